Background: an optimization exercise with open tools, aiming at small area. Do not read the settings as production practice.
RTL that was checked went through simulation tests only; none was proved equivalent to the original.
Order is by start time. A run may have started before the one above it ended, and the first run may already hold edits.
The series may have gaps, and a smaller design here may also do less where the tests do not look.
The RTL of run 3 was laid out without a check of its function.

## design/flow/design.v

```verilog
module Counter(clk, rst, Counter_in ,Counter_out);
	input clk, rst, Counter_in;
	output[3:0] Counter_out;
	reg[3:0] Counter_out;
	always @(posedge clk)
		begin
			if(rst == 0)
				begin
					Counter_out <= 0;
				end
			else 
				begin
					if(Counter_in == 1)
						begin
							if(Counter_out >= 9)
								begin
									Counter_out <= 0;
								end
							else
								begin
									Counter_out <= Counter_out+1;
								end
						end
					else
						begin
							Counter_out <= Counter_out;
						end
				end
		end
endmodule
module Random_Number_Generator(clk, rst, Button_in, Random_Number);
	input clk, rst;
	input Button_in;
	output[3:0] Random_Number;
	reg[3:0] Random_Number;
	wire Button_invert;
	wire[3:0] count;
	assign Button_invert = ~Button_in;
	Counter Counter_module1(clk, rst, Button_invert, count);
	always @(posedge clk)
		begin
			if(rst == 0)
				Random_Number <= 0;
			else
				begin
					if(Button_invert == 0)
						Random_Number <= count;
					else
						Random_Number <= 0;
				end
		end
endmodule
module Button_Shaper(Button_in,clk,rst,Pulse_out);
	input Button_in;
	input clk, rst;
	output Pulse_out;
	reg Pulse_out;
	parameter INITIAL = 0, PULSE = 1, WAIT = 2;
	reg[1:0] Present_State, Next_State;
	always @(Button_in, Present_State)
	 begin
	  case(Present_State)
	    INITIAL: 
	      begin
	        Pulse_out <= 0;
	        if(Button_in == 1)
	          Next_State <= INITIAL;
	        else
	          Next_State <= PULSE;              
	      end
	    PULSE:
	      begin
	        Pulse_out <= 1;
	        Next_State <= WAIT;
	      end
	    WAIT:
	      begin
	        Pulse_out <= 0;
	        if(Button_in == 1)
	          Next_State <= INITIAL;
	        else
	          Next_State <= WAIT;
	      end
	    default:
	      begin
	        Pulse_out <= 0;
	        Next_State <= INITIAL;
	      end
	 endcase
	end
	always @(posedge clk)
	 begin	 
	  if(rst == 0)
	     Present_State <= INITIAL;
	  else
	     Present_State <= Next_State;
	 end
endmodule
module LoadRegister_4bit(load,reset, clk, Register_in,Register_out);
	input[3:0] Register_in;
	input load;
	output[3:0] Register_out;
	input clk,reset;
	reg[3:0] Register_out;
	always @(posedge clk)
	  begin
	    if(reset == 0)
	      begin
	       Register_out <= 4'b0000;
	      end
	    else if(load == 1)
	      begin
	       Register_out <= Register_in;
	      end
	    else
	      begin
	      end
	  end
endmodule
module Adder(a,b,sum_ones,sum_tens);
input [3:0] a,b;
output reg [3:0] sum_ones,sum_tens;
always@(a,b)
 begin
sum_ones= ((a+b) % 10);
sum_tens = ((a+b) / 10);
 end
endmodule
module OneMilliSec (clk, rst, enable, OneMilliSec);
input clk, rst, enable;
output reg OneMilliSec;
reg [15:0] LFSR;
wire Feedback = LFSR[15];
	always @ (posedge clk)
	begin
		if(rst == 0)
		begin
			LFSR <= 16'b1111111111111111; 
			OneMilliSec<=0;
		end
		else
		begin
			if (enable == 1)
			begin
	     			 LFSR[0] <= Feedback;
 				 LFSR[1] <= LFSR[0];
   				 LFSR[2] <= LFSR[1] ^ Feedback;
   				 LFSR[3] <= LFSR[2] ^ Feedback;
   				 LFSR[4] <= LFSR[3];
   				 LFSR[5] <= LFSR[4] ^ Feedback;
   				 LFSR[6] <= LFSR[5];
   				 LFSR[7] <= LFSR[6];
    				 LFSR[8] <= LFSR[7];
    				 LFSR[9] <= LFSR[8];
    				 LFSR[10] <= LFSR[9];
    				 LFSR[11] <= LFSR[10];
    				 LFSR[12] <= LFSR[11];
    				 LFSR[13] <= LFSR[12];
    				 LFSR[14] <= LFSR[13];
   				 LFSR[15] <= LFSR[14];
					if (LFSR == 16'b1111111100111011)
					begin
						OneMilliSec<=1;
					        LFSR <= 16'b1111111111111111; 
					end
					else
					begin
						OneMilliSec<=0;
					end
			end
		end
	end
endmodule
module Count1000(clk,rst,count,out);
input clk,rst,count;
output reg out;
reg [9:0] counter;
	always@(posedge clk)
	begin
		if(rst==0)
			begin
				out<=0;
				counter<=0;
			end
		else
			begin
				if(count==1)
				begin
					if(counter>=999)
						begin
							out<=1;
							counter<=0;
						end
					else
						begin
							counter<=counter+1;
							out<=0;
						end
				end
				else
					begin
						out<=0;
					end
			end
	end
endmodule
module OneSecond(clk, rst, enable, OneSecond);
input clk, rst, enable;
output OneSecond;
wire OneMilliSec;	
	OneMilliSec om1 (clk, rst, enable, OneMilliSec);
	Count1000   c1  (clk, rst, OneMilliSec, OneSecond);
endmodule
module Count1000_WatchDog(clk,rst,count, WatchDogEnable, out);
input clk,rst,count,WatchDogEnable;
output reg out;
reg [9:0] counter;
	always@(posedge clk)
	begin
		if(rst==0)
			begin
				out<=0;
				counter<=0;
			end
		else
			begin
				if(WatchDogEnable==1)
				begin
					if(count==1)
					begin
							if(counter>=999)
							begin
								out<=1;
								counter<=0;
							end
							else
							begin
								counter<=counter+1;
								out<=0;
							end
					end
					else
					begin
						out<=0;
					end
				end
				else
				begin
					counter<=0;
					out<=0;
				end
			end
	end
endmodule
module OneSecond_WatchDog(clk, rst, enable, WatchDogEnable, OneSecond);
input clk, rst, enable, WatchDogEnable;
output OneSecond;
wire OneMilliSec;	
	OneMilliSec om1 (clk, rst, enable, OneMilliSec);
	Count1000_WatchDog   c1  (clk, rst, OneMilliSec, WatchDogEnable, OneSecond);
endmodule
module Digit(clk, rst, Binary_in, Binary_load, Borrow_disable, dec, Binary_out, Borrow_req, TimeOut);
	input clk, rst;
	input Binary_load, Borrow_disable, dec;
	input[3:0] Binary_in;
	output[3:0] Binary_out;
	output Borrow_req, TimeOut;
	reg[3:0] Binary_out;
	reg Borrow_req, TimeOut;
	always @(posedge clk)
		begin
		     if( rst == 0)
		    	 begin
			       Binary_out <= 0;
			       Borrow_req <= 0;
			       TimeOut <= 0;
			       Binary_out <= 0;
		    	 end
		     else
		    	 begin
			       if( Binary_load == 1 )
				  begin
					Borrow_req <= 0;
					TimeOut <= 0;
					if( Binary_in > 9 )
					    Binary_out <= 9;
					else
					     Binary_out <= Binary_in;
				  end
			       else
				  begin
				       if( dec == 1 )
					  begin
					       if( Binary_out == 0 )
						  begin
						       if( Borrow_disable == 0 )
							  begin
								Binary_out <= 9;
								TimeOut <= 0;
								Borrow_req <= 1;
							  end
						       else 
							  begin
								Borrow_req <= 0;
								Binary_out <= 0;
								TimeOut <= 1;
							  end
						  end
					       else
						  begin
						       if( Binary_out == 1 )
							   begin
								if( Borrow_disable == 1 )
								   begin 
									TimeOut <= 1;
									Borrow_req <= 0;
									Binary_out <= 0;
								   end
								else
								   begin 
									Binary_out <= Binary_out - 1;
									TimeOut <= 0;
									Borrow_req <= 0;
								   end
							   end
						       else
							   begin
								Binary_out <= Binary_out - 1;
								TimeOut <= 0;
								Borrow_req <= 0;
							   end
						  end  
					  end  
				       else
					  begin
						TimeOut <= TimeOut;
						Binary_out <= Binary_out;
						Borrow_req <= 0;	
						if( Borrow_disable == 1 && Binary_out == 0 )
						    begin
							Binary_out <= 0;
							TimeOut <= 1;
							Borrow_req <= 0;
						    end		
					  end  
				  end  
		    	 end  
		end  
endmodule
module digitTimer (clk, rst, Binary_Tens_in, Binary_Units_in, Timer_Load, dec, Binary_Tens_out, Binary_Units_out, TimeOut_Final);
	input clk, rst;
	input Timer_Load, dec;
	input [3:0] Binary_Tens_in, Binary_Units_in;
	output [3:0] Binary_Tens_out, Binary_Units_out;
	output TimeOut_Final;
	wire Borrow_req_Units, TimeOut_Tens, Borrow_req_Tens;
	Digit Digit_Units(clk, rst, Binary_Units_in, Timer_Load, TimeOut_Tens, dec, Binary_Units_out, Borrow_req_Units, TimeOut_Final);
	Digit Digit_Tens(clk, rst, Binary_Tens_in, Timer_Load, 1'b1, Borrow_req_Units, Binary_Tens_out, Borrow_req_Tens, TimeOut_Tens);
endmodule
module user_id_rom (
	address,
	clock,
	q);
	input	[4:0]  address;
	input	  clock;
	output	[3:0]  q;
	reg [4:0] address_reg;
	reg [3:0] q;
	reg [3:0] rom_data;
	always @(*)
	  begin
	    case(address_reg)
	      5'd0: rom_data = 4'd8;
	      5'd1: rom_data = 4'd0;
	      5'd2: rom_data = 4'd4;
	      5'd3: rom_data = 4'd6;
	      5'd4: rom_data = 4'd9;
	      5'd5: rom_data = 4'd1;
	      5'd6: rom_data = 4'd1;
	      5'd7: rom_data = 4'd1;
	      5'd8: rom_data = 4'd7;
	      5'd9: rom_data = 4'd2;
	      5'd10: rom_data = 4'd3;
	      5'd11: rom_data = 4'd1;
	      5'd12: rom_data = 4'd5;
	      5'd13: rom_data = 4'd4;
	      5'd14: rom_data = 4'd2;
	      5'd15: rom_data = 4'd1;
	      5'd16: rom_data = 4'd6;
	      5'd17: rom_data = 4'd9;
	      5'd18: rom_data = 4'd4;
	      5'd19: rom_data = 4'd3;
	      default: rom_data = 4'd0;
	    endcase
	  end
	always @(posedge clock)
	  begin
	    address_reg <= address;
	    q <= rom_data;
	  end
endmodule
module password_ROM (
	address,
	clock,
	q);
	input	[4:0]  address;
	input	  clock;
	output	[3:0]  q;
	reg [4:0] address_reg;
	reg [3:0] q;
	reg [3:0] rom_data;
	always @(*)
	  begin
	    case(address_reg)
	      5'd0: rom_data = 4'd1;
	      5'd1: rom_data = 4'd0;
	      5'd2: rom_data = 4'd0;
	      5'd3: rom_data = 4'd1;
	      5'd4: rom_data = 4'd2;
	      5'd5: rom_data = 4'd0;
	      5'd6: rom_data = 4'd0;
	      5'd7: rom_data = 4'd2;
	      5'd8: rom_data = 4'd3;
	      5'd9: rom_data = 4'd0;
	      5'd10: rom_data = 4'd0;
	      5'd11: rom_data = 4'd3;
	      5'd12: rom_data = 4'd4;
	      5'd13: rom_data = 4'd0;
	      5'd14: rom_data = 4'd0;
	      5'd15: rom_data = 4'd4;
	      5'd16: rom_data = 4'd5;
	      5'd17: rom_data = 4'd0;
	      5'd18: rom_data = 4'd0;
	      5'd19: rom_data = 4'd5;
	      default: rom_data = 4'd0;
	    endcase
	  end
	always @(posedge clock)
	  begin
	    address_reg <= address;
	    q <= rom_data;
	  end
endmodule
module user_id_rom_controller(user_id_inp, clk, reset, Load_pwd, GreenLed, RedLed, user_id_display, Logout_signal, address_out);
	input [3:0] user_id_inp;
	input clk, reset, Load_pwd, Logout_signal;   
	output GreenLed, RedLed;
	output [3:0] user_id_display;
	output [4:0] address_out;
	reg Load_random_num_out, Load_player2_out_value, GreenLed, RedLed;
	reg [3:0] user_id_display;
	reg [5:0] STATE;
	reg [4:0] address_out;
	reg counter_flag;
	reg[4:0] ROM_address;
	reg[15:0] stored_pwd_ROM, entered_pwd;
	wire[3:0] ROM_data;
	parameter PWD_1_DIGIT = 0, PWD_2_DIGIT = 1, PWD_3_DIGIT = 2, PWD_4_DIGIT = 3, DIGIT_1_FETCH = 4, WAIT_CYCLE1_DIG_1 = 5,  WAIT_CYCLE2_DIG_1 = 6,
	CATCH_1_DIGIT = 7, DIGIT_2_FETCH = 8, WAIT_CYCLE1_DIG_2 = 9,  WAIT_CYCLE2_DIG_2 = 10, CATCH_2_DIGIT = 11, DIGIT_3_FETCH = 12, WAIT_CYCLE1_DIG_3 = 13, 
	WAIT_CYCLE2_DIG_3 = 14, CATCH_3_DIGIT = 15, DIGIT_4_FETCH = 16, WAIT_CYCLE1_DIG_4 = 17,  WAIT_CYCLE2_DIG_4 = 18, CATCH_4_DIGIT = 19, AUTHORIZE = 20, CHECK_FOR_LOGOUT=21;
	user_id_rom mem(ROM_address ,clk , ROM_data);
	always @(posedge clk)
	  begin
	    if(reset == 0)
	       begin
		 RedLed<=1'b1; GreenLed<=1'b0;
		 user_id_display <=4'b1010;   
		 stored_pwd_ROM <= 0;
		 entered_pwd <= 0;
		 ROM_address <= 0;
		 counter_flag <= 0;
		 STATE <= PWD_1_DIGIT;
		 address_out <= 0;
	       end
	    else
	       begin
		 case(STATE)
		   PWD_1_DIGIT:
			begin
			  if(Load_pwd == 1)
			     begin
				user_id_display <= user_id_inp;
				entered_pwd[15:12] <= user_id_inp;
				STATE <= PWD_2_DIGIT;
			     end
			  else
			     begin
				STATE <= PWD_1_DIGIT;
			     end
			end 
		   PWD_2_DIGIT:
			begin
			  if(Load_pwd == 1)
			     begin
				user_id_display <= user_id_inp;
				entered_pwd[11:8] <= user_id_inp;
				STATE <= PWD_3_DIGIT;
			     end
			  else
			     begin
				STATE <= PWD_2_DIGIT;
			     end
			end 
		   PWD_3_DIGIT:
			begin
			  if(Load_pwd == 1)
			     begin
				user_id_display <= user_id_inp;
				entered_pwd[7:4] <= user_id_inp;
				STATE <= PWD_4_DIGIT;
			     end
			  else
			     begin
				STATE <= PWD_3_DIGIT;
			     end
			end 
		   PWD_4_DIGIT:
			begin
			  if(Load_pwd == 1)
			     begin
				user_id_display <= user_id_inp;
				entered_pwd[3:0] <= user_id_inp;
				STATE <= DIGIT_1_FETCH;
			     end
			  else
			     begin
				STATE <= PWD_4_DIGIT;
			     end
			end 
		   DIGIT_1_FETCH:
			begin
			  ROM_address <= 0;
			  STATE <= WAIT_CYCLE1_DIG_1;
			end 
		   WAIT_CYCLE1_DIG_1:
			begin
			  STATE <= WAIT_CYCLE2_DIG_1;
			end 
		   WAIT_CYCLE2_DIG_1:
			begin
			  STATE <= CATCH_1_DIGIT;
			end 
		   CATCH_1_DIGIT:
			begin
			  stored_pwd_ROM[15:12] = ROM_data;
			  STATE <= DIGIT_2_FETCH;
			end 
		   DIGIT_2_FETCH:
			begin
			  ROM_address <= ROM_address + 1;
			  STATE <= WAIT_CYCLE1_DIG_2;
			end 
		   WAIT_CYCLE1_DIG_2:
			begin
			  STATE <= WAIT_CYCLE2_DIG_2;
			end 
		   WAIT_CYCLE2_DIG_2:
			begin
			  STATE <= CATCH_2_DIGIT;
			end 
		   CATCH_2_DIGIT:
			begin
			  stored_pwd_ROM[11:8] = ROM_data;
			  STATE <= DIGIT_3_FETCH;
			end 
		   DIGIT_3_FETCH:
			begin
			  ROM_address <= ROM_address + 1;
			  STATE <= WAIT_CYCLE1_DIG_3;
			end 
		   WAIT_CYCLE1_DIG_3:
			begin
			  STATE <= WAIT_CYCLE2_DIG_3;
			end 
		   WAIT_CYCLE2_DIG_3:
			begin
			  STATE <= CATCH_3_DIGIT;
			end 
		   CATCH_3_DIGIT:
			begin
			  stored_pwd_ROM[7:4] = ROM_data;
			  STATE <= DIGIT_4_FETCH;
			end 
		   DIGIT_4_FETCH:
			begin
			  ROM_address <= ROM_address + 1;
			  STATE <= WAIT_CYCLE1_DIG_4;
			end 
		   WAIT_CYCLE1_DIG_4:
			begin
			  STATE <= WAIT_CYCLE2_DIG_4;
			end 
		   WAIT_CYCLE2_DIG_4:
			begin
			  STATE <= CATCH_4_DIGIT;
			end 
		   CATCH_4_DIGIT:
			begin
			  stored_pwd_ROM[3:0] = ROM_data;
			  STATE <= AUTHORIZE;
			end 
		   AUTHORIZE:
			begin
			  if( entered_pwd == stored_pwd_ROM)
			     begin
		 		RedLed <= 1'b0;
		 		GreenLed <= 1'b1;
				STATE <= CHECK_FOR_LOGOUT;
                                counter_flag <= 0;
				address_out <= ROM_address - 3;
			     end
			  else
			     begin
                                if (counter_flag <= 4)
					begin
					ROM_address <= ROM_address + 1;
					STATE <= WAIT_CYCLE1_DIG_1;
                                	counter_flag <= counter_flag + 1;
					stored_pwd_ROM <= 0;
					end
				else
					begin
					RedLed <= 1'b1;
					GreenLed <= 1'b0;
					STATE <= AUTHORIZE;
					end
			     end
			end 
                   CHECK_FOR_LOGOUT:    
			begin
			  if( Logout_signal == 1)
			     begin
				STATE <= PWD_1_DIGIT;
		 	  	ROM_address <= 0;
		 	  	RedLed <= 1'b1;
		 	  	GreenLed <= 1'b0;
		 	  	user_id_display <= 4'b1010;
		 	  	stored_pwd_ROM <= 0;
				counter_flag <= 0;
		 	  	entered_pwd<= 0;
				address_out <= 0;
			     end
			  else
			     begin
				STATE <= CHECK_FOR_LOGOUT;
			     end
			end
                    default:
			begin
		 	  STATE <= PWD_1_DIGIT;
		 	   ROM_address<= 0;
		 	   RedLed<= 1'b1;
		 	   GreenLed<= 1'b0;
		 	   user_id_display <= 4'b1010;
		 	   stored_pwd_ROM<= 0;
		 	   entered_pwd<= 0;
			   counter_flag <= 0;
			   address_out <= 0;
			end
               endcase
        end
    end
endmodule
module password_controller(Password_inp, clk, reset, Load_pwd, GreenLed, RedLed, pswrd_display, Logout_signal, address_inp, user_id_success);
	input [3:0] Password_inp;
	input clk, reset, Load_pwd, Logout_signal, user_id_success;
	input [4:0] address_inp;
	output GreenLed, RedLed;
	output [3:0] pswrd_display;
	reg Load_random_num_out, Load_player2_out_value, GreenLed, RedLed;
	reg [3:0] pswrd_display;
	reg [5:0] STATE;
	reg[4:0] ROM_address;
	reg[15:0] stored_pwd_ROM, entered_pwd;
	wire[3:0] ROM_data;
	parameter PASS_AUTHENTICATION_USER_ID = 0, PWD_1_DIGIT = 1, PWD_2_DIGIT = 2, PWD_3_DIGIT = 3, PWD_4_DIGIT = 4, DIGIT_1_FETCH = 5, WAIT_CYCLE1_DIG_1 = 6,  WAIT_CYCLE2_DIG_1 = 7,
	CATCH_1_DIGIT = 8, DIGIT_2_FETCH = 9, WAIT_CYCLE1_DIG_2 = 10,  WAIT_CYCLE2_DIG_2 = 11, CATCH_2_DIGIT = 12, DIGIT_3_FETCH = 13, WAIT_CYCLE1_DIG_3 = 14, 
	WAIT_CYCLE2_DIG_3 = 15, CATCH_3_DIGIT = 16, DIGIT_4_FETCH = 17, WAIT_CYCLE1_DIG_4 = 18,  WAIT_CYCLE2_DIG_4 = 19, CATCH_4_DIGIT = 20, AUTHORIZE = 21, CHECK_FOR_LOGOUT=22;
	password_ROM mem1(ROM_address, clk , ROM_data);
	always @(posedge clk)
	  begin
	    if(reset == 0)
	       begin
		 RedLed<=1'b1; GreenLed<=1'b0;
		 pswrd_display <=4'b0000;
		 stored_pwd_ROM <= 0;
		 entered_pwd <= 0;
		 ROM_address <= 0;
		 STATE <= PASS_AUTHENTICATION_USER_ID;
	       end
	    else
	       begin
		 case(STATE)
                   PASS_AUTHENTICATION_USER_ID: 
			begin
			   if (user_id_success == 1)
				begin
				  STATE <= PWD_1_DIGIT;
				end
			   else 
  				begin
				  STATE <= PASS_AUTHENTICATION_USER_ID;
				end
			end
		   PWD_1_DIGIT:
			begin
			  if(Load_pwd == 1)
			     begin
				entered_pwd[15:12] <= Password_inp;
				STATE <= PWD_2_DIGIT;
			     end
			  else
			     begin
				STATE <= PWD_1_DIGIT;
			     end
			end 
		   PWD_2_DIGIT:
			begin
			  if(Load_pwd == 1)
			     begin
				entered_pwd[11:8] <= Password_inp;
				STATE <= PWD_3_DIGIT;
			     end
			  else
			     begin
				STATE <= PWD_2_DIGIT;
			     end
			end 
		   PWD_3_DIGIT:
			begin
			  if(Load_pwd == 1)
			     begin
				entered_pwd[7:4] <= Password_inp;
				STATE <= PWD_4_DIGIT;
			     end
			  else
			     begin
				STATE <= PWD_3_DIGIT;
			     end
			end 
		   PWD_4_DIGIT:
			begin
			  if(Load_pwd == 1)
			     begin
				pswrd_display <= Password_inp;
				entered_pwd[3:0] <= Password_inp;
				STATE <= DIGIT_1_FETCH;
			     end
			  else
			     begin
				STATE <= PWD_4_DIGIT;
			     end
			end 
		   DIGIT_1_FETCH:
			begin
			  ROM_address <= address_inp;
			  STATE <= WAIT_CYCLE1_DIG_1;
			end 
		   WAIT_CYCLE1_DIG_1:
			begin
			  STATE <= WAIT_CYCLE2_DIG_1;
			end 
		   WAIT_CYCLE2_DIG_1:
			begin
			  STATE <= CATCH_1_DIGIT;
			end 
		   CATCH_1_DIGIT:
			begin
			  stored_pwd_ROM[15:12] = ROM_data;
			  STATE <= DIGIT_2_FETCH;
			end 
		   DIGIT_2_FETCH:
			begin
			  ROM_address <= ROM_address + 1;
			  STATE <= WAIT_CYCLE1_DIG_2;
			end 
		   WAIT_CYCLE1_DIG_2:
			begin
			  STATE <= WAIT_CYCLE2_DIG_2;
			end 
		   WAIT_CYCLE2_DIG_2:
			begin
			  STATE <= CATCH_2_DIGIT;
			end 
		   CATCH_2_DIGIT:
			begin
			  stored_pwd_ROM[11:8] = ROM_data;
			  STATE <= DIGIT_3_FETCH;
			end 
		   DIGIT_3_FETCH:
			begin
			  ROM_address <= ROM_address + 1;
			  STATE <= WAIT_CYCLE1_DIG_3;
			end 
		   WAIT_CYCLE1_DIG_3:
			begin
			  STATE <= WAIT_CYCLE2_DIG_3;
			end 
		   WAIT_CYCLE2_DIG_3:
			begin
			  STATE <= CATCH_3_DIGIT;
			end 
		   CATCH_3_DIGIT:
			begin
			  stored_pwd_ROM[7:4] = ROM_data;
			  STATE <= DIGIT_4_FETCH;
			end 
		   DIGIT_4_FETCH:
			begin
			  ROM_address <= ROM_address + 1;
			  STATE <= WAIT_CYCLE1_DIG_4;
			end 
		   WAIT_CYCLE1_DIG_4:
			begin
			  STATE <= WAIT_CYCLE2_DIG_4;
			end 
		   WAIT_CYCLE2_DIG_4:
			begin
			  STATE <= CATCH_4_DIGIT;
			end 
		   CATCH_4_DIGIT:
			begin
			  stored_pwd_ROM[3:0] = ROM_data;
			  STATE <= AUTHORIZE;
			end 
		   AUTHORIZE:
			begin
			  if( entered_pwd == stored_pwd_ROM)
			     begin
		 		RedLed <= 1'b0;
		 		GreenLed <= 1'b1;
                                STATE <= CHECK_FOR_LOGOUT;
			     end
			  else
			     begin
				STATE <= AUTHORIZE;
			     end
			end 
                   CHECK_FOR_LOGOUT:
			begin
			  if( Logout_signal == 1)
			     begin
				STATE <= PASS_AUTHENTICATION_USER_ID;
		 	  	ROM_address <= 0;
		 	  	RedLed <= 1'b1;
		 	  	GreenLed <= 1'b0;
		 	  	pswrd_display <= 4'b0000;
		 	  	stored_pwd_ROM <= 0;
		 	  	entered_pwd<= 0;
			     end
			  else
			     begin
				STATE <= CHECK_FOR_LOGOUT;
			     end
			end
                    default:
			begin
		 	   STATE <= PASS_AUTHENTICATION_USER_ID;
		 	   ROM_address<= 0;
		 	   RedLed<= 1'b1;
		 	   GreenLed<= 1'b0;
		 	   pswrd_display <= 4'b0000;
		 	   stored_pwd_ROM<= 0;
		 	   entered_pwd<= 0;
			end
               endcase
        end
    end
endmodule
module Access_Control_Top(clk, reset, Pwd_In, pwd_BS, user_id_inp, user_id_BS, SevSeg_userID , SevSeg_PWD, Red_LED, Green_LED, RLED_pwd, GLED_pwd, Logout_signal, address_out_user_id);
	input [3:0] Pwd_In, user_id_inp;
	input pwd_BS, user_id_BS, clk, reset, Logout_signal;
	output Red_LED, Green_LED, RLED_pwd, GLED_pwd;
	output [3:0] SevSeg_userID , SevSeg_PWD;
	output [4:0] address_out_user_id;
user_id_rom_controller user_id(user_id_inp, clk, reset, user_id_BS, Green_LED, Red_LED, SevSeg_userID, Logout_signal, address_out_user_id);
password_controller pwd(Pwd_In, clk, reset, pwd_BS, GLED_pwd, RLED_pwd, SevSeg_PWD, Logout_signal, address_out_user_id, Green_LED);
endmodule
module score_level2(clock, reset,clear, player_toggle,RNG_op, rng_load, Player_Ld, SC_Tens, SC_Units,ledr_out ,
 ledg_out);
	input clock, reset;
	input rng_load, Player_Ld;
	input clear;
	input[3:0] player_toggle;
	output reg [3:0] SC_Tens, SC_Units;
	input  [3:0] RNG_op;
	output ledr_out , ledg_out;
    reg ledr_out , ledg_out;
	parameter LOAD_WAIT = 0, SCORE_CAL = 1, WAIT_RNGLOAD =2;
	reg [1:0] state;
	always@(posedge clock) 
	  begin
		if(reset == 0 | clear==1)
			 begin
				if(reset == 0)
					state <= LOAD_WAIT;
   				SC_Tens <= 0;
   				SC_Units <= 0;
				ledr_out <=0 ; 
                                ledg_out <=0;
 			end
		else 
 		   	begin
				case(state) 
					LOAD_WAIT: 
						begin
						  if(Player_Ld == 1) begin
							state <= SCORE_CAL; end
						  else begin
							state <= LOAD_WAIT; end
						end
					SCORE_CAL: 
						begin
						     if( player_toggle == RNG_op ) 
							begin
							  ledr_out = 1'b0;		
							  ledg_out = 1'b1;
							     if( SC_Units == 9)
								begin
								    SC_Units <= 0;
								    SC_Tens <= SC_Tens + 1;
								end
					     		     else
								begin
								    SC_Units <= SC_Units + 1;
								    SC_Tens <= SC_Tens;
								end 
							     state <= WAIT_RNGLOAD;
						        end
						  else 
                        begin
						        ledr_out = 1'b1;
                          ledg_out = 1'b0;
 							     SC_Units <= SC_Units;
							     SC_Tens <= SC_Tens;
							     state <= LOAD_WAIT; 
                        end
                  end							  
					WAIT_RNGLOAD: 
						begin
						  SC_Units <= SC_Units;
					 	  SC_Tens <= SC_Tens;
						  if(rng_load == 0)
							state <= LOAD_WAIT;
						  else
							state <= WAIT_RNGLOAD;
						end
					default:
						begin
   						     SC_Tens <= 0;
   						     SC_Units <= 0;
								  ledr_out <=0 ; 
                          ledg_out <=0;
						     state <= LOAD_WAIT;
						end
				endcase				   					   									
 		   end	
	  end
endmodule 
module score_level3(clock, reset,clear, sum_ones,sum_tens,plyr_toggle_Tens, plyr_toggle_Units, rng_load, rng2_load, Player_Ld, SC_Tens, SC_Units,verifier_flag);
	input clock, reset;
	input rng_load, Player_Ld, rng2_load;
	input clear;
	input[3:0] plyr_toggle_Tens, plyr_toggle_Units;
	output reg [3:0] SC_Tens, SC_Units;
	input  [3:0] sum_ones,sum_tens;
	output reg verifier_flag;
	parameter LOAD_WAIT = 0, SCORE_CAL = 1, WAIT_RNGLOAD =2, WAIT_RNG2LOAD =3;
	reg [1:0] state;
	always@(posedge clock) 
	  begin
		if(reset == 0 | clear==1)
			 begin
				if(reset == 0)
					state <= LOAD_WAIT;
   				SC_Tens <= 0;
   				SC_Units <= 0;
				verifier_flag <=0;
 			end
		else 
 		   	begin
				case(state)
					LOAD_WAIT: 
						begin
						  if(Player_Ld == 1)
							state <= SCORE_CAL;
						  else
							state <= LOAD_WAIT;
						end
					SCORE_CAL: 
						begin
						     if( ( sum_ones == plyr_toggle_Units ) && ( sum_tens == plyr_toggle_Tens ))
							begin
							 verifier_flag <=1;
							     if( SC_Units == 9)
								begin
								    SC_Units <= 0;
								    SC_Tens <= SC_Tens + 1;
								end
					     		     else
								begin
								    SC_Units <= SC_Units + 1;
								    SC_Tens <= SC_Tens;
								end
							     state <= WAIT_RNGLOAD;
							end
						     else
							begin
							     verifier_flag <=0;
							     SC_Units <= SC_Units;
							     SC_Tens <= SC_Tens;
							     state <= LOAD_WAIT;
							end
						end
					WAIT_RNGLOAD: 
						begin
						  verifier_flag <=0;
						  SC_Units <= SC_Units;
					 	  SC_Tens <= SC_Tens;
						  if(rng_load == 0)
							state <= WAIT_RNG2LOAD;
						  else
							state <= WAIT_RNGLOAD;
						end
					WAIT_RNG2LOAD: 
						begin
						  verifier_flag <=0;
						  SC_Units <= SC_Units;
					 	  SC_Tens <= SC_Tens;
						  if(rng2_load == 0)
							state <= LOAD_WAIT;
						  else
							state <= WAIT_RNG2LOAD;
						end
					default:
						begin
   						     SC_Tens <= 0;
   						     SC_Units <= 0;
						     verifier_flag <=0;
						     state <= LOAD_WAIT;
						end
				endcase				   					   									
 		   	end
	  end
endmodule 
module Verifier_level3( verifier , ledr_out , ledg_out ); 
  input verifier;
  output ledr_out , ledg_out;
  reg ledr_out , ledg_out;
  always @ (verifier)
    begin
  if(verifier==1)
        begin
          ledr_out = 1'b0;		 
          ledg_out = 1'b1;		 
        end
      else
	begin
          ledr_out = 1'b1;
          ledg_out = 1'b0;
        end
    end
endmodule
module SSD_Router(Level,password_auth, user_id, Password,index, RNG1, RNG2, PlayerTIn, PlayerUIn, FRndOrig, 
FRndEncryp, SRndEncryp, 
SRndOrig,SC_Tens_l2,SC_Units_l2,SC_Tens_l3,SC_Units_l3, NumOut1, NumOut2, NumOut3, NumOut4, NumOut5, NumOut6, 
Encrypt_on1, Encrypt_on2, Encrypt_on3, Encrypt_on4,Encrypt_on5, Encrypt_on6);
	input [2:0] Level;
	input password_auth;
	input [3:0] user_id, Password, RNG1, RNG2, PlayerTIn, PlayerUIn, FRndOrig, FRndEncryp, SRndEncryp, SRndOrig, SC_Tens_l2,SC_Units_l2,SC_Tens_l3,SC_Units_l3,index;
	output [3:0]  NumOut1, NumOut2, NumOut3, NumOut4,NumOut5, NumOut6 ;
	output  Encrypt_on1, Encrypt_on2, Encrypt_on3, Encrypt_on4,Encrypt_on5, Encrypt_on6 ;
	reg [3:0] NumOut1, NumOut2, NumOut3, NumOut4,NumOut5, NumOut6 ;
	reg Encrypt_on1, Encrypt_on2, Encrypt_on3, Encrypt_on4,Encrypt_on5, Encrypt_on6;
	always@(Level, password_auth,user_id, Password,index, RNG1, RNG2, PlayerTIn, PlayerUIn, FRndOrig, FRndEncryp, SRndEncryp, 
	SRndOrig, SC_Tens_l2,SC_Units_l2,SC_Tens_l3,SC_Units_l3)
		begin
		if(password_auth==0)
		begin
		NumOut1=Password; Encrypt_on1 = 0;
		NumOut2=user_id; Encrypt_on2 = 0;
		NumOut3=4'b1111; Encrypt_on3 = 1;
		NumOut4=4'b1111; Encrypt_on4 = 1;
		NumOut5=4'b1111; Encrypt_on5 = 1;
		NumOut6=4'b1111; Encrypt_on6 = 1;
		end
		else
		begin
			case(Level)
				1: begin
					NumOut1=Password; Encrypt_on1 = 0;
					NumOut2=FRndOrig; Encrypt_on2 = 0;
					NumOut3=FRndEncryp; Encrypt_on3 = 1;
					NumOut4=4'b1111; Encrypt_on4 = 1;
					NumOut5=4'b1111; Encrypt_on5 = 1;
					NumOut6=4'b1111; Encrypt_on6 = 1;
				   end
				2: begin
					NumOut1=Password; Encrypt_on1 = 0;
					NumOut2=SRndOrig; Encrypt_on2 = 0;
					NumOut3=SRndEncryp; Encrypt_on3 = 1;
					NumOut4=4'b1111; Encrypt_on4 = 1;	
                 	NumOut5=SC_Tens_l2; Encrypt_on5 = 0;
					NumOut6=SC_Units_l2; Encrypt_on6 = 0;				
				   end
				3: begin
					NumOut1=RNG1; Encrypt_on1 = 1;
					NumOut2=RNG2; Encrypt_on2 = 1;
					NumOut3=PlayerTIn; Encrypt_on3 = 1;
					NumOut4=PlayerUIn; Encrypt_on4 = 1;		
					NumOut5=SC_Tens_l3; Encrypt_on5 = 0;
					NumOut6=SC_Units_l3; Encrypt_on6 = 0;
					end
				4:begin
					NumOut1=4'b1111; Encrypt_on1 = 1;
					NumOut2=index; Encrypt_on2 = 0;
					NumOut3=SC_Tens_l2; Encrypt_on3 = 0;
					NumOut4=SC_Units_l2; Encrypt_on4 = 0;		
					NumOut5=SC_Tens_l3; Encrypt_on5 = 0;
					NumOut6=SC_Units_l3; Encrypt_on6 = 0;				
				   end
				default: begin
					NumOut1=Password; Encrypt_on1 = 0;
					NumOut2=4'b1111; Encrypt_on2 = 1;
					NumOut3=4'b1111; Encrypt_on3 = 1;
					NumOut4=4'b1111; Encrypt_on4 = 1;	
					NumOut5=4'b1111; Encrypt_on5 = 1;
					NumOut6=4'b1111; Encrypt_on6 = 1;					
				   	 end
			endcase
		end
	end
endmodule
module Seven_segment_symbol(Input_to_segment, output_from_segment, Encrypt_on);
   input [3:0]Input_to_segment;
   input Encrypt_on;
   output [6:0]output_from_segment;
   reg [6:0]output_from_segment;
   always @(Input_to_segment, Encrypt_on)
     begin
       if(Encrypt_on == 1)
	 begin 
          case(Input_to_segment)
                   4'b0000: begin output_from_segment = 7'b0101010; end  
                   4'b0001: begin output_from_segment = 7'b0001001; end
                   4'b0010: begin output_from_segment = 7'b0110110; end
                   4'b0011: begin output_from_segment = 7'b0110111; end
                   4'b0100: begin output_from_segment = 7'b1100100; end
                   4'b0101: begin output_from_segment = 7'b1000101; end
                   4'b0110: begin output_from_segment = 7'b0010101; end
                   4'b0111: begin output_from_segment = 7'b0111010; end
                   4'b1000: begin output_from_segment = 7'b1000000; end
                   4'b1001: begin output_from_segment = 7'b0000010; end
                   4'b1010: begin output_from_segment = 7'b1111111; end
                   4'b1011: begin output_from_segment = 7'b1111111; end
                   4'b1100: begin output_from_segment = 7'b1111111; end
                   4'b1101: begin output_from_segment = 7'b1111111; end
                   4'b1110: begin output_from_segment = 7'b1111111; end
                   4'b1111: begin output_from_segment = 7'b1111111; end
                   default: begin output_from_segment = 7'b1111111; end 
          endcase
	 end
       else
	 begin 
	  case(Input_to_segment)
	      4'b0000: begin output_from_segment = 7'b1000000; end
	      4'b0001: begin output_from_segment = 7'b1001111; end
	      4'b0010: begin output_from_segment = 7'b0100100; end
	      4'b0011: begin output_from_segment = 7'b0110000; end
	      4'b0100: begin output_from_segment = 7'b0011001; end
	      4'b0101: begin output_from_segment = 7'b0010010; end
	      4'b0110: begin output_from_segment = 7'b0000010; end
	      4'b0111: begin output_from_segment = 7'b1111000; end
	      4'b1000: begin output_from_segment = 7'b0000000; end
	      4'b1001: begin output_from_segment = 7'b0010000; end
	      4'b1010: begin output_from_segment = 7'b0001000; end
	      4'b1011: begin output_from_segment = 7'b0000011; end
	      4'b1100: begin output_from_segment = 7'b1000110; end
	      4'b1101: begin output_from_segment = 7'b0100001; end
	      4'b1110: begin output_from_segment = 7'b0000110; end
	      4'b1111: begin output_from_segment = 7'b0001110; end
	      default: begin output_from_segment = 7'b1111111; end
	  endcase
	 end
      end
endmodule
module GameControl(clk, rst, User_Key, RNG_Load, Player_Load, Game_Control, Authorization_Success, Level_Select,WatchDog_TimeOut, WatchDog_Enable, Timer_TimeOut, 
Clear_Score_Level2, Clear_Score_Level3, RNG_Load_Final,RNG2_Load_Final, Player_Load_Final, Timer_Load, Timer_Enable, Timer_Tens_Digit, Timer_Units_Digit, Digit_FirstRound, LogOut, Game_Level, ScoreTens_Level2, ScoreUnits_Level2, ScoreTens_Level3, ScoreUnits_Level3, Winner_Index, Winner_Level2_Tens, Winner_Level2_Units, Winner_Level3_Tens, Winner_Level3_Units, Level3_Count );
	input clk, rst;
	input RNG_Load, Player_Load, Game_Control, Authorization_Success, WatchDog_TimeOut, Timer_TimeOut;
	input [1:0] Level_Select;
	input [3:0] ScoreTens_Level2, ScoreUnits_Level2, ScoreTens_Level3, ScoreUnits_Level3;
	input [4:0] User_Key;
	output Level3_Count, WatchDog_Enable, Clear_Score_Level2, Clear_Score_Level3, RNG_Load_Final, RNG2_Load_Final, Player_Load_Final, Timer_Load, Timer_Enable, LogOut;
	output [3:0] Timer_Tens_Digit, Timer_Units_Digit, Digit_FirstRound, Winner_Index, Winner_Level2_Tens, Winner_Level2_Units, Winner_Level3_Tens, Winner_Level3_Units;
	output [2:0] Game_Level;
	reg WatchDog_Enable, Clear_Score_Level2, Clear_Score_Level3, RNG_Load_Final, RNG2_Load_Final, Player_Load_Final, Game_Control_Final, Timer_Load, Timer_Enable, LogOut;
	reg [3:0] Timer_Tens_Digit, Timer_Units_Digit, Digit_FirstRound, Winner_Index, Winner_Level2_Tens, Winner_Level2_Units, Winner_Level3_Tens, Winner_Level3_Units;
	reg Level3_Count;
	reg [2:0] Game_Level;
	reg [18:0] RAM [4:0];
	reg [7:0] Total_Score[4:0];
	wire[3:0] ActualID;
	assign ActualID=User_Key/4;
	wire ID_Valid = (ActualID < 5);
	wire [18:0] RAM_Cur = ID_Valid ? RAM[ActualID[2:0]] : 19'd0;
	parameter WAIT_FOR_ACCESS_GRANT = 0, CHOOSE_LEVEL = 1, LEVEL1 = 2, LEVEL2_TIMER_CONFIG = 3, 
	LEVEL2_LOAD_TIMER = 4, LEVEL2_GAME_START = 5, LEVEL2_GAME_GOING_ON = 6, LEVEL2_OVER = 7, 
	LEVEL3_TIMER_CONFIG = 8, LEVEL3_LOAD_TIMER = 9, LEVEL3_GAME_START = 10, LEVEL3_GAME_GOING_ON = 11, 
	LEVEL3_COUNT = 12, LEVEL3_WAIT = 13, GAME_OVER = 14, CHECK_LEVEL_TRANSITION = 15, PAUSE = 16, RESUME = 17, 
	LOGOUT = 18, WAIT_FOR_PASSWORD_ENTER = 19, HIGH_SCORE = 20, GAME_INTERRUPT = 21;
	reg[4:0] state;
	always @(posedge clk)
	  begin
	    if(rst == 0)
	      begin
		RNG_Load_Final <= 1;
		RNG2_Load_Final <= 1;
		Player_Load_Final <= 0;
		Timer_Load <= 0;
		Timer_Enable <= 0;
		LogOut <= 0;
		WatchDog_Enable <= 0;
		Digit_FirstRound <= 0;
		Game_Level <= 0;
		Clear_Score_Level2 <= 0;
	        Clear_Score_Level3 <= 0;
		state <= WAIT_FOR_ACCESS_GRANT;
		Timer_Tens_Digit <= 0;
		Timer_Units_Digit <= 0;
		Winner_Index <= 0;
		Winner_Level2_Units <= 0;
		Winner_Level2_Tens <= 0;
		Winner_Level3_Units <= 0;
		Winner_Level3_Tens <= 0;
		Level3_Count <= 0;
		RAM[4]<= 0;
		RAM[3]<= 0;
		RAM[2]<= 0;
		RAM[1]<= 0;
		RAM[0]<= 0;
		Total_Score[4] <= 0;
		Total_Score[3] <= 0;
		Total_Score[2] <= 0;
		Total_Score[1] <= 0;
		Total_Score[0] <= 0;
	      end
	    else
	      begin
		case(state)
		  WAIT_FOR_ACCESS_GRANT:
		     begin
			if(Authorization_Success == 1)
			  begin
			    state <= CHOOSE_LEVEL;
			  end
			else
			  begin
			    state <= WAIT_FOR_ACCESS_GRANT;
			  end
		     end
		  CHOOSE_LEVEL:
		     begin
		       Game_Level <= 0;
				 Clear_Score_Level3 <= 1;
		       if(Game_Control == 1)
		 	 begin
			   if(Level_Select == 0)
			     begin
			       state <= HIGH_SCORE;
			     end
			   else if(Level_Select == 1)
			     begin
			       state <= LEVEL1;
			     end
			   else if(Level_Select == 2)
			     begin
			       if(RAM_Cur[18]== 1)
			         begin
			    	  state <= LEVEL2_TIMER_CONFIG;
			         end
			       else
			         begin
			    	  state <= LEVEL1;
			         end
			     end
			   else if(Level_Select == 3)
			     begin
			       if(RAM_Cur[17]== 1)
			         begin
			    	  state <= LEVEL3_TIMER_CONFIG;
			         end
			       else if(RAM_Cur[18]== 1)
			         begin
			    	  state <= LEVEL2_TIMER_CONFIG;
			         end
			       else
			         begin
			    	  state <= LEVEL1;
			         end
			     end
			   else
			     begin
			       state <= LEVEL1;
			     end
		 	 end
		       else
		 	 begin
			   state <= CHOOSE_LEVEL;
		 	 end
		     end
		  LEVEL1:
		     begin
			Game_Level <= 1;
		        RNG_Load_Final <= 1;
		        RNG2_Load_Final <= 1;
			Player_Load_Final <= 0;
			WatchDog_Enable <= 1;
			if(Game_Control == 1)
			  begin
			    WatchDog_Enable <= 0;
			    state <= GAME_INTERRUPT;
			  end
			else
			  begin
			    if(Player_Load == 1)
			      begin
				if(Digit_FirstRound >= 9)
				  begin
				    if(ID_Valid) RAM[ActualID[2:0]][18] <= 1;
				    Digit_FirstRound <= 0;
				  end
				else
				  begin
				    Digit_FirstRound <= Digit_FirstRound + 1;
				  end
			      end
			    else
			      begin
				Digit_FirstRound <= Digit_FirstRound;
			      end
			    state <= LEVEL1;
			  end
		     end
		  LEVEL2_TIMER_CONFIG:
		     begin
			Game_Level <= 2;
			Timer_Enable <= 0;
			Timer_Tens_Digit <= 9;
			Timer_Units_Digit <= 0;
			state <= LEVEL2_LOAD_TIMER;
		     end
		  LEVEL2_LOAD_TIMER:
		     begin
			  Clear_Score_Level2 <=1;
			Game_Level <= 2;
			Timer_Enable <= 0;
			Timer_Load <= 1;
			state <= LEVEL2_GAME_START;
		     end
		  LEVEL2_GAME_START:
		     begin
			Clear_Score_Level2 <=0;
			Game_Level <= 2;
			Timer_Load <= 0;
			Timer_Enable <= 0;
			if(Game_Control == 1)
			  begin
			    state <= LEVEL2_GAME_GOING_ON;
			  end
			else
			  begin
			    state <= LEVEL2_GAME_START;
			  end
		     end
		  LEVEL2_GAME_GOING_ON:
		     begin
			Game_Level <= 2;
			Timer_Enable <= 1;
			WatchDog_Enable <= 1;
			if(Game_Control == 1)
			  begin
			    WatchDog_Enable <= 0;
			    state <= GAME_INTERRUPT;
			  end
			else
			  begin
			    if(Timer_TimeOut == 1)
			      begin
				Timer_Enable <= 0;
				RNG_Load_Final <= 1;
				RNG2_Load_Final <= 1;
				Player_Load_Final <= 0;
				state <= LEVEL2_OVER;
			      end
			    else
			      begin
				RNG_Load_Final <= RNG_Load;
				RNG2_Load_Final <= 1;
				Player_Load_Final <= Player_Load;
				state <= LEVEL2_GAME_GOING_ON;
			      end   
			  end
		     end
		  LEVEL2_OVER:
		     begin
			Game_Level <= 2;
			Timer_Load <= 0;
			Timer_Enable <= 0;
			RNG_Load_Final <= 1;
			RNG2_Load_Final <= 1;
			Player_Load_Final <= 0;
			if(ID_Valid) RAM[ActualID[2:0]][17] <= 1;
			if(ID_Valid) RAM[ActualID[2:0]][12:9] <= ScoreUnits_Level2;
			if(ID_Valid) RAM[ActualID[2:0]][16:13] <= ScoreTens_Level2;
			if(Game_Control == 1)
			  begin
			    state <= LEVEL3_TIMER_CONFIG;
			  end
			else
			  begin
			    state <= LEVEL2_OVER;
			  end
		     end
		  LEVEL3_TIMER_CONFIG:
		     begin
			Game_Level <= 3;
			Clear_Score_Level2 <= 1;
			Timer_Enable <= 0;
			Timer_Tens_Digit <= 6;
			Timer_Units_Digit <= 0;
			state <= LEVEL3_LOAD_TIMER;
		     end
		  LEVEL3_LOAD_TIMER:
		     begin
			  Clear_Score_Level3 <=1;
			Game_Level <= 3;
			Timer_Enable <= 0;
			Timer_Load <= 1;
			state <= LEVEL3_GAME_START;
		     end
		  LEVEL3_GAME_START:
		     begin
			  Clear_Score_Level3 <=0;
			Game_Level <= 3;
			Timer_Load <= 0;
			Timer_Enable <= 0;
			if(Game_Control == 1)
			  begin
			    state <= LEVEL3_GAME_GOING_ON;
			  end
			else
			  begin
			    state <= LEVEL3_GAME_START;
			  end
		     end
		  LEVEL3_GAME_GOING_ON:
		     begin
			Game_Level <= 3;
			Timer_Enable <= 1;
			if(Game_Control == 1)
			  begin
			    WatchDog_Enable <= 0;
			    state <= GAME_INTERRUPT;
			  end
			else
			  begin
			    if(Timer_TimeOut == 1)
			      begin
				Timer_Enable <= 0;
				RNG_Load_Final <= 1;
				RNG2_Load_Final <= 1;
				Player_Load_Final <= 0;
				state <= GAME_OVER;
			      end
			    else
			      begin
				if(RNG_Load == 0)
				  begin
				  		case(Level3_Count)
				      0: begin RNG_Load_Final <= RNG_Load; RNG2_Load_Final <= 1;  end
				      1: begin RNG_Load_Final <= 1; RNG2_Load_Final <= RNG_Load;  end
				      default: begin RNG_Load_Final <= 1; RNG2_Load_Final <= 1;  end
				    endcase
				    state <= LEVEL3_COUNT;
				  end
				else
				  begin
				    RNG_Load_Final <= 1; 
				    RNG2_Load_Final <= 1;
				    state <= LEVEL3_GAME_GOING_ON;
				  end
				Player_Load_Final <= Player_Load;
			      end   
			  end
		     end
		  LEVEL3_COUNT:
		     begin
			Game_Level <= 3;
			Level3_Count <= ~ Level3_Count;
			state <= LEVEL3_WAIT;
		     end
		  LEVEL3_WAIT:
		     begin
			Game_Level <= 3;
			if(RNG_Load == 1)
			  begin
			    state <= LEVEL3_GAME_GOING_ON;
			  end
			else
			  begin
			    state <= LEVEL3_WAIT;
			  end
		     end
		  GAME_OVER:
		     begin
			Game_Level <= 3;
			Timer_Load <= 0;
			Timer_Enable <= 0;
			RNG_Load_Final <= 1;
			Player_Load_Final <= 0;
			if(ID_Valid) RAM[ActualID[2:0]][8] <= 1;
			if(ID_Valid) RAM[ActualID[2:0]][3:0] <= ScoreUnits_Level3;
			if(ID_Valid) RAM[ActualID[2:0]][7:4] <= ScoreTens_Level3;
			if(Game_Control == 1)
			  begin			    
			    state <= CHOOSE_LEVEL;
			  end
			else
			  begin
			    state <= GAME_OVER;
			  end
		     end
		  LOGOUT:
		     begin
			Timer_Enable <= 0;
			RNG_Load_Final <= 1;
			Player_Load_Final <= 0;
			Timer_Tens_Digit <= 6;
			Timer_Units_Digit <= 0;
			Timer_Load <= 1;
			LogOut <= 1;
		   Clear_Score_Level2 <= 1;
	      Clear_Score_Level3 <= 1;
			state <= WAIT_FOR_PASSWORD_ENTER;
		     end
		  WAIT_FOR_PASSWORD_ENTER:
		     begin
			Timer_Load <= 0;
			Timer_Enable <= 0;
			RNG_Load_Final <= 1;
			Player_Load_Final <= 0;
			LogOut <= 0;
			Clear_Score_Level2 <= 0;
			Clear_Score_Level3 <= 0;
			state <= WAIT_FOR_ACCESS_GRANT;
		     end
		  CHECK_LEVEL_TRANSITION:
		     begin
		       Timer_Enable <= 0;
		       RNG_Load_Final <= 1;
		       Player_Load_Final <= 0;
		       WatchDog_Enable <= 0;
		       case(Game_Level)	 
			1: 
			  begin
			    if(RAM_Cur[18]== 1)
			      begin
				state <= LEVEL2_TIMER_CONFIG;
			      end
			    else
			      begin
				state <= LEVEL1;
			      end
			  end
			2: 
			  begin
			    if(RAM_Cur[17]== 1)
			      begin
				state <= LEVEL3_TIMER_CONFIG;
			      end
			    else
			      begin
				state <= LEVEL2_GAME_GOING_ON;
			      end
			  end
			3: 
			  begin
			    if(RAM_Cur[8]== 1)
			      begin
				state <= LEVEL1;
			      end
			    else
			      begin
				state <= LEVEL3_GAME_GOING_ON;
			      end
			  end
			default: 
			  begin
			    if(RAM_Cur[18]== 0)
			      begin
				state <= LEVEL1;
			      end
			    else if(RAM_Cur[17]== 0) 
			      begin
				state <= LEVEL2_TIMER_CONFIG;
			      end
			    else if(RAM_Cur[8]== 0) 
			      begin
				state <= LEVEL3_TIMER_CONFIG;
			      end
			    else 
			      begin
				state <= LEVEL1;
			      end
			  end
		       endcase
		     end
		  PAUSE:
		     begin
		       Timer_Enable <= 0;
		       WatchDog_Enable <= 1;
		       RNG2_Load_Final <= 1;
		       RNG_Load_Final <= 1;
		       Player_Load_Final <= 0;
		       if(WatchDog_TimeOut == 1)
			       begin
			    WatchDog_Enable <= 0;
			    state <= RESUME;
			       end
		       else
			  begin
		       if(Game_Control == 1)
			      begin
			        WatchDog_Enable <= 0;
			        state <= LOGOUT;
			      end
		       	    else
			      begin
			        state <= PAUSE;
			      end
			  end
		     end
		  RESUME:
		     begin
		       Timer_Enable <= 0;
		       RNG_Load_Final <= 1;
		       RNG2_Load_Final <= 1;
		       Player_Load_Final <= 0;
		       WatchDog_Enable <= 0;
		       if(Game_Control == 1)
			 begin
		       	   case(Game_Level)
			     1: begin state <= LEVEL1; end
			     2: begin state <= LEVEL2_GAME_GOING_ON; end
			     3: begin state <= LEVEL3_GAME_GOING_ON; end
			     default: begin state <= LEVEL1; end
		       	   endcase
			 end
		       else
			 begin
		       	   state <= RESUME;
			 end
		     end
		  HIGH_SCORE:
		     begin
			Game_Level <= 4;
			Total_Score[4][7:0] <=(RAM[4][7:4]*10 + RAM[4][3:0]) + (RAM[4][16:13]*10 + RAM[4][12:9]);
			Total_Score[3][7:0] <=(RAM[3][7:4]*10 + RAM[3][3:0]) + (RAM[3][16:13]*10 + RAM[3][12:9]);
			Total_Score[2][7:0] <=(RAM[2][7:4]*10 + RAM[2][3:0]) + (RAM[2][16:13]*10 + RAM[2][12:9]);
			Total_Score[1][7:0] <=(RAM[1][7:4]*10 + RAM[1][3:0]) + (RAM[1][16:13]*10 + RAM[1][12:9]);
			Total_Score[0][7:0] <=(RAM[0][7:4]*10 + RAM[0][3:0]) + (RAM[0][16:13]*10 + RAM[0][12:9]);
			if(Total_Score[4][7:0] > Total_Score[3][7:0] && Total_Score[4][7:0] > Total_Score[2][7:0] && Total_Score[4][7:0] > Total_Score[1][7:0] && Total_Score[4][7:0] > Total_Score[0][7:0])
			  begin
			     Winner_Index <= 4;
			     Winner_Level2_Units <= RAM[4][12:9];
			     Winner_Level2_Tens <= RAM[4][16:13];
			     Winner_Level3_Units <= RAM[4][3:0];
			     Winner_Level3_Tens <= RAM[4][7:4];
			  end
			else if(Total_Score[3][7:0] > Total_Score[4] [7:0]&& Total_Score[3][7:0] > Total_Score[2][7:0] && Total_Score[3][7:0] > Total_Score[1][7:0] && Total_Score[3][7:0] > Total_Score[0][7:0])
			  begin
			     Winner_Index <= 3;
			     Winner_Level2_Units <= RAM[3][12:9];
			     Winner_Level2_Tens <= RAM[3][16:13];
			     Winner_Level3_Units <= RAM[3][3:0];
			     Winner_Level3_Tens <= RAM[3][7:4];
			  end
			  else if(Total_Score[2][7:0] > Total_Score[4][7:0] && Total_Score[2][7:0] > Total_Score[3][7:0] && Total_Score[2][7:0] > Total_Score[1][7:0] && Total_Score[2][7:0] > Total_Score[0][7:0])
			  begin
			     Winner_Index <= 2;
			     Winner_Level2_Units <= RAM[2][12:9];
			     Winner_Level2_Tens <= RAM[2][16:13];
			     Winner_Level3_Units <= RAM[2][3:0];
			     Winner_Level3_Tens <= RAM[2][7:4];
			  end
           else if(Total_Score[1][7:0] > Total_Score[4][7:0] && Total_Score[1][7:0] > Total_Score[3][7:0] && Total_Score[1][7:0] > Total_Score[2][7:0] && Total_Score[1][7:0] > Total_Score[0][7:0])
			  begin
			     Winner_Index <= 1;
			     Winner_Level2_Units <= RAM[1][12:9];
			     Winner_Level2_Tens <= RAM[1][16:13];
			     Winner_Level3_Units <= RAM[1][3:0];
			     Winner_Level3_Tens <= RAM[1][7:4];
			  end
          else if(Total_Score[0][7:0] > Total_Score[4][7:0] && Total_Score[0][7:0] > Total_Score[3][7:0] && Total_Score[0][7:0] > Total_Score[2][7:0] && Total_Score[0][7:0] > Total_Score[1][7:0])
			  begin
			     Winner_Index <= 0;
			     Winner_Level2_Units <= RAM[0][12:9];
			     Winner_Level2_Tens <= RAM[0][16:13];
			     Winner_Level3_Units <= RAM[0][3:0];
			     Winner_Level3_Tens <= RAM[0][7:4];
			  end
                       else 
			  begin
			     Winner_Index <= 0;
			     Winner_Level2_Units <= 0;
			     Winner_Level2_Tens <= 0;
			     Winner_Level3_Units <= 0;
			     Winner_Level3_Tens <= 0;
			  end
			if(Game_Control == 1)
			  begin
			     state <= CHOOSE_LEVEL;
			  end
			else
			  begin
			     state <= HIGH_SCORE;
			  end
		     end
		  GAME_INTERRUPT:
		     begin
		       Timer_Enable <= 0;
		       RNG_Load_Final <= 1;
		       RNG2_Load_Final <= 1;
		       Player_Load_Final <= 0;
		       WatchDog_Enable <= 1;
		       if(WatchDog_TimeOut == 1)
			 begin
			   WatchDog_Enable <= 0;
		           state <= CHECK_LEVEL_TRANSITION;
			 end
		       else
			 begin
		           if(Game_Control == 1)
			      begin
				WatchDog_Enable <= 0;
				state <= PAUSE;
			      end
		           else
			      begin
				    state <= GAME_INTERRUPT;
			      end
			 end
		     end
		endcase
	      end
	  end
endmodule
module IlluminatiTop(clk, rst, UserIDIn, PwdIn, Game_Load, PlayerTensIn, PlayerUnitsIn, Player_Load_in, RNG_Load_in, Level_Select,
 HEX0, HEX1, HEX2, HEX3, HEX4, HEX5, HEX6, HEX7, RUsrLED, GUsrLED, RPwdLED, GPwdLED, SuccLev2LEDR, 
 SuccLev2LEDG, SuccLev3LEDR, SuccLev3LEDG, Level3_Count);
	input clk, rst;
	input[3:0] UserIDIn, PwdIn, PlayerTensIn, PlayerUnitsIn;
	input[1:0] Level_Select;
	input Game_Load, Player_Load_in, RNG_Load_in;
	output[6:0] HEX0, HEX1, HEX2, HEX3, HEX4, HEX5, HEX6, HEX7;
	output RUsrLED, GUsrLED, RPwdLED, GPwdLED, SuccLev2LEDR, SuccLev2LEDG, SuccLev3LEDR, 
	SuccLev3LEDG, Level3_Count;
	wire  Player_Load, Game_Control, Clear_Score_Level2, Clear_Score_Level3, RNG_Load_Final, RNG2_Load_Final, 
		Player_Load_Final, Game_Control_Final, Timer_Load, Timer_Enable, LogOut, verifier_flag, Encrypt_on1, Encrypt_on2, Encrypt_on3, Encrypt_on4,
		Encrypt_on5, Encrypt_on6, WatchDog_TimeOut, WatchDog_Enable, Timer_TimeOut, OneSecond  ;
	wire [3:0] RNG1, RNG2, Timer_Tens_Digit, Timer_Units_Digit, Digit_FirstRound, Winner_Index, Winner_Level2_Tens, Winner_Level2_Units, Winner_Level3_Tens, 
		Winner_Level3_Units, userID , PWD, Timer_Tens_out, Timer_Units_out, sum_ones,sum_tens, PlayerTensDisp, PlayerUnitsDisp, NumOut1, NumOut2, 
		NumOut3, NumOut4, NumOut5, NumOut6, Counter_Out,ScoreTens_Level2, ScoreUnits_Level2, ScoreTens_Level3, ScoreUnits_Level3;
	wire [2:0] Game_Level; 
	wire[4:0] User_Key;
Access_Control_Top Access_Control_Module(clk, rst, PwdIn, Game_Control, UserIDIn, Game_Control, userID , PWD, RUsrLED, GUsrLED, RPwdLED, GPwdLED, LogOut, User_Key);
GameControl Game_Control_Module(clk, rst, User_Key, RNG_Load_in, Player_Load, Game_Control, GPwdLED, Level_Select, WatchDog_TimeOut, 
WatchDog_Enable, Timer_TimeOut, Clear_Score_Level2, Clear_Score_Level3, RNG_Load_Final,RNG2_Load_Final, Player_Load_Final, Timer_Load, Timer_Enable, 
Timer_Tens_Digit, Timer_Units_Digit, Digit_FirstRound, LogOut, Game_Level, ScoreTens_Level2, ScoreUnits_Level2, ScoreTens_Level3, ScoreUnits_Level3, 
Winner_Index, Winner_Level2_Tens, Winner_Level2_Units, Winner_Level3_Tens, Winner_Level3_Units, Level3_Count );
OneSecond_WatchDog WatchDog_Timer(clk, rst, WatchDog_Enable, WatchDog_Enable, WatchDog_TimeOut);
SSD_Router SSD_Routing_Module(.Level(Game_Level), .password_auth(GPwdLED), .user_id(userID), .Password(PWD), .index(Winner_Index),
.RNG1(RNG1), .RNG2(RNG2), .PlayerTIn(PlayerTensDisp), .PlayerUIn(PlayerUnitsDisp), .FRndOrig(Digit_FirstRound), .FRndEncryp(Digit_FirstRound),
.SRndEncryp(RNG1), .SRndOrig(PlayerUnitsDisp), .SC_Tens_l2(ScoreTens_Level2), .SC_Units_l2(ScoreUnits_Level2), .SC_Tens_l3(ScoreTens_Level3),
.SC_Units_l3(ScoreUnits_Level3), .NumOut1(NumOut1), .NumOut2(NumOut2), .NumOut3(NumOut3), .NumOut4(NumOut4), .NumOut5(NumOut5), .NumOut6(NumOut6),
.Encrypt_on1(Encrypt_on1), .Encrypt_on2(Encrypt_on2), .Encrypt_on3(Encrypt_on3), .Encrypt_on4(Encrypt_on4), .Encrypt_on5(Encrypt_on5), .Encrypt_on6(Encrypt_on6));
OneSecond OneSecond_module(clk, rst, Timer_Enable, OneSecond);
digitTimer Timer_module(clk, rst, Timer_Tens_Digit, Timer_Units_Digit, Timer_Load, OneSecond, Timer_Tens_out, Timer_Units_out, Timer_TimeOut);
score_level3 score_level3_module(clk, rst, Clear_Score_Level3, sum_ones, sum_tens, PlayerTensIn, PlayerUnitsIn, RNG_Load_Final,RNG2_Load_Final, 
Player_Load_Final, ScoreTens_Level3, ScoreUnits_Level3, verifier_flag);
Verifier_level3 Verifier_level3_module( verifier_flag , SuccLev3LEDR, SuccLev3LEDG );
score_level2 score_level2_Module(clk, rst, Clear_Score_Level2, PlayerUnitsIn, RNG1, RNG_Load_Final,
 Player_Load, ScoreTens_Level2, ScoreUnits_Level2, SuccLev2LEDR, SuccLev2LEDG);
Adder adder_module(RNG1, RNG2, sum_ones, sum_tens);
LoadRegister_4bit Player_Tens_Load(Player_Load_Final, rst, clk, PlayerTensIn, PlayerTensDisp);
LoadRegister_4bit Player_Units_Load(Player_Load_Final, rst, clk, PlayerUnitsIn, PlayerUnitsDisp);
Button_Shaper Game_Button(Game_Load, clk, rst, Game_Control);
Button_Shaper Player_Button(Player_Load_in, clk, rst, Player_Load);
Random_Number_Generator RNG1_Module(clk, rst, RNG_Load_Final, RNG1);
Random_Number_Generator RNG2_Module(clk, rst, RNG2_Load_Final, RNG2);
Seven_segment_symbol SSD1(Timer_Tens_out, HEX7, 1'b0);
Seven_segment_symbol SSD2(Timer_Units_out, HEX6, 1'b0);
Seven_segment_symbol SSD3(NumOut1, HEX5, Encrypt_on1);
Seven_segment_symbol SSD4(NumOut2, HEX4, Encrypt_on2);
Seven_segment_symbol SSD5(NumOut3, HEX3, Encrypt_on3);
Seven_segment_symbol SSD6(NumOut4, HEX2, Encrypt_on4);
Seven_segment_symbol SSD7(NumOut5, HEX1, Encrypt_on5);
Seven_segment_symbol SSD8(NumOut6, HEX0, Encrypt_on6);
endmodule
```

## design/flow/run.sh

```bash
#!/bin/bash
# synth_recipe.tcl (not shown) runs the flow's synth.tcl, then flattens the netlist and writes it again
# the make line also repeats each setting of config.mk as NAME=value (left out here)
make -C /OpenROAD-flow-scripts/flow DESIGN_CONFIG=/design/flow/config.mk WORK_HOME=/design/flow/orfs CLKGATE_MAP_FILE= SYNTH_SCRIPT=/design/flow/synth_recipe.tcl finish
```

## design/flow/config.mk

```make
export PLATFORM = sky130hd
export DESIGN_NAME = IlluminatiTop
export DESIGN_NICKNAME = IlluminatiTop
export VERILOG_FILES = /design/flow/design.v
export SDC_FILE = /design/flow/constraint.sdc
export NUM_CORES = 4
export LEC_CHECK = 0
export CAP_MARGIN = 20
export CORE_MARGIN = 2
export CORE_UTILIZATION = 40
export SLEW_MARGIN = 20
```

## design/flow/constraint.sdc

```tcl
create_clock -name core_clock -period 8.0 [get_ports {clk}]
set_input_delay 1.6000 -clock core_clock [delete_from_list [all_inputs] [get_ports {clk}]]
set_output_delay 1.6000 -clock core_clock [all_outputs]
set_load 0.01 [all_outputs]
```

==> summary.txt, run 1 <==
* Crit. Startpoint: Game_Control_Module.Game_Level[0]
* Final Hold Viols at 0
* Largest regs: Game_Control_Module.RAM (98), Game_Control_Module.Total_Score (40)
* Register with the most flip-flops: Game_Control_Module.RAM
* Mapped Area at approximately 26,000 µm²
* Die height at 259 µm
* Final std cells w/o fill at 3,924
* Antenna diodes at 0
* Initial antenna violation count at 2
* DP Area at ~28,000 µm²
* Synth top cells by count: dfxtp_1 (326), nor2_1 (317), nand2_1 (300)
* Largest stage delay, worst path at slightly below 900 ps
* Fmax achieved at approximately 150 MHz
* Post-synth net total at approximately 3,300
* Synth Warn # at 20
* # rows at 93
* Most common cell in the netlist: dfxtp_1
* CTS clk-pin slew, worst paths at approximately 60 ps
* Chip width at ~260 µm
* Avg Cell Area, Syn at between 8 and 9 µm²
* Ys async rst share at 0
* Antenna Nets Post-Route at 0
* Root Driver: clkbuf_16
* Slew margin rel. at 0.276
* H-tree levels at 2
* Share of cells above drive strength 1 at 0.0424
* Hold-fix buffers, CTS at 0
* Grt total ovfl at 0
* Type of origin of the critical path: flop
* Fill count at 6,208
* Yosys reg bits at 410
* Vias in the first global route at 21,400
* Dominant synthesized flop cell: dfxtp_1
* Clock Skews at roughly 26 ps
* Netlist cell types at 89
* WP data required at 6400 ps
* Core Box Area at around 64,000 µm²
* Critical path endpoint category: primary output
* RR Startpoint: RNG1_Module.Random_Number[0]
* Initial Util at 0.405
* Flip-flop count of the largest register after layout at 98
* Largest cells by area after synthesis: dfxtp_1 (25%), ha_1 (12%), edfxtp_1 (9.7%)
* Worst Hold Class: flop to flop
* Post-synthesis sequential area ratio at 0.347
* Clock Tree Buf Depth at 3
* Cells after DPL at 3,838
* CP arrival at 4920 ps
* Slowest CP cell: dfxtp_1
* Total CTS buffers at 47
* P&R area growth vs syn at 11.9%
* CTS tree: done
* Kind of critical path: flop to primary output
* Max_cap viols at 0
* CTS Sinks at 410
* Global-route wire length before repair at roughly 110,000 µm
* Fin crit period at ~6500 ps
* EDFF count, synth at 84
* GP Congestion at 0.896
* Fin util at 0.453
* Post-Synthesis Cells at between 3,000 and 4,000
* FF/Latch Area at 9050 µm²
* Fin crit share at 0.814
* Routed Wire Length at 71,100 µm
* Post-CTS sizing at 0
* Run status: timing/DRC/antenna clean
* Worst-path fanout max at 23
* IO Port Bufs at 87
* Hold_sp: Game_Control_Module.RAM[5][18]
* Via density at ~5.6
* WL per Instance at 18.1 µm
* Setup TNS at 0 ps
* DRC viols at 0
* Synth area leader: dfxtp_1
* DRT iter0 DRCs at 1,654
* # IOs at 88
* RSZ-0062 raised after global routing: false
* Area share of the largest cell type after synthesis at 0.250
* GRT Total Usage at 0.206
* Worst-Margin Slew at 1070 ps
* Setup bufs post-CTS at 0
* Vias post-DR at around 22,000
* Post-route design area at approximately 30,000 µm²
* Die area at around 67,000 µm²
* Largest net degree at the start of global routing at 90
* DRT Pass-1 Iters at 6
* Nets at 3,361
* Multi-input logic area at 15,900 µm²
* Setup Viol. Count Final at 0
* Final Max Tran Viols at 0
* Worst-path cell chain: nor3b_2 -> buf_4 -> nor2_1 -> nor2_1 -> buf_4 -> o22ai_1 -> inv_1 -> ha_1 -> nand2_1 -> o211ai_1 -> a32oi_1 -> clkdlybuf4s50_1
* DP HPWL at 52,800 µm
* Clk Latency, worst-skew pair at around 600 ps
## layer usage
layer,vias to the layer above,track usage,wire length [µm]
li1,10800,-,-
met2,589,0.363,34800
met3,132,0.0256,2970
met1,10600,0.260,31400
met4,4,0.0677,1910
met5,-,0,26
## placed cells by master (no fill, tap or decap), types with 14 or more instances in the layout
| cell type | n |
|---|---|
| a211oi_1 | 30 |
| a21o_1 | 48 |
| a21oi_1 | 249 |
| a22oi_1 | 48 |
| a31oi_1 | 31 |
| and2_1 | 71 |
| and3_1 | 14 |
| buf_4 | 24 |
| clkbuf_16 | 47 |
| clkdlybuf4s50_1 | 86 |
| dfxtp_1 | 326 |
| edfxtp_1 | 84 |
| fa_1 | 46 |
| ha_1 | 259 |
| inv_1 | 141 |
| mux2i_1 | 59 |
| nand2_1 | 300 |
| nand2b_1 | 37 |
| nand3_1 | 62 |
| nand4_1 | 50 |
| nor2_1 | 316 |
| nor2b_1 | 43 |
| nor3_1 | 63 |
| nor4_1 | 25 |
| o211ai_1 | 22 |
| o21a_1 | 18 |
| o21ai_0 | 135 |
| o221ai_1 | 14 |
| o22ai_1 | 32 |
| or3_1 | 15 |
| xnor2_1 | 57 |
| xor2_1 | 71 |
## worst paths after layout
path / endpoint / slack [ps] / cells after the start
max: HEX5[3] / 1480 / 12
min: Game_Control_Module.RAM[5][18] / 350 / 0
max reg2reg: score_level3_module.SC_Tens[2] / 3220 / 13
min reg2reg: Game_Control_Module.RAM[5][18] / 350 / 0
## metrics by stage
| stage | hold slack (ps) | setup WS, ps |
|---|---|---|
| 2_1_floorplan | 329 | 3500 |
| 3_3_place_gp | 336 | 2280 |
| 3_5_place_dp | 337 | 2160 |
| 4_1_cts | 351 | 1480 |
| 5_1_grt | 362 | 1050 |
| 6_report | 349 | 1480 |
## worst max-delay path, delay by kind of cell, from the launching register on
kind,cells,cell delay (ps)
compound gates,3,940
fa+ha+maj,1,370
buf+inv,4,1270
flops,1,870
simple gates,4,850
## cell families after synthesis
| kind of cell | after synthesis | share of synthesized area |
|---|---|---|
| DFF | 410 | 0.347 |
| AOI/OAI and AO/OA | 768 | 0.189 |
| and+or+nand+nor | 1043 | 0.188 |
| xor gates and xnor gates | 128 | 0.0430 |
| adders and majority gates | 306 | 0.160 |
| muxes | 72 | 0.0313 |
| buffers and inverters | 292 | 0.0422 |
## area by class of cell
cell class / count / share of cell area
well taps: 855 / 0.0367
multi-input cells: 2317 / 0.546
inverters: 145 / 0.0188
clock buffers: 65 / 0.0447
repair buffers: 112 / 0.0360
clock inverters: 20 / 0.00763
flip-flops and latches: 410 / 0.310
Power of run 1 is not shown: the default activity estimate is doubtful for this run.
==> inputs of run 2 (changes only) <==
==> design/flow/design.v (replaced) <==
module SSD_Router(Level,password_auth, user_id, Password,index, RNG1, RNG2, PlayerTIn, PlayerUIn, FRndOrig, 
FRndEncryp, SRndEncryp, 
SRndOrig,SC_Tens_l2,SC_Units_l2,SC_Tens_l3,SC_Units_l3, NumOut1, NumOut2, NumOut3, NumOut4, NumOut5, NumOut6, 
Encrypt_on1, Encrypt_on2, Encrypt_on3, Encrypt_on4,Encrypt_on5, Encrypt_on6);
	input [2:0] Level;
	input password_auth;
	input [3:0] user_id, Password, RNG1, RNG2, PlayerTIn, PlayerUIn, FRndOrig, FRndEncryp, SRndEncryp, SRndOrig, SC_Tens_l2,SC_Units_l2,SC_Tens_l3,SC_Units_l3,index;
	output [3:0]  NumOut1, NumOut2, NumOut3, NumOut4,NumOut5, NumOut6 ;
	output  Encrypt_on1, Encrypt_on2, Encrypt_on3, Encrypt_on4,Encrypt_on5, Encrypt_on6 ;
	reg [3:0] NumOut1, NumOut2, NumOut3, NumOut4,NumOut5, NumOut6 ;
	reg Encrypt_on1, Encrypt_on2, Encrypt_on3, Encrypt_on4,Encrypt_on5, Encrypt_on6;
	always@(Level, password_auth,user_id, Password,index, RNG1, RNG2, PlayerTIn, PlayerUIn, FRndOrig, FRndEncryp, SRndEncryp, 
	SRndOrig, SC_Tens_l2,SC_Units_l2,SC_Tens_l3,SC_Units_l3)
		begin
		if(password_auth==0)
		begin
		NumOut1=Password; Encrypt_on1 = 0;
		NumOut2=user_id; Encrypt_on2 = 0;
		NumOut3=4'b1111; Encrypt_on3 = 1;
		NumOut4=4'b1111; Encrypt_on4 = 1;
		NumOut5=4'b1111; Encrypt_on5 = 1;
		NumOut6=4'b1111; Encrypt_on6 = 1;
		end
		else
		begin
			case(Level)
				1: begin
					NumOut1=Password; Encrypt_on1 = 0;
					NumOut2=FRndOrig; Encrypt_on2 = 0;
					NumOut3=FRndEncryp; Encrypt_on3 = 1;
					NumOut4=4'b1111; Encrypt_on4 = 1;
					NumOut5=4'b1111; Encrypt_on5 = 1;
					NumOut6=4'b1111; Encrypt_on6 = 1;
				   end
				2: begin
					NumOut1=Password; Encrypt_on1 = 0;
					NumOut2=SRndOrig; Encrypt_on2 = 0;
					NumOut3=SRndEncryp; Encrypt_on3 = 1;
					NumOut4=4'b1111; Encrypt_on4 = 1;	
                 	NumOut5=SC_Tens_l2; Encrypt_on5 = 0;
					NumOut6=SC_Units_l2; Encrypt_on6 = 0;				
				   end
				3: begin
					NumOut1=RNG1; Encrypt_on1 = 1;
					NumOut2=RNG2; Encrypt_on2 = 1;
					NumOut3=PlayerTIn; Encrypt_on3 = 1;
					NumOut4=PlayerUIn; Encrypt_on4 = 1;		
					NumOut5=SC_Tens_l3; Encrypt_on5 = 0;
					NumOut6=SC_Units_l3; Encrypt_on6 = 0;
					end
				4:begin
					NumOut1=4'b1111; Encrypt_on1 = 1;
					NumOut2=index; Encrypt_on2 = 0;
					NumOut3=SC_Tens_l2; Encrypt_on3 = 0;
					NumOut4=SC_Units_l2; Encrypt_on4 = 0;		
					NumOut5=SC_Tens_l3; Encrypt_on5 = 0;
					NumOut6=SC_Units_l3; Encrypt_on6 = 0;				
				   end
				default: begin
					NumOut1=Password; Encrypt_on1 = 0;
					NumOut2=4'b1111; Encrypt_on2 = 1;
					NumOut3=4'b1111; Encrypt_on3 = 1;
					NumOut4=4'b1111; Encrypt_on4 = 1;	
					NumOut5=4'b1111; Encrypt_on5 = 1;
					NumOut6=4'b1111; Encrypt_on6 = 1;					
				   	 end
			endcase
		end
	end
endmodule
module Seven_segment_symbol(Input_to_segment, output_from_segment, Encrypt_on);
   input [3:0]Input_to_segment;
   input Encrypt_on;
   output [6:0]output_from_segment;
   reg [6:0]output_from_segment;
   always @(Input_to_segment, Encrypt_on)
     begin
       if(Encrypt_on == 1)
	 begin 
          case(Input_to_segment)
                   4'b0000: begin output_from_segment = 7'b0101010; end  
                   4'b0001: begin output_from_segment = 7'b0001001; end
                   4'b0010: begin output_from_segment = 7'b0110110; end
                   4'b0011: begin output_from_segment = 7'b0110111; end
                   4'b0100: begin output_from_segment = 7'b1100100; end
                   4'b0101: begin output_from_segment = 7'b1000101; end
                   4'b0110: begin output_from_segment = 7'b0010101; end
                   4'b0111: begin output_from_segment = 7'b0111010; end
                   4'b1000: begin output_from_segment = 7'b1000000; end
                   4'b1001: begin output_from_segment = 7'b0000010; end
                   4'b1010: begin output_from_segment = 7'b1111111; end
                   4'b1011: begin output_from_segment = 7'b1111111; end
                   4'b1100: begin output_from_segment = 7'b1111111; end
                   4'b1101: begin output_from_segment = 7'b1111111; end
                   4'b1110: begin output_from_segment = 7'b1111111; end
                   4'b1111: begin output_from_segment = 7'b1111111; end
                   default: begin output_from_segment = 7'b1111111; end 
          endcase
	 end
       else
	 begin 
	  case(Input_to_segment)
	      4'b0000: begin output_from_segment = 7'b1000000; end
	      4'b0001: begin output_from_segment = 7'b1001111; end
	      4'b0010: begin output_from_segment = 7'b0100100; end
	      4'b0011: begin output_from_segment = 7'b0110000; end
	      4'b0100: begin output_from_segment = 7'b0011001; end
	      4'b0101: begin output_from_segment = 7'b0010010; end
	      4'b0110: begin output_from_segment = 7'b0000010; end
	      4'b0111: begin output_from_segment = 7'b1111000; end
	      4'b1000: begin output_from_segment = 7'b0000000; end
	      4'b1001: begin output_from_segment = 7'b0010000; end
	      4'b1010: begin output_from_segment = 7'b0001000; end
	      4'b1011: begin output_from_segment = 7'b0000011; end
	      4'b1100: begin output_from_segment = 7'b1000110; end
	      4'b1101: begin output_from_segment = 7'b0100001; end
	      4'b1110: begin output_from_segment = 7'b0000110; end
	      4'b1111: begin output_from_segment = 7'b0001110; end
	      default: begin output_from_segment = 7'b1111111; end
	  endcase
	 end
      end
endmodule
module IlluminatiTop(clk, rst, UserIDIn, PwdIn, Game_Load, PlayerTensIn, PlayerUnitsIn, Player_Load_in, RNG_Load_in, Level_Select,
 HEX0, HEX1, HEX2, HEX3, HEX4, HEX5, HEX6, HEX7, RUsrLED, GUsrLED, RPwdLED, GPwdLED, SuccLev2LEDR,
 SuccLev2LEDG, SuccLev3LEDR, SuccLev3LEDG, Level3_Count);
	input clk, rst;
	input[3:0] UserIDIn, PwdIn, PlayerTensIn, PlayerUnitsIn;
	input[1:0] Level_Select;
	input Game_Load, Player_Load_in, RNG_Load_in;
	output[6:0] HEX0, HEX1, HEX2, HEX3, HEX4, HEX5, HEX6, HEX7;
	output RUsrLED, GUsrLED, RPwdLED, GPwdLED, SuccLev2LEDR, SuccLev2LEDG, SuccLev3LEDR,
	SuccLev3LEDG, Level3_Count;
	reg gb_p, gb_w, pb_p, pb_w;
	wire Game_Control = gb_p;
	wire Player_Load = pb_p;
	always @(posedge clk) begin
	  if (rst == 0) begin
	    gb_p <= 0; gb_w <= 0; pb_p <= 0; pb_w <= 0;
	  end else begin
	    gb_p <= ~gb_p & ~gb_w & ~Game_Load;
	    gb_w <= gb_p | (gb_w & ~Game_Load);
	    pb_p <= ~pb_p & ~pb_w & ~Player_Load_in;
	    pb_w <= pb_p | (pb_w & ~Player_Load_in);
	  end
	end
	reg GUsr, GPwd;
	reg [2:0] ac_ph;       
	reg [6:0] ac_cnt;
	reg [2:0] uk;          
	reg [3:0] user_disp, pwd_disp;
	wire LogOut;
	reg [2:0] uk_first;
	always @(*) begin
	  case (UserIDIn)
	    4'd8: uk_first = 3'd0;
	    4'd9: uk_first = 3'd1;
	    4'd7: uk_first = 3'd2;
	    4'd5: uk_first = 3'd3;
	    4'd6: uk_first = 3'd4;
	    4'd0: uk_first = 3'd5;
	    default: uk_first = 3'd7;
	  endcase
	end
	reg [3:0] id_digit;
	always @(*) begin
	  case ({uk, ac_ph[1:0]})
	    {3'd0, 2'd1}: id_digit = 4'd0;
	    {3'd0, 2'd2}: id_digit = 4'd4;
	    {3'd0, 2'd3}: id_digit = 4'd6;
	    {3'd1, 2'd1}: id_digit = 4'd1;
	    {3'd1, 2'd2}: id_digit = 4'd1;
	    {3'd1, 2'd3}: id_digit = 4'd1;
	    {3'd2, 2'd1}: id_digit = 4'd2;
	    {3'd2, 2'd2}: id_digit = 4'd3;
	    {3'd2, 2'd3}: id_digit = 4'd1;
	    {3'd3, 2'd1}: id_digit = 4'd4;
	    {3'd3, 2'd2}: id_digit = 4'd2;
	    {3'd3, 2'd3}: id_digit = 4'd1;
	    {3'd4, 2'd1}: id_digit = 4'd9;
	    {3'd4, 2'd2}: id_digit = 4'd4;
	    {3'd4, 2'd3}: id_digit = 4'd3;
	    default: id_digit = 4'd0;
	  endcase
	end
	wire [3:0] pwd_end = (uk == 3'd5) ? 4'd0 : {1'b0, uk} + 4'd1;
	wire [3:0] pwd_digit = (ac_ph[1:0] == 2'd0 || ac_ph[1:0] == 2'd3) ? pwd_end : 4'd0;
	wire [2:0] ac_target = GUsr ? 3'd1 : uk + 3'd1;
	wire ac_done = (ac_cnt[3:0] == 4'd0) && (ac_cnt[6:4] == ac_target) && (uk != 3'd7);
	always @(posedge clk) begin
	  if (rst == 0) begin
	    GUsr <= 0; GPwd <= 0; ac_ph <= 0;
	    user_disp <= 4'b1010; pwd_disp <= 4'b0000;
	  end else if (GPwd) begin
	    if (LogOut) begin
	      GUsr <= 0; GPwd <= 0; ac_ph <= 0;
	      user_disp <= 4'b1010; pwd_disp <= 4'b0000;
	    end
	  end else if (ac_ph[2] == 0) begin
	    ac_cnt <= 0;
	    if (Game_Control) begin
	      ac_ph <= ac_ph + 1;
	      if (!GUsr) begin
	        user_disp <= UserIDIn;
	        if (ac_ph[1:0] == 2'd0) uk <= uk_first;
	        else if (UserIDIn != id_digit) uk <= 3'd7;
	      end else begin
	        if (ac_ph[1:0] == 2'd3) pwd_disp <= PwdIn;
	        if (PwdIn != pwd_digit) uk <= 3'd7;
	      end
	    end
	  end else if (ac_ph[0] == 0) begin
	    ac_cnt <= ac_cnt + 1;
	    if (ac_done) begin
	      if (!GUsr) begin GUsr <= 1; ac_ph <= 3'd5; end
	      else GPwd <= 1;
	    end
	  end else begin
	    ac_ph <= 0;
	  end
	end
	assign GUsrLED = GUsr;
	assign RUsrLED = ~GUsr;
	assign GPwdLED = GPwd;
	assign RPwdLED = ~GPwd;
	parameter WAIT_FOR_ACCESS_GRANT = 0, CHOOSE_LEVEL = 1, LEVEL1 = 2, LEVEL2_TIMER_CONFIG = 3,
	LEVEL2_LOAD_TIMER = 4, LEVEL2_GAME_START = 5, LEVEL2_GAME_GOING_ON = 6, LEVEL2_OVER = 7,
	LEVEL3_TIMER_CONFIG = 8, LEVEL3_LOAD_TIMER = 9, LEVEL3_GAME_START = 10, LEVEL3_GAME_GOING_ON = 11,
	LEVEL3_COUNT = 12, LEVEL3_WAIT = 13, GAME_OVER = 14, CHECK_LEVEL_TRANSITION = 15, PAUSE = 16, RESUME = 17,
	LOGOUT = 18, WAIT_FOR_PASSWORD_ENTER = 19, HIGH_SCORE = 20, GAME_INTERRUPT = 21;
	reg [4:0] state;
	reg RNG_Load_Final, RNG2_Load_Final, Player_Load_Final, Timer_Load, Timer_Enable, WatchDog_Enable;
	reg Clear_Score_Level2, Clear_Score_Level3, L3Count;
	reg [3:0] Digit_FirstRound;
	reg [2:0] Game_Level;
	reg [2:0] Winner_Index;
	reg [4:0] unl2, unl3, done3;            
	reg [7:0] sc2 [0:4];                    
	reg [7:0] sc3 [0:4];                    
	wire WatchDog_TimeOut, Timer_TimeOut;
	wire [3:0] ScoreTens_Level2, ScoreUnits_Level2, ScoreTens_Level3, ScoreUnits_Level3;
	assign LogOut = (state == WAIT_FOR_PASSWORD_ENTER);
	assign Level3_Count = L3Count;
	wire ID_Valid = (uk < 3'd5);
	wire cur_unl2 = ID_Valid & unl2[uk];
	wire cur_unl3 = ID_Valid & unl3[uk];
	wire cur_done3 = ID_Valid & done3[uk];
	wire st_l3 = (state == GAME_OVER);
	wire [3:0] st_tens = st_l3 ? ScoreTens_Level3 : ScoreTens_Level2;
	wire [3:0] st_units = st_l3 ? ScoreUnits_Level3 : ScoreUnits_Level2;
	wire [7:0] st_val = {st_tens, 3'b000} + {3'b000, st_tens, 1'b0} + {4'b0000, st_units};
	wire [7:0] tot0 = sc2[0] + sc3[0];
	wire [7:0] tot1 = sc2[1] + sc3[1];
	wire [7:0] tot2 = sc2[2] + sc3[2];
	wire [7:0] tot3 = sc2[3] + sc3[3];
	wire [7:0] tot4 = sc2[4] + sc3[4];
	wire a_gt = tot0 > tot1, a_lt = tot0 < tot1;
	wire [7:0] ma = a_lt ? tot1 : tot0;
	wire [2:0] ia = a_lt ? 3'd1 : 3'd0;
	wire ta = ~a_gt & ~a_lt;
	wire b_gt = tot2 > tot3, b_lt = tot2 < tot3;
	wire [7:0] mb = b_lt ? tot3 : tot2;
	wire [2:0] ib = b_lt ? 3'd3 : 3'd2;
	wire tb_ = ~b_gt & ~b_lt;
	wire c_gt = ma > mb, c_lt = ma < mb;
	wire [7:0] mc = c_lt ? mb : ma;
	wire [2:0] ic = c_lt ? ib : ia;
	wire tc = c_lt ? tb_ : c_gt ? ta : 1'b1;
	wire d_gt = mc > tot4, d_lt = mc < tot4;
	wire [2:0] id_ = d_lt ? 3'd4 : ic;
	wire td = d_lt ? 1'b0 : d_gt ? tc : 1'b1;
	wire [2:0] winner = td ? 3'd0 : id_;
	integer i;
	always @(posedge clk) begin
	  if (rst == 0) begin
	    RNG_Load_Final <= 1;
	    RNG2_Load_Final <= 1;
	    Player_Load_Final <= 0;
	    Timer_Load <= 0;
	    Timer_Enable <= 0;
	    WatchDog_Enable <= 0;
	    Digit_FirstRound <= 0;
	    Game_Level <= 0;
	    Clear_Score_Level2 <= 0;
	    Clear_Score_Level3 <= 0;
	    state <= WAIT_FOR_ACCESS_GRANT;
	    Winner_Index <= 0;
	    L3Count <= 0;
	    unl2 <= 0; unl3 <= 0; done3 <= 0;
	    for (i = 0; i < 5; i = i + 1) begin sc2[i] <= 0; sc3[i] <= 0; end
	  end else begin
	    case (state)
	      WAIT_FOR_ACCESS_GRANT: begin
	        if (GPwd) state <= CHOOSE_LEVEL;
	      end
	      CHOOSE_LEVEL: begin
	        Game_Level <= 0;
	        Clear_Score_Level3 <= 1;
	        if (Game_Control) begin
	          if (Level_Select == 0) state <= HIGH_SCORE;
	          else if (Level_Select == 1) state <= LEVEL1;
	          else if (Level_Select == 2) state <= cur_unl2 ? LEVEL2_TIMER_CONFIG : LEVEL1;
	          else state <= cur_unl3 ? LEVEL3_TIMER_CONFIG : cur_unl2 ? LEVEL2_TIMER_CONFIG : LEVEL1;
	        end
	      end
	      LEVEL1: begin
	        Game_Level <= 1;
	        RNG_Load_Final <= 1;
	        RNG2_Load_Final <= 1;
	        Player_Load_Final <= 0;
	        WatchDog_Enable <= 1;
	        if (Game_Control) begin
	          WatchDog_Enable <= 0;
	          state <= GAME_INTERRUPT;
	        end else if (Player_Load) begin
	          if (Digit_FirstRound >= 9) begin
	            if (ID_Valid) unl2[uk] <= 1;
	            Digit_FirstRound <= 0;
	          end else
	            Digit_FirstRound <= Digit_FirstRound + 1;
	        end
	      end
	      LEVEL2_TIMER_CONFIG: begin
	        Game_Level <= 2;
	        Timer_Enable <= 0;
	        state <= LEVEL2_LOAD_TIMER;
	      end
	      LEVEL2_LOAD_TIMER: begin
	        Clear_Score_Level2 <= 1;
	        Game_Level <= 2;
	        Timer_Enable <= 0;
	        Timer_Load <= 1;
	        state <= LEVEL2_GAME_START;
	      end
	      LEVEL2_GAME_START: begin
	        Clear_Score_Level2 <= 0;
	        Game_Level <= 2;
	        Timer_Load <= 0;
	        Timer_Enable <= 0;
	        if (Game_Control) state <= LEVEL2_GAME_GOING_ON;
	      end
	      LEVEL2_GAME_GOING_ON: begin
	        Game_Level <= 2;
	        Timer_Enable <= 1;
	        WatchDog_Enable <= 1;
	        if (Game_Control) begin
	          WatchDog_Enable <= 0;
	          state <= GAME_INTERRUPT;
	        end else if (Timer_TimeOut) begin
	          Timer_Enable <= 0;
	          RNG_Load_Final <= 1;
	          RNG2_Load_Final <= 1;
	          Player_Load_Final <= 0;
	          state <= LEVEL2_OVER;
	        end else begin
	          RNG_Load_Final <= RNG_Load_in;
	          RNG2_Load_Final <= 1;
	          Player_Load_Final <= Player_Load;
	        end
	      end
	      LEVEL2_OVER: begin
	        Game_Level <= 2;
	        Timer_Load <= 0;
	        Timer_Enable <= 0;
	        RNG_Load_Final <= 1;
	        RNG2_Load_Final <= 1;
	        Player_Load_Final <= 0;
	        if (ID_Valid) begin
	          unl3[uk] <= 1;
	          sc2[uk] <= st_val;
	        end
	        if (Game_Control) state <= LEVEL3_TIMER_CONFIG;
	      end
	      LEVEL3_TIMER_CONFIG: begin
	        Game_Level <= 3;
	        Clear_Score_Level2 <= 1;
	        Timer_Enable <= 0;
	        state <= LEVEL3_LOAD_TIMER;
	      end
	      LEVEL3_LOAD_TIMER: begin
	        Clear_Score_Level3 <= 1;
	        Game_Level <= 3;
	        Timer_Enable <= 0;
	        Timer_Load <= 1;
	        state <= LEVEL3_GAME_START;
	      end
	      LEVEL3_GAME_START: begin
	        Clear_Score_Level3 <= 0;
	        Game_Level <= 3;
	        Timer_Load <= 0;
	        Timer_Enable <= 0;
	        if (Game_Control) state <= LEVEL3_GAME_GOING_ON;
	      end
	      LEVEL3_GAME_GOING_ON: begin
	        Game_Level <= 3;
	        Timer_Enable <= 1;
	        if (Game_Control) begin
	          WatchDog_Enable <= 0;
	          state <= GAME_INTERRUPT;
	        end else if (Timer_TimeOut) begin
	          Timer_Enable <= 0;
	          RNG_Load_Final <= 1;
	          RNG2_Load_Final <= 1;
	          Player_Load_Final <= 0;
	          state <= GAME_OVER;
	        end else begin
	          if (RNG_Load_in == 0) begin
	            RNG_Load_Final <= L3Count;
	            RNG2_Load_Final <= ~L3Count;
	            state <= LEVEL3_COUNT;
	          end else begin
	            RNG_Load_Final <= 1;
	            RNG2_Load_Final <= 1;
	          end
	          Player_Load_Final <= Player_Load;
	        end
	      end
	      LEVEL3_COUNT: begin
	        Game_Level <= 3;
	        L3Count <= ~L3Count;
	        state <= LEVEL3_WAIT;
	      end
	      LEVEL3_WAIT: begin
	        Game_Level <= 3;
	        if (RNG_Load_in) state <= LEVEL3_GAME_GOING_ON;
	      end
	      GAME_OVER: begin
	        Game_Level <= 3;
	        Timer_Load <= 0;
	        Timer_Enable <= 0;
	        RNG_Load_Final <= 1;
	        Player_Load_Final <= 0;
	        if (ID_Valid) begin
	          done3[uk] <= 1;
	          sc3[uk] <= st_val;
	        end
	        if (Game_Control) state <= CHOOSE_LEVEL;
	      end
	      LOGOUT: begin
	        Timer_Enable <= 0;
	        RNG_Load_Final <= 1;
	        Player_Load_Final <= 0;
	        Timer_Load <= 1;
	        Clear_Score_Level2 <= 1;
	        Clear_Score_Level3 <= 1;
	        state <= WAIT_FOR_PASSWORD_ENTER;
	      end
	      WAIT_FOR_PASSWORD_ENTER: begin
	        Timer_Load <= 0;
	        Timer_Enable <= 0;
	        RNG_Load_Final <= 1;
	        Player_Load_Final <= 0;
	        Clear_Score_Level2 <= 0;
	        Clear_Score_Level3 <= 0;
	        state <= WAIT_FOR_ACCESS_GRANT;
	      end
	      CHECK_LEVEL_TRANSITION: begin
	        Timer_Enable <= 0;
	        RNG_Load_Final <= 1;
	        Player_Load_Final <= 0;
	        WatchDog_Enable <= 0;
	        case (Game_Level)
	          1: state <= cur_unl2 ? LEVEL2_TIMER_CONFIG : LEVEL1;
	          2: state <= cur_unl3 ? LEVEL3_TIMER_CONFIG : LEVEL2_GAME_GOING_ON;
	          3: state <= cur_done3 ? LEVEL1 : LEVEL3_GAME_GOING_ON;
	          default: begin
	            if (!cur_unl2) state <= LEVEL1;
	            else if (!cur_unl3) state <= LEVEL2_TIMER_CONFIG;
	            else if (!cur_done3) state <= LEVEL3_TIMER_CONFIG;
	            else state <= LEVEL1;
	          end
	        endcase
	      end
	      PAUSE: begin
	        Timer_Enable <= 0;
	        WatchDog_Enable <= 1;
	        RNG2_Load_Final <= 1;
	        RNG_Load_Final <= 1;
	        Player_Load_Final <= 0;
	        if (WatchDog_TimeOut) begin
	          WatchDog_Enable <= 0;
	          state <= RESUME;
	        end else if (Game_Control) begin
	          WatchDog_Enable <= 0;
	          state <= LOGOUT;
	        end
	      end
	      RESUME: begin
	        Timer_Enable <= 0;
	        RNG_Load_Final <= 1;
	        RNG2_Load_Final <= 1;
	        Player_Load_Final <= 0;
	        WatchDog_Enable <= 0;
	        if (Game_Control) begin
	          case (Game_Level)
	            2: state <= LEVEL2_GAME_GOING_ON;
	            3: state <= LEVEL3_GAME_GOING_ON;
	            default: state <= LEVEL1;
	          endcase
	        end
	      end
	      HIGH_SCORE: begin
	        Game_Level <= 4;
	        if (Game_Level == 4) Winner_Index <= winner;
	        if (Game_Control) state <= CHOOSE_LEVEL;
	      end
	      GAME_INTERRUPT: begin
	        Timer_Enable <= 0;
	        RNG_Load_Final <= 1;
	        RNG2_Load_Final <= 1;
	        Player_Load_Final <= 0;
	        WatchDog_Enable <= 1;
	        if (WatchDog_TimeOut) begin
	          WatchDog_Enable <= 0;
	          state <= CHECK_LEVEL_TRANSITION;
	        end else if (Game_Control) begin
	          WatchDog_Enable <= 0;
	          state <= PAUSE;
	        end
	      end
	      default: ;
	    endcase
	  end
	end
	reg [1:0] wd_ph;
	reg wd_ms, wd_out;
	reg [9:0] wd_cnt;
	assign WatchDog_TimeOut = wd_out;
	always @(posedge clk) begin
	  if (rst == 0) begin
	    wd_ph <= 0; wd_ms <= 0; wd_cnt <= 0; wd_out <= 0;
	  end else begin
	    if (WatchDog_Enable) begin
	      wd_ph <= wd_ph + 1;
	      wd_ms <= (wd_ph == 2'd3);
	      if (wd_ms) begin
	        if (&{wd_cnt[9:5], wd_cnt[2:0]}) begin wd_out <= 1; wd_cnt <= 0; end
	        else begin wd_cnt <= wd_cnt + 1; wd_out <= 0; end
	      end else
	        wd_out <= 0;
	    end else begin
	      wd_cnt <= 0;
	      wd_out <= 0;
	    end
	  end
	end
	reg [1:0] tm_ph;
	reg tm_ms, tm_sec;
	reg [9:0] tm_cnt;
	always @(posedge clk) begin
	  if (rst == 0) begin
	    tm_ph <= 0; tm_ms <= 0; tm_cnt <= 0; tm_sec <= 0;
	  end else begin
	    if (Timer_Enable) begin
	      tm_ph <= tm_ph + 1;
	      tm_ms <= (tm_ph == 2'd3);
	    end
	    if (tm_ms) begin
	      if (&{tm_cnt[9:5], tm_cnt[2:0]}) begin tm_sec <= 1; tm_cnt <= 0; end
	      else begin tm_cnt <= tm_cnt + 1; tm_sec <= 0; end
	    end else
	      tm_sec <= 0;
	  end
	end
	reg [3:0] du, dt;
	reg du_br, du_to, dt_to;
	assign Timer_TimeOut = du_to;
	always @(posedge clk) begin
	  if (rst == 0) begin
	    du <= 0; du_br <= 0; du_to <= 0; dt <= 0; dt_to <= 0;
	  end else if (Timer_Load) begin
	    du <= 0; du_br <= 0; du_to <= 0;
	    dt <= (state == LEVEL2_GAME_START) ? 4'd9 : 4'd6;
	    dt_to <= 0;
	  end else begin
	    if (tm_sec) begin
	      if (du == 0) begin
	        if (!dt_to) begin du <= 9; du_to <= 0; du_br <= 1; end
	        else begin du_br <= 0; du_to <= 1; end
	      end else begin
	        du <= du - 1;
	        du_to <= (du == 1) & dt_to;
	        du_br <= 0;
	      end
	    end else begin
	      du_br <= 0;
	      if (dt_to && du == 0) du_to <= 1;
	    end
	    if (du_br) begin
	      if (dt[3:1] == 0) begin dt <= 0; dt_to <= 1; end
	      else begin dt <= dt - 1; dt_to <= 0; end
	    end else if (dt == 0)
	      dt_to <= 1;
	  end
	end
	reg [3:0] rc1, rc2;
	reg rl1, rl2;
	wire [3:0] RNG1 = rl1 ? rc1 : 4'd0;
	wire [3:0] RNG2 = rl2 ? rc2 : 4'd0;
	always @(posedge clk) begin
	  rl1 <= RNG_Load_Final;
	  rl2 <= RNG2_Load_Final;
	  if (rst == 0) begin
	    rc1 <= 0; rc2 <= 0;
	  end else begin
	    if (!RNG_Load_Final) rc1 <= (rc1[3] & rc1[0]) ? 4'd0 : rc1 + 1;
	    if (!RNG2_Load_Final) rc2 <= (rc2[3] & rc2[0]) ? 4'd0 : rc2 + 1;
	  end
	end
	reg [3:0] PlayerTensDisp, PlayerUnitsDisp;
	always @(posedge clk) begin
	  if (rst == 0) begin
	    PlayerTensDisp <= 0; PlayerUnitsDisp <= 0;
	  end else if (Player_Load_Final) begin
	    PlayerTensDisp <= PlayerTensIn; PlayerUnitsDisp <= PlayerUnitsIn;
	  end
	end
	reg s2_cal, s2_wait;
	reg [3:0] sc2_t, sc2_u;
	reg l2r, l2g;
	assign ScoreTens_Level2 = sc2_t;
	assign ScoreUnits_Level2 = sc2_u;
	assign SuccLev2LEDR = l2r;
	assign SuccLev2LEDG = l2g;
	wire m2 = (PlayerUnitsIn == RNG1);
	always @(posedge clk) begin
	  if (rst == 0 || Clear_Score_Level2) begin
	    if (rst == 0) begin s2_cal <= 0; s2_wait <= 0; end
	    sc2_t <= 0; sc2_u <= 0; l2r <= 0; l2g <= 0;
	  end else begin
	    s2_cal <= ~s2_cal & ~s2_wait & Player_Load;
	    s2_wait <= (s2_cal & m2) | (s2_wait & RNG_Load_Final);
	    if (s2_cal) begin
	      l2r <= ~m2;
	      l2g <= m2;
	      if (m2) begin
	        if (sc2_u == 9) begin sc2_u <= 0; sc2_t <= sc2_t + 1; end
	        else sc2_u <= sc2_u + 1;
	      end
	    end
	  end
	end
	reg [1:0] s3;
	reg [3:0] sc3_t, sc3_u;
	reg vflag;
	assign ScoreTens_Level3 = sc3_t;
	assign ScoreUnits_Level3 = sc3_u;
	assign SuccLev3LEDR = ~vflag;
	assign SuccLev3LEDG = vflag;
	wire [4:0] rsum = RNG1 + RNG2;
	wire rge10 = (rsum >= 5'd10);
	wire [4:0] rones = rge10 ? rsum - 5'd10 : rsum;
	wire m3 = (PlayerUnitsIn == rones[3:0]) && (PlayerTensIn == {3'b000, rge10});
	always @(posedge clk) begin
	  if (rst == 0 || Clear_Score_Level3) begin
	    if (rst == 0) s3 <= 0;
	    sc3_t <= 0; sc3_u <= 0; vflag <= 0;
	  end else begin
	    case (s3)
	      2'd0: if (Player_Load_Final) s3 <= 2'd1;
	      2'd1: begin
	        vflag <= m3;
	        if (m3) begin
	          if (sc3_u == 9) begin sc3_u <= 0; sc3_t <= sc3_t + 1; end
	          else sc3_u <= sc3_u + 1;
	          s3 <= 2'd2;
	        end else
	          s3 <= 2'd0;
	      end
	      2'd2: begin vflag <= 0; if (!RNG_Load_Final) s3 <= 2'd3; end
	      2'd3: begin vflag <= 0; if (!RNG2_Load_Final) s3 <= 2'd0; end
	    endcase
	  end
	end
	wire [3:0] NumOut1, NumOut2, NumOut3, NumOut4, NumOut5, NumOut6;
	wire Encrypt_on1, Encrypt_on2, Encrypt_on3, Encrypt_on4, Encrypt_on5, Encrypt_on6;
	SSD_Router SSD_Routing_Module(.Level(Game_Level), .password_auth(GPwd), .user_id(user_disp), .Password(pwd_disp), .index({1'b0, Winner_Index}),
	.RNG1(RNG1), .RNG2(RNG2), .PlayerTIn(PlayerTensDisp), .PlayerUIn(PlayerUnitsDisp), .FRndOrig(Digit_FirstRound), .FRndEncryp(Digit_FirstRound),
	.SRndEncryp(RNG1), .SRndOrig(PlayerUnitsDisp), .SC_Tens_l2(sc2_t), .SC_Units_l2(sc2_u), .SC_Tens_l3(sc3_t),
	.SC_Units_l3(sc3_u), .NumOut1(NumOut1), .NumOut2(NumOut2), .NumOut3(NumOut3), .NumOut4(NumOut4), .NumOut5(NumOut5), .NumOut6(NumOut6),
	.Encrypt_on1(Encrypt_on1), .Encrypt_on2(Encrypt_on2), .Encrypt_on3(Encrypt_on3), .Encrypt_on4(Encrypt_on4), .Encrypt_on5(Encrypt_on5), .Encrypt_on6(Encrypt_on6));
	Seven_segment_symbol SSD1(dt, HEX7, 1'b0);
	Seven_segment_symbol SSD2(du, HEX6, 1'b0);
	Seven_segment_symbol SSD3(NumOut1, HEX5, Encrypt_on1);
	Seven_segment_symbol SSD4(NumOut2, HEX4, Encrypt_on2);
	Seven_segment_symbol SSD5(NumOut3, HEX3, Encrypt_on3);
	Seven_segment_symbol SSD6(NumOut4, HEX2, Encrypt_on4);
	Seven_segment_symbol SSD7(NumOut5, HEX1, Encrypt_on5);
	Seven_segment_symbol SSD8(NumOut6, HEX0, Encrypt_on6);
endmodule
==> run 2 against run 1 <==
Compared with the run above: clock-buffer cell count decreased by 25; synthesized cell count fell by 31%; area after synthesis decreased by 34%; cell count fell by 32%; critical path depth increased by 1; maximum frequency fell by 1.4%; sequential share of layout area fell by 1.6 points; setup slack got worse by 89 ps; still clean; non-clock buffer count fell by 7.
==> summary.txt, run 2 <==
* Run status: timing/DRC/antenna clean
* Commonest non-fill, non-tap cell in the layout: nor2_1
* Antenna diodes at 0
* RSZ-0062 raised after global routing: false
* H-tree levels at 1
* Setup TNS at 0 ps
* Clk Latency, worst-skew pair at roughly 560 ps
* Core Box Area at between 40,000 and 50,000 µm²
* Synth Warn # at 3
* DRT iter0 DRCs at between 1,000 and 1,500
* Clock Tree Buf Depth at 3
* CP arrival at around 5000 ps
* Antenna Nets Post-Route at 0
* Most common cell in the netlist: nor2_1
* Post-synth net total at between 2,000 and 2,500
* Mapped Area at around 17,000 µm²
* P&R area growth vs syn at 13.7%
* Yosys reg bits at 240
* Setup bufs post-CTS at 0
* Chip width at approximately 210 µm
* Final Max Tran Viols at 0
* CTS clk-pin slew, worst paths at roughly 60 ps
* Grt total ovfl at 0
* DRC viols at 0
* Root Driver: clkbuf_16
* # IOs at 88
* CTS tree: done
* Die height at approximately 210 µm
* DP HPWL at 34,800 µm
* GRT Total Usage at 0.212
* Final worst setup slack at approximately 1400 ps
* Routed Wire Length at a little under 50,000 µm
* Max_cap viols at 0
* Nets at about 2,300
* Final std cells w/o fill at around 2,700
* Synth top cells by count: nor2_1 (315), nand2_1 (196), ha_1 (155)
* Ys async rst share at 0
* Via density at around 5.7
* GP Congestion at between 0.9 and 1
* Setup Viol. Count Final at 0
* Worst-Margin Slew at 1090 ps
* Share of cells above drive strength 1 at 0.0568
* Vias in the first global route at roughly 15,000
* Die area at between 40,000 and 50,000 µm²
* Netlist cell types at between 90 and 100
* Worst Hold Class: flop to flop
* Vias post-DR at 15,300
* Clock Skews at about 20 ps
* WL per Instance at 17.9 µm
* Fin crit share at 0.826
* Worst-path fanout max at 18
* Fmax achieved at around 150 MHz
* IO Port Bufs at between 80 and 90
* Post-synthesis sequential area ratio at 0.334
* CTS Sinks at 240
* Cells after DPL at between 2,000 and 3,000
* Fin crit period at 6600 ps
* Initial antenna violation count at 0
* # rows at 75
* EDFF count, synth at 94
* Total CTS buffers at 28
* Fill count at between 4,000 and 5,000
* Type of origin of the critical path: flop
* Global-route wire length before repair at 76,500 µm
* Post-CTS sizing at 0
* Setup WS pre-CTS at 1560 ps
* Dominant synthesized flop cell: dfxtp_1
* Largest cells by area after synthesis: dfxtp_1 (17%), edfxtp_1 (16%), ha_1 (11%)
* Largest regs: sc2 (40), sc3 (40)
* Hold-fix buffers, CTS at 0
* Kind of critical path: flop to primary output
* Area share of the largest cell type after synthesis at 0.170
* WP data required at approximately 6400 ps
* Synth area leader: dfxtp_1
* DRT Pass-1 Iters at 8
* Commonest non-fill, non-tap cells in the layout: nor2_1 (315), nand2_1 (196), ha_1 (155), a21oi_1 (151), dfxtp_1 (146)
* Largest net degree at the start of global routing at 53
* Final Hold Viols at 0
* Post-Synthesis Cells at ~2,100
* Initial Util at 0.407
* Slew margin rel. at 0.270
* Avg Cell Area, Syn at ~8.3 µm²
* Critical path endpoint category: primary output
## run 2: changes by cell type after synthesis, moves of 50 or more
cell,change
clkbuf_1,-50
and2_1,-57
dfxtp_1,-180
ha_1,-104
a21oi_1,-98
nand2_1,-104
## run 2: layout make-up
| cell class | count | area (µm²) | area share |
|---|---|---|---|
| timing repair buffer | 105 | 998 | 0.0511 |
| clock inverter | 12 | 161 | 0.00825 |
| clock buffer | 40 | 838 | 0.0429 |
| tap | 539 | 674 | 0.0345 |
| multi-input combinational | 1644 | 10700 | 0.549 |
| inverter | 105 | 394 | 0.0202 |
| sequential | 240 | 5750 | 0.294 |
## run 2: layer usage
metal	up-vias	global-route usage	share of wire
li1	7529	-	-
met1	7262	0.288	0.45
met2	466	0.347	0.46
met3	87	0.0317	0.063
met4	0	0.0634	0.029
met5	-	0	0
## run 2: path summary, 6_finish.rpt
kind | startpoint | endpoint | slack, ps | cells after the start
worst min-delay path | gb_w | gb_p | 420 | 1
worst max register to register | sc3[3][0] | Winner_Index[0] | 1520 | 30
worst max-delay path | Game_Level[0] | HEX5[0] | 1400 | 13
worst min register to register | gb_w | gb_p | 420 | 1
## run 2: per-stage QoR
stage	util	hold WS [ps]	area [µm²]
global placement	0.439	404	18500
finish	0.463	418	19600
detailed placement	0.439	410	18500
floorplan	-	329	17200
CTS	0.463	420	19500
global route	0.463	433	19600
## run 2: cell families after synthesis
family	synth area share
fa+ha+maj	0.122
xor+xnor	0.0458
buf+inv	0.0440
mux	0.0420
flops	0.334
compound gates	0.198
simple gates	0.214
## run 2: critical path, cell delays in order (launching register included)
cell	delay, ps
dfxtp_1	580
buf_4	320
and3b_1	460
buf_4	300
o21a_1	560
nor2_1	80
a31oi_1	600
inv_1	260
ha_1	280
nor2_1	110
a21oi_1	50
o311ai_0	100
o21ai_0	180
clkdlybuf4s50_1	570
Power of run 2 is not shown: the default activity estimate is doubtful for this run.
==> inputs of run 3 (changes only) <==
--- a/design/flow/design.v
+++ b/design/flow/design.v
@@ -1,3 +1,51 @@
+module rc_add #(parameter W = 8) (a, b, ci, s, co);
+	input [W-1:0] a, b;
+	input ci;
+	output [W-1:0] s;
+	output co;
+	wire [W:0] c;
+	assign c[0] = ci;
+	genvar i;
+	generate for (i = 0; i < W; i = i + 1) begin : bit_
+	  assign s[i] = a[i] ^ b[i] ^ c[i];
+	  assign c[i+1] = (a[i] & b[i]) | (c[i] & (a[i] ^ b[i]));
+	end endgenerate
+	assign co = c[W];
+endmodule
+module rc_inc #(parameter W = 4) (a, ci, s);
+	input [W-1:0] a;
+	input ci;
+	output [W-1:0] s;
+	wire [W:0] c;
+	assign c[0] = ci;
+	genvar i;
+	generate for (i = 0; i < W; i = i + 1) begin : bit_
+	  assign s[i] = a[i] ^ c[i];
+	  assign c[i+1] = a[i] & c[i];
+	end endgenerate
+endmodule
+module rc_dec #(parameter W = 4) (a, s);
+	input [W-1:0] a;
+	output [W-1:0] s;
+	wire [W:0] b;
+	assign b[0] = 1'b1;
+	genvar i;
+	generate for (i = 0; i < W; i = i + 1) begin : bit_
+	  assign s[i] = a[i] ^ b[i];
+	  assign b[i+1] = ~a[i] & b[i];
+	end endgenerate
+endmodule
+module rc_lt #(parameter W = 8) (a, b, lt);
+	input [W-1:0] a, b;
+	output lt;
+	wire [W:0] l;
+	assign l[0] = 1'b0;
+	genvar i;
+	generate for (i = 0; i < W; i = i + 1) begin : bit_
+	  assign l[i+1] = (~a[i] & b[i]) | (~(a[i] ^ b[i]) & l[i]);
+	end endgenerate
+	assign lt = l[W];
+endmodule
 module SSD_Router(Level,password_auth, user_id, Password,index, RNG1, RNG2, PlayerTIn, PlayerUIn, FRndOrig, 
 FRndEncryp, SRndEncryp, 
 SRndOrig,SC_Tens_l2,SC_Units_l2,SC_Tens_l3,SC_Units_l3, NumOut1, NumOut2, NumOut3, NumOut4, NumOut5, NumOut6, 
@@ -69,57 +117,11 @@
 	end
 endmodule
 module Seven_segment_symbol(Input_to_segment, output_from_segment, Encrypt_on);
-   input [3:0]Input_to_segment;
+   input [3:0] Input_to_segment;
    input Encrypt_on;
-   output [6:0]output_from_segment;
-   reg [6:0]output_from_segment;
-   always @(Input_to_segment, Encrypt_on)
-     begin
-       if(Encrypt_on == 1)
-	 begin 
-          case(Input_to_segment)
-                   4'b0000: begin output_from_segment = 7'b0101010; end  
-                   4'b0001: begin output_from_segment = 7'b0001001; end
-                   4'b0010: begin output_from_segment = 7'b0110110; end
-                   4'b0011: begin output_from_segment = 7'b0110111; end
-                   4'b0100: begin output_from_segment = 7'b1100100; end
-                   4'b0101: begin output_from_segment = 7'b1000101; end
-                   4'b0110: begin output_from_segment = 7'b0010101; end
-                   4'b0111: begin output_from_segment = 7'b0111010; end
-                   4'b1000: begin output_from_segment = 7'b1000000; end
-                   4'b1001: begin output_from_segment = 7'b0000010; end
-                   4'b1010: begin output_from_segment = 7'b1111111; end
-                   4'b1011: begin output_from_segment = 7'b1111111; end
-                   4'b1100: begin output_from_segment = 7'b1111111; end
-                   4'b1101: begin output_from_segment = 7'b1111111; end
-                   4'b1110: begin output_from_segment = 7'b1111111; end
-                   4'b1111: begin output_from_segment = 7'b1111111; end
-                   default: begin output_from_segment = 7'b1111111; end 
-          endcase
-	 end
-       else
-	 begin 
-	  case(Input_to_segment)
-	      4'b0000: begin output_from_segment = 7'b1000000; end
-	      4'b0001: begin output_from_segment = 7'b1001111; end
-	      4'b0010: begin output_from_segment = 7'b0100100; end
-	      4'b0011: begin output_from_segment = 7'b0110000; end
-	      4'b0100: begin output_from_segment = 7'b0011001; end
-	      4'b0101: begin output_from_segment = 7'b0010010; end
-	      4'b0110: begin output_from_segment = 7'b0000010; end
-	      4'b0111: begin output_from_segment = 7'b1111000; end
-	      4'b1000: begin output_from_segment = 7'b0000000; end
-	      4'b1001: begin output_from_segment = 7'b0010000; end
-	      4'b1010: begin output_from_segment = 7'b0001000; end
-	      4'b1011: begin output_from_segment = 7'b0000011; end
-	      4'b1100: begin output_from_segment = 7'b1000110; end
-	      4'b1101: begin output_from_segment = 7'b0100001; end
-	      4'b1110: begin output_from_segment = 7'b0000110; end
-	      4'b1111: begin output_from_segment = 7'b0001110; end
-	      default: begin output_from_segment = 7'b1111111; end
-	  endcase
-	 end
-      end
+   output [6:0] output_from_segment;
+   localparam [223:0] SEG_TABLE = 224'b11111111111111111111111111111111111111111100000101000000011101000101011000101110010001101110110110000100101010100001110000011001000011000110000001100010000010000000000011110000000010001001000110010110000010010010011111000000;
+   assign output_from_segment = SEG_TABLE[{Encrypt_on, Input_to_segment}*7 +: 7];
 endmodule
 module IlluminatiTop(clk, rst, UserIDIn, PwdIn, Game_Load, PlayerTensIn, PlayerUnitsIn, Player_Load_in, RNG_Load_in, Level_Select,
  HEX0, HEX1, HEX2, HEX3, HEX4, HEX5, HEX6, HEX7, RUsrLED, GUsrLED, RPwdLED, GPwdLED, SuccLev2LEDR,
@@ -146,7 +148,6 @@
 	end
 	reg GUsr, GPwd;
 	reg [2:0] ac_ph;       
-	reg [6:0] ac_cnt;
 	reg [2:0] uk;          
 	reg [3:0] user_disp, pwd_disp;
 	wire LogOut;
@@ -183,10 +184,25 @@
 	    default: id_digit = 4'd0;
 	  endcase
 	end
-	wire [3:0] pwd_end = (uk == 3'd5) ? 4'd0 : {1'b0, uk} + 4'd1;
+	reg [3:0] pwd_end;
+	reg [2:0] uk_inc;
+	always @(*) begin
+	  case (uk)
+	    3'd0: begin pwd_end = 4'd1; uk_inc = 3'd1; end
+	    3'd1: begin pwd_end = 4'd2; uk_inc = 3'd2; end
+	    3'd2: begin pwd_end = 4'd3; uk_inc = 3'd3; end
+	    3'd3: begin pwd_end = 4'd4; uk_inc = 3'd4; end
+	    3'd4: begin pwd_end = 4'd5; uk_inc = 3'd5; end
+	    3'd5: begin pwd_end = 4'd0; uk_inc = 3'd6; end
+	    3'd6: begin pwd_end = 4'd7; uk_inc = 3'd7; end
+	    default: begin pwd_end = 4'd8; uk_inc = 3'd0; end
+	  endcase
+	end
 	wire [3:0] pwd_digit = (ac_ph[1:0] == 2'd0 || ac_ph[1:0] == 2'd3) ? pwd_end : 4'd0;
-	wire [2:0] ac_target = GUsr ? 3'd1 : uk + 3'd1;
-	wire ac_done = (ac_cnt[3:0] == 4'd0) && (ac_cnt[6:4] == ac_target) && (uk != 3'd7);
+	wire [2:0] ac_target = GUsr ? 3'd1 : uk_inc;
+	wire [9:0] wd_cnt;
+	wire ac_wait = ~GPwd & (ac_ph == 3'd4);
+	wire ac_done = (wd_cnt[3:0] == 4'd0) && (wd_cnt[6:4] == ac_target) && (uk != 3'd7);
 	always @(posedge clk) begin
 	  if (rst == 0) begin
 	    GUsr <= 0; GPwd <= 0; ac_ph <= 0;
@@ -197,9 +213,8 @@
 	      user_disp <= 4'b1010; pwd_disp <= 4'b0000;
 	    end
 	  end else if (ac_ph[2] == 0) begin
-	    ac_cnt <= 0;
 	    if (Game_Control) begin
-	      ac_ph <= ac_ph + 1;
+	      ac_ph <= {ac_ph[1] & ac_ph[0], ac_ph[1] ^ ac_ph[0], ~ac_ph[0]};
 	      if (!GUsr) begin
 	        user_disp <= UserIDIn;
 	        if (ac_ph[1:0] == 2'd0) uk <= uk_first;
@@ -210,7 +225,6 @@
 	      end
 	    end
 	  end else if (ac_ph[0] == 0) begin
-	    ac_cnt <= ac_cnt + 1;
 	    if (ac_done) begin
 	      if (!GUsr) begin GUsr <= 1; ac_ph <= 3'd5; end
 	      else GPwd <= 1;
@@ -241,36 +255,59 @@
 	wire [3:0] ScoreTens_Level2, ScoreUnits_Level2, ScoreTens_Level3, ScoreUnits_Level3;
 	assign LogOut = (state == WAIT_FOR_PASSWORD_ENTER);
 	assign Level3_Count = L3Count;
-	wire ID_Valid = (uk < 3'd5);
+	wire ID_Valid = ~uk[2] | (~uk[1] & ~uk[0]);
 	wire cur_unl2 = ID_Valid & unl2[uk];
 	wire cur_unl3 = ID_Valid & unl3[uk];
 	wire cur_done3 = ID_Valid & done3[uk];
 	wire st_l3 = (state == GAME_OVER);
 	wire [3:0] st_tens = st_l3 ? ScoreTens_Level3 : ScoreTens_Level2;
 	wire [3:0] st_units = st_l3 ? ScoreUnits_Level3 : ScoreUnits_Level2;
-	wire [7:0] st_val = {st_tens, 3'b000} + {3'b000, st_tens, 1'b0} + {4'b0000, st_units};
-	wire [7:0] tot0 = sc2[0] + sc3[0];
-	wire [7:0] tot1 = sc2[1] + sc3[1];
-	wire [7:0] tot2 = sc2[2] + sc3[2];
-	wire [7:0] tot3 = sc2[3] + sc3[3];
-	wire [7:0] tot4 = sc2[4] + sc3[4];
-	wire a_gt = tot0 > tot1, a_lt = tot0 < tot1;
+	wire [4:0] st_lo;
+	wire st_lo_c;
+	wire [7:0] st_val;
+	wire st_c;
+	rc_add #(4) st_add1({st_tens[2:0], 1'b0}, st_units, 1'b0, st_lo[3:0], st_lo_c);
+	assign st_lo[4] = st_tens[3] ^ st_lo_c;
+	rc_add #(5) st_add2({1'b0, st_tens}, {2'b00, st_tens[3] & st_lo_c, st_lo[4:3]}, 1'b0, st_val[7:3], st_c);
+	assign st_val[2:0] = st_lo[2:0];
+	wire [7:0] tot0;
+	wire tot0_c;
+	rc_add #(8) tot_add0(sc2[0], sc3[0], 1'b0, tot0, tot0_c);
+	wire [7:0] tot1;
+	wire tot1_c;
+	rc_add #(8) tot_add1(sc2[1], sc3[1], 1'b0, tot1, tot1_c);
+	wire [7:0] tot2;
+	wire tot2_c;
+	rc_add #(8) tot_add2(sc2[2], sc3[2], 1'b0, tot2, tot2_c);
+	wire [7:0] tot3;
+	wire tot3_c;
+	rc_add #(8) tot_add3(sc2[3], sc3[3], 1'b0, tot3, tot3_c);
+	wire [7:0] tot4;
+	wire tot4_c;
+	rc_add #(8) tot_add4(sc2[4], sc3[4], 1'b0, tot4, tot4_c);
+	wire a_lt, a_eq = tot0 == tot1;
+	rc_lt #(8) lt_a(tot0, tot1, a_lt);
 	wire [7:0] ma = a_lt ? tot1 : tot0;
-	wire [2:0] ia = a_lt ? 3'd1 : 3'd0;
-	wire ta = ~a_gt & ~a_lt;
-	wire b_gt = tot2 > tot3, b_lt = tot2 < tot3;
+	wire [2:0] ia = {2'b00, a_lt};
+	wire ta = a_eq;
+	wire b_lt, b_eq = tot2 == tot3;
+	rc_lt #(8) lt_b(tot2, tot3, b_lt);
 	wire [7:0] mb = b_lt ? tot3 : tot2;
-	wire [2:0] ib = b_lt ? 3'd3 : 3'd2;
-	wire tb_ = ~b_gt & ~b_lt;
-	wire c_gt = ma > mb, c_lt = ma < mb;
+	wire [2:0] ib = {2'b01, b_lt};
+	wire tb_ = b_eq;
+	wire c_lt, c_eq = ma == mb;
+	rc_lt #(8) lt_c(ma, mb, c_lt);
 	wire [7:0] mc = c_lt ? mb : ma;
 	wire [2:0] ic = c_lt ? ib : ia;
-	wire tc = c_lt ? tb_ : c_gt ? ta : 1'b1;
-	wire d_gt = mc > tot4, d_lt = mc < tot4;
+	wire tc = c_eq | (c_lt ? tb_ : ta);
+	wire d_lt, d_eq = mc == tot4;
+	rc_lt #(8) lt_d(mc, tot4, d_lt);
 	wire [2:0] id_ = d_lt ? 3'd4 : ic;
-	wire td = d_lt ? 1'b0 : d_gt ? tc : 1'b1;
+	wire td = d_eq | (~d_lt & tc);
 	wire [2:0] winner = td ? 3'd0 : id_;
 	integer i;
+	wire [3:0] dfr_inc;
+	rc_inc #(4) dfr_add(Digit_FirstRound, 1'b1, dfr_inc);
 	always @(posedge clk) begin
 	  if (rst == 0) begin
 	    RNG_Load_Final <= 1;
@@ -313,11 +350,11 @@
 	          WatchDog_Enable <= 0;
 	          state <= GAME_INTERRUPT;
 	        end else if (Player_Load) begin
-	          if (Digit_FirstRound >= 9) begin
+	          if (Digit_FirstRound[3] & Digit_FirstRound[0]) begin
 	            if (ID_Valid) unl2[uk] <= 1;
 	            Digit_FirstRound <= 0;
 	          end else
-	            Digit_FirstRound <= Digit_FirstRound + 1;
+	            Digit_FirstRound <= dfr_inc;
 	        end
 	      end
 	      LEVEL2_TIMER_CONFIG: begin
@@ -524,22 +561,25 @@
 	end
 	reg [1:0] wd_ph;
 	reg wd_ms, wd_out;
-	reg [9:0] wd_cnt;
+	reg [9:0] wd_cnt_r;
+	wire [9:0] wd_inc;
+	rc_inc #(10) wd_add(wd_cnt_r, 1'b1, wd_inc);
+	assign wd_cnt = wd_cnt_r;
 	assign WatchDog_TimeOut = wd_out;
 	always @(posedge clk) begin
 	  if (rst == 0) begin
-	    wd_ph <= 0; wd_ms <= 0; wd_cnt <= 0; wd_out <= 0;
+	    wd_ph <= 0; wd_ms <= 0; wd_cnt_r <= 0; wd_out <= 0;
 	  end else begin
 	    if (WatchDog_Enable) begin
-	      wd_ph <= wd_ph + 1;
+	      wd_ph <= {wd_ph[1] ^ wd_ph[0], ~wd_ph[0]};
 	      wd_ms <= (wd_ph == 2'd3);
 	      if (wd_ms) begin
-	        if (&{wd_cnt[9:5], wd_cnt[2:0]}) begin wd_out <= 1; wd_cnt <= 0; end
-	        else begin wd_cnt <= wd_cnt + 1; wd_out <= 0; end
+	        if (&{wd_cnt_r[9:5], wd_cnt_r[2:0]}) begin wd_out <= 1; wd_cnt_r <= 0; end
+	        else begin wd_cnt_r <= wd_inc; wd_out <= 0; end
 	      end else
 	        wd_out <= 0;
 	    end else begin
-	      wd_cnt <= 0;
+	      wd_cnt_r <= ac_wait ? wd_inc : 10'd0;
 	      wd_out <= 0;
 	    end
 	  end
@@ -547,22 +587,27 @@
 	reg [1:0] tm_ph;
 	reg tm_ms, tm_sec;
 	reg [9:0] tm_cnt;
+	wire [9:0] tm_inc;
+	rc_inc #(10) tm_add(tm_cnt, 1'b1, tm_inc);
 	always @(posedge clk) begin
 	  if (rst == 0) begin
 	    tm_ph <= 0; tm_ms <= 0; tm_cnt <= 0; tm_sec <= 0;
 	  end else begin
 	    if (Timer_Enable) begin
-	      tm_ph <= tm_ph + 1;
+	      tm_ph <= {tm_ph[1] ^ tm_ph[0], ~tm_ph[0]};
 	      tm_ms <= (tm_ph == 2'd3);
 	    end
 	    if (tm_ms) begin
 	      if (&{tm_cnt[9:5], tm_cnt[2:0]}) begin tm_sec <= 1; tm_cnt <= 0; end
-	      else begin tm_cnt <= tm_cnt + 1; tm_sec <= 0; end
+	      else begin tm_cnt <= tm_inc; tm_sec <= 0; end
 	    end else
 	      tm_sec <= 0;
 	  end
 	end
 	reg [3:0] du, dt;
+	wire [3:0] du_dec, dt_dec;
+	rc_dec #(4) du_sub(du, du_dec);
+	rc_dec #(4) dt_sub(dt, dt_dec);
 	reg du_br, du_to, dt_to;
 	assign Timer_TimeOut = du_to;
 	always @(posedge clk) begin
@@ -578,7 +623,7 @@
 	        if (!dt_to) begin du <= 9; du_to <= 0; du_br <= 1; end
 	        else begin du_br <= 0; du_to <= 1; end
 	      end else begin
-	        du <= du - 1;
+	        du <= du_dec;
 	        du_to <= (du == 1) & dt_to;
 	        du_br <= 0;
 	      end
@@ -588,13 +633,16 @@
 	    end
 	    if (du_br) begin
 	      if (dt[3:1] == 0) begin dt <= 0; dt_to <= 1; end
-	      else begin dt <= dt - 1; dt_to <= 0; end
+	      else begin dt <= dt_dec; dt_to <= 0; end
 	    end else if (dt == 0)
 	      dt_to <= 1;
 	  end
 	end
 	reg [3:0] rc1, rc2;
 	reg rl1, rl2;
+	wire [3:0] rc1_inc, rc2_inc;
+	rc_inc #(4) rc1_add(rc1, 1'b1, rc1_inc);
+	rc_inc #(4) rc2_add(rc2, 1'b1, rc2_inc);
 	wire [3:0] RNG1 = rl1 ? rc1 : 4'd0;
 	wire [3:0] RNG2 = rl2 ? rc2 : 4'd0;
 	always @(posedge clk) begin
@@ -603,8 +651,8 @@
 	  if (rst == 0) begin
 	    rc1 <= 0; rc2 <= 0;
 	  end else begin
-	    if (!RNG_Load_Final) rc1 <= (rc1[3] & rc1[0]) ? 4'd0 : rc1 + 1;
-	    if (!RNG2_Load_Final) rc2 <= (rc2[3] & rc2[0]) ? 4'd0 : rc2 + 1;
+	    if (!RNG_Load_Final) rc1 <= (rc1[3] & rc1[0]) ? 4'd0 : rc1_inc;
+	    if (!RNG2_Load_Final) rc2 <= (rc2[3] & rc2[0]) ? 4'd0 : rc2_inc;
 	  end
 	end
 	reg [3:0] PlayerTensDisp, PlayerUnitsDisp;
@@ -618,6 +666,9 @@
 	reg s2_cal, s2_wait;
 	reg [3:0] sc2_t, sc2_u;
 	reg l2r, l2g;
+	wire [3:0] sc2_t_inc, sc2_u_inc;
+	rc_inc #(4) sc2t_add(sc2_t, 1'b1, sc2_t_inc);
+	rc_inc #(4) sc2u_add(sc2_u, 1'b1, sc2_u_inc);
 	assign ScoreTens_Level2 = sc2_t;
 	assign ScoreUnits_Level2 = sc2_u;
 	assign SuccLev2LEDR = l2r;
@@ -634,8 +685,8 @@
 	      l2r <= ~m2;
 	      l2g <= m2;
 	      if (m2) begin
-	        if (sc2_u == 9) begin sc2_u <= 0; sc2_t <= sc2_t + 1; end
-	        else sc2_u <= sc2_u + 1;
+	        if (sc2_u[3] & sc2_u[0]) begin sc2_u <= 0; sc2_t <= sc2_t_inc; end
+	        else sc2_u <= sc2_u_inc;
 	      end
 	    end
 	  end
@@ -643,14 +694,20 @@
 	reg [1:0] s3;
 	reg [3:0] sc3_t, sc3_u;
 	reg vflag;
+	wire [3:0] sc3_t_inc, sc3_u_inc;
+	rc_inc #(4) sc3t_add(sc3_t, 1'b1, sc3_t_inc);
+	rc_inc #(4) sc3u_add(sc3_u, 1'b1, sc3_u_inc);
 	assign ScoreTens_Level3 = sc3_t;
 	assign ScoreUnits_Level3 = sc3_u;
 	assign SuccLev3LEDR = ~vflag;
 	assign SuccLev3LEDG = vflag;
-	wire [4:0] rsum = RNG1 + RNG2;
-	wire rge10 = (rsum >= 5'd10);
-	wire [4:0] rones = rge10 ? rsum - 5'd10 : rsum;
-	wire m3 = (PlayerUnitsIn == rones[3:0]) && (PlayerTensIn == {3'b000, rge10});
+	wire [4:0] rsum;
+	rc_add #(4) rsum_add(RNG1, RNG2, 1'b0, rsum[3:0], rsum[4]);
+	wire rge10 = rsum[4] | (rsum[3] & (rsum[2] | rsum[1]));
+	wire [3:0] rones;
+	wire rones_c;
+	rc_add #(4) rones_add(rsum[3:0], {1'b0, rge10, rge10, 1'b0}, 1'b0, rones, rones_c);
+	wire m3 = (PlayerUnitsIn == rones) && (PlayerTensIn == {3'b000, rge10});
 	always @(posedge clk) begin
 	  if (rst == 0 || Clear_Score_Level3) begin
 	    if (rst == 0) s3 <= 0;
@@ -661,8 +718,8 @@
 	      2'd1: begin
 	        vflag <= m3;
 	        if (m3) begin
-	          if (sc3_u == 9) begin sc3_u <= 0; sc3_t <= sc3_t + 1; end
-	          else sc3_u <= sc3_u + 1;
+	          if (sc3_u[3] & sc3_u[0]) begin sc3_u <= 0; sc3_t <= sc3_t_inc; end
+	          else sc3_u <= sc3_u_inc;
 	          s3 <= 2'd2;
 	        end else
 	          s3 <= 2'd0;
--- a/design/flow/config.mk
+++ b/design/flow/config.mk
@@ -5,7 +5,9 @@
 export SDC_FILE = /design/flow/constraint.sdc
 export NUM_CORES = 4
 export LEC_CHECK = 0
+export ABC_AREA = 1
 export CAP_MARGIN = 20
 export CORE_MARGIN = 2
 export CORE_UTILIZATION = 40
+export CTS_BUF_LIST = sky130_fd_sc_hd__clkbuf_4 sky130_fd_sc_hd__clkbuf_8
 export SLEW_MARGIN = 20
==> run 3 against run 2 <==
Compared with the run above: non-clock buffer count down 14; register-to-register slack worse by 870 ps; highest routed layer unchanged; global-route usage decreased by 0.49 points.
==> summary.txt, run 3 <==
* WHS at between 400 and 500 ps
* Chip width at 200 µm
* Final Hold Viols at 0
* Nets at between 2,000 and 2,500
* DRC viols at 0
* Antenna diodes at 0
* Cells after DPL at approximately 2,600
* Clk Latency, worst-skew pair at around 560 ps
* Gr busiest metal: met2
* Slowest CP cell: fa_1
* Run status: timing/DRC/antenna clean
* Yosys reg bits at around 220
* Critical path endpoint category: flop
* DRT Pass-1 Iters at 5
* CTS Sinks at 219
* Netlist cell types at 53
* Adder-cell share of the synthesized area at 0.169
* CTS clk-pin slew, worst paths at around 60 ps
* Largest net degree at the start of global routing at 48
* Kind of critical path: flop to flop
* Clock Tree Buf Depth at 3
* Critical path's most frequent cell: nand2_1
* Post-Synthesis Cells at a little over 2,000
* Synth top cells by count: nand2_1 (385), inv_1 (283), nor2_1 (265)
* Type of origin of the critical path: flop
* DRT iter0 DRCs at 925
* Most common cell in the netlist: nand2_1
* # IOs at slightly below 90
* Dominant synthesized flop cell: dfxtp_1
* WL per Instance at 15.4 µm
* Setup bufs post-CTS at 0
* Largest stage delay, worst path at roughly 460 ps
* Root Driver: clkbuf_8
* # rows at slightly above 70
* Area share of the largest cell type after synthesis at 0.172
* Met3 usage at 0.0307
* Antenna Nets Post-Route at 0
* Post-Synth Simple-Gate Area at 0.228
* Final std cells w/o fill at ~2,700
* Vias in the first global route at between 10,000 and 15,000
* Fin crit period at roughly 7300 ps
* Synth Warn # at 2
* Via density at around 5.2
* Ys async rst share at 0
* Post-synthesis sequential area ratio at 0.342
* Die height at ~200 µm
* Avg Cell Area, Syn at around 7.5 µm²
* Worst-path fanout max at 16
* DP HPWL at between 30,000 and 40,000 µm
* Global-route wire length before repair at between 60,000 and 70,000 µm
* Vias post-DR at 14,000
* Post-synth net total at around 2,300
* Compound-Gate Fraction of Synth Area at 0.154
* CP arrival at 7820 ps
* Largest family of logic cells by synthesized area: simple AND/OR/NAND/NOR gates
* Total CTS buffers at 40
* Mapped Area at around 15,000 µm²
* Initial antenna violation count at 1
* Grt total ovfl at 0
* Fin crit share at 0.918
* Largest regs: sc2 (40), sc3 (40)
* Slew margin rel. at 0.266
* P&R area growth vs syn at 14.4%
* GP Congestion at between 0.9 and 1
* Mux cell area share after synthesis at 0
* Synth area leader: dfxtp_1
* Worst-Margin Slew at about 1100 ps
* Setup Viol. Count Final at 0
* Commonest non-fill, non-tap cells in the layout: nand2_1 (385), inv_1 (283), nor2_1 (265), o21ai_0 (155), ha_1 (147)
* Share of cells above drive strength 1 at 0.0555
* Largest cells by area after synthesis: dfxtp_1 (17%), edfxtp_1 (17%), ha_1 (12%)
* Fmax achieved at 136 MHz
* Setup TNS at 0 ps
* RSZ-0062 raised after global routing: false
* Post-synthesis xor/xnor area fraction at 0.0182
* Final Max Tran Viols at 0
* Initial Util at 0.407
* Max_cap viols at 0
* Commonest non-fill, non-tap cell in the layout: nand2_1
* CTS tree: done
* H-tree levels at 2
* Met2 Track Usage GR at 0.342
* Die area at between 40,000 and 50,000 µm²
* Core Box Area at between 30,000 and 40,000 µm²
* WP data required at about 8500 ps
* IO Port Bufs at slightly below 90
* Met1 Use GR at 0.280
* EDFF count, synth at 87
* Routed Wire Length at about 41,000 µm
* GRT Total Usage at 0.207
* Clock Skews at ~23 ps
* Worst Hold Class: flop to flop
[run 3: cell count changes after synthesis, moves of 23 or more]
cell	previous run	this run
a21o_1	23	0
a21oi_1	151	125
clkbuf_1	76	29
fa_1	8	38
inv_1	99	283
mux2i_1	46	0
nand2_1	196	385
nand2b_1	36	0
nand3_1	51	102
nor2_1	315	265
nor2b_1	34	0
xnor2_1	55	13
[run 3: final timing paths]
check | startpoint | end | slack [ps] | cells after the start
setup / recovery | sc2[2][0] | Winner_Index[0] | 650 | 37
hold / removal | gb_w | gb_p | 410 | 1
setup reg to reg | sc2[2][0] | Winner_Index[0] | 650 | 37
hold reg to reg | gb_w | gb_p | 410 | 1
[run 3: repair_timing]
| action | CTS | global route |
|---|---|---|
| hold buffers | 0 | 0 |
| resized for setup | 0 | 1 |
| endpoints found under the setup margin | 0 | 2 |
[run 3: kinds of logic after synthesis]
logic type / after synthesis
adders and majority gates: 185
DFF: 219
AOI/OAI and AO/OA: 410
buffers and inverters: 355
xor gates and xnor gates: 32
and+or+nand+nor: 846
[run 3: cell type report]
cell class	count	area [µm²]
Multi-Input combinational cell	1473	8760
Inverter	310	1160
Clock buffer	66	833
Timing Repair Buffer	91	896
Clock inverter	5	28.8
Sequential cell	219	5260
Tap cell	511	639
Fill cell	3752	20200
[run 3: critical path: cells and delay by family (launching register included)]
kind | cells | cell delay [ps]
and+or+nand+nor | 18 | 1440
adders and majority gates | 10 | 3910
AOI/OAI and AO/OA | 7 | 1090
DFF | 1 | 360
xor gates and xnor gates | 1 | 190
buffers and inverters | 1 | 280
[run 3: through the flow]
step           setup WS [ps]  cell area, µm²   util
2_1_floorplan            947           15400      -
3_3_place_gp             775           16700  0.443
3_5_place_dp             594           16700  0.443
4_1_cts                  544           17600  0.466
5_1_grt                 34.6           17600  0.466
6_report                 654           17600  0.466
[run 3: metal layers]
metal / share of wire / wire (µm) / up-vias
met2: 0.46 / 19000 / 443
met1: 0.46 / 18800 / 6445
met4: 0.023 / 963 / 0
met3: 0.058 / 2380 / 84
met5: 0 / 0 / -
li1: - / - / 6980
Power of run 3 is not shown: the default activity estimate is doubtful for this run.
==> inputs of run 4 (changes only) <==
--- a/design/flow/design.v
+++ b/design/flow/design.v
@@ -46,76 +46,6 @@
 	end endgenerate
 	assign lt = l[W];
 endmodule
-module SSD_Router(Level,password_auth, user_id, Password,index, RNG1, RNG2, PlayerTIn, PlayerUIn, FRndOrig, 
-FRndEncryp, SRndEncryp, 
-SRndOrig,SC_Tens_l2,SC_Units_l2,SC_Tens_l3,SC_Units_l3, NumOut1, NumOut2, NumOut3, NumOut4, NumOut5, NumOut6, 
-Encrypt_on1, Encrypt_on2, Encrypt_on3, Encrypt_on4,Encrypt_on5, Encrypt_on6);
-	input [2:0] Level;
-	input password_auth;
-	input [3:0] user_id, Password, RNG1, RNG2, PlayerTIn, PlayerUIn, FRndOrig, FRndEncryp, SRndEncryp, SRndOrig, SC_Tens_l2,SC_Units_l2,SC_Tens_l3,SC_Units_l3,index;
-	output [3:0]  NumOut1, NumOut2, NumOut3, NumOut4,NumOut5, NumOut6 ;
-	output  Encrypt_on1, Encrypt_on2, Encrypt_on3, Encrypt_on4,Encrypt_on5, Encrypt_on6 ;
-	reg [3:0] NumOut1, NumOut2, NumOut3, NumOut4,NumOut5, NumOut6 ;
-	reg Encrypt_on1, Encrypt_on2, Encrypt_on3, Encrypt_on4,Encrypt_on5, Encrypt_on6;
-	always@(Level, password_auth,user_id, Password,index, RNG1, RNG2, PlayerTIn, PlayerUIn, FRndOrig, FRndEncryp, SRndEncryp, 
-	SRndOrig, SC_Tens_l2,SC_Units_l2,SC_Tens_l3,SC_Units_l3)
-		begin
-		if(password_auth==0)
-		begin
-		NumOut1=Password; Encrypt_on1 = 0;
-		NumOut2=user_id; Encrypt_on2 = 0;
-		NumOut3=4'b1111; Encrypt_on3 = 1;
-		NumOut4=4'b1111; Encrypt_on4 = 1;
-		NumOut5=4'b1111; Encrypt_on5 = 1;
-		NumOut6=4'b1111; Encrypt_on6 = 1;
-		end
-		else
-		begin
-			case(Level)
-				1: begin
-					NumOut1=Password; Encrypt_on1 = 0;
-					NumOut2=FRndOrig; Encrypt_on2 = 0;
-					NumOut3=FRndEncryp; Encrypt_on3 = 1;
-					NumOut4=4'b1111; Encrypt_on4 = 1;
-					NumOut5=4'b1111; Encrypt_on5 = 1;
-					NumOut6=4'b1111; Encrypt_on6 = 1;
-				   end
-				2: begin
-					NumOut1=Password; Encrypt_on1 = 0;
-					NumOut2=SRndOrig; Encrypt_on2 = 0;
-					NumOut3=SRndEncryp; Encrypt_on3 = 1;
-					NumOut4=4'b1111; Encrypt_on4 = 1;	
-                 	NumOut5=SC_Tens_l2; Encrypt_on5 = 0;
-					NumOut6=SC_Units_l2; Encrypt_on6 = 0;				
-				   end
-				3: begin
-					NumOut1=RNG1; Encrypt_on1 = 1;
-					NumOut2=RNG2; Encrypt_on2 = 1;
-					NumOut3=PlayerTIn; Encrypt_on3 = 1;
-					NumOut4=PlayerUIn; Encrypt_on4 = 1;		
-					NumOut5=SC_Tens_l3; Encrypt_on5 = 0;
-					NumOut6=SC_Units_l3; Encrypt_on6 = 0;
-					end
-				4:begin
-					NumOut1=4'b1111; Encrypt_on1 = 1;
-					NumOut2=index; Encrypt_on2 = 0;
-					NumOut3=SC_Tens_l2; Encrypt_on3 = 0;
-					NumOut4=SC_Units_l2; Encrypt_on4 = 0;		
-					NumOut5=SC_Tens_l3; Encrypt_on5 = 0;
-					NumOut6=SC_Units_l3; Encrypt_on6 = 0;				
-				   end
-				default: begin
-					NumOut1=Password; Encrypt_on1 = 0;
-					NumOut2=4'b1111; Encrypt_on2 = 1;
-					NumOut3=4'b1111; Encrypt_on3 = 1;
-					NumOut4=4'b1111; Encrypt_on4 = 1;	
-					NumOut5=4'b1111; Encrypt_on5 = 1;
-					NumOut6=4'b1111; Encrypt_on6 = 1;					
-				   	 end
-			endcase
-		end
-	end
-endmodule
 module Seven_segment_symbol(Input_to_segment, output_from_segment, Encrypt_on);
    input [3:0] Input_to_segment;
    input Encrypt_on;
@@ -123,6 +53,34 @@
    localparam [223:0] SEG_TABLE = 224'b11111111111111111111111111111111111111111100000101000000011101000101011000101110010001101110110110000100101010100001110000011001000011000110000001100010000010000000000011110000000010001001000110010110000010010010011111000000;
    assign output_from_segment = SEG_TABLE[{Encrypt_on, Input_to_segment}*7 +: 7];
 endmodule
+module seg_p9_e16(Input_to_segment, output_from_segment, Encrypt_on);
+   input [3:0] Input_to_segment;
+   input Encrypt_on;
+   output [6:0] output_from_segment;
+   localparam [223:0] SEG_TABLE = 224'b11111111111111111111111111111111111111111100000101000000011101000101011000101110010001101110110110000100101010101111000000001000100000011001011000001001000010000000000011110000000010001001000110010110000010010010011111000000;
+   assign output_from_segment = SEG_TABLE[{Encrypt_on, Input_to_segment}*7 +: 7];
+endmodule
+module seg_p16_e9(Input_to_segment, output_from_segment, Encrypt_on);
+   input [3:0] Input_to_segment;
+   input Encrypt_on;
+   output [6:0] output_from_segment;
+   localparam [223:0] SEG_TABLE = 224'b00110101010100100011010001000010110101010000000101000000011101000101011000101110010001101110110110000100101010100001110000011001000011000110000001100010000010000000000011110000000010001001000110010110000010010010011111000000;
+   assign output_from_segment = SEG_TABLE[{Encrypt_on, Input_to_segment}*7 +: 7];
+endmodule
+module seg_p9_b(Input_to_segment, output_from_segment, Encrypt_on);
+   input [3:0] Input_to_segment;
+   input Encrypt_on;
+   output [6:0] output_from_segment;
+   localparam [223:0] SEG_TABLE = 224'b11111111111111111111111111111111111111111111111111111111111111111111111111111111111111111111111111111111111111111111000000001000100000011001011000001001000010000000000011110000000010001001000110010110000010010010011111000000;
+   assign output_from_segment = SEG_TABLE[{Encrypt_on, Input_to_segment}*7 +: 7];
+endmodule
+module seg_p16_b(Input_to_segment, output_from_segment, Encrypt_on);
+   input [3:0] Input_to_segment;
+   input Encrypt_on;
+   output [6:0] output_from_segment;
+   localparam [223:0] SEG_TABLE = 224'b11111111111111111111111111111111111111111111111111111111111111111111111111111111111111111111111111111111111111110001110000011001000011000110000001100010000010000000000011110000000010001001000110010110000010010010011111000000;
+   assign output_from_segment = SEG_TABLE[{Encrypt_on, Input_to_segment}*7 +: 7];
+endmodule
 module IlluminatiTop(clk, rst, UserIDIn, PwdIn, Game_Load, PlayerTensIn, PlayerUnitsIn, Player_Load_in, RNG_Load_in, Level_Select,
  HEX0, HEX1, HEX2, HEX3, HEX4, HEX5, HEX6, HEX7, RUsrLED, GUsrLED, RPwdLED, GPwdLED, SuccLev2LEDR,
  SuccLev2LEDG, SuccLev3LEDR, SuccLev3LEDG, Level3_Count);
@@ -270,41 +228,41 @@
 	assign st_lo[4] = st_tens[3] ^ st_lo_c;
 	rc_add #(5) st_add2({1'b0, st_tens}, {2'b00, st_tens[3] & st_lo_c, st_lo[4:3]}, 1'b0, st_val[7:3], st_c);
 	assign st_val[2:0] = st_lo[2:0];
-	wire [7:0] tot0;
-	wire tot0_c;
-	rc_add #(8) tot_add0(sc2[0], sc3[0], 1'b0, tot0, tot0_c);
-	wire [7:0] tot1;
-	wire tot1_c;
-	rc_add #(8) tot_add1(sc2[1], sc3[1], 1'b0, tot1, tot1_c);
-	wire [7:0] tot2;
-	wire tot2_c;
-	rc_add #(8) tot_add2(sc2[2], sc3[2], 1'b0, tot2, tot2_c);
-	wire [7:0] tot3;
-	wire tot3_c;
-	rc_add #(8) tot_add3(sc2[3], sc3[3], 1'b0, tot3, tot3_c);
-	wire [7:0] tot4;
-	wire tot4_c;
-	rc_add #(8) tot_add4(sc2[4], sc3[4], 1'b0, tot4, tot4_c);
-	wire a_lt, a_eq = tot0 == tot1;
-	rc_lt #(8) lt_a(tot0, tot1, a_lt);
-	wire [7:0] ma = a_lt ? tot1 : tot0;
-	wire [2:0] ia = {2'b00, a_lt};
-	wire ta = a_eq;
-	wire b_lt, b_eq = tot2 == tot3;
-	rc_lt #(8) lt_b(tot2, tot3, b_lt);
-	wire [7:0] mb = b_lt ? tot3 : tot2;
-	wire [2:0] ib = {2'b01, b_lt};
-	wire tb_ = b_eq;
-	wire c_lt, c_eq = ma == mb;
-	rc_lt #(8) lt_c(ma, mb, c_lt);
-	wire [7:0] mc = c_lt ? mb : ma;
-	wire [2:0] ic = c_lt ? ib : ia;
-	wire tc = c_eq | (c_lt ? tb_ : ta);
-	wire d_lt, d_eq = mc == tot4;
-	rc_lt #(8) lt_d(mc, tot4, d_lt);
-	wire [2:0] id_ = d_lt ? 3'd4 : ic;
-	wire td = d_eq | (~d_lt & tc);
-	wire [2:0] winner = td ? 3'd0 : id_;
+	reg [2:0] hs_p;                        
+	reg [7:0] hs_best;
+	reg [2:0] hs_bi;
+	reg hs_tie;
+	reg [7:0] hs_s2, hs_s3;
+	always @(*) begin
+	  case (hs_p)
+	    3'd0: begin hs_s2 = sc2[0]; hs_s3 = sc3[0]; end
+	    3'd1: begin hs_s2 = sc2[1]; hs_s3 = sc3[1]; end
+	    3'd2: begin hs_s2 = sc2[2]; hs_s3 = sc3[2]; end
+	    3'd3: begin hs_s2 = sc2[3]; hs_s3 = sc3[3]; end
+	    default: begin hs_s2 = sc2[4]; hs_s3 = sc3[4]; end
+	  endcase
+	end
+	wire [7:0] hs_tot;
+	wire hs_tot_c;
+	rc_add #(8) hs_add(hs_s2, hs_s3, 1'b0, hs_tot, hs_tot_c);
+	wire hs_gt;
+	rc_lt #(8) hs_cmp(hs_best, hs_tot, hs_gt);
+	wire hs_eq = (hs_tot == hs_best);
+	wire hs_act = ~(hs_p[2] & hs_p[0]);
+	wire hs_new = hs_act & (hs_p == 3'd0 || hs_gt);
+	wire [7:0] hs_best_n = hs_new ? hs_tot : hs_best;
+	wire [2:0] hs_bi_n = hs_new ? hs_p : hs_bi;
+	wire hs_tie_n = hs_new ? 1'b0 : (hs_tie | (hs_act & hs_eq));
+	wire [2:0] winner = hs_tie_n ? 3'd0 : hs_bi_n;
+	always @(posedge clk) begin
+	  if (rst == 0 || state == LEVEL2_OVER || state == GAME_OVER)
+	    hs_p <= 0;
+	  else if (hs_act)
+	    hs_p <= {hs_p[1] & hs_p[0], hs_p[1] ^ hs_p[0], ~hs_p[0]} | {hs_p[2], 2'b00};
+	  hs_best <= hs_best_n;
+	  hs_bi <= hs_bi_n;
+	  hs_tie <= hs_tie_n;
+	end
 	integer i;
 	wire [3:0] dfr_inc;
 	rc_inc #(4) dfr_add(Digit_FirstRound, 1'b1, dfr_inc);
@@ -729,19 +687,30 @@
 	    endcase
 	  end
 	end
-	wire [3:0] NumOut1, NumOut2, NumOut3, NumOut4, NumOut5, NumOut6;
-	wire Encrypt_on1, Encrypt_on2, Encrypt_on3, Encrypt_on4, Encrypt_on5, Encrypt_on6;
-	SSD_Router SSD_Routing_Module(.Level(Game_Level), .password_auth(GPwd), .user_id(user_disp), .Password(pwd_disp), .index({1'b0, Winner_Index}),
-	.RNG1(RNG1), .RNG2(RNG2), .PlayerTIn(PlayerTensDisp), .PlayerUIn(PlayerUnitsDisp), .FRndOrig(Digit_FirstRound), .FRndEncryp(Digit_FirstRound),
-	.SRndEncryp(RNG1), .SRndOrig(PlayerUnitsDisp), .SC_Tens_l2(sc2_t), .SC_Units_l2(sc2_u), .SC_Tens_l3(sc3_t),
-	.SC_Units_l3(sc3_u), .NumOut1(NumOut1), .NumOut2(NumOut2), .NumOut3(NumOut3), .NumOut4(NumOut4), .NumOut5(NumOut5), .NumOut6(NumOut6),
-	.Encrypt_on1(Encrypt_on1), .Encrypt_on2(Encrypt_on2), .Encrypt_on3(Encrypt_on3), .Encrypt_on4(Encrypt_on4), .Encrypt_on5(Encrypt_on5), .Encrypt_on6(Encrypt_on6));
-	Seven_segment_symbol SSD1(dt, HEX7, 1'b0);
-	Seven_segment_symbol SSD2(du, HEX6, 1'b0);
-	Seven_segment_symbol SSD3(NumOut1, HEX5, Encrypt_on1);
-	Seven_segment_symbol SSD4(NumOut2, HEX4, Encrypt_on2);
-	Seven_segment_symbol SSD5(NumOut3, HEX3, Encrypt_on3);
-	Seven_segment_symbol SSD6(NumOut4, HEX2, Encrypt_on4);
-	Seven_segment_symbol SSD7(NumOut5, HEX1, Encrypt_on5);
-	Seven_segment_symbol SSD8(NumOut6, HEX0, Encrypt_on6);
+	wire A = GPwd;
+	wire L4 = Game_Level[2];
+	wire L3 = Game_Level[1] & Game_Level[0];
+	wire L2 = Game_Level[1] & ~Game_Level[0];
+	wire L1 = ~Game_Level[1] & Game_Level[0];
+	wire L0 = ~Game_Level[2] & ~Game_Level[1] & ~Game_Level[0];
+	wire [3:0] n0 = L2 ? sc2_u : sc3_u;
+	wire [3:0] n1 = L2 ? sc2_t : sc3_t;
+	wire [3:0] n2 = L3 ? PlayerUnitsDisp : sc2_u;
+	wire [3:0] n3 = L1 ? Digit_FirstRound : L2 ? RNG1 : L3 ? PlayerTensDisp : sc2_t;
+	wire [3:0] n4 = ~A ? user_disp : L1 ? Digit_FirstRound : L2 ? PlayerUnitsDisp : L3 ? RNG2 : {1'b0, Winner_Index};
+	wire [3:0] n5 = (A & L3) ? RNG1 : pwd_disp;
+	wire sh01 = A & ~L1 & ~L0;
+	wire sh2 = A & (L3 | L4);
+	wire sh3 = A & ~L0;
+	wire [6:0] h4, h5;
+	seg_p9_b SSD1(dt, HEX7, 1'b0);
+	seg_p9_b SSD2(du, HEX6, 1'b0);
+	seg_p16_e9 SSD3(n5, h5, A & L3);
+	seg_p16_e9 SSD4(n4, h4, A & L3);
+	Seven_segment_symbol SSD5(sh3 ? n3 : 4'hf, HEX3, ~L4 | ~sh3);
+	seg_p9_e16 SSD6(sh2 ? n2 : 4'hf, HEX2, L3 | ~sh2);
+	seg_p16_b SSD7(n1, HEX1, ~sh01);
+	seg_p9_b SSD8(n0, HEX0, ~sh01);
+	assign HEX4 = (A & L0) ? 7'h7f : h4;
+	assign HEX5 = (A & L4) ? 7'h7f : h5;
 endmodule
==> design/flow/flow/run.sh (new file) <==
#!/bin/bash
# Own layout flow: the standard synthesis, then the combinational logic between
# the registers is mapped again by ABC for area (registers, their names and
# cell types are kept as the standard synthesis made them), then the standard
# ORFS layout with small port buffers and a lean clock tree.
set -euo pipefail
WORK=$(pwd)
FLOWDIR=$WORK/flow
RES=$WORK/orfs/results/$FLOW_PLATFORM/IlluminatiTop/base
LIB=$FLOW_HOME/platforms/$FLOW_PLATFORM/lib/sky130_fd_sc_hd__tt_025C_1v80.lib
YOSYS=$FLOW_HOME/../tools/install/yosys/bin/yosys
[ -x "$YOSYS" ] || YOSYS=yosys

# 1. standard synthesis
bash standard.sh synth > $WORK/flow_synth.log 2>&1

# 2. remap the combinational logic
cp $RES/1_2_yosys.v $WORK/std_synth.v
DU=$(sed -n '/^export DONT_USE_CELLS/,/^$/p' $FLOW_HOME/platforms/$FLOW_PLATFORM/config.mk | grep -oE 'sky130_fd_sc_hd__[A-Za-z0-9_]+' | sed 's/^/-dont_use /' | tr '\n' ' ')
FFS=$(grep -oE 'sky130_fd_sc_hd__(e?s?df|dl)[A-Za-z0-9_]+' $WORK/std_synth.v | sort -u | tr '\n' ' ')
cat > $WORK/remap.ys <<EOT
read_liberty -ignore_miss_func $LIB
$( [ -n "$FFS" ] && echo "blackbox $FFS" )
read_verilog $WORK/std_synth.v
hierarchy -top $FLOW_TOP
flatten
opt -purge
abc -liberty $LIB $DU -script $FLOWDIR/remap.abc
opt_clean -purge
hilomap -singleton -hicell sky130_fd_sc_hd__conb_1 HI -locell sky130_fd_sc_hd__conb_1 LO
insbuf -buf sky130_fd_sc_hd__buf_4 A X
splitnets
opt_clean -purge
stat -liberty $LIB
write_verilog -noattr -nohex -nodec $WORK/remap.v
EOT
$YOSYS -l $WORK/flow_remap.log -s $WORK/remap.ys > /dev/null 2>&1
cp $WORK/remap.v $RES/1_2_yosys.v
rm -f $RES/1_synth.odb $RES/1_synth.sdc

# 3. layout
bash standard.sh \
  "BUFFER_PORTS_ARGS=-buffer_cell sky130_fd_sc_hd__buf_1" \
  "CTS_ARGS=-sink_clustering_enable -repair_clock_nets -sink_clustering_size 16 -sink_clustering_max_diameter 60 -buf_list sky130_fd_sc_hd__clkbuf_8 -dont_use_dummy_load" \
  finish > $WORK/flow_layout.log 2>&1
==> design/flow/flow/remap.abc (new file) <==
strash; &get -n; &deepsyn -T 60; &put; strash; &get -n; &dch -f; &nf -R 1000; &put
==> design/flow/standard.sh (new file) <==
#!/bin/bash
# synth_recipe.tcl (not shown) runs the flow's synth.tcl, then flattens the netlist and writes it again
# the make line also repeats each setting of config.mk as NAME=value (left out here)
make -C /OpenROAD-flow-scripts/flow DESIGN_CONFIG=/design/flow/config.mk WORK_HOME=/design/flow/orfs CLKGATE_MAP_FILE= SYNTH_SCRIPT=/design/flow/synth_recipe.tcl "${@:-finish}"
--- a/design/flow/config.mk
+++ b/design/flow/config.mk
@@ -9,5 +9,4 @@
 export CAP_MARGIN = 20
 export CORE_MARGIN = 2
 export CORE_UTILIZATION = 40
-export CTS_BUF_LIST = sky130_fd_sc_hd__clkbuf_4 sky130_fd_sc_hd__clkbuf_8
 export SLEW_MARGIN = 20
removed: design/flow/run.sh
==> run 4 against run 3 <==
Compared with the run above: hold slack worse by 29 ps; global-route usage rose by 1.3 points; sequential share of layout area up 12 points; maximum frequency is 23% higher.
==> summary.txt, run 4 <==
* Die area at 31,800 µm²
* Worst-path fanout max at 23
* Fmax achieved at between 150 and 200 MHz
* Mapped Area at approximately 12,000 µm²
* Grt total ovfl at 0
* Initial antenna violation count at 0
* Commonest non-fill, non-tap cell in the layout: nor2_1
* Post-synth net total at 1,481
* DRT iter0 DRCs at around 900
* RR Startpoint: hs_p[2]
* CTS tree: done
* Fin crit period at 5990 ps
* Worst-path cell chain: clkinv_1 -> nor2_1 -> nor2_1 -> nor2_1 -> nand2_1 -> or3_1 -> o21ai_0 -> o22ai_1 -> nor2_1 -> nor3_1 -> o21ai_0 -> a21oi_1 -> buf_1
* CTS clk-pin slew, worst paths at around 100 ps
* Antenna Nets Post-Route at 0
* Share of cells above drive strength 1 at 0.0247
* Vias in the first global route at between 10,000 and 15,000
* Nets at approximately 1,600
* Worst Hold Class: flop to flop
* Type of origin of the critical path: flop
* Clock Tree Buf Depth at 3
* Setup Viol. Count Final at 0
* Setup bufs post-CTS at 0
* WL per Instance at roughly 18 µm
* FF-to-FF setup slack at ~2200 ps
* DRC viols at 0
* Critical path's most frequent cell: nor2_1
* Run status: timing/DRC/antenna clean
* Hold_sp: gb_w
* Post-Synthesis Cells at approximately 1,500
* Clock Skews at ~57 ps
* Max_cap viols at 0
* Largest regs: sc2 (40), sc3 (40)
* Synth Warn # at 1
* CTS Sinks at approximately 230
* Slew margin rel. at 0.315
* GP Congestion at about 0.94
* Setup TNS at 0 ps
* Commonest non-fill, non-tap cells in the layout: nor2_1 (270), nand2_1 (240), dfxtp_1 (139), edfxtp_1 (95), buf_1 (86)
* RSZ-0062 raised after global routing: false
* Routed Wire Length at roughly 35,000 µm
* Crit path buf inv count at 2
* Hold endpoint: gb_p
* Total CTS buffers at 24
* IO Port Bufs at 87
* P&R area growth vs syn at 10.2%
* Die height at about 180 µm
* Largest net degree at the start of global routing at 68
* Met3 usage at 0.0258
* Core Box Area at between 20,000 and 30,000 µm²
* Hold depth at 1
* Crit-path leading delay family: simple AND/OR/NAND/NOR gates
* WP data required at roughly 6400 ps
* H-tree levels at 1
* Gr busiest metal: met2
* GRT Total Usage at 0.219
* Fin crit share at 0.748
* Clk Latency, worst-skew pair at 560 ps
* Avg Cell Area, Syn at approximately 8.3 µm²
* Root Driver: clkbuf_8
* Hold-fix buffers, CTS at 0
* Final Hold Viols at 0
* Met1 Use GR at 0.309
* Chip width at between 150 and 200 µm
* Largest stage delay, worst path at around 810 ps
* Post-CTS sizing at 0
* Crit path depth at 13
* DRT Pass-1 Iters at 6
* Worst R2R Path Depth at 22
* Slowest CP cell: dfxtp_1
* CP arrival at roughly 4400 ps
* Met2 Track Usage GR at 0.354
* Final Max Tran Viols at 0
* Kind of critical path: flop to primary output
* Global-route wire length before repair at 55,700 µm
* Via density at just under 6
* Antenna diodes at 0
* # IOs at between 80 and 90
* DP HPWL at 26,500 µm
* Initial Util at 0.407
* Vias post-DR at between 10,000 and 15,000
* RR Endpoint: Winner_Index[1]
* Worst-Margin Slew at 1020 ps
* # rows at 63
* Critical path endpoint category: primary output
-- run 4: worst reg2reg max path, cell delays in order, from the launching register on --
cell	delay [ps]
dfxtp_1	580
nor2b_1	340
nor2b_1	720
a222oi_1	200
and3_1	250
or2_0	270
maj3_1	400
o22ai_1	260
a21oi_1	150
nor2b_1	150
a21oi_1	200
o21ai_0	170
nand2_1	90
nand2_1	60
xnor2_1	240
a22oi_1	130
a211oi_1	310
nor2_1	150
nor2_1	190
clkinv_1	300
nor2_1	220
or2_0	200
o22ai_1	90
-- run 4: cell type report --
type	instances	area, µm²
clock buffers	24	330
fillers	3033	16400
inverters	39	146
multi-input cells	1185	6360
flip-flops and latches	234	5640
well taps	390	488
repair buffers	98	414
-- run 4: layer usage --
metal	wire length, µm	up-vias
met3	2050	82
met4	1150	0
met2	16100	389
met5	0	-
li1	-	5546
met1	15900	5394
-- run 4: metrics by stage --
stage / hold WS [ps] / area (µm²) / instances / util / worst slack (ps)
4_1_cts: 385 / 13400 / 1970 / 0.449 / 2060
6_report: 383 / 13400 / 1970 / 0.449 / 2010
2_1_floorplan: 372 / 12100 / 1458 / - / 2980
3_3_place_gp: 407 / 13000 / 1945 / 0.437 / 2540
5_1_grt: 410 / 13400 / 1970 / 0.449 / 1590
3_5_place_dp: 414 / 13000 / 1946 / 0.438 / 2300
-- run 4: worst max path at each step --
| stage | startpoint | to | slack [ps] |
|---|---|---|---|
| 2_1_floorplan | hs_p[2] | Winner_Index[2] | 2980 |
| 3_3_place_gp | hs_p[2] | Winner_Index[2] | 2540 |
| 3_5_place_dp | hs_p[2] | Winner_Index[0] | 2300 |
| 4_1_cts | GPwd | HEX2[2] | 2060 |
| 5_1_grt | hs_p[2] | Winner_Index[1] | 1590 |
| 6_report | GPwd | HEX2[2] | 2010 |
Power of run 4 is not shown: the default activity estimate is doubtful for this run.
==> inputs of run 5 (changes only) <==
--- a/design/flow/design.v
+++ b/design/flow/design.v
@@ -195,11 +195,7 @@
 	assign RUsrLED = ~GUsr;
 	assign GPwdLED = GPwd;
 	assign RPwdLED = ~GPwd;
-	parameter WAIT_FOR_ACCESS_GRANT = 0, CHOOSE_LEVEL = 1, LEVEL1 = 2, LEVEL2_TIMER_CONFIG = 3,
-	LEVEL2_LOAD_TIMER = 4, LEVEL2_GAME_START = 5, LEVEL2_GAME_GOING_ON = 6, LEVEL2_OVER = 7,
-	LEVEL3_TIMER_CONFIG = 8, LEVEL3_LOAD_TIMER = 9, LEVEL3_GAME_START = 10, LEVEL3_GAME_GOING_ON = 11,
-	LEVEL3_COUNT = 12, LEVEL3_WAIT = 13, GAME_OVER = 14, CHECK_LEVEL_TRANSITION = 15, PAUSE = 16, RESUME = 17,
-	LOGOUT = 18, WAIT_FOR_PASSWORD_ENTER = 19, HIGH_SCORE = 20, GAME_INTERRUPT = 21;
+	parameter WAIT_FOR_ACCESS_GRANT = 0, CHOOSE_LEVEL = 1, LEVEL1 = 2, LEVEL2_TIMER_CONFIG = 3, LEVEL2_LOAD_TIMER = 4, LEVEL2_GAME_START = 5, LEVEL2_GAME_GOING_ON = 10, LEVEL2_OVER = 7, LEVEL3_TIMER_CONFIG = 8, LEVEL3_LOAD_TIMER = 9, LEVEL3_GAME_START = 6, LEVEL3_GAME_GOING_ON = 11, LEVEL3_COUNT = 13, LEVEL3_WAIT = 12, GAME_OVER = 14, CHECK_LEVEL_TRANSITION = 15, PAUSE = 16, RESUME = 17, LOGOUT = 18, WAIT_FOR_PASSWORD_ENTER = 19, HIGH_SCORE = 20, GAME_INTERRUPT = 21;
 	reg [4:0] state;
 	reg RNG_Load_Final, RNG2_Load_Final, Player_Load_Final, Timer_Load, Timer_Enable, WatchDog_Enable;
 	reg Clear_Score_Level2, Clear_Score_Level3, L3Count;
==> design/flow/flow/run.sh (replaced) <==
#!/bin/bash
# Own layout flow: the standard synthesis, then the combinational logic between
# the registers is mapped again by ABC for area (registers, their names and
# cell types are kept as the standard synthesis made them; a few ABC runs with
# different seeds, the smallest result is kept), then the standard ORFS layout
# with small port buffers and a lean clock tree.
set -euo pipefail
WORK=$(pwd)
FLOWDIR=$WORK/flow
RES=$WORK/orfs/results/$FLOW_PLATFORM/IlluminatiTop/base
LIB=$FLOW_HOME/platforms/$FLOW_PLATFORM/lib/sky130_fd_sc_hd__tt_025C_1v80.lib
YOSYS=$FLOW_HOME/../tools/install/yosys/bin/yosys
[ -x "$YOSYS" ] || YOSYS=yosys

# 1. standard synthesis
bash standard.sh synth > $WORK/flow_synth.log 2>&1

# 2. remap the combinational logic
cp $RES/1_2_yosys.v $WORK/std_synth.v
DU=$(sed -n '/^export DONT_USE_CELLS/,/^$/p' $FLOW_HOME/platforms/$FLOW_PLATFORM/config.mk | grep -oE 'sky130_fd_sc_hd__[A-Za-z0-9_]+' | sed 's/^/-dont_use /' | tr '\n' ' ')
FFS=$(grep -oE 'sky130_fd_sc_hd__(e?s?df|dl)[A-Za-z0-9_]+' $WORK/std_synth.v | sort -u | tr '\n' ' ')
BB=""
[ -n "$FFS" ] && BB="blackbox $FFS"
for v in 0 3 5 nf; do
cat > $WORK/remap_$v.ys <<EOT
read_liberty -ignore_miss_func $LIB
$BB
read_verilog $WORK/std_synth.v
hierarchy -top $FLOW_TOP
flatten
opt -purge
abc -liberty $LIB $DU -script $FLOWDIR/remap$v.abc
opt_clean -purge
hilomap -singleton -hicell sky130_fd_sc_hd__conb_1 HI -locell sky130_fd_sc_hd__conb_1 LO
insbuf -buf sky130_fd_sc_hd__buf_4 A X
splitnets
opt_clean -purge
stat -liberty $LIB
write_verilog -noattr -nohex -nodec $WORK/remap_$v.v
EOT
( $YOSYS -l $WORK/flow_remap_$v.log -s $WORK/remap_$v.ys > /dev/null 2>&1 || true ) &
done
wait
best=""; besta=""
for v in 0 3 5 nf; do
  a=$(grep -oE "Chip area for module '[^']*': [0-9.]+" $WORK/flow_remap_$v.log 2>/dev/null | grep -oE '[0-9.]+$' || true)
  [ -n "$a" ] && [ -s $WORK/remap_$v.v ] || continue
  echo "remap $v: $a" >> $WORK/flow_remap_choice.log
  if [ -z "$best" ] || awk "BEGIN{exit !($a < $besta)}"; then best=$v; besta=$a; fi
done
echo "chosen: $best ($besta)" >> $WORK/flow_remap_choice.log
if [ -n "$best" ]; then
  cp $WORK/remap_$best.v $RES/1_2_yosys.v
  rm -f $RES/1_synth.odb $RES/1_synth.sdc
fi

# 3. layout
bash standard.sh \
  "BUFFER_PORTS_ARGS=-buffer_cell sky130_fd_sc_hd__buf_1" \
  "CTS_ARGS=-sink_clustering_enable -repair_clock_nets -sink_clustering_size 16 -sink_clustering_max_diameter 60 -buf_list sky130_fd_sc_hd__clkbuf_8 -dont_use_dummy_load" \
  finish > $WORK/flow_layout.log 2>&1
==> design/flow/flow/remap0.abc (new file) <==
strash; &get -n; &deepsyn -T 60 -S 0; &put; strash; dch -f; amap
==> design/flow/flow/remap3.abc (new file) <==
strash; &get -n; &deepsyn -T 60 -S 3; &put; strash; dch -f; amap
==> design/flow/flow/remap5.abc (new file) <==
strash; &get -n; &deepsyn -T 60 -S 5; &put; strash; dch -f; amap
==> design/flow/flow/remapnf.abc (new file) <==
strash; &get -n; &deepsyn -T 60; &put; strash; &get -n; &dch -f; &nf -R 1000; &put
removed: design/flow/flow/remap.abc
==> run 5 against run 4 <==
Compared with the run above: still clean on timing, DRC and antenna; core utilization is 0.28 points lower; clock-buffer cell count fell by 2; hold slack better by 14 ps; wire length shrank 4.0%; die area decreased by 1.3%; clock skew decreased by 3.9 ps; area after synthesis fell by 1.4%; synthesized cell count decreased by 2.5%; via count decreased by 3.0%; cell area fell by 1.4%; critical path type is now flop to flop; largest cell class unchanged; highest routed layer unchanged.
==> summary.txt, run 5 <==
* # rows at 63
* Fmax achieved at around 160 MHz
* Fill count at roughly 3,000
* Max_cap viols at 0
* Fin crit share at 0.762
* Hold-fix buffers, CTS at 0
* Antenna Nets Post-Route at 0
* CTS clk-pin slew, worst paths at 90 ps
* Vias post-DR at approximately 11,000
* GP Congestion at between 0.9 and 1
* Worst-Margin Slew at 963 ps
* H-tree levels at 1
* Post-Synthesis Cells at 1,421
* Setup Viol. Count Final at 0
* DRC viols at 0
* Avg Cell Area, Syn at ~8.4 µm²
* Largest net degree at the start of global routing at between 50 and 60
* DP HPWL at approximately 25,000 µm
* Antenna diodes at 0
* Final Max Tran Viols at 0
* Root Driver: clkbuf_8
* Worst-path fanout max at 22
* Slew margin rel. at 0.352
* Crit. Startpoint: hs_p[2]
* Grt total ovfl at 0
* WP data required at ~8400 ps
* Post-CTS sizing at 0
* P&R area growth vs syn at 10.1%
* Initial Util at 0.405
* Fin crit period at 6100 ps
* WHS at between 300 and 400 ps
* GRT Total Usage at 0.214
* WL per Instance at around 17 µm
* Chip width at ~180 µm
* Post-synth net total at 1,444
* Worst Hold Class: flop to flop
* Multi-input logic area at just over 6000 µm²
* CTS tree: done
* RSZ-0062 raised after global routing: false
* RR Startpoint: hs_p[2]
* Die area at approximately 31,000 µm²
* CTS Sinks at roughly 230
* Commonest non-fill, non-tap cells in the layout: nor2_1 (231), nand2_1 (227), dfxtp_1 (139), edfxtp_1 (95), a21oi_1 (89)
* DRT Pass-1 Iters at 7
* Global-route wire length before repair at roughly 54,000 µm
* Via density at 5.73
* # IOs at a little under 90
* Nets at about 1,600
* Setup bufs post-CTS at 0
* Routed Wire Length at 33,800 µm
* FF/Latch Area at 5640 µm²
* Share of cells above drive strength 1 at 0.0227
* IO Port Bufs at a little under 90
* CP arrival at 6520 ps
* Clk Latency, worst-skew pair at approximately 530 ps
* Commonest non-fill, non-tap cell in the layout: nor2_1
* Clock Skews at approximately 53 ps
* Die height at about 180 µm
* Clock Tree Buf Depth at 3
* Total CTS buffers at 22
* DRT iter0 DRCs at between 1,000 and 1,500
* Synth Warn # at 1
* Vias in the first global route at 10,000
* Final Hold Viols at 0
* Mapped Area at ~12,000 µm²
* Type of origin of the critical path: flop
* Run status: timing/DRC/antenna clean
* Setup TNS at 0 ps
* Hold_sp: RNG2_Load_Final
* Critical path endpoint category: flop
* Largest regs: sc2 (40), sc3 (40)
* Initial antenna violation count at 0
* Core Box Area at approximately 30,000 µm²
* Kind of critical path: flop to flop
[run 5: changes by cell type in the layout (fill, tap and decap cells not counted), moves of 7 or more]
cell / previous run / this run
nor2b_1: 13 / 21
a21oi_1: 78 / 89
nand2_1: 240 / 227
clkinv_1: 39 / 46
nand2b_1: 32 / 24
o22ai_1: 9 / 18
nor2_1: 270 / 231
[run 5: final cells by class]
type / instances / share of cell area
multi-input combinational: 1141 / 0.468
timing repair buffer: 99 / 0.0317
clock buffer: 22 / 0.0230
sequential: 234 / 0.428
inverter: 46 / 0.0131
tap: 390 / 0.0370
[run 5: path summary, 6_finish.rpt]
| check | depth (start not counted) | end | slack, ps |
|---|---|---|---|
| max | 22 | Winner_Index[2] | 1900 |
| min reg2reg | 0 | rl2 | 400 |
| min | 0 | rl2 | 400 |
| max reg2reg | 22 | Winner_Index[2] | 1900 |
[run 5: critical path: stages, from the launching register on]
cell,delay (ps)
dfxtp_1,810
nor2b_1,170
and2_0,530
a222oi_1,490
and3_1,220
or2_0,210
maj3_1,240
o22ai_1,100
nand2_1,70
o21ai_0,120
maj3_1,410
maj3_1,400
maj3_1,370
xnor2_1,260
a22oi_1,130
o21a_1,130
nor3_1,210
nor2_1,110
nor2_1,180
clkinv_1,290
nor2_1,220
or2_0,190
o31ai_1,90
[run 5: routing by layer]
layer / vias to the layer above / global-route usage / share of wire
met5: - / 0 / 0
met4: 0 / 0.0572 / 0.027
met3: 72 / 0.0316 / 0.067
met2: 408 / 0.337 / 0.44
met1: 5133 / 0.307 / 0.46
li1: 5451 / - / -
[run 5: stage by stage]
step / setup WS (ps) / cell area [µm²] / std cells / utilization
global route: 1260 / 13200 / 1932 / 0.446
floorplan: 2750 / 12000 / 1421 / -
finish: 1900 / 13200 / 1932 / 0.446
detailed placement: 1920 / 12900 / 1910 / 0.436
CTS: 1880 / 13200 / 1932 / 0.446
global placement: 2140 / 12900 / 1910 / 0.436
Power of run 5 is not shown: the default activity estimate is doubtful for this run.
==> inputs of run 6 (changes only) <==
--- a/design/flow/design.v
+++ b/design/flow/design.v
@@ -203,8 +203,6 @@
 	reg [2:0] Game_Level;
 	reg [2:0] Winner_Index;
 	reg [4:0] unl2, unl3, done3;            
-	reg [7:0] sc2 [0:4];                    
-	reg [7:0] sc3 [0:4];                    
 	wire WatchDog_TimeOut, Timer_TimeOut;
 	wire [3:0] ScoreTens_Level2, ScoreUnits_Level2, ScoreTens_Level3, ScoreUnits_Level3;
 	assign LogOut = (state == WAIT_FOR_PASSWORD_ENTER);
@@ -224,6 +222,21 @@
 	assign st_lo[4] = st_tens[3] ^ st_lo_c;
 	rc_add #(5) st_add2({1'b0, st_tens}, {2'b00, st_tens[3] & st_lo_c, st_lo[4:3]}, 1'b0, st_val[7:3], st_c);
 	assign st_val[2:0] = st_lo[2:0];
+	wire [7:0] st_d = st_val & {8{rst}};
+	wire wr2 = (state == LEVEL2_OVER) & ID_Valid;
+	wire wr3 = (state == GAME_OVER) & ID_Valid;
+	wire [7:0] sc2 [0:4];
+	wire [7:0] sc3 [0:4];
+	genvar gi;
+	generate for (gi = 0; gi < 5; gi = gi + 1) begin : score_table
+	  reg [7:0] s2, s3;
+	  always @(posedge clk) begin
+	    if (~rst | (wr2 & (uk == gi))) s2 <= st_d;
+	    if (~rst | (wr3 & (uk == gi))) s3 <= st_d;
+	  end
+	  assign sc2[gi] = s2;
+	  assign sc3[gi] = s3;
+	end endgenerate
 	reg [2:0] hs_p;                        
 	reg [7:0] hs_best;
 	reg [2:0] hs_bi;
@@ -278,7 +291,6 @@
 	    Winner_Index <= 0;
 	    L3Count <= 0;
 	    unl2 <= 0; unl3 <= 0; done3 <= 0;
-	    for (i = 0; i < 5; i = i + 1) begin sc2[i] <= 0; sc3[i] <= 0; end
 	  end else begin
 	    case (state)
 	      WAIT_FOR_ACCESS_GRANT: begin
@@ -358,7 +370,6 @@
 	        Player_Load_Final <= 0;
 	        if (ID_Valid) begin
 	          unl3[uk] <= 1;
-	          sc2[uk] <= st_val;
 	        end
 	        if (Game_Control) state <= LEVEL3_TIMER_CONFIG;
 	      end
@@ -423,7 +434,6 @@
 	        Player_Load_Final <= 0;
 	        if (ID_Valid) begin
 	          done3[uk] <= 1;
-	          sc3[uk] <= st_val;
 	        end
 	        if (Game_Control) state <= CHOOSE_LEVEL;
 	      end
@@ -450,17 +460,9 @@
 	        RNG_Load_Final <= 1;
 	        Player_Load_Final <= 0;
 	        WatchDog_Enable <= 0;
-	        case (Game_Level)
-	          1: state <= cur_unl2 ? LEVEL2_TIMER_CONFIG : LEVEL1;
-	          2: state <= cur_unl3 ? LEVEL3_TIMER_CONFIG : LEVEL2_GAME_GOING_ON;
-	          3: state <= cur_done3 ? LEVEL1 : LEVEL3_GAME_GOING_ON;
-	          default: begin
-	            if (!cur_unl2) state <= LEVEL1;
-	            else if (!cur_unl3) state <= LEVEL2_TIMER_CONFIG;
-	            else if (!cur_done3) state <= LEVEL3_TIMER_CONFIG;
-	            else state <= LEVEL1;
-	          end
-	        endcase
+	        if (!Game_Level[1]) state <= cur_unl2 ? LEVEL2_TIMER_CONFIG : LEVEL1;
+	        else if (!Game_Level[0]) state <= cur_unl3 ? LEVEL3_TIMER_CONFIG : LEVEL2_GAME_GOING_ON;
+	        else state <= cur_done3 ? LEVEL1 : LEVEL3_GAME_GOING_ON;
 	      end
 	      PAUSE: begin
 	        Timer_Enable <= 0;
@@ -483,11 +485,9 @@
 	        Player_Load_Final <= 0;
 	        WatchDog_Enable <= 0;
 	        if (Game_Control) begin
-	          case (Game_Level)
-	            2: state <= LEVEL2_GAME_GOING_ON;
-	            3: state <= LEVEL3_GAME_GOING_ON;
-	            default: state <= LEVEL1;
-	          endcase
+	          if (!Game_Level[1]) state <= LEVEL1;
+	          else if (!Game_Level[0]) state <= LEVEL2_GAME_GOING_ON;
+	          else state <= LEVEL3_GAME_GOING_ON;
 	        end
 	      end
 	      HIGH_SCORE: begin
@@ -517,32 +517,30 @@
 	reg wd_ms, wd_out;
 	reg [9:0] wd_cnt_r;
 	wire [9:0] wd_inc;
-	rc_inc #(10) wd_add(wd_cnt_r, 1'b1, wd_inc);
 	assign wd_cnt = wd_cnt_r;
 	assign WatchDog_TimeOut = wd_out;
 	always @(posedge clk) begin
 	  if (rst == 0) begin
-	    wd_ph <= 0; wd_ms <= 0; wd_cnt_r <= 0; wd_out <= 0;
-	  end else begin
-	    if (WatchDog_Enable) begin
-	      wd_ph <= {wd_ph[1] ^ wd_ph[0], ~wd_ph[0]};
-	      wd_ms <= (wd_ph == 2'd3);
-	      if (wd_ms) begin
-	        if (&{wd_cnt_r[9:5], wd_cnt_r[2:0]}) begin wd_out <= 1; wd_cnt_r <= 0; end
-	        else begin wd_cnt_r <= wd_inc; wd_out <= 0; end
-	      end else
-	        wd_out <= 0;
-	    end else begin
-	      wd_cnt_r <= ac_wait ? wd_inc : 10'd0;
-	      wd_out <= 0;
-	    end
+	    wd_ph <= 0; wd_ms <= 0;
+	  end else if (WatchDog_Enable) begin
+	    wd_ph <= {wd_ph[1] ^ wd_ph[0], ~wd_ph[0]};
+	    wd_ms <= (wd_ph == 2'd3);
 	  end
 	end
+	wire wd_term = &{wd_cnt_r[9:5], wd_cnt_r[2:0]};
+	wire wd_step = WatchDog_Enable ? wd_ms : ac_wait;
+	wire wd_clr = WatchDog_Enable ? (wd_ms & wd_term) : ~ac_wait;
+	rc_inc #(10) wd_add(wd_cnt_r, wd_step, wd_inc);
+	always @(posedge clk) begin
+	  wd_cnt_r <= wd_clr ? 10'd0 : wd_inc;
+	  wd_out <= WatchDog_Enable & wd_ms & wd_term;
+	end
 	reg [1:0] tm_ph;
 	reg tm_ms, tm_sec;
 	reg [9:0] tm_cnt;
 	wire [9:0] tm_inc;
-	rc_inc #(10) tm_add(tm_cnt, 1'b1, tm_inc);
+	rc_inc #(10) tm_add(tm_cnt, tm_ms, tm_inc);
+	wire tm_term = &{tm_cnt[9:5], tm_cnt[2:0]};
 	always @(posedge clk) begin
 	  if (rst == 0) begin
 	    tm_ph <= 0; tm_ms <= 0; tm_cnt <= 0; tm_sec <= 0;
@@ -551,11 +549,8 @@
 	      tm_ph <= {tm_ph[1] ^ tm_ph[0], ~tm_ph[0]};
 	      tm_ms <= (tm_ph == 2'd3);
 	    end
-	    if (tm_ms) begin
-	      if (&{tm_cnt[9:5], tm_cnt[2:0]}) begin tm_sec <= 1; tm_cnt <= 0; end
-	      else begin tm_cnt <= tm_inc; tm_sec <= 0; end
-	    end else
-	      tm_sec <= 0;
+	    tm_cnt <= (tm_ms & tm_term) ? 10'd0 : tm_inc;
+	    tm_sec <= tm_ms & tm_term;
 	  end
 	end
 	reg [3:0] du, dt;
==> run 6 against run 5 <==
Compared with the run above: first-iteration DRC count decreased by 5.2%; wire length is 1.7% lower; non-clock buffer count increased by 2; cell area fell by 2.0%; maximum frequency shrank 8.5%; core utilization is 0.42 points higher; via count shrank 0.47%; synthesized cell count rose by 1.3%; hold slack lost 40 ps; sequential cell count is the same; area after synthesis down 2.7%; sequential share of layout area rose by 0.87 points.
==> summary.txt, run 6 <==
* Run status: timing/DRC/antenna clean
* Vias in the first global route at ~10,000
* Share of cells above drive strength 1 at 0.0288
* Type of origin of the critical path: flop
* Largest regs: score_table.s2 (40), score_table.s3 (40)
* Worst-path cell chain: clkinv_1 -> nor2_1 -> clkinv_1 -> nor2_1 -> clkinv_1 -> o21ai_0 -> clkinv_1 -> nor2_1 -> o21ai_0 -> o32a_1 -> buf_1
* Post-synth net total at roughly 1,500
* Multi-input logic area at approximately 5400 µm²
* Clock Skews at 69.0 ps
* IO Port Bufs at between 80 and 90
* Clock Tree Buf Depth at 3
* Fin crit period at between 6000 and 7000 ps
* DP Area at 12,600 µm²
* CTS Sinks at 234
* GP Congestion at 0.971
* CTS tree: done
* H-tree levels at 1
* Hold_sp: RNG2_Load_Final
* Total CTS buffers at 24
* Hold-fix buffers, CTS at 0
* Final Hold Viols at 0
* Post-Synthesis Cells at 1,440
* Crit. Startpoint: Game_Level[1]
* Fin crit share at 0.833
* Worst-path fanout max at 20
* Root Driver: clkbuf_8
* Grt total ovfl at 0
* Worst-Margin Slew at approximately 1100 ps
* Antenna Nets Post-Route at 0
* Setup TNS at 0 ps
* DRT iter0 DRCs at between 1,000 and 1,500
* Post-CTS sizing at 0
* Slew margin rel. at 0.258
* Worst Hold Class: flop to flop
* Global-route wire length before repair at between 50,000 and 60,000 µm
* Commonest non-fill, non-tap cell in the layout: nor2_1
* Largest stage delay, worst path at between 800 and 900 ps
* # IOs at 88
* RR Startpoint: hs_p[2]
* CTS clk-pin slew, worst paths at 80 ps
* WHS at between 300 and 400 ps
* Crit path buf inv count at 5
* Fill count at between 2,000 and 3,000
* Commonest non-fill, non-tap cells in the layout: nor2_1 (318), clkinv_1 (169), dfxtp_1 (139), nand2_1 (112), o21ai_0 (99)
* Kind of critical path: flop to primary output
* Chip width at approximately 170 µm
* Nets at ~1,600
* Via density at 5.65
* Vias post-DR at roughly 11,000
* Critical path endpoint category: primary output
* Largest net degree at the start of global routing at 50
* Post-route design area at roughly 13,000 µm²
* Hold endpoint: rl2
* # rows at between 60 and 70
* DP HPWL at between 20,000 and 25,000 µm
* DRT Pass-1 Iters at 6
* Synth Warn # at 1
* Initial antenna violation count at 0
* Fmax achieved at around 150 MHz
* Setup bufs post-CTS at 0
* Worst R2R Path Depth at 26
* Cells after DPL at just under 2,000
* Final Max Tran Viols at 0
* DRC viols at 0
* Mapped Area at 11,700 µm²
* Slowest CP cell: o21ai_0
* Core Box Area at 28,700 µm²
* Avg Cell Area, Syn at ~8.1 µm²
* Hold depth at 0
* Routed Wire Length at roughly 33,000 µm
* RSZ-0062 raised after global routing: false
* RR Endpoint: Winner_Index[1]
* WP data required at around 6400 ps
* FF/Latch Area at ~5600 µm²
* Die area at between 30,000 and 40,000 µm²
* Final std cells w/o fill at ~1,900
* Initial Util at 0.406
* Die height at about 170 µm
* P&R area growth vs syn at 10.9%
* Setup Viol. Count Final at 0
* Clk Latency, worst-skew pair at ~560 ps
* WL per Instance at 17.0 µm
* CP arrival at between 5000 and 6000 ps
* Max_cap viols at 0
* Crit-path leading delay family: buffers and inverters
* Antenna diodes at 0
* GRT Total Usage at 0.214
* FF-to-FF setup slack at roughly 2300 ps
* Critical path's most frequent cell: clkinv_1
==> run 6: worst max-delay path by stage <==
stage,to,depth (start not counted)
4_1_cts,HEX2[3],11
6_report,HEX2[3],11
5_1_grt,HEX5[2],13
3_5_place_dp,HEX2[3],11
3_3_place_gp,HEX5[2],13
2_1_floorplan,HEX5[3],11
==> run 6: final cells by class <==
type	instances	area share
tap	384	0.0372
sequential	234	0.436
clock buffer	24	0.0256
timing repair buffer	101	0.0332
multi-input combinational	1036	0.418
inverter	170	0.0494
==> run 6: metal layers <==
| metal | wire, µm | GRT usage |
|---|---|---|
| met5 | 0 | 0 |
| met4 | 701 | 0.0538 |
| met3 | 2040 | 0.0233 |
| met2 | 14900 | 0.342 |
| met1 | 15600 | 0.309 |
==> run 6: worst reg2reg max path: stages (launching register included) <==
cell and delay [ps]:
dfxtp_1 930, clkinv_1 770, a32oi_1 380, nand2_1 80, a221oi_1 310, nor2_1 90, a21oi_1 170, nand2_1 90
o21ai_0 100, nor2_1 90, nor2_1 130, nor2_1 70, nor2_1 130, nor2_1 70, a21oi_1 240, nor2_1 90
a2111oi_0 400, o22ai_1 130, a21oi_1 120, nor3_1 70, nor3_1 380, nor2_1 130, buf_4 210, nor2_1 100
a21oi_1 60, a22oi_1 170, nor2_1 50
==> run 6: per-stage QoR <==
step           setup slack, ps  utilization
2_1_floorplan             3100            -
3_3_place_gp              2130        0.438
3_5_place_dp              2010        0.439
4_1_cts                   1430        0.450
5_1_grt                    935        0.450
6_report                  1340        0.450
Power of run 6 is not shown: the default activity estimate is doubtful for this run.
==> inputs of run 7 (changes only) <==
--- a/design/flow/design.v
+++ b/design/flow/design.v
@@ -273,8 +273,12 @@
 	  hs_tie <= hs_tie_n;
 	end
 	integer i;
+	wire dfr_step = (state == LEVEL1) & ~Game_Control & Player_Load;
+	wire dfr_wrap = dfr_step & Digit_FirstRound[3] & Digit_FirstRound[0];
 	wire [3:0] dfr_inc;
-	rc_inc #(4) dfr_add(Digit_FirstRound, 1'b1, dfr_inc);
+	rc_inc #(4) dfr_add(Digit_FirstRound, dfr_step, dfr_inc);
+	always @(posedge clk)
+	  Digit_FirstRound <= (rst == 0 || dfr_wrap) ? 4'd0 : dfr_inc;
 	always @(posedge clk) begin
 	  if (rst == 0) begin
 	    RNG_Load_Final <= 1;
@@ -283,7 +287,6 @@
 	    Timer_Load <= 0;
 	    Timer_Enable <= 0;
 	    WatchDog_Enable <= 0;
-	    Digit_FirstRound <= 0;
 	    Game_Level <= 0;
 	    Clear_Score_Level2 <= 0;
 	    Clear_Score_Level3 <= 0;
@@ -318,9 +321,7 @@
 	        end else if (Player_Load) begin
 	          if (Digit_FirstRound[3] & Digit_FirstRound[0]) begin
 	            if (ID_Valid) unl2[uk] <= 1;
-	            Digit_FirstRound <= 0;
-	          end else
-	            Digit_FirstRound <= dfr_inc;
+	          end
 	        end
 	      end
 	      LEVEL2_TIMER_CONFIG: begin
--- a/design/flow/config.mk
+++ b/design/flow/config.mk
@@ -8,5 +8,5 @@
 export ABC_AREA = 1
 export CAP_MARGIN = 20
 export CORE_MARGIN = 2
-export CORE_UTILIZATION = 40
+export CORE_UTILIZATION = 65
 export SLEW_MARGIN = 20
==> run 7 against run 6 <==
Compared with the run above: register-to-register slack gained 20 ps; wire length decreased by 6.0%; critical path depth increased by 3; global-route usage increased by 10 points; critical endpoint is now HEX5[0]; largest cell class unchanged.
==> summary.txt, run 7 <==
* Final Hold Viols at 0
* Crit-path leading delay family: buffers and inverters
* Fin crit share at 0.777
* Fin crit period at around 6200 ps
* Die area at roughly 19,000 µm²
* DRT iter0 DRCs at 992
* Largest net degree at the start of global routing at 48
* DRT Pass-1 Iters at 6
* DRC viols at 0
* Final std cells w/o fill at approximately 1,800
* DP HPWL at between 20,000 and 25,000 µm
* Worst Hold Class: flop to flop
* H-tree levels at 1
* Worst-path fanout max at 13
* CP arrival at about 4600 ps
* Core Box Area at about 18,000 µm²
* # IOs at slightly below 90
* Vias post-DR at between 10,000 and 15,000
* CTS tree: done
* GP Congestion at approximately 0.99
* Clock Skews at slightly below 60 ps
* Final worst setup slack at about 1800 ps
* Synth Warn # at 1
* Post-Synthesis Cells at ~1,500
* WL per Instance at ~17 µm
* Hold-fix buffers, CTS at 0
* Total CTS buffers at 20
* Initial Util at 0.657
* Post-route design area at roughly 13,000 µm²
* Fill count at between 1,000 and 1,500
* CTS Sinks at 234
* IO Port Bufs at 87
* DP Area at approximately 13,000 µm²
* Run status: timing/DRC/antenna clean
* Commonest non-fill, non-tap cell in the layout: nor2_1
* Antenna Nets Post-Route at 0
* Largest regs: score_table.s2 (40), score_table.s3 (40)
* Setup bufs post-CTS at 0
* Critical path endpoint category: primary output
* Slowest CP cell: nor2_1
* # rows at 49
* Max_cap viols at 0
* Post-synth net total at about 1,500
* Share of cells above drive strength 1 at 0.0284
* Clk Latency, worst-skew pair at approximately 530 ps
* Type of origin of the critical path: flop
* Worst-path cell chain: clkinv_1 -> nor2_1 -> buf_4 -> clkinv_1 -> nor2_1 -> clkinv_1 -> o22ai_1 -> clkinv_1 -> nor2_1 -> a31oi_1 -> a211oi_1 -> nor2_1 -> o21ai_0 -> buf_1
* Die height at roughly 140 µm
* Avg Cell Area, Syn at a little over 8 µm²
* Kind of critical path: flop to primary output
* Chip width at 138 µm
* Worst-Margin Slew at 1040 ps
* Post-CTS sizing at 0
* CTS clk-pin slew, worst paths at around 100 ps
* GRT Total Usage at 0.313
* Cells after DPL at roughly 1,800
* Slew margin rel. at 0.304
* Via density at approximately 6.3
* Setup TNS at 0 ps
* Root Driver: clkbuf_8
* Initial antenna violation count at 0
* Fmax achieved at 161 MHz
* Grt total ovfl at 0
* Largest stage delay, worst path at about 700 ps
* Crit path buf inv count at 6
* Commonest non-fill, non-tap cells in the layout: nor2_1 (286), clkinv_1 (210), dfxtp_1 (139), nand2_1 (110), o21ai_0 (100)
* WP data required at about 6400 ps
* Setup WS pre-CTS at ~2500 ps
* Mapped Area at 11,700 µm²
* Antenna diodes at 0
* P&R area growth vs syn at 9.08%
* Routed Wire Length at approximately 31,000 µm
* Vias in the first global route at 10,500
* Global-route wire length before repair at 50,100 µm
* Setup Viol. Count Final at 0
* Final Max Tran Viols at 0
* Nets at between 1,500 and 2,000
* RSZ-0062 raised after global routing: false
* Clock Tree Buf Depth at 3
## run 7: cell type report
cell class / count / area, µm² / share of cell area
well taps: 229 / 287 / 0.0224
flip-flops and latches: 234 / 5640 / 0.441
multi-input cells: 1011 / 5330 / 0.417
repair buffers: 107 / 477 / 0.0373
inverters: 210 / 788 / 0.0616
clock buffers: 20 / 275 / 0.0215
## run 7: path summary, 6_finish.rpt
check,slack [ps],depth (start not counted),endpoint,from
setup / recovery,1790,14,HEX5[0],Game_Level[1]
hold / removal,410,1,gb_p,gb_w
setup reg to reg,2340,33,Winner_Index[0],hs_p[0]
hold reg to reg,410,1,gb_p,gb_w
## run 7: through the flow
stage,util,hold slack [ps]
5_1_grt,0.717,431
2_1_floorplan,-,377
3_5_place_dp,0.701,404
6_report,0.717,411
3_3_place_gp,0.701,397
4_1_cts,0.716,411
## run 7: layer usage
layer  up-vias  track usage  routed length [µm]
met2       499        0.520               14700
met3        88       0.0405                2310
li1       5534            -                   -
met4         0        0.130                1120
met5         -            0                   0
met1      5264        0.418               13100
Power of run 7 is not shown: the default activity estimate is doubtful for this run.
==> inputs of run 8 (changes only) <==
--- a/design/flow/config.mk
+++ b/design/flow/config.mk
@@ -9,4 +9,5 @@
 export CAP_MARGIN = 20
 export CORE_MARGIN = 2
 export CORE_UTILIZATION = 65
+export GPL_TIMING_DRIVEN = 0
 export SLEW_MARGIN = 20
==> run 8 against run 7 <==
Compared with the run above: area after synthesis did not move; maximum frequency down 16%; synthesized cell count did not move; critical path depth shrank 1; critical path type unchanged; critical endpoint unchanged; highest routed layer unchanged.
==> summary.txt, run 8 <==
* Fin crit period at between 7000 and 8000 ps
* Commonest non-fill, non-tap cell in the layout: nor2_1
* DP HPWL at around 23,000 µm
* DRT Pass-1 Iters at 8
* Crit. Startpoint: Game_Level[1]
* Vias post-DR at 11,200
* Run status: timing/DRC/antenna clean
* Setup bufs post-CTS at 0
* WL per Instance at 17.2 µm
* Worst-path fanout max at 13
* CTS clk-pin slew, worst paths at roughly 100 ps
* H-tree levels at 1
* Critical path's most frequent cell: clkinv_1
* Fmax achieved at about 140 MHz
* Largest net degree at the start of global routing at 36
* Global-route wire length before repair at between 50,000 and 60,000 µm
* Hold_sp: gb_w
* Post-Synthesis Cells at between 1,000 and 1,500
* Die area at between 15,000 and 20,000 µm²
* Clock Tree Buf Depth at 3
* Root Driver: clkbuf_8
* Hold depth at 1
* Nets at around 1,600
* Share of cells above drive strength 1 at 0.0230
* Routed Wire Length at 30,900 µm
* Clk Latency, worst-skew pair at 520 ps
* Die height at 138 µm
* Avg Cell Area, Syn at 8.06 µm²
* FF-to-FF setup slack at ~1600 ps
* Slew margin rel. at 0.256
* CP arrival at about 5800 ps
* Final Max Tran Viols at 0
* Largest stage delay, worst path at around 670 ps
* Worst Hold Class: flop to flop
* Antenna Nets Post-Route at 0
* Type of origin of the critical path: flop
* Core Box Area at ~18,000 µm²
* Largest regs: score_table.s2 (40), score_table.s3 (40)
* # rows at roughly 50
* P&R area growth vs syn at 8.39%
* Critical path endpoint category: primary output
* DRC viols at 0
* Final std cells w/o fill at ~1,800
* GRT Total Usage at 0.317
* Cells after DPL at 1,776
* RR Startpoint: hs_p[0]
* Setup Viol. Count Final at 0
* Kind of critical path: flop to primary output
* GP Congestion at about 1
* Antenna diodes at 0
* Max_cap viols at 0
* IO Port Bufs at 87
* Total CTS buffers at 20
* Synth Warn # at 1
* Initial Util at 0.657
* Worst R2R Path Depth at 33
* Grt total ovfl at 0
* Setup TNS at 0 ps
* Slowest CP cell: nor2_1
* Fin crit share at 0.920
* CTS Sinks at around 230
* Final Hold Viols at 0
* RSZ-0062 raised after global routing: false
* # IOs at 88
* WP data required at between 6000 and 7000 ps
* Clock Skews at approximately 27 ps
* Commonest non-fill, non-tap cells in the layout: nor2_1 (285), clkinv_1 (209), dfxtp_1 (138), nand2_1 (110), edfxtp_1 (95)
* Worst-path cell chain: clkinv_1 -> nor2_1 -> clkinv_1 -> nor2_2 -> clkinv_1 -> o22ai_1 -> clkinv_1 -> nor2_1 -> a31oi_1 -> a211oi_1 -> nor2_1 -> o21ai_0 -> buf_1
* Post-synth net total at about 1,500
* Initial antenna violation count at 0
* DRT iter0 DRCs at 1,250
* Mapped Area at 11,700 µm²
* Vias in the first global route at 10,300
* Via density at around 6.3
* CTS tree: done
* Chip width at between 100 and 150 µm
* Fill count at between 1,000 and 1,500
* Worst-Margin Slew at 1090 ps
run 8: final cells by class:
type,count,area [µm²],area share
repair buffers,92,380,0.0299
inverters,210,790,0.0621
clock buffers,20,275,0.0217
well taps,229,287,0.0225
multi-input cells,1011,5340,0.420
flip-flops and latches,234,5640,0.443
run 8: critical path: cells and delay by family (launching register included):
family / cells / cell delay (ps)
buf+inv: 5 / 1740
simple gates: 4 / 1660
compound gates: 4 / 1330
flops: 1 / 500
run 8: routing by layer:
metal  GRT usage  routed length (µm)  part of all wire
met5           0                   0                 0
met4       0.111                1050             0.034
met3      0.0450                2360             0.076
met2       0.529               14400              0.47
met1       0.426               13100              0.42
run 8: path summary, 6_finish.rpt:
path,endpoint
setup / recovery,HEX5[0]
hold / removal,gb_p
setup reg to reg,Winner_Index[1]
hold reg to reg,gb_p
run 8: metrics by stage:
step | cell area [µm²] | hold WS (ps) | util | worst slack [ps]
after global placement | 12300 | 403 | 0.692 | 1160
after CTS | 12700 | 418 | 0.711 | 564
final | 12700 | 418 | 0.712 | 642
after detailed placement | 12400 | 409 | 0.696 | 1140
after floorplan | 11700 | 377 | - | 2830
after global routing | 12700 | 436 | 0.712 | 256
run 8: timing repair:
action                                  in CTS  in global routing
resized for setup                            0                  1
hold buffers                                 0                  0
endpoints found under the setup margin       0                  4
Power of run 8 is not shown: the default activity estimate is doubtful for this run.
==> inputs of run 9 (changes only) <==
==> design/flow/flow/remap0.abc (replaced) <==
strash; &get -n; &deepsyn -T 90 -S 0; &put; strash; dch -f; amap
==> design/flow/flow/remap3.abc (replaced) <==
strash; &get -n; &deepsyn -T 90 -S 3; &put; strash; dch -f; amap
==> design/flow/flow/remap5.abc (replaced) <==
strash; &get -n; &deepsyn -T 90 -S 5; &put; strash; dch -f; amap
==> design/flow/flow/remapnf.abc (replaced) <==
strash; &get -n; &deepsyn -T 90; &put; strash; &get -n; &dch -f; &nf -R 1000; &put
--- a/design/flow/config.mk
+++ b/design/flow/config.mk
@@ -6,8 +6,8 @@
 export NUM_CORES = 4
 export LEC_CHECK = 0
 export ABC_AREA = 1
-export CAP_MARGIN = 20
+export CAP_MARGIN = 0
 export CORE_MARGIN = 2
 export CORE_UTILIZATION = 65
 export GPL_TIMING_DRIVEN = 0
-export SLEW_MARGIN = 20
+export SLEW_MARGIN = 0
==> run 9 against run 8 <==
Compared with the run above: sequential share of layout area rose by 0.17 points; clock skew increased by 3.1 ps; synthesized cell count stayed put; hold slack worse by 1.1 ps; critical path type unchanged; non-clock buffer count fell by 2; global-route usage down 0.085 points; wire length fell by 0.11%; still clean on timing, DRC and antenna; first-iteration DRC count down 9.0%; via count rose by 0.23%; critical path depth is the same.
==> summary.txt, run 9 <==
* Grt total ovfl at 0
* Hold-fix buffers, CTS at 0
* Setup Viol. Count Final at 0
* Final worst setup slack at 639 ps
* Chip width at about 140 µm
* CTS Sinks at about 230
* DP HPWL at between 20,000 and 25,000 µm
* Type of origin of the critical path: flop
* Global-route wire length before repair at 50,200 µm
* Worst-path fanout max at 13
* Slew margin rel. at 0.113
* Worst R2R Path Depth at 32
* Avg Cell Area, Syn at between 8 and 9 µm²
* RSZ-0062 raised after global routing: false
* Fill count at 1,492
* Core Box Area at around 18,000 µm²
* Root Driver: clkbuf_8
* Commonest non-fill, non-tap cells in the layout: nor2_1 (285), clkinv_1 (209), dfxtp_1 (139), nand2_1 (110), o21ai_0 (98)
* Vias in the first global route at slightly above 10,000
* # IOs at 88
* Hold depth at 1
* CTS clk-pin slew, worst paths at 100 ps
* Slowest CP cell: clkinv_1
* Fin crit share at 0.920
* Run status: timing/DRC/antenna clean
* Via density at ~6.3
* Fin crit period at roughly 7400 ps
* Setup WS pre-CTS at 1120 ps
* Worst-path cell chain: clkinv_1 -> nor2_1 -> clkinv_1 -> nor2_2 -> clkinv_1 -> o22ai_1 -> clkinv_1 -> nor2_1 -> a31oi_1 -> a211oi_1 -> nor2_1 -> o21ai_0 -> buf_1
* WP data required at 6400 ps
* GP Congestion at ~1
* P&R area growth vs syn at 7.95%
* Post-synth net total at approximately 1,500
* Crit path buf inv count at 5
* Initial Util at 0.657
* Antenna diodes at 0
* Max_cap viols at 0
* Antenna Nets Post-Route at 0
* Die height at ~140 µm
* Critical path's most frequent cell: clkinv_1
* Post-Synthesis Cells at 1,455
* Kind of critical path: flop to primary output
* Share of cells above drive strength 1 at 0.0185
* Clk Latency, worst-skew pair at 530 ps
* H-tree levels at 1
* Final Max Tran Viols at 0
* DRT iter0 DRCs at 1,137
* Worst-Margin Slew at ~1300 ps
* Crit path depth at 13
* # rows at 49
* Synth Warn # at 1
* GRT Total Usage at 0.316
* DRT Pass-1 Iters at 6
* Vias post-DR at 11,300
* Final Hold Viols at 0
* Commonest non-fill, non-tap cell in the layout: nor2_1
* Setup TNS at 0 ps
* Initial antenna violation count at 0
* Mapped Area at 11,700 µm²
* Clock Skews at approximately 30 ps
* Fmax achieved at around 140 MHz
* Routed Wire Length at 30,900 µm
* FF-to-FF setup slack at approximately 1600 ps
* Largest net degree at the start of global routing at 57
* WL per Instance at between 15 and 20 µm
* Critical path endpoint category: primary output
* DRC viols at 0
* Total CTS buffers at 20
* IO Port Bufs at between 80 and 90
* WHS at 417 ps
* Clock Tree Buf Depth at 3
* Die area at 19,100 µm²
* Largest stage delay, worst path at around 660 ps
* Crit-path leading delay family: buffers and inverters
* Worst Hold Class: flop to flop
* CP arrival at 5760 ps
* CTS tree: done
* Nets at around 1,600
* Largest regs: score_table.s2 (40), score_table.s3 (40)
==> run 9: cell types whose count changed in the layout (fill, tap and decap cells not counted), moves of 2 or more <==
cell,delta
nor3_2,-2
clkbuf_4,+2
o21ai_1,-6
buf_2,-2
nor3_1,+2
o21ai_0,+6
==> run 9: per-layer routing <==
| layer | vias to the layer above | routed length, µm | GRT usage |
|---|---|---|---|
| met4 | 0 | 966 | 0.0999 |
| met3 | 89 | 2450 | 0.0364 |
| met1 | 5140 | 12900 | 0.437 |
| li1 | 5496 | - | - |
| met2 | 545 | 14600 | 0.525 |
| met5 | - | 0 | 0 |
==> run 9: final timing paths <==
kind	start	endpoint
setup / recovery	Game_Level[1]	HEX5[0]
hold / removal	gb_w	gb_p
setup reg to reg	hs_p[0]	Winner_Index[1]
hold reg to reg	gb_w	gb_p
==> run 9: cell type report <==
cell class	count	area, µm²	area share
Sequential cell	234	5640	0.445
Clock buffer	20	275	0.0217
Tap cell	229	287	0.0226
Timing Repair Buffer	90	350	0.0277
Multi-Input combinational cell	1011	5320	0.420
Inverter	210	790	0.0624
==> run 9: through the flow <==
step	utilization	cells	instance area (µm²)
after floorplan	-	1455	11700
after global placement	0.692	1771	12300
after detailed placement	0.692	1771	12400
after CTS	0.708	1791	12600
after global routing	0.710	1794	12700
final	0.710	1794	12700
==> run 9: repair_timing <==
action,4_1_cts,5_1_grt
hold endpoints to repair,0,0
setup endpoints to repair,0,3
resized for setup,0,1
setup buffers,0,0
Power of run 9 is not shown: the default activity estimate is doubtful for this run.
==> inputs of run 10 (changes only) <==
--- a/design/flow/config.mk
+++ b/design/flow/config.mk
@@ -6,8 +6,8 @@
 export NUM_CORES = 4
 export LEC_CHECK = 0
 export ABC_AREA = 1
-export CAP_MARGIN = 0
+export CAP_MARGIN = 20
 export CORE_MARGIN = 2
-export CORE_UTILIZATION = 65
+export CORE_UTILIZATION = 75
 export GPL_TIMING_DRIVEN = 0
-export SLEW_MARGIN = 0
+export SLEW_MARGIN = 20
==> run 10 against run 9 <==
Compared with the run above: register-to-register slack worse by 700 ps; clock-buffer cell count is 2 lower; synthesized cell count stayed put; first-iteration DRC count is 83% higher; via count is 7.3% higher; still clean; die area is 13% lower; cell count is 0.78% lower; critical path depth stayed put; maximum frequency is 2.7% higher; setup slack better by 190 ps; highest routed layer unchanged; sequential share of layout area is 0.075 points lower.
==> summary.txt, run 10 <==
* Run status: timing/DRC/antenna clean
* Clock Tree Buf Depth at 3
* CTS Sinks at approximately 230
* Met2 WL at approximately 16,000 µm
* Routed Wire Length at ~34,000 µm
* Die area at roughly 17,000 µm²
* Met1 Wirelength at approximately 12,000 µm
* Post-synth net total at ~1,500
* Fmax achieved at 139 MHz
* Final Max Tran Viols at 0
* Initial antenna violation count at 0
* Commonest non-fill, non-tap cell in the layout: nor2_1
* Hold-fix buffers, CTS at 0
* Met3 wire length at between 4000 and 5000 µm
* GRT Total Usage at 0.407
* Final Hold Viols at 0
* CP arrival at 5570 ps
* Share of cells above drive strength 1 at 0.0242
* RSZ-0062 raised after global routing: false
* Initial Util at 0.769
* Total CTS buffers at 18
* Critical path endpoint category: primary output
* Root Driver: clkbuf_8
* Top Layer Used: met4
* Max_cap viols at 0
* WHS at roughly 400 ps
* Antenna diodes at 0
* Synth Warn # at 1
* Clock Skews at 64.6 ps
* Worst Hold Class: flop to flop
* Mapped Area at 11,700 µm²
* Slowest CP cell: nor2_1
* Largest stage delay, worst path at about 630 ps
* Fin crit share at 0.896
* Worst-Margin Slew at 1170 ps
* WL per Instance at ~19 µm
* Nets at between 1,500 and 2,000
* WP data required at 6400 ps
* Fill count at 970
* CTS tree: done
* DP HPWL at around 24,000 µm
* Setup TNS at 0 ps
* Setup Viol. Count Final at 0
* Worst-path cell chain: clkinv_1 -> nor2_1 -> clkinv_1 -> nor2_2 -> clkinv_1 -> o22ai_1 -> clkinv_1 -> nor2_1 -> a31oi_1 -> a211oi_1 -> nor2_1 -> o21ai_0 -> buf_1
* Slew margin rel. at 0.217
* P&R area growth vs syn at 8.13%
* Worst-path fanout max at 13
* Kind of critical path: flop to primary output
* Post-Synthesis Cells at approximately 1,500
* Vias in the first global route at ~11,000
* DRC viols at 0
* Chip width at approximately 130 µm
* Clk Latency, worst-skew pair at between 500 and 600 ps
* DRT iter0 DRCs at roughly 2,100
* Antenna Nets Post-Route at 0
* Type of origin of the critical path: flop
* IO Port Bufs at 87
* Fin util at 0.831
* Fin crit period at 7170 ps
* Commonest non-fill, non-tap cells in the layout: nor2_1 (285), clkinv_1 (209), dfxtp_1 (139), nand2_1 (110)
* GP Congestion at between 0.9 and 1
* Post-route design area at roughly 13,000 µm²
* # rows at 45
* Via density at ~6.8
* Avg Cell Area, Syn at ~8 µm²
* Die height at between 100 and 150 µm
* DRT Pass-1 Iters at 10
* # IOs at 88
* Largest regs: score_table.s2 (40), score_table.s3 (40)
* Critical path's most frequent cell: clkinv_1
* Vias post-DR at 12,100
* Grt total ovfl at 0
* DP Area at 12,400 µm²
* Largest net degree at the start of global routing at between 50 and 60
* Core Box Area at 15,300 µm²
* Global-route wire length before repair at 54,300 µm
* CTS clk-pin slew, worst paths at 110 ps
* H-tree levels at 1
run 10: layout make-up:
type / instances / area (µm²) / area share
clock buffers: 18 / 248 / 0.0195
inverters: 210 / 790 / 0.0623
multi-input cells: 1011 / 5350 / 0.422
flip-flops and latches: 234 / 5640 / 0.444
well taps: 211 / 264 / 0.0208
repair buffers: 96 / 398 / 0.0314
run 10: critical path: cells and delay by family, from the launching register on:
family                 cells  cell delay (ps)
DFF                        1              370
AOI/OAI and AO/OA          4             1290
buffers and inverters      5             1740
and+or+nand+nor            4             1610
run 10: repair_timing:
action / CTS / global route
gates resized for setup: 0 / 1
setup buffers: 0 / 0
setup endpoints to repair: 0 / 1
run 10: worst paths after layout:
kind	from	endpoint	slack, ps	cells past startpoint
worst max-delay path	Game_Level[0]	HEX5[0]	830	13
worst min-delay path	gb_w	gb_p	400	1
worst max register to register	hs_p[2]	Winner_Index[1]	850	30
worst min register to register	gb_w	gb_p	400	1
run 10: routing by layer:
metal | vias to the layer above | track usage
met4 | 0 | 0.197
met3 | 224 | 0.107
met1 | 5419 | 0.501
met5 | - | 0
li1 | 5499 | -
met2 | 955 | 0.670
run 10: metrics by stage:
step	cells	setup WS, ps
CTS	1777	726
finish	1780	830
global placement	1753	1380
detailed placement	1759	1320
global route	1780	413
floorplan	1455	2830
Power of run 10 is not shown: the default activity estimate is doubtful for this run.
==> inputs of run 11 (changes only) <==
--- a/design/flow/flow/run.sh
+++ b/design/flow/flow/run.sh
@@ -1,7 +1,7 @@
 #!/bin/bash
 # Own layout flow: the standard synthesis, then the combinational logic between
 # the registers is mapped again by ABC for area (registers, their names and
-# cell types are kept as the standard synthesis made them; a few ABC runs with
+# cell types are kept as the standard synthesis made them; eight ABC runs with
 # different seeds, the smallest result is kept), then the standard ORFS layout
 # with small port buffers and a lean clock tree.
 set -euo pipefail
@@ -21,7 +21,8 @@
 FFS=$(grep -oE 'sky130_fd_sc_hd__(e?s?df|dl)[A-Za-z0-9_]+' $WORK/std_synth.v | sort -u | tr '\n' ' ')
 BB=""
 [ -n "$FFS" ] && BB="blackbox $FFS"
-for v in 0 3 5 nf; do
+run_remap() {
+v=$1
 cat > $WORK/remap_$v.ys <<EOT
 read_liberty -ignore_miss_func $LIB
 $BB
@@ -38,11 +39,13 @@
 stat -liberty $LIB
 write_verilog -noattr -nohex -nodec $WORK/remap_$v.v
 EOT
-( $YOSYS -l $WORK/flow_remap_$v.log -s $WORK/remap_$v.ys > /dev/null 2>&1 || true ) &
-done
-wait
+$YOSYS -l $WORK/flow_remap_$v.log -s $WORK/remap_$v.ys > /dev/null 2>&1 || true
+}
+VARIANTS="0 3 4 5 8 9 2 7"
+for v in 0 3 4 5; do run_remap $v & done; wait
+for v in 8 9 2 7; do run_remap $v & done; wait
 best=""; besta=""
-for v in 0 3 5 nf; do
+for v in $VARIANTS; do
   a=$(grep -oE "Chip area for module '[^']*': [0-9.]+" $WORK/flow_remap_$v.log 2>/dev/null | grep -oE '[0-9.]+$' || true)
   [ -n "$a" ] && [ -s $WORK/remap_$v.v ] || continue
   echo "remap $v: $a" >> $WORK/flow_remap_choice.log
==> design/flow/flow/remap0.abc (replaced) <==
strash; &get -n; &deepsyn -T 60 -S 0; &put; strash; dch -f; amap
==> design/flow/flow/remap2.abc (new file) <==
strash; &get -n; &deepsyn -T 60 -S 2; &put; strash; dch -f; amap
==> design/flow/flow/remap3.abc (replaced) <==
strash; &get -n; &deepsyn -T 60 -S 3; &put; strash; dch -f; amap
==> design/flow/flow/remap4.abc (new file) <==
strash; &get -n; &deepsyn -T 60 -S 4; &put; strash; dch -f; amap
==> design/flow/flow/remap5.abc (replaced) <==
strash; &get -n; &deepsyn -T 60 -S 5; &put; strash; dch -f; amap
==> design/flow/flow/remap7.abc (new file) <==
strash; &get -n; &deepsyn -T 60 -S 7; &put; strash; dch -f; amap
==> design/flow/flow/remap8.abc (new file) <==
strash; &get -n; &deepsyn -T 60 -S 8; &put; strash; dch -f; amap
==> design/flow/flow/remap9.abc (new file) <==
strash; &get -n; &deepsyn -T 60 -S 9; &put; strash; dch -f; amap
--- a/design/flow/config.mk
+++ b/design/flow/config.mk
@@ -6,8 +6,8 @@
 export NUM_CORES = 4
 export LEC_CHECK = 0
 export ABC_AREA = 1
-export CAP_MARGIN = 20
+export CAP_MARGIN = 0
 export CORE_MARGIN = 2
-export CORE_UTILIZATION = 75
+export CORE_UTILIZATION = 65
 export GPL_TIMING_DRIVEN = 0
-export SLEW_MARGIN = 20
+export SLEW_MARGIN = 0
removed: design/flow/flow/remapnf.abc
==> run 11 against run 10 <==
Compared with the run above: sequential share of layout area increased by 0.47 points; synthesized cell count is 2.0% lower; hold slack better by 37 ps; first-iteration DRC count down 49%; cell area down 1.1%; clock skew decreased by 13 ps; global-route usage fell by 9.1 points; critical path type unchanged.
==> summary.txt, run 11 <==
* Largest regs: score_table.s2 (40), score_table.s3 (40)
* Kind of critical path: flop to primary output
* Type of origin of the critical path: flop
* Final std cells w/o fill at 1,760
* IO Port Bufs at 87
* Antenna Nets Post-Route at 0
* CTS Sinks at 234
* Total CTS buffers at 19
* H-tree levels at 1
* Worst Hold Class: flop to flop
* Post-CTS sizing at 0
* Synth Warn # at 1
* Avg Cell Area, Syn at about 8.2 µm²
* Hold_sp: RNG2_Load_Final
* DRT Pass-1 Iters at 7
* Via density at about 6.3
* Critical path endpoint category: primary output
* Commonest non-fill, non-tap cells in the layout: nor2_1 (268), clkinv_1 (205), dfxtp_1 (139), nand2_1 (130), edfxtp_1 (95)
* Worst-Margin Slew at between 1000 and 1500 ps
* # IOs at just under 90
* Core Box Area at between 15,000 and 20,000 µm²
* Slew margin rel. at 0.0735
* Vias post-DR at roughly 11,000
* Fmax achieved at 139 MHz
* Hold endpoint: rl2
* Largest net degree at the start of global routing at 51
* DP HPWL at 22,500 µm
* Cells after DPL at about 1,700
* Fin crit share at 0.898
* Post-synth net total at between 1,000 and 1,500
* Nets at between 1,500 and 2,000
* P&R area growth vs syn at 7.77%
* Antenna diodes at 0
* Initial antenna violation count at 0
* CTS tree: done
* Chip width at 138 µm
* Commonest non-fill, non-tap cell in the layout: nor2_1
* Max_cap viols at 0
* CTS clk-pin slew, worst paths at 100 ps
* FF-to-FF setup slack at 1420 ps
* Worst-path fanout max at 13
* Clock Tree Buf Depth at 3
* Setup Viol. Count Final at 0
* Final worst setup slack at 816 ps
* Worst R2R Path Depth at 24
* Met2 WL at 14,500 µm
* Routed Wire Length at approximately 30,000 µm
* Die height at between 100 and 150 µm
* Clock Skews at around 52 ps
* RR Startpoint: hs_p[2]
* Setup bufs post-CTS at 0
* Setup TNS at 0 ps
* GP Congestion at approximately 1
* Top Layer Used: met4
* Fin crit period at just over 7000 ps
* DRC viols at 0
* Mapped Area at roughly 12,000 µm²
* Met3 wire length at roughly 2200 µm
* Final Max Tran Viols at 0
* Post-Synthesis Cells at approximately 1,400
* Run status: timing/DRC/antenna clean
* CP arrival at between 5000 and 6000 ps
* WHS at around 440 ps
* Initial Util at 0.668
* Final Hold Viols at 0
* Grt total ovfl at 0
* Setup WS pre-CTS at approximately 1600 ps
* RR Endpoint: Winner_Index[2]
* GRT Total Usage at 0.315
* RSZ-0062 raised after global routing: false
* Met1 Wirelength at ~13,000 µm
* Root Driver: clkbuf_8
* Hold-fix buffers, CTS at 0
* DRT iter0 DRCs at approximately 1,100
* Global-route wire length before repair at 47,600 µm
* Share of cells above drive strength 1 at 0.0169
* Hold depth at 0
* WP data required at between 6000 and 7000 ps
* WL per Instance at ~17 µm
* Die area at roughly 19,000 µm²
* Vias in the first global route at about 9,900
* # rows at 48
* Clk Latency, worst-skew pair at ~530 ps
## run 11: per-stage QoR
step | instance area, µm² | util
after floorplan | 11600 | -
after global placement | 12300 | 0.703
after detailed placement | 12300 | 0.705
after CTS | 12500 | 0.720
after global routing | 12500 | 0.720
final | 12500 | 0.720
## run 11: worst max path at each step
stage,startpoint,endpoint,slack (ps),depth (start not counted)
2_1_floorplan,GPwd,HEX3[0],2640,11
3_3_place_gp,rst,score_table[4].s2[3],1460,3
3_5_place_dp,hs_p[2],Winner_Index[0],1620,24
4_1_cts,GPwd,HEX3[0],1090,15
5_1_grt,GPwd,HEX3[0],530,15
6_report,GPwd,HEX3[0],820,15
## run 11: layout make-up
class | count | area, µm²
inverter | 206 | 774
multi-input combinational | 986 | 5250
clock buffer | 19 | 262
sequential | 234 | 5640
fill | 1461 | 4870
timing repair buffer | 90 | 349
tap | 225 | 282
## run 11: routing by layer
layer / vias up / track usage
li1: 5416 / -
met2: 463 / 0.531
met5: - / 0
met4: 0 / 0.0862
met1: 5168 / 0.430
met3: 79 / 0.0412
## run 11: worst max-delay path: stages (launching register included)
cell and delay (ps):
dfxtp_1 630, clkinv_1 490, nor2_1 860, clkinv_1 550
o32a_1 470, a221oi_1 400, clkinv_1 330, nor2_1 230
clkinv_1 160, nor2_1 140, o21ai_0 100, o21a_1 150
o21ai_0 120, a31oi_1 90, a31oi_1 170, buf_1 160
Power of run 11 is not shown: the default activity estimate is doubtful for this run.
==> inputs of run 12 (changes only) <==
==> design/flow/flow/remap0.abc (replaced) <==
strash; &get -n; &deepsyn -T 60 -S 0; &put; strash; dch -f; amap -F 4 -A 8
==> design/flow/flow/remap2.abc (replaced) <==
strash; &get -n; &deepsyn -T 60 -S 2; &put; strash; dch -f; amap -F 4 -A 8
==> design/flow/flow/remap3.abc (replaced) <==
strash; &get -n; &deepsyn -T 60 -S 3; &put; strash; dch -f; amap -F 4 -A 8
==> design/flow/flow/remap4.abc (replaced) <==
strash; &get -n; &deepsyn -T 60 -S 4; &put; strash; dch -f; amap -F 4 -A 8
==> design/flow/flow/remap5.abc (replaced) <==
strash; &get -n; &deepsyn -T 60 -S 5; &put; strash; dch -f; amap -F 4 -A 8
==> design/flow/flow/remap7.abc (replaced) <==
strash; &get -n; &deepsyn -T 60 -S 7; &put; strash; dch -f; amap -F 4 -A 8
==> design/flow/flow/remap8.abc (replaced) <==
strash; &get -n; &deepsyn -T 60 -S 8; &put; strash; dch -f; amap -F 4 -A 8
==> design/flow/flow/remap9.abc (replaced) <==
strash; &get -n; &deepsyn -T 60 -S 9; &put; strash; dch -f; amap -F 4 -A 8
==> run 12 against run 11 <==
Compared with the run above: the layout now fails its checks (capacitance limit, slew limit); global-route usage grew 1.1 points; non-clock buffer count is the same; clock-buffer cell count is the same; sequential share of layout area grew 0.13 points; setup slack lost 140 ps; wire length grew 2.1%; synthesized cell count shrank 1.9%; critical path depth grew 2; clock skew grew 3.7 ps; critical endpoint is now HEX4[6]; core utilization is essentially flat; sequential cell count is the same; largest cell class unchanged; first-iteration DRC count grew 14%.
==> summary.txt, run 12 <==
* GRT Total Usage at 0.326
* Setup bufs post-CTS at 0
* Clock Skews at 55.4 ps
* Worst Hold Class: flop to flop
* Worst-path fanout max at 17
* Initial Util at 0.669
* RSZ-0062 raised after global routing: false
* Final std cells w/o fill at 1,733
* CP arrival at 5720 ps
* FF-to-FF setup slack at roughly 1400 ps
* Type of origin of the critical path: flop
* Critical path endpoint category: primary output
* Die area at about 19,000 µm²
* Initial antenna violation count at 0
* Hold_sp: RNG2_Load_Final
* DP HPWL at 23,100 µm
* Core Box Area at 17,400 µm²
* Total CTS buffers at 19
* Largest stage delay, worst path at approximately 710 ps
* Setup TNS at 0 ps
* DRT Pass-1 Iters at 6
* Crit. Startpoint: Game_Level[1]
* Final Hold Viols at 0
* Mapped Area at roughly 12,000 µm²
* Cells after DPL at around 1,700
* Avg Cell Area, Syn at between 8 and 9 µm²
* WHS at between 400 and 500 ps
* Layout check faults: capacitance limit, slew limit
* CTS Sinks at about 230
* Routed Wire Length at 31,100 µm
* Post-CTS sizing at 0
* Commonest non-fill, non-tap cell in the layout: clkinv_1
* Worst-Margin Slew at 1560 ps
* Vias in the first global route at between 10,000 and 15,000
* WP data required at between 6000 and 7000 ps
* Die height at ~140 µm
* Global-route wire length before repair at approximately 49,000 µm
* Slew margin rel. at -0.0477
* Nets at about 1,500
* Max_cap viols at 1
* Critical path's most frequent cell: clkinv_1
* Fill count at roughly 1,400
* Synth Warn # at 1
* RR Startpoint: hs_p[0]
* Antenna Nets Post-Route at 0
* Clock Tree Buf Depth at 3
* Setup Viol. Count Final at 0
* Kind of critical path: flop to primary output
* P&R area growth vs syn at 7.82%
* DRT iter0 DRCs at between 1,000 and 1,500
* Post-synth net total at 1,422
* Grt total ovfl at 0
* # IOs at 88
* CTS clk-pin slew, worst paths at roughly 100 ps
* # rows at 48
* Largest regs: score_table.s2 (40), score_table.s3 (40)
* Post-Synthesis Cells at about 1,400
* IO Port Bufs at 87
* Slowest CP cell: nor2_1
* Crit path buf inv count at 7
* CTS tree: done
* Commonest non-fill, non-tap cells in the layout: clkinv_1 (231), nor2_1 (230), dfxtp_1 (139), o21ai_0 (119)
* Run status: complete, but fails checks
* Fmax achieved at between 100 and 150 MHz
* Vias post-DR at 11,100
* Largest net degree at the start of global routing at 48
* WL per Instance at roughly 18 µm
* Worst-path cell chain: clkinv_1 -> nor2_1 -> clkinv_1 -> nor2_1 -> clkinv_1 -> o21ai_0 -> clkinv_1 -> nor2_1 -> clkinv_1 -> nor2_1 -> clkinv_1 -> nand2_1 -> nor2_1 -> nor3_1 -> a221oi_1 -> o21ai_0 -> buf_1
* Final Max Tran Viols at 9
* Antenna diodes at 0
* Clk Latency, worst-skew pair at 530 ps
* Fin crit period at 7320 ps
* Root Driver: clkbuf_8
* H-tree levels at 1
* Crit-path leading delay family: simple AND/OR/NAND/NOR gates
* Fin crit share at 0.916
* Via density at between 6 and 7
* GP Congestion at 0.955
* DRC viols at 0
* Chip width at 138 µm
* Share of cells above drive strength 1 at 0.0172
* Fin util at 0.721
* Hold-fix buffers, CTS at 0
run 12: area by class of cell:
type | count | area (µm²) | area share
repair buffers | 90 | 354 | 0.0283
multi-input cells | 933 | 5110 | 0.408
clock buffers | 19 | 262 | 0.0209
well taps | 225 | 282 | 0.0225
flip-flops and latches | 234 | 5640 | 0.450
inverters | 232 | 871 | 0.0696
run 12: path summary, 6_finish.rpt:
check             depth (start not counted)               to
setup reg to reg                         29  Winner_Index[0]
setup / recovery                         17          HEX4[6]
hold reg to reg                           0              rl2
hold / removal                            0              rl2
run 12: worst register-to-register path, delay by kind of cell (launching register included):
family                 cells  cell delay [ps]
AO/OA/AOI/OAI              9             1780
flip-flops                 1              560
buffers and inverters      5              920
AND/OR/NAND/NOR           15             3280
run 12: per-stage QoR:
stage,instance area [µm²],setup slack [ps]
after floorplan,11600,2960
after global placement,12200,737
after detailed placement,12200,1460
after CTS,12500,874
after global routing,12500,196
final,12500,675
run 12: per-layer routing:
metal,track usage,up-vias,routed length (µm)
li1,-,5355,-
met1,0.449,5132,13100
met2,0.531,557,14300
met3,0.0438,80,2740
met4,0.110,0,933
met5,0,-,0
Power of run 12 is not shown: the default activity estimate is doubtful for this run.
==> inputs of run 13 (changes only) <==
--- a/design/flow/design.v
+++ b/design/flow/design.v
@@ -558,15 +558,15 @@
 	wire [3:0] du_dec, dt_dec;
 	rc_dec #(4) du_sub(du, du_dec);
 	rc_dec #(4) dt_sub(dt, dt_dec);
-	reg du_br, du_to, dt_to;
+	reg du_br, du_to;
+	wire dt_to = (dt == 4'd0);
 	assign Timer_TimeOut = du_to;
 	always @(posedge clk) begin
 	  if (rst == 0) begin
-	    du <= 0; du_br <= 0; du_to <= 0; dt <= 0; dt_to <= 0;
+	    du <= 0; du_br <= 0; du_to <= 0; dt <= 0;
 	  end else if (Timer_Load) begin
 	    du <= 0; du_br <= 0; du_to <= 0;
 	    dt <= (state == LEVEL2_GAME_START) ? 4'd9 : 4'd6;
-	    dt_to <= 0;
 	  end else begin
 	    if (tm_sec) begin
 	      if (du == 0) begin
@@ -581,11 +581,8 @@
 	      du_br <= 0;
 	      if (dt_to && du == 0) du_to <= 1;
 	    end
-	    if (du_br) begin
-	      if (dt[3:1] == 0) begin dt <= 0; dt_to <= 1; end
-	      else begin dt <= dt_dec; dt_to <= 0; end
-	    end else if (dt == 0)
-	      dt_to <= 1;
+	    if (du_br)
+	      dt <= (dt[3:1] == 0) ? 4'd0 : dt_dec;
 	  end
 	end
 	reg [3:0] rc1, rc2;
--- a/design/flow/config.mk
+++ b/design/flow/config.mk
@@ -6,8 +6,8 @@
 export NUM_CORES = 4
 export LEC_CHECK = 0
 export ABC_AREA = 1
-export CAP_MARGIN = 0
+export CAP_MARGIN = 20
 export CORE_MARGIN = 2
 export CORE_UTILIZATION = 65
 export GPL_TIMING_DRIVEN = 0
-export SLEW_MARGIN = 0
+export SLEW_MARGIN = 20
==> run 13 against run 12 <==
Compared with the run above: global-route usage increased by 1.5 points; die area decreased by 1.3%; cell area decreased by 0.42%; setup slack improved by 140 ps; via count increased by 0.67%; clock skew increased by 0.59 ps; maximum frequency increased by 1.9%; wire length increased by 3.2%; largest cell class unchanged; the run now finishes clean; clock-buffer cell count unchanged; critical path type unchanged; area after synthesis decreased by 1.3%.
==> summary.txt, run 13 <==
* Final Max Tran Viols at 0
* Grt total ovfl at 0
* RR Startpoint: hs_p[2]
* WL per Instance at 18.6 µm
* Largest regs: score_table.s2 (40), score_table.s3 (40)
* Initial antenna violation count at 0
* Hold_sp: du_br
* Final Hold Viols at 0
* Total CTS buffers at 19
* Kind of critical path: flop to primary output
* Via density at between 6 and 7
* Post-CTS sizing at 0
* Vias post-DR at 11,200
* Worst R2R Path Depth at 23
* WP data required at about 6400 ps
* Hold depth at 1
* WHS at 450 ps
* Hold-fix buffers, CTS at 0
* Nets at around 1,500
* GRT Total Usage at 0.341
* Slew margin rel. at 0.221
* # IOs at 88
* Fin crit share at 0.898
* DRT iter0 DRCs at around 1,300
* DRT Pass-1 Iters at 7
* Clock Skews at 55.9 ps
* Commonest non-fill, non-tap cell in the layout: nor2_1
* Global-route wire length before repair at 50,700 µm
* Run status: timing/DRC/antenna clean
* Fin crit period at a little over 7000 ps
* CTS clk-pin slew, worst paths at ~100 ps
* Worst-Margin Slew at 1160 ps
* Routed Wire Length at ~32,000 µm
* FF-to-FF setup slack at 1710 ps
* Setup Viol. Count Final at 0
* Vias in the first global route at 10,100
* Critical path endpoint category: primary output
* Largest net degree at the start of global routing at 50
* Hold endpoint: dt[0]
* Die height at roughly 140 µm
* Setup TNS at 0 ps
* CP arrival at between 5000 and 6000 ps
* Met3 usage at 0.0400
* Worst Hold Class: flop to flop
* IO Port Bufs at 87
* GP Congestion at between 0.9 and 1
* RR Endpoint: Winner_Index[0]
* Fill count at about 1,400
* Clk Latency, worst-skew pair at between 500 and 600 ps
* Max_cap viols at 0
* Root Driver: clkbuf_8
* Post-route design area at 12,500 µm²
* Met1 Use GR at 0.458
* CTS Sinks at roughly 230
* Fmax achieved at ~140 MHz
* Commonest non-fill, non-tap cells in the layout: nor2_1 (230), clkinv_1 (205), dfxtp_1 (138), o21ai_0 (131), nand2_1 (102)
* DRC viols at 0
* Mapped Area at about 11,000 µm²
* Worst-path fanout max at 15
* Type of origin of the critical path: flop
* Setup bufs post-CTS at 0
* Die area at between 15,000 and 20,000 µm²
* Post-synth net total at around 1,400
* H-tree levels at 1
* Chip width at approximately 140 µm
* Post-Synthesis Cells at 1,380
* RSZ-0062 raised after global routing: false
* Antenna Nets Post-Route at 0
* Synth Warn # at 1
* Antenna diodes at 0
* # rows at 48
* Gr busiest metal: met2
* Share of cells above drive strength 1 at 0.0241
* DP Area at approximately 12,000 µm²
* Core Box Area at around 17,000 µm²
* Met2 Track Usage GR at 0.563
* P&R area growth vs syn at 8.82%
* Avg Cell Area, Syn at about 8.3 µm²
* DP HPWL at roughly 24,000 µm
* Initial Util at 0.664
* CTS tree: done
* Clock Tree Buf Depth at 3
-- run 13: layout make-up --
type,instances,area [µm²],area share
flip-flops and latches,233,5620,0.451
multi-input cells,941,5080,0.408
inverters,206,774,0.0622
repair buffers,97,444,0.0357
well taps,225,282,0.0226
clock buffers,19,262,0.0210
-- run 13: layer usage --
metal	up-vias	routed length, µm
li1	5334	-
met1	5172	13000
met2	576	15100
met3	117	2570
met4	0	1330
met5	-	0
-- run 13: worst max path at each step --
stage	start	endpoint	slack, ps
finish	Game_Level[1]	HEX4[2]	810
global route	Game_Level[1]	HEX4[2]	350
CTS	Game_Level[1]	HEX4[2]	1000
detailed placement	Game_Level[1]	HEX4[2]	1530
global placement	rst	user_disp[3]	1050
floorplan	Game_Level[1]	HEX4[2]	2820
-- run 13: metrics by stage --
stage | std cells | setup slack [ps] | util
after floorplan | 1380 | 2820 | -
after global placement | 1692 | 1050 | 0.699
after detailed placement | 1702 | 1530 | 0.708
after CTS | 1721 | 1000 | 0.723
after global routing | 1721 | 349 | 0.723
final | 1721 | 812 | 0.723
-- run 13: critical path: stages, from the launching register on --
cell      delay (ps)
dfxtp_1          450
clkinv_1         140
nor2_1           570
clkinv_1         510
nor2_1           810
clkinv_1         640
nor3_1           500
nor2_1           210
clkinv_1         140
nor2_1            70
clkinv_1         100
o21ai_0           80
a311o_1          340
nor2_1           110
a21oi_1           50
o32a_1           200
buf_1            130
Power of run 13 is not shown: the default activity estimate is doubtful for this run.
==> inputs of run 14 (changes only) <==
--- a/design/flow/config.mk
+++ b/design/flow/config.mk
@@ -6,8 +6,8 @@
 export NUM_CORES = 4
 export LEC_CHECK = 0
 export ABC_AREA = 1
-export CAP_MARGIN = 20
+export CAP_MARGIN = 10
 export CORE_MARGIN = 2
 export CORE_UTILIZATION = 65
 export GPL_TIMING_DRIVEN = 0
-export SLEW_MARGIN = 20
+export SLEW_MARGIN = 10
==> run 14 against run 13 <==
Compared with the run above: maximum frequency grew 0.47%; global-route usage shrank 0.69 points; non-clock buffer count shrank 3; core utilization shrank 0.33 points; die area is the same; critical endpoint unchanged; sequential cell count is the same.
==> summary.txt, run 14 <==
* DRT Pass-1 Iters at 6
* Clock Tree Buf Depth at 3
* Run status: timing/DRC/antenna clean
* IO Port Bufs at 87
* Die height at 137 µm
* Worst-path fanout max at 15
* Root Driver: clkbuf_8
* Core Box Area at approximately 17,000 µm²
* Clock Skews at 55.9 ps
* H-tree levels at 1
* Slew margin rel. at 0.213
* Share of cells above drive strength 1 at 0.0221
* Largest regs: score_table.s2 (40), score_table.s3 (40)
* Grt total ovfl at 0
* Commonest non-fill, non-tap cell in the layout: nor2_1
* GRT Total Usage at 0.334
* Type of origin of the critical path: flop
* Vias in the first global route at 10,000
* Global-route wire length before repair at about 49,000 µm
* GP Congestion at 0.996
* Hold-fix buffers, CTS at 0
* Mapped Area at 11,400 µm²
* Antenna diodes at 0
* DP HPWL at approximately 23,000 µm
* Kind of critical path: flop to primary output
* Via density at 6.49
* RSZ-0062 raised after global routing: false
* Avg Cell Area, Syn at between 8 and 9 µm²
* Chip width at roughly 140 µm
* Worst Hold Class: flop to flop
* Routed Wire Length at about 32,000 µm
* Antenna Nets Post-Route at 0
* # rows at 48
* Commonest non-fill, non-tap cells in the layout: nor2_1 (230), clkinv_1 (205), dfxtp_1 (138), o21ai_0 (131), nand2_1 (102)
* WP data required at approximately 6400 ps
* Initial antenna violation count at 0
* Worst-Margin Slew at 1180 ps
* Initial Util at 0.664
* Post-synth net total at between 1,000 and 1,500
* Final std cells w/o fill at 1,718
* CTS tree: done
* Fin crit period at about 7200 ps
* Vias post-DR at roughly 11,000
* Setup Viol. Count Final at 0
* Cells after DPL at 1,699
* Nets at between 1,500 and 2,000
* Critical path endpoint category: primary output
* Die area at around 19,000 µm²
* Post-CTS sizing at 0
* DRC viols at 0
* CTS clk-pin slew, worst paths at 90 ps
* P&R area growth vs syn at 8.33%
* Max_cap viols at 0
* Clk Latency, worst-skew pair at about 550 ps
* Setup bufs post-CTS at 0
* DRT iter0 DRCs at about 1,200
* Fin crit share at 0.894
* WL per Instance at about 18 µm
* Final Max Tran Viols at 0
* Fmax achieved at ~140 MHz
* CTS Sinks at ~230
* # IOs at just under 90
* Synth Warn # at 1
* Post-Synthesis Cells at ~1,400
* CP arrival at ~5600 ps
* Setup TNS at 0 ps
* Total CTS buffers at 19
* Final Hold Viols at 0
* Largest net degree at the start of global routing at 55
==> run 14: cell types whose count changed in the layout (fill, tap and decap cells not counted), sizes merged <==
| cell | previous run | this run |
|---|---|---|
| buf | 97 | 94 |
==> run 14: worst paths after layout <==
path | from | endpoint | slack, ps | cells past startpoint
worst min-delay path | du_br | dt[0] | 440 | 1
worst max register to register | hs_p[2] | Winner_Index[1] | 1740 | 23
worst min register to register | du_br | dt[0] | 440 | 1
worst max-delay path | Game_Level[1] | HEX4[2] | 850 | 16
==> run 14: final cells by class <==
| type | count | area (µm²) |
|---|---|---|
| Sequential cell | 233 | 5620 |
| Multi-Input combinational cell | 941 | 5080 |
| Fill cell | 1427 | 4830 |
| Inverter | 206 | 774 |
| Timing Repair Buffer | 94 | 388 |
| Tap cell | 225 | 282 |
| Clock buffer | 19 | 262 |
==> run 14: through the flow <==
stage                     hold WS [ps]   util  instance area, µm²  worst slack, ps
after global placement             424  0.699               12100             1050
after floorplan                    381      -               11400             2820
final                              438  0.720               12400              846
after global routing               469  0.720               12400              423
after detailed placement           427  0.704               12100             1510
after CTS                          442  0.719               12400              967
==> run 14: worst max-delay path, cell delays in order (launching register included) <==
cell and delay, ps:
dfxtp_1 450, clkinv_1 130, nor2_1 560, clkinv_1 500, nor2_1 800, clkinv_1 660
nor3_1 510, nor2_1 210, clkinv_1 140, nor2_1 70, clkinv_1 100, o21ai_0 80
a311o_1 340, nor2_1 110, a21oi_1 50, o32a_1 190, buf_1 130
==> run 14: layer usage <==
layer / vias to the layer above / wire length [µm] / track usage
met4: 0 / 1180 / 0.134
li1: 5328 / - / -
met5: - / 0 / 0
met1: 5180 / 12800 / 0.441
met2: 550 / 15000 / 0.558
met3: 95 / 2680 / 0.0467
Power of run 14 is not shown: the default activity estimate is doubtful for this run.

separate check: timing with driven ports:
How much do the figures lean on ideal ports? The routed layouts below were timed once more, with nothing changed but the port constraints. Step 1 assumes that a clkbuf_16 drives the clock port and a buf_2 every other input. Step 2 adds t to the input delays and takes it off the output delays; t is the mean of the earliest and latest rising clock arrival at the registers after step 1. Input paths then give back, and output paths get back, about the clock's delay inside the block. Three values: ideal, step 1, step 2; two values: the first two.
run | t, ns | setup WS [ns] | clock arrival spread, ns
run 1 | 0.651 | 1.484 / 1.423 / 2.073 | 0.029 / 0.029
run 2 | 0.611 | 1.395 / 1.339 / 1.521 | 0.020 / 0.020
run 3 | 0.593 | 0.654 / 0.654 / 0.654 | 0.023 / 0.023
run 4 | 0.578 | 2.012 / 1.966 / 2.210 | 0.062 / 0.061
run 5 | 0.555 | 1.901 / 1.901 / 1.901 | 0.059 / 0.059
run 6 | 0.581 | 1.338 / 1.290 / 1.871 | 0.077 / 0.076
run 7 | 0.542 | 1.787 / 1.748 / 2.291 | 0.061 / 0.061
run 8 | 0.556 | 0.642 / 0.598 / 1.154 | 0.029 / 0.030
run 9 | 0.565 | 0.639 / 0.593 / 1.158 | 0.031 / 0.031
run 10 | 0.570 | 0.830 / 0.789 / 0.854 | 0.065 / 0.065
run 11 | 0.546 | 0.816 / 0.775 / 1.321 | 0.052 / 0.052
run 12 | 0.551 | 0.675 / 0.633 / 1.185 | 0.063 / 0.063
run 13 | 0.549 | 0.812 / 0.774 / 1.323 | 0.087 / 0.087
run 14 | 0.546 | 0.846 / 0.802 / 1.348 | 0.096 / 0.096
